Source: an optimization exercise on an open RTL-to-GDS flow (aim: small area). Production flows keep margins and buffers that such runs may drop.
RTL that was checked went through simulation tests only; none was proved equivalent to the original.
Runs are listed by start time; runs that overlapped did not see each other's results, and the first one shown may already differ from the original design.
Not every run is shown, and edits may drop behaviour that the tests do not exercise.
Only the layout flow was run in run 3; the RTL was not checked for function there.
The clock cells of runs 16 to 27 come from the design's own scripts or RTL, not from TritonCTS.
No driver is modelled on the clock port, so clock power and skew are understated where the tree is cut down; a real chip needs a root buffer or a tree.

--- design.v ---
`timescale 1ns / 1ps
module spi_controller(
    input clk,
    input reset,
    output reg sensor_select,
    output reg write_start,
    output reg [7:0] write_data,
    output reg [2:0] write_count_bytes,
    input write_ready
    );
    parameter GYRO = 0;
    parameter ACCL = 1;
    parameter state_init = 0;
    parameter state_idle = 1;
    parameter state_gyro_x = 2;
    parameter state_idle_1 = 3;
    parameter state_gyro_y = 4;
    parameter state_idle_2 = 5;
    parameter state_accl_x = 6;
    parameter state_idle_3 = 7;
    parameter state_accl_y = 8;
    parameter state_idle_4 = 9;
    parameter state_accl_z = 10;
    parameter state_idle_5 = 11;
    reg [3:0] current_state;
    reg [3:0] next_state;
    always @ (posedge clk) begin
        if (reset)
            current_state <= state_init;
        else
            current_state <= next_state;
        end
    always @ (*) begin
        next_state = current_state;
        case (current_state)
            state_init: begin
                next_state = state_idle;
                end
            state_idle: begin
                if (write_ready)
                    next_state = state_gyro_x;
                end
            state_gyro_x: begin
                next_state = state_idle_1;
                end
            state_idle_1: begin
                if (write_ready)
                    next_state = state_gyro_y;
                end
            state_gyro_y: begin
                next_state = state_idle_2;
                end
            state_idle_2: begin
                if (write_ready)
                    next_state = state_accl_x;
                end
            state_accl_x: begin
                next_state = state_idle_3;
                end
            state_idle_3: begin
                if (write_ready)
                    next_state = state_accl_y;
                end
            state_accl_y: begin
                next_state = state_idle_4;
                end
            state_idle_4: begin
                if (write_ready)
                    next_state = state_accl_z;
                end
            state_accl_z: begin
                next_state = state_idle_5;
                end
            state_idle_5: begin
                if (write_ready)
                    next_state = state_gyro_x;
                end
            endcase
        end
    always @ (*) begin
        case (current_state)
            state_init: begin
                sensor_select = 1'b0;
                write_start = 1'b0;
                write_data = 8'd0;
                write_count_bytes = 3'b0;
                end
            state_idle: begin
                sensor_select = 1'b0;
                write_start = 1'b0;
                write_data = 8'd0;
                write_count_bytes = 3'b0;
                end
            state_gyro_x: begin
                sensor_select = GYRO;
                write_start = 1'b1;
                write_data = 8'h02;
                write_count_bytes = 3'd3;
                end
            state_idle_1: begin
                sensor_select = GYRO;
                write_start = 1'b0;
                write_data = 8'h02;
                write_count_bytes = 3'd3;
                end
            state_gyro_y: begin
                sensor_select = GYRO;
                write_start = 1'b1;
                write_data = 8'h04;
                write_count_bytes = 3'd3;
                end
            state_idle_2: begin
                sensor_select = GYRO;
                write_start = 1'b0;
                write_data = 8'h04;
                write_count_bytes = 3'd3;
                end
            state_accl_x: begin
                sensor_select = ACCL;
                write_start = 1'b1;
                write_data = 8'h12;
                write_count_bytes = 3'd4;
                end
            state_idle_3: begin
                sensor_select = ACCL;
                write_start = 1'b0;
                write_data = 8'h12;
                write_count_bytes = 3'd4;
                end
            state_accl_y: begin
                sensor_select = ACCL;
                write_start = 1'b1;
                write_data = 8'h14;
                write_count_bytes = 3'd4;
                end
            state_idle_4: begin
                sensor_select = ACCL;
                write_start = 1'b0;
                write_data = 8'h14;
                write_count_bytes = 3'd4;
                end
            state_accl_z: begin
                sensor_select = ACCL;
                write_start = 1'b1;
                write_data = 8'h16;
                write_count_bytes = 3'd4;
                end
            state_idle_5: begin
                sensor_select = ACCL;
                write_start = 1'b0;
                write_data = 8'h16;
                write_count_bytes = 3'd4;
                end
            default: begin
                sensor_select = 1'b0;
                write_start = 1'b0;
                write_data = 8'd0;
                write_count_bytes = 3'b0;
                end
            endcase
        end
endmodule
`timescale 1ns / 1ps
module spi_interface(
    input div_clk,
    input reset,
    input sensor_select,
    input write_start,
    input [7:0] write_data,
    input [2:0] write_count_bytes,
    output reg write_ready,
    output wire read_ready,
    output wire [7:0] read_data,
    output wire SCLK,
    output wire MOSI,
    input  wire MISO_G,
    output wire SS_G,
    input  wire MISO_A,
    output wire SS_A
    );
    parameter GYRO = 0;
    parameter ACCL = 1;
    parameter state_init = 0;
    parameter state_idle = 1;
    parameter state_write_init = 2;
    parameter state_write_set_ss = 3;
    parameter state_write_hi = 4;
    parameter state_write_lo = 5;
    parameter state_write_done = 6;
    reg [3:0] current_state;
    reg [3:0] next_state;
    reg [7:0] shift_reg_tx;
    reg tx_reset;
    reg tx_parallel_load_enable;
    reg tx_shift_right_enable;
    reg [7:0] shift_reg_rx;
    reg rx_reset;
    reg rx_shift_left_enable;
    reg slave_select_gyro;
    reg slave_select_accl;
    reg shared_clk;
    reg [3:0] count;
    reg [2:0] count_bytes;
    reg count_reset;
    reg count_load;
    reg count_enable;
    reg count_done;
    reg count_bytes_done;
    always @ (posedge div_clk) begin
        if (reset)
            current_state <= state_init;
        else
            current_state <= next_state;
        end
    always @ (*) begin
        next_state = current_state;
        case (current_state)
            state_init: begin
                next_state = state_idle;
                end
            state_idle: begin
                if (write_start)
                    next_state = state_write_init;
                end
            state_write_init: begin
                next_state = state_write_set_ss;
                end
            state_write_set_ss: begin
                next_state = state_write_hi;
                end
            state_write_hi: begin
                if (count_bytes_done)
                    next_state = state_write_done;
                else
                    next_state = state_write_lo;
                end
            state_write_lo: begin
                next_state = state_write_hi;
                end
            state_write_done: begin
                next_state = state_idle;
                end
            default: begin
                next_state = state_init;
                end
            endcase
        end
    always @ (posedge div_clk) begin
        if (tx_reset)
            shift_reg_tx <= 8'd0;
        else if (tx_parallel_load_enable)
            shift_reg_tx <= write_data;
        else if (tx_shift_right_enable)
            shift_reg_tx <= {shift_reg_tx[6:0], 1'b0};
        if (rx_reset)
            shift_reg_rx <= 8'd0;
        else if (rx_shift_left_enable && (sensor_select == GYRO))
            shift_reg_rx <= {shift_reg_rx[6:0], MISO_G};
        else if (rx_shift_left_enable && (sensor_select == ACCL))
            shift_reg_rx <= {shift_reg_rx[6:0], MISO_A};
        if (count_reset) begin
            count <= 4'd0;
            count_bytes <= 3'd0;
            count_done <= 1'b0;
            count_bytes_done <= 1'b0;
            end
        else if (count_load) begin
            count <= 4'd15;
            count_bytes <= write_count_bytes;
            end
        else if (count_enable) begin
            count <= count - 1;
            count_done <= 1'b0;
            if (count == 4'd1 && (write_count_bytes != count_bytes))
                count_done <= 1'b1;
            if (count == 4'd0) begin
                count_bytes <= count_bytes - 1;
                end
            if (count_bytes == 3'd1 && count == 4'd2)
                count_bytes_done <= 1'b1;
            end
        end
    always @ (*) begin
            write_ready = 1'b0;
            tx_reset = 1'b0;
            tx_parallel_load_enable = 1'b0;
            tx_shift_right_enable = 1'b0;
            rx_reset = 1'b0;
            rx_shift_left_enable = 1'b0;
            slave_select_gyro = 1'b1;
            slave_select_accl = 1'b1;
            shared_clk = 1'b0;
            count_reset = 1'b0;
            count_load = 1'b0;
            count_enable = 1'b0;
            case (current_state)
                state_init: begin
                    tx_reset = 1'b1;
                    rx_reset = 1'b1;
                    count_reset = 1'b1;
                    end
                state_idle: begin
                    write_ready = 1'b1;
                    count_reset = 1'b1;
                    end
                state_write_init: begin
                    count_load = 1'b1;
                    tx_parallel_load_enable = 1'b1;
                    end
                state_write_set_ss: begin
                    rx_shift_left_enable = 1'b1;
                    if (sensor_select == GYRO)
                        slave_select_gyro = 1'b0;
                    else
                        slave_select_accl = 1'b0;
                    end
                state_write_hi: begin
                    shared_clk = 1'b1;
                    tx_shift_right_enable = 1'b1;
                    count_enable = 1'b1;
                    if (sensor_select == GYRO)
                        slave_select_gyro = 1'b0;
                    else
                        slave_select_accl = 1'b0;
                    end
                state_write_lo: begin
                    shared_clk = 1'b0;
                    rx_shift_left_enable = 1'b1;
                    count_enable = 1'b1;
                    if (sensor_select == GYRO)
                        slave_select_gyro = 1'b0;
                    else
                        slave_select_accl = 1'b0;
                    end
                state_write_done: begin
                    shared_clk = 1'b0;
                    count_enable = 1'b1;
                    if (sensor_select == GYRO)
                        slave_select_gyro = 1'b0;
                    else
                        slave_select_accl = 1'b0;
                    end
                endcase
            end
        assign MOSI = shift_reg_tx[7];
        assign SS_G = slave_select_gyro;
        assign SS_A = slave_select_accl;
        assign SCLK = shared_clk;
        assign read_ready = count_done;
        assign read_data = shift_reg_rx;
endmodule
`timescale 1ns / 1ps
module spi_master(
    input clk,
    input reset,
    output wire read_ready,
    output wire [7:0] read_data,
    output wire SCLK,
    output wire MOSI,
    input  wire MISO_G,
    output wire SS_G,
    input  wire MISO_A,
    output wire SS_A
    );
    wire sensor_select;
    wire write_start;
    wire [7:0] write_data;
    wire [2:0] write_count_bytes;
    wire write_ready;
    spi_controller controller(.clk(clk),
                              .reset(reset),
                              .sensor_select(sensor_select),
                              .write_start(write_start),
                              .write_data(write_data),
                              .write_count_bytes(write_count_bytes),
                              .write_ready(write_ready));
    spi_interface spi_if(.div_clk(clk),
                            .reset(reset),
                            .sensor_select(sensor_select),
                            .write_start(write_start),
                            .write_data(write_data),
                            .write_count_bytes(write_count_bytes),
                            .write_ready(write_ready),
                            .read_ready(read_ready),
                            .read_data(read_data),
                            .SCLK(SCLK),
                            .MOSI(MOSI),
                            .MISO_G(MISO_G),
                            .SS_G(SS_G),
                            .MISO_A(MISO_A),
                            .SS_A(SS_A));
endmodule
`timescale 1ns / 1ps
module spi_axis_bridge(
    input clk,
    input reset,
    input read_ready,
    input [7:0] read_data,
    input TREADY,
    output reg TVALID,
    output [103:0] TDATA
    );
    reg [103:0] register_buffer;
    reg [3:0] internal_counter;
    always @ (posedge clk) begin
        if (reset)
            register_buffer <= 104'd0;
        else if (read_ready)
            register_buffer <= {register_buffer[95:0], read_data};
        end
    always @ (posedge clk) begin
        if (reset)
            internal_counter <= 4'd0;
        else if (internal_counter == 4'd13)
            internal_counter <= 4'd0;
        else if (read_ready)
            internal_counter <= internal_counter + 1'b1;
        end
    always @ (posedge clk) begin
        if (reset)
            TVALID <= 1'b0;
        else if (internal_counter == 4'd13)
            TVALID <= 1'b1;
        else if (TVALID && TREADY)
            TVALID <= 1'b0;
        end
    assign TDATA = register_buffer;
endmodule
`timescale 1 ns / 1 ns
module preprocessor
          (clk,
           reset,
           RAW_GYRO_X,
           RAW_GYRO_Y,
           RAW_ACCL_X,
           RAW_ACCL_Y,
           RAW_ACCL_Z,
           GYRO_X,
           GYRO_Y,
           ACCL_X,
           ACCL_Y,
           ACCL_Z,
           TVALID,
           TREADY);
  input   clk;
  input   reset;
  input   signed [15:0] RAW_GYRO_X;   
  input   signed [15:0] RAW_GYRO_Y;   
  input   signed [15:0] RAW_ACCL_X;   
  input   signed [15:0] RAW_ACCL_Y;   
  input   signed [15:0] RAW_ACCL_Z;   
  output  signed [15:0] GYRO_X;   
  output  signed [15:0] GYRO_Y;   
  output  signed [15:0] ACCL_X;   
  output  signed [15:0] ACCL_Y;   
  output  signed [15:0] ACCL_Z;   
  input TVALID;
  output TREADY;
  assign TREADY = 1'b1;
  wire signed [30:0] Data_Type_Conversion6_out1;   
  wire signed [61:0] Gain8_mul_temp;   
  wire signed [16:0] Gain8_out1;   
  wire signed [33:0] Gain12_mul_temp;   
  wire signed [15:0] Gain12_out1;   
  reg signed [15:0] Unit_Delay_out1;   
  wire signed [30:0] Data_Type_Conversion1_out1;   
  wire signed [61:0] Gain2_mul_temp;   
  wire signed [16:0] Gain2_out1;   
  wire signed [33:0] Gain1_mul_temp;   
  wire signed [15:0] Gain1_out1;   
  reg signed [15:0] Unit_Delay1_out1;   
  wire signed [30:0] Data_Type_Conversion_out1;   
  wire signed [61:0] Gain3_mul_temp;   
  wire signed [16:0] Gain3_out1;   
  wire signed [33:0] Gain4_mul_temp;   
  wire signed [15:0] Gain4_out1;   
  reg signed [15:0] Unit_Delay2_out1;   
  wire signed [30:0] Data_Type_Conversion2_out1;   
  wire signed [61:0] Gain5_mul_temp;   
  wire signed [16:0] Gain5_out1;   
  wire signed [33:0] Gain6_mul_temp;   
  wire signed [15:0] Gain6_out1;   
  reg signed [15:0] Unit_Delay3_out1;   
  wire signed [30:0] Data_Type_Conversion3_out1;   
  wire signed [61:0] Gain7_mul_temp;   
  wire signed [16:0] Gain7_out1;   
  wire signed [33:0] Gain9_mul_temp;   
  wire signed [15:0] Gain9_out1;   
  reg signed [15:0] Unit_Delay4_out1;   
  assign Data_Type_Conversion6_out1 = {RAW_GYRO_X, 15'b000000000000000};
  assign Gain8_mul_temp = 31'sb0100000000000000100000000000001 * Data_Type_Conversion6_out1;
  assign Gain8_out1 = Gain8_mul_temp[60:44] + $signed({1'b0, Gain8_mul_temp[43] & (( ~ Gain8_mul_temp[61]) | (|Gain8_mul_temp[42:0]))});
  assign Gain12_mul_temp = 17'sb01111101000000000 * Gain8_out1;
  assign Gain12_out1 = Gain12_mul_temp[31:16] + $signed({1'b0, Gain12_mul_temp[15] & (( ~ Gain12_mul_temp[33]) | (|Gain12_mul_temp[14:0]))});
  always @(posedge clk)
    begin : Unit_Delay_process
      if (reset == 1'b1) begin
        Unit_Delay_out1 <= 16'sb0000000000000000;
      end
      else if (TREADY && TVALID) begin
        Unit_Delay_out1 <= Gain12_out1;
      end
    end
  assign GYRO_X = Unit_Delay_out1;
  assign Data_Type_Conversion1_out1 = {RAW_GYRO_Y, 15'b000000000000000};
  assign Gain2_mul_temp = 31'sb0100000000000000100000000000001 * Data_Type_Conversion1_out1;
  assign Gain2_out1 = Gain2_mul_temp[60:44] + $signed({1'b0, Gain2_mul_temp[43] & (( ~ Gain2_mul_temp[61]) | (|Gain2_mul_temp[42:0]))});
  assign Gain1_mul_temp = 17'sb01111101000000000 * Gain2_out1;
  assign Gain1_out1 = Gain1_mul_temp[31:16] + $signed({1'b0, Gain1_mul_temp[15] & (( ~ Gain1_mul_temp[33]) | (|Gain1_mul_temp[14:0]))});
  always @(posedge clk)
    begin : Unit_Delay1_process
      if (reset == 1'b1) begin
        Unit_Delay1_out1 <= 16'sb0000000000000000;
      end
      else if (TREADY && TVALID) begin
        Unit_Delay1_out1 <= Gain1_out1;
      end
    end
  assign GYRO_Y = Unit_Delay1_out1;
  assign Data_Type_Conversion_out1 = {RAW_ACCL_X, 15'b000000000000000};
  assign Gain3_mul_temp = 31'sb0100000000000000100000000000001 * Data_Type_Conversion_out1;
  assign Gain3_out1 = Gain3_mul_temp[60:44] + $signed({1'b0, Gain3_mul_temp[43] & (( ~ Gain3_mul_temp[61]) | (|Gain3_mul_temp[42:0]))});
  assign Gain4_mul_temp = 17'sb01011101110000000 * Gain3_out1;
  assign Gain4_out1 = Gain4_mul_temp[31:16] + $signed({1'b0, Gain4_mul_temp[15] & (( ~ Gain4_mul_temp[33]) | (|Gain4_mul_temp[14:0]))});
  always @(posedge clk)
    begin : Unit_Delay2_process
      if (reset == 1'b1) begin
        Unit_Delay2_out1 <= 16'sb0000000000000000;
      end
      else if (TREADY && TVALID) begin
        Unit_Delay2_out1 <= Gain4_out1;
      end
    end
  assign ACCL_X = Unit_Delay2_out1;
  assign Data_Type_Conversion2_out1 = {RAW_ACCL_Y, 15'b000000000000000};
  assign Gain5_mul_temp = 31'sb0100000000000000100000000000001 * Data_Type_Conversion2_out1;
  assign Gain5_out1 = Gain5_mul_temp[60:44] + $signed({1'b0, Gain5_mul_temp[43] & (( ~ Gain5_mul_temp[61]) | (|Gain5_mul_temp[42:0]))});
  assign Gain6_mul_temp = 17'sb01011101110000000 * Gain5_out1;
  assign Gain6_out1 = Gain6_mul_temp[31:16] + $signed({1'b0, Gain6_mul_temp[15] & (( ~ Gain6_mul_temp[33]) | (|Gain6_mul_temp[14:0]))});
  always @(posedge clk)
    begin : Unit_Delay3_process
      if (reset == 1'b1) begin
        Unit_Delay3_out1 <= 16'sb0000000000000000;
      end
      else if (TREADY && TVALID) begin
        Unit_Delay3_out1 <= Gain6_out1;
      end
    end
  assign ACCL_Y = Unit_Delay3_out1;
  assign Data_Type_Conversion3_out1 = {RAW_ACCL_Z, 15'b000000000000000};
  assign Gain7_mul_temp = 31'sb0100000000000000100000000000001 * Data_Type_Conversion3_out1;
  assign Gain7_out1 = Gain7_mul_temp[60:44] + $signed({1'b0, Gain7_mul_temp[43] & (( ~ Gain7_mul_temp[61]) | (|Gain7_mul_temp[42:0]))});
  assign Gain9_mul_temp = 17'sb01011101110000000 * Gain7_out1;
  assign Gain9_out1 = Gain9_mul_temp[31:16] + $signed({1'b0, Gain9_mul_temp[15] & (( ~ Gain9_mul_temp[33]) | (|Gain9_mul_temp[14:0]))});
  always @(posedge clk)
    begin : Unit_Delay4_process
      if (reset == 1'b1) begin
        Unit_Delay4_out1 <= 16'sb0000000000000000;
      end
      else if (TREADY && TVALID) begin
        Unit_Delay4_out1 <= Gain9_out1;
      end
    end
  assign ACCL_Z = Unit_Delay4_out1;
endmodule
`timescale 1ns / 1ps
module attitude_estimation(
    input clk,
    input reset,
    output SCLK,
    output MOSI,
    input  MISO_G,
    output SS_G,
    input  MISO_A,
    output SS_A,
    output [15:0] gyro_x,
    output [15:0] gyro_y,
    output [15:0] accl_x,
    output [15:0] accl_y,
    output [15:0] accl_z
    );
    wire read_ready;
    wire [7:0] read_data;
    wire TREADY;
    wire TVALID;
    wire [103:0] TDATA;
    spi_master master (.clk(clk),
                       .reset(reset),
                       .read_ready(read_ready),
                       .read_data(read_data),
                       .SCLK(SCLK),
                       .MOSI(MOSI),
                       .MISO_G(MISO_G),
                       .SS_G(SS_G),
                       .MISO_A(MISO_A),
                       .SS_A(SS_A));
    spi_axis_bridge bridge (.clk(clk),
                            .reset(reset),
                            .read_ready(read_ready),
                            .read_data(read_data),
                            .TREADY(TREADY),
                            .TVALID(TVALID),
                            .TDATA(TDATA));
    preprocessor preprocessor (.clk(clk),
                               .reset(reset),
                               .RAW_GYRO_X({TDATA[95:88], TDATA[103:96]}),
                               .RAW_GYRO_Y({TDATA[79:72], TDATA[87:80]}),
                               .RAW_ACCL_X({TDATA[55:48], TDATA[63:56]}),
                               .RAW_ACCL_Y({TDATA[31:24], TDATA[39:32]}),
                               .RAW_ACCL_Z({TDATA[7:0], TDATA[15:8]}),
                               .GYRO_X(gyro_x),
                               .GYRO_Y(gyro_y),
                               .ACCL_X(accl_x),
                               .ACCL_Y(accl_y),
                               .ACCL_Z(accl_z),
                               .TREADY(TREADY),
                               .TVALID(TVALID));
endmodule
--- constraint.sdc ---
create_clock -name core_clock -period 16.0 [get_ports {clk}]
set_input_delay 3.2000 -clock core_clock [delete_from_list [all_inputs] [get_ports {clk}]]
set_output_delay 3.2000 -clock core_clock [all_outputs]
set_load 0.01 [all_outputs]
--- config.mk ---
export PLATFORM = sky130hd
export DESIGN_NAME = attitude_estimation
export DESIGN_NICKNAME = attitude_estimation
export VERILOG_FILES = /design/flow/design.v
export SDC_FILE = /design/flow/constraint.sdc
export NUM_CORES = 4
export LEC_CHECK = 0
export CAP_MARGIN = 20
export CORE_MARGIN = 2
export CORE_UTILIZATION = 40
export SLEW_MARGIN = 20
--- run.sh ---
#!/bin/bash
# synth_recipe.tcl (not shown) runs the flow's synth.tcl, then flattens the netlist and writes it again
# the make line also repeats each setting of config.mk as NAME=value (left out here)
make -C /OpenROAD-flow-scripts/flow DESIGN_CONFIG=/design/flow/config.mk WORK_HOME=/design/flow/orfs CLKGATE_MAP_FILE= SYNTH_SCRIPT=/design/flow/synth_recipe.tcl finish
==> run_results.csv, run 1 <==
group,metric,value,unit
die,fp.dieH,326,um
drt,ant_nets,0,
logic_synthesis,synth_nets,5910,
finish,seqCellArea,0.00451,mm^2
setup_path,critPathArrivalTime,14.41,ns
finish,fin_nets,5903,
global_route,grt_overflow_total,0,
logic_synthesis,ys_ff_latch,225,
timing,setup_viol,0,
setup_path,r2r_cells,53,
setup_path,crit_slowest_cell,"dfxtp_1",
drt,drt_first_pass_iters,5,
finish,multi_input_area,0.0335,mm^2
outcome,status,"timing/DRC/antenna clean",
timing,fin_tns_setup,0,ns
timing,hold_viol,0,
drt,top_layer,"met5",
die,die_w,326,um
timing,fmax,0.0715,GHz
min_path,holdPathEnd,"master.spi_if.shift_reg_tx[1]",
timing,rsz0062_at_grt,"false",
min_path,min_delay_path_depth,1,
drt,vias,32900,
global_route,track_usage,0.186,
finish,drive_above_1_share,0.0287,
timing,period_share,0.874,
die,ios,88,
finish,fillers,10300,
clock_tree,htree_levels,1,
drt,dr_wl_met3,3.60,mm
clock_tree,root_buffer,"clkbuf_16",
finish,utilization,0.433,
placement,place_ws,2.01,ns
setup_path,worstReg2RegEnd,"preprocessor.Unit_Delay3_out1[14]",
clock_tree,cts_buffers,29,
timing,worst_pin_slew,1.07,ns
clock_tree,clkLatencyLatePin,0.64,ns
global_route,grt_pass1_vias,32900,
clock_tree,clk_pin_slew_worst_paths,0.06,ns
die,coreArea,0.103,mm^2
logic_synthesis,synth_top_area_cell,"ha_1",
timing,fin_crit,13.99,ns
setup_path,rrSetupSlack,2.01,ns
placement,place.gp.congestion,0.936,
timing,slew_headroom,0.289,
logic_synthesis,synth_commonest_cells,"inv_1, ha_1, fa_1, nor2_1, dfxtp_1",
logic_synthesis,synth.area.top_cells,"ha_1, fa_1, dfxtp_1",
clock_tree,cts_tree,"yes",
setup_path,path_max_fanout,18,
global_route,antenna_found_initial,1,
clock_tree,cts_buffer_depth,3,
logic_synthesis,synthCells,4785,
die,rows,118,
drt,met2_length,44.5,mm
die,initial_utilization,0.402,
clock_tree,cts_num_sinks,225,
clock_tree,hold_buffers,0,
logic_synthesis,synth_edf_count,0,
logic_synthesis,yosysSeqAreaShare,0.109,
min_path,hold_class,"reg -> reg",
drt,avgRoutedWirePerCell,15.9,um
logic_synthesis,synth_ff_type,"dfxtp_1",
logic_synthesis,yosysTopAreaCellShare,0.224,
finish,syn_to_final_growth,7.78,%
placement,io_buffers,87,
logic_synthesis,synthDistinctLibCells,106,
drt,first_iter_violations,1879,
die,dieArea,0.106,mm^2
setup_path,worstSetupPathType,"reg -> reg",
drt,wl_met1,47.8,mm
logic_synthesis,yosysMostFrequentCell,"inv_1",
logic_synthesis,avgSynthCellArea,8.65,um^2
global_route,grt_pass1_wl,167,mm
setup_path,required,16.42,ns
placement,dp_hpwl,81.1,mm
logic_synthesis,async_flop_share,0,
run,cap_viol_max_count,0,
logic_synthesis,yosys_warnings,4,
setup_path,reg2reg_from,"bridge.register_buffer[31]",
setup_path,max_stage_delay,0.75,ns
timing,slew_violations,0,
setup_path,end_kind,"flip-flop",
drt,drt-total-wl,98.6,mm
min_path,hp-start,"master.spi_if.write_data[1]",
clock_tree,cts_setup_buffers,0,
global_route,grt_max_degree,143,
drt,routed_via_density,5.32,
finish,antenna_cells,0,
clock_tree,ctsResizeCount,0,
timing,clock_skew,0.0482,ns
setup_path,cp-start-kind,"flip-flop",
drt,drc_errors,0,
logic_synthesis,syn_area,0.0414,mm^2
setup_path,cpMostUsedCell,"ha_1",
timing,fin_ws,2.01,ns
==> flip-flops by register name, summed over array words and instances (netlist names), 4 cells and up <==
signal                           cells
master.spi_if.shift_reg_tx           7
master.spi_if.shift_reg_rx           8
bridge.register_buffer             104
preprocessor.Unit_Delay4_out1       16
preprocessor.Unit_Delay2_out1       16
preprocessor.Unit_Delay_out1        16
preprocessor.Unit_Delay1_out1       16
bridge.internal_counter              4
master.spi_if.count                  4
master.controller.current_state      4
preprocessor.Unit_Delay3_out1       16
==> through the flow <==
stage	std cells	area, um^2	hold WS (ns)
after floorplan	4785	41400	0.424
after CTS	6181	44600	0.465
final	6181	44600	0.469
after detailed placement	6127	43500	0.451
after global routing	6181	44600	0.495
after global placement	6127	43500	0.453
==> placed cells by master (no fill, tap or decap), types with 11 or more instances in the layout <==
cell type,n
a2111oi_0,13
a211o_1,17
a211oi_1,79
a21o_1,91
a21oi_1,202
a221oi_1,11
a311oi_1,20
a31o_2,11
a31oi_1,46
and2_1,43
and3_1,46
and4_1,30
clkbuf_16,30
clkdlybuf4s50_1,86
dfxtp_1,223
fa_1,381
ha_1,740
inv_1,761
mux2i_1,133
nand2_1,187
nand2b_1,36
nand3_1,94
nand4_1,71
nor2_1,356
nor2b_1,29
nor3_1,97
nor3b_1,14
nor4_1,43
o2111ai_1,15
o211ai_1,30
o21a_1,37
o21ai_0,133
o21bai_1,19
o22ai_1,13
o31ai_1,14
or2_2,20
or3_1,36
or4_1,13
xnor2_1,201
xor2_1,151
==> critical path: cells and delay by family (launching register included) <==
kind	cells	cell delay (ns)
flip-flops	1	0.75
adder cells (fa/ha/maj)	16	5.76
XOR/XNOR	4	1.06
buffers and inverters	7	0.40
AND/OR/NAND/NOR	10	2.27
AO/OA/AOI/OAI	16	3.56
==> cell type report <==
class                   count  share of cell area
well taps                1380              0.0387
clock inverters            19             0.00620
multi-input cells        3661               0.750
flip-flops and latches    225               0.101
inverters                 763              0.0642
repair buffers             98              0.0217
clock buffers              35              0.0179
==> layer usage <==
metal | GRT usage | vias to the layer above
li1 | - | 16600
met1 | 0.262 | 15700
met2 | 0.305 | 523
met3 | 0.0175 | 124
met4 | 0.0510 | 2
met5 | 0 | -
==> worst max-delay path by stage <==
stage,startpoint,endpoint,slack [ns]
2_1_floorplan,bridge.register_buffer[31],preprocessor.Unit_Delay3_out1[14],3.17
3_3_place_gp,bridge.register_buffer[31],preprocessor.Unit_Delay3_out1[14],2.31
3_5_place_dp,bridge.register_buffer[31],preprocessor.Unit_Delay3_out1[14],2.01
4_1_cts,bridge.register_buffer[31],preprocessor.Unit_Delay3_out1[14],1.96
5_1_grt,bridge.register_buffer[31],preprocessor.Unit_Delay3_out1[14],0.94
6_report,bridge.register_buffer[31],preprocessor.Unit_Delay3_out1[14],2.01
==> logic make-up (layout without fill, tap and decap cells) <==
logic type | count (synthesis) | in the layout | share of synthesized area
adder cells (fa/ha/maj) | 1121 | 1121 | 0.408
AO/OA/AOI/OAI | 874 | 874 | 0.145
buffers and inverters | 899 | 915 | 0.0828
AND/OR/NAND/NOR | 1171 | 1171 | 0.145
XOR/XNOR | 358 | 358 | 0.0774
flip-flops | 225 | 225 | 0.109
multiplexers | 137 | 137 | 0.0332
Power of run 1 is not shown: the default activity estimate is doubtful for this run.
==> run 2: changes to the inputs <==
==> design.v (replaced) <==
module rca #(parameter W = 8) (input [W-1:0] a, input [W-1:0] b, input ci, output [W-1:0] s);
  wire [W:0] c;
  assign c[0] = ci;
  genvar i;
  generate for (i = 0; i < W; i = i + 1) begin : g
    assign s[i] = a[i] ^ b[i] ^ c[i];
    assign c[i+1] = (a[i] & b[i]) | (c[i] & (a[i] ^ b[i]));
  end endgenerate
endmodule
module preprocessor(input [15:0] x, input acc, output [15:0] r);
  wire s = x[15];
  wire pos = ~x[15] & x[14];
  wire neg = x[15] & (~x[14] | ~|x[13:0]);
  wire [16:0] y;
  rca #(17) ay (.a({x[15], x}), .b({{16{neg}}, pos|neg}), .ci(1'b0), .s(y));
  wire [19:0] y20 = {{3{y[16]}}, y};
  wire [18:0] A;
  rca #(18) aa (.a(y20[18:1]), .b(y20[17:0]), .ci(1'b1), .s(A[18:1]));
  assign A[0] = y[0];
  wire [18:0] Pm = acc ? A : {y20[16:0], 2'b10};
  wire [19:0] Q;
  rca #(20) aq (.a({y20[16:0], 3'b0}), .b(acc ? y20 : {y20[17:0], s, s}), .ci(1'b0), .s(Q));
  wire [25:0] m;
  rca #(26) am (.a({Pm, 7'b0}), .b(~{{6{Q[19]}}, Q}), .ci(~s), .s(m));
  assign r = m[24:9];
endmodule
`timescale 1ns / 1ps
module attitude_estimation(
    input clk,
    input reset,
    output SCLK,
    output MOSI,
    input  MISO_G,
    output SS_G,
    input  MISO_A,
    output SS_A,
    output [15:0] gyro_x,
    output [15:0] gyro_y,
    output [15:0] accl_x,
    output [15:0] accl_y,
    output [15:0] accl_z
    );
    reg [8:0] t;
    always @(posedge clk)
        if (reset)        t <= 9'd0;
        else if (t == 310) t <= 9'd3;
        else              t <= t + 9'd1;
    wire ssg = (t >= 4 && t <= 104 && !(t >= 53 && t <= 55));
    wire ssa = (t >= 108 && t <= 308 && !(t >= 173 && t <= 175) && !(t >= 241 && t <= 243));
    assign SS_G = ~ssg;
    assign SS_A = ~ssa;
    assign SCLK = t[0] & (ssg | ssa);
    reg mosi;
    always @* case (t[8:1])
        8, 33, 57, 60, 91, 93, 125, 127, 128: mosi = 1'b1;
        default: mosi = 1'b0;
    endcase
    assign MOSI = mosi;
    wire sample = ~t[0] & ((t >= 20 && t <= 50) || (t >= 72 && t <= 102) || (t >= 140 && t <= 170) ||
                           (t >= 208 && t <= 238) || (t >= 276 && t <= 306));
    wire wb = (t == 51) || (t == 103) || (t == 171) || (t == 239);
    wire acc = t[8] | (t > 105);
    reg [79:0] S;
    wire [15:0] r;
    preprocessor pp (.x({S[7:0], S[15:8]}), .acc(acc), .r(r));
    always @(posedge clk)
        if (sample)  S <= {S[78:0], (t < 105) ? MISO_G : MISO_A};
        else if (wb) S[15:0] <= r;
    reg [79:0] O;
    always @(posedge clk)
        if (reset)         O <= 80'd0;
        else if (t == 310) O <= {S[79:16], r};
    assign {gyro_x, gyro_y, accl_x, accl_y, accl_z} = O;
endmodule
==> run_results.csv, run 2 <==
group,metric,value,unit
outcome,status,"timing/DRC/antenna clean",
min_path,hold_class,"reg -> reg",
finish,fin_area,0.00988,mm^2
logic_synthesis,synth_top_area_cell,"edfxtp_1",
clock_tree,cts_buffers,17,
global_route,grt_pass1_wl,29.0,mm
clock_tree,ctsResizeCount,0,
timing,fmax,0.0817,GHz
finish,fin_nets,908,
drt,first_iter_violations,415,
setup_path,cp-start-kind,"flip-flop",
logic_synthesis,synth_ff_type,"dfxtp_1",
clock_tree,cts_num_sinks,169,
finish,seqCellArea,0.00418,mm^2
die,coreArea,0.0202,mm^2
die,initial_utilization,0.409,
logic_synthesis,syn_area,0.00827,mm^2
setup_path,crit_slowest_cell,"fa_1",
timing,hold_viol,0,
timing,holdWs,0.440,ns
global_route,track_usage,0.167,
logic_synthesis,synthCells,772,
drt,vias,5627,
clock_tree,htree_levels,4,
timing,worst_pin_slew,0.987,ns
finish,final_common_cell,"nand2_1",
timing,fin_ws,3.77,ns
clock_tree,clk_pin_slew_worst_paths,0.08,ns
placement,place_ws,3.68,ns
logic_synthesis,synth.area.top_cells,"edfxtp_1, dfxtp_1, fa_1",
drt,avgRoutedWirePerCell,15.8,um
logic_synthesis,yosys_warnings,1,
finish,antenna_cells,0,
timing,period_share,0.765,
placement,dp_hpwl,11.5,mm
setup_path,cpMostUsedCell,"fa_1",
timing,slew_violations,0,
logic_synthesis,ys_ff_latch,169,
clock_tree,cts_setup_buffers,0,
setup_path,critPathArrivalTime,12.39,ns
logic_synthesis,yosysTopAreaCellShare,0.290,
global_route,grt_max_degree,98,
drt,drc_errors,0,
drt,routed_via_density,5.03,
clock_tree,root_buffer,"clkbuf_16",
logic_synthesis,synth_edf_count,80,
drt,dr_wl_met3,742,um
setup_path,crit_family,"adder cells",
timing,rsz0062_at_grt,"false",
logic_synthesis,synth_nets,845,
placement,io_buffers,87,
setup_path,max_stage_delay,0.56,ns
setup_path,rrSetupSlack,3.77,ns
die,fp.dieH,148,um
timing,setup_viol,0,
logic_synthesis,synth_commonest_cells,"nand2_1, dfxtp_1, a21oi_1, edfxtp_1, fa_1",
placement,place.gp.congestion,0.850,
timing,fin_tns_setup,0,ns
clock_tree,clkLatencyLatePin,0.43,ns
clock_tree,cts_buffer_depth,2,
finish,top_regs,"O: 80 flops, S: 80 flops, t: 9 flops",
clock_tree,cts_tree,"yes",
finish,syn_to_final_growth,19.5,%
finish,drive_above_1_share,0.0731,
logic_synthesis,avgSynthCellArea,10.7,um^2
setup_path,required,16.16,ns
timing,slew_headroom,0.342,
finish,fillers,1867,
logic_synthesis,yosysSeqAreaShare,0.506,
die,dieArea,0.0218,mm^2
global_route,grt_pass1_vias,5422,
setup_path,worst-path-buf-inv,6,
setup_path,end_kind,"flip-flop",
global_route,grt_overflow_total,0,
run,cap_viol_max_count,0,
drt,drt_first_pass_iters,5,
placement,placed_cell_area,0.00928,mm^2
logic_synthesis,synthDistinctLibCells,63,
drt,wl_met1,8.26,mm
timing,clock_skew,0.00985,ns
die,rows,52,
drt,drt-total-wl,17.7,mm
die,die_w,148,um
finish,mostFrequentLayoutCells,"nand2_1, dfxtp_1, a21oi_1",
drt,met2_length,8.59,mm
die,ios,88,
logic_synthesis,yosysMostFrequentCell,"nand2_1",
setup_path,path_max_fanout,6,
logic_synthesis,async_flop_share,0,
timing,fin_crit,12.24,ns
drt,top_layer,"met4",
drt,ant_nets,0,
setup_path,worstSetupPathType,"reg -> reg",
finish,multi_input_area,0.00365,mm^2
global_route,antenna_found_initial,0,
clock_tree,hold_buffers,0,
[run 2: cell types whose count changed in the layout (fill, tap and decap cells not counted), sizes merged, moves of 89 or more]
cell	change
ha	-730
a21oi	-115
dfxtp	-136
nor2	-318
inv	-702
xnor2	-193
nand3	-89
fa	-322
mux2i	-120
o21ai	-129
xor2	-150
[run 2: layer usage]
layer  GRT usage  vias up
met5           0        -
met4      0.0346        0
met3      0.0404        6
met2       0.272      127
met1       0.229     2758
li1            -     2736
[run 2: area by class of cell]
type | instances | area share
timing repair buffer | 92 | 0.0938
multi-input combinational | 500 | 0.370
inverter | 55 | 0.0209
clock buffer | 17 | 0.0430
sequential | 169 | 0.423
tap | 270 | 0.0342
clock inverter | 15 | 0.0151
[run 2: kinds of logic (layout without fill, tap and decap cells)]
| family | count (synthesis) | in the layout | synth area share |
|---|---|---|---|
| mux | 25 | 25 | 0.0321 |
| simple gates | 249 | 249 | 0.130 |
| fa+ha+maj | 69 | 69 | 0.158 |
| flops | 169 | 169 | 0.506 |
| xor+xnor | 10 | 10 | 0.0106 |
| buf+inv | 103 | 179 | 0.0537 |
| compound gates | 147 | 147 | 0.110 |
[run 2: through the flow]
stage / std cells / util
after floorplan: 772 / -
after global placement: 1085 / 0.459
after detailed placement: 1085 / 0.459
after CTS: 1117 / 0.487
after global routing: 1118 / 0.488
final: 1118 / 0.488
[run 2: path summary, 6_finish.rpt]
path / start / endpoint / cells after the start
worst max-delay path: S[1] / S[15] / 40
worst min-delay path: S[55] / S[56] / 0
worst max register to register: S[1] / S[15] / 40
worst min register to register: S[55] / S[56] / 0
[run 2: worst reg2reg max path: cells and delay by family (launching register included)]
family,cells,cell delay [ns]
fa+ha+maj,26,9.91
mux,1,0.09
simple gates,3,0.22
flops,1,0.43
buf+inv,6,0.41
xor+xnor,2,0.37
compound gates,2,0.55
Power of run 2 is not shown: the default activity estimate is doubtful for this run.
==> run 3: changes to the inputs <==
--- a/design.v
+++ b/design.v
@@ -60,10 +60,29 @@
                            (t >= 208 && t <= 238) || (t >= 276 && t <= 306));
-    wire wb = (t == 51) || (t == 103) || (t == 171) || (t == 239);
-    wire acc = t[8] | (t > 105);
-    reg [79:0] S;
+    wire wb = (t == 54) || (t == 106) || (t == 174) || (t == 242);
+    wire acc = t[8] | (t > 107);
+    reg [16:0] rw;
+    always @(posedge clk)
+        rw <= {rw[15:0], sample ? ((t < 105) ? MISO_G : MISO_A) : rw[16]};
+    wire [15:0] x = {rw[0], rw[15], rw[13], rw[11], rw[9], rw[7], rw[5], rw[3],
+                     rw[16], rw[14], rw[12], rw[10], rw[8], rw[6], rw[4], rw[2]};
     wire [15:0] r;
-    preprocessor pp (.x({S[7:0], S[15:8]}), .acc(acc), .r(r));
-    always @(posedge clk)
-        if (sample)  S <= {S[78:0], (t < 105) ? MISO_G : MISO_A};
-        else if (wb) S[15:0] <= r;
+    preprocessor pp (.x(x), .acc(acc), .r(r));
+    reg [63:0] rp;
+    wire [63:0] rot = {rp[62:0], rp[63]};
+    integer i;
+    reg [63:0] rpn;
+    always @* begin
+        rpn = rot;
+        if (wb)
+            for (i = 0; i < 16; i = i + 1)
+                rpn[16*(i/4) + i%4] = r[i];
+    end
+    always @(posedge clk) rp <= rpn;
+    function [15:0] pick(input [63:0] v, input integer T);
+        integer b;
+        begin
+            for (b = 0; b < 16; b = b + 1)
+                pick[b] = v[(16*(b/4) + b%4 + 309 - T) % 64];
+        end
+    endfunction
     reg [79:0] O;
@@ -71,3 +90,3 @@
         if (reset)         O <= 80'd0;
-        else if (t == 310) O <= {S[79:16], r};
+        else if (t == 310) O <= {pick(rp, 54), pick(rp, 106), pick(rp, 174), pick(rp, 242), r};
     assign {gyro_x, gyro_y, accl_x, accl_y, accl_z} = O;
--- a/config.mk
+++ b/config.mk
@@ -9,3 +9,5 @@
 export CORE_MARGIN = 2
-export CORE_UTILIZATION = 40
+export CORE_UTILIZATION = 70
+export CTS_BUF_LIST = sky130_fd_sc_hd__clkbuf_8
+export PLACE_DENSITY = 0.8
 export SLEW_MARGIN = 20
==> run_results.csv, run 3 <==
group,metric,value,unit
timing,setup_viol,0,
clock_tree,hold_buffers,0,
logic_synthesis,yosysSeqAreaShare,0.458,
finish,top_regs,"O: 80 flops, rp: 64 flops, rw: 17 flops",
timing,slew_violations,0,
setup_path,critPathArrivalTime,13.01,ns
setup_path,end_kind,"flip-flop",
timing,period_share,0.795,
setup_path,r2r_cells,42,
outcome,status,"timing/DRC/antenna clean",
logic_synthesis,synth.area.top_cells,"dfxtp_1, fa_1, nand2_1",
clock_tree,cts_buffer_depth,2,
setup_path,rrSetupSlack,3.28,ns
logic_synthesis,synthDistinctLibCells,53,
logic_synthesis,ys_ff_latch,170,
placement,io_buffers,87,
timing,fin_crit,12.72,ns
finish,stdcell_count,993,
timing,worst_pin_slew,0.811,ns
drt,first_iter_violations,366,
die,ios,88,
placement,place.gp.congestion,0.886,
timing,rsz0062_at_grt,"false",
die,fp.dieH,107,um
placement,placedCellCount,961,
die,coreArea,0.0103,mm^2
clock_tree,cts_buffers,17,
die,rows,37,
min_path,holdPathEnd,"rp[42]",
min_path,hold_class,"reg -> reg",
die,dieArea,0.0115,mm^2
timing,hold_viol,0,
clock_tree,htree_levels,4,
clock_tree,ctsResizeCount,0,
setup_path,path_max_fanout,10,
finish,drive_above_1_share,0.0677,
logic_synthesis,synth_nets,855,
drt,vias,5660,
clock_tree,root_buffer,"clkbuf_8",
global_route,grt_pass1_wl,27.6,mm
logic_synthesis,yosysMostFrequentCell,"nand2_1",
finish,largest_reg_flops,80,
global_route,antenna_found_initial,0,
min_path,hp-start,"rp[41]",
setup_path,reg2reg_from,"rw[12]",
clock_tree,cts_setup_buffers,0,
die,die_w,107,um
setup_path,cp-start-kind,"flip-flop",
global_route,grt_pass1_vias,5656,
drt,ant_nets,0,
min_path,min_delay_path_depth,0,
drt,drt-total-wl,16.8,mm
drt,avgRoutedWirePerCell,16.9,um
finish,fillers,581,
logic_synthesis,synth_ff_type,"dfxtp_1",
clock_tree,cts_tree,"yes",
clock_tree,cts_num_sinks,170,
setup_path,worstSetupPathType,"reg -> reg",
timing,clock_skew,0.0157,ns
global_route,grt_overflow_total,0,
drt,routed_via_density,5.70,
logic_synthesis,yosys_warnings,1,
clock_tree,clk_pin_slew_worst_paths,0.10,ns
logic_synthesis,avgSynthCellArea,9.51,um^2
setup_path,worstReg2RegEnd,"O[15]",
placement,dp_hpwl,11.4,mm
die,initial_utilization,0.720,
finish,mostFrequentLayoutCells,"nand2_1, dfxtp_1, a21oi_1",
finish,regMostFlops,"O",
finish,final_common_cell,"nand2_1",
clock_tree,clkLatencyLatePin,0.45,ns
finish,syn_to_final_growth,16.9,%
global_route,grt_max_degree,80,
logic_synthesis,synth_commonest_cells,"nand2_1, dfxtp_1, a21oi_1, fa_1, inv_1",
global_route,track_usage,0.308,
timing,fin_tns_setup,0,ns
logic_synthesis,syn_area,0.00743,mm^2
drt,drc_errors,0,
logic_synthesis,synthCells,782,
timing,slew_headroom,0.458,
logic_synthesis,yosysTopAreaCellShare,0.458,
run,cap_viol_max_count,0,
setup_path,cpMostUsedCell,"fa_1",
drt,drt_first_pass_iters,5,
finish,fin_nets,917,
setup_path,required,16.29,ns
finish,antenna_cells,0,
logic_synthesis,synth_top_area_cell,"dfxtp_1",
logic_synthesis,async_flop_share,0,
setup_path,crit_slowest_cell,"nand2b_1",
setup_path,max_stage_delay,0.65,ns
logic_synthesis,synth_edf_count,0,
timing,fmax,0.0786,GHz
run 3: cell types whose count changed after synthesis, sizes merged, moves of 3 or more:
cell and delta:
a211oi -10, a21oi +15, a31oi +3, dfxtp +81
edfxtp -80, mux2i -9, nand2 +10, nand3 +5
nor2 -11, o21ai +3, or2 +3
run 3: metrics by stage:
step                utilization  hold slack (ns)  cell area, um^2  worst slack, ns
CTS                       0.842            0.347             8690             3.24
global placement          0.803            0.317             8290             3.83
floorplan                     -            0.310             7430             4.18
finish                    0.842            0.344             8690             3.28
global route              0.842            0.354             8690             2.64
detailed placement        0.803            0.323             8290             3.34
run 3: worst max path at each step:
| stage | end | from | cells past startpoint |
|---|---|---|---|
| finish | O[15] | rw[12] | 42 |
| global route | O[15] | rw[12] | 42 |
| CTS | O[15] | rw[12] | 42 |
| detailed placement | O[15] | rw[12] | 42 |
| global placement | O[15] | rw[6] | 42 |
| floorplan | O[15] | rw[6] | 42 |
run 3: cell families after synthesis:
kind of cell / synth area share
adders and majority gates: 0.176
and+or+nand+nor: 0.143
DFF: 0.458
muxes: 0.0296
xor gates and xnor gates: 0.0118
buffers and inverters: 0.0571
AOI/OAI and AO/OA: 0.125
run 3: worst max-delay path, delay by kind of cell (launching register included):
kind	cells	cell delay, ns
flip-flops	1	0.40
adder cells (fa/ha/maj)	25	9.27
buffers and inverters	9	1.00
AO/OA/AOI/OAI	4	0.77
XOR/XNOR	2	0.42
AND/OR/NAND/NOR	2	0.74
run 3: layout make-up:
type	count	area, um^2	share of cell area
multi-input cells	508	3610	0.416
repair buffers	91	896	0.103
clock inverters	15	163	0.0187
inverters	56	210	0.0242
clock buffers	17	234	0.0269
flip-flops and latches	170	3400	0.392
well taps	136	170	0.0196
run 3: routing by layer:
layer / vias up / share of wire / wire (um) / track usage
li1: 2672 / - / - / -
met1: 2756 / 0.42 / 7040 / 0.396
met2: 197 / 0.50 / 8480 / 0.522
met3: 35 / 0.054 / 912 / 0.0590
met4: 0 / 0.024 / 401 / 0.109
met5: - / 0 / 0 / 0
Power of run 3 is not shown: the default activity estimate is doubtful for this run.
==> run 4: changes to the inputs <==
==> design.v (replaced) <==
module rca #(parameter W = 8) (input [W-1:0] a, input [W-1:0] b, input ci, output [W-1:0] s);
  wire [W:0] c;
  assign c[0] = ci;
  genvar i;
  generate for (i = 0; i < W; i = i + 1) begin : g
    assign s[i] = a[i] ^ b[i] ^ c[i];
    assign c[i+1] = (a[i] & b[i]) | (c[i] & (a[i] ^ b[i]));
  end endgenerate
endmodule
module preprocessor(input [15:0] x, input acc, output [15:0] r);
  wire s = x[15];
  wire pos = ~x[15] & x[14];
  wire neg = x[15] & (~x[14] | ~|x[13:0]);
  wire [16:0] y;
  rca #(17) ay (.a({x[15], x}), .b({{16{neg}}, pos|neg}), .ci(1'b0), .s(y));
  wire [19:0] y20 = {{3{y[16]}}, y};
  wire [18:0] A;
  rca #(18) aa (.a(y20[18:1]), .b(y20[17:0]), .ci(1'b1), .s(A[18:1]));
  assign A[0] = y[0];
  wire [18:0] Pm = acc ? A : {y20[16:0], 2'b10};
  wire [19:0] Q;
  rca #(20) aq (.a({y20[16:0], 3'b0}), .b(acc ? y20 : {y20[17:0], s, s}), .ci(1'b0), .s(Q));
  wire [25:0] m;
  rca #(26) am (.a({Pm, 7'b0}), .b(~{{6{Q[19]}}, Q}), .ci(~s), .s(m));
  assign r = m[24:9];
endmodule
`timescale 1ns / 1ps
module attitude_estimation(
    input clk,
    input reset,
    output SCLK,
    output MOSI,
    input  MISO_G,
    output SS_G,
    input  MISO_A,
    output SS_A,
    output [15:0] gyro_x,
    output [15:0] gyro_y,
    output [15:0] accl_x,
    output [15:0] accl_y,
    output [15:0] accl_z
    );
    reg [3:0] c; reg [2:0] j; reg [2:0] k;
    wire gyro = ~k[2] & ~k[1];
    wire accl = (k == 2) | (k == 3) | (k == 4);
    wire ovh = j[2];
    wire c15 = &c;
    always @(posedge clk)
        if (reset) begin c <= 4'd12; j <= 3'd4; k <= 3'd7; end
        else begin
            c <= (c15 & (j == 3)) ? 4'd12 : c + 4'd1;
            if (c15) begin
                case (j)
                  0: j <= gyro ? 3'd2 : 3'd1;
                  1: j <= 3'd2;
                  2: j <= 3'd3;
                  3: j <= 3'd4;
                  default: j <= 3'd0;
                endcase
                if (ovh) k <= (k == 4 || k == 7) ? 3'd0 : k + 3'd1;
            end
        end
    wire act = ~ovh | (c == 12);
    assign SS_G = ~(gyro & act);
    assign SS_A = ~(accl & act);
    assign SCLK = c[0] & ~ovh;
    wire [2:0] bi = c[3:1];
    assign MOSI = (j == 0) & ((bi == 6 & (k == 0 | k == 2 | k == 4)) | (bi == 5 & (k == 1 | k == 3 | k == 4)) | (bi == 3 & ~gyro));
    wire sample = ~ovh & j[1] & ~c[0];
    wire wb = (c == 14) & ovh;
    wire upd = wb & (k == 4);
    wire acc = ~gyro;
    reg [16:0] rw;
    always @(posedge clk)
        rw <= {rw[15:0], sample ? (gyro ? MISO_G : MISO_A) : rw[16]};
    wire [15:0] x = {rw[0], rw[15], rw[13], rw[11], rw[9], rw[7], rw[5], rw[3],
                     rw[16], rw[14], rw[12], rw[10], rw[8], rw[6], rw[4], rw[2]};
    wire [15:0] r;
    preprocessor pp (.x(x), .acc(acc), .r(r));
    reg [63:0] rp;
    wire [63:0] rpn;
    genvar g;
    generate for (g = 0; g < 64; g = g + 1) begin : ring
        if ((g % 16) < 4)
            assign rpn[g] = wb ? r[4*(g/16) + g%16] : rp[(g + 63) % 64];
        else
            assign rpn[g] = rp[(g + 63) % 64];
    end endgenerate
    always @(posedge clk) rp <= rpn;
    wire [15:0] p0, p1, p2, p3;
    generate for (g = 0; g < 16; g = g + 1) begin : pk
        assign p0[g] = rp[(16*(g/4) + g%4 + 255) % 64];
        assign p1[g] = rp[(16*(g/4) + g%4 + 203) % 64];
        assign p2[g] = rp[(16*(g/4) + g%4 + 135) % 64];
        assign p3[g] = rp[(16*(g/4) + g%4 + 67) % 64];
    end endgenerate
    reg [79:0] O;
    always @(posedge clk)
        if (reset)         O <= 80'd0;
        else if (upd) O <= {p0, p1, p2, p3, r};
    assign {gyro_x, gyro_y, accl_x, accl_y, accl_z} = O;
endmodule
--- a/config.mk
+++ b/config.mk
@@ -7,2 +7,3 @@
 export LEC_CHECK = 0
+export ABC_AREA = 1
 export CAP_MARGIN = 20
==> run_results.csv, run 4 <==
group,metric,value,unit
setup_path,end_kind,"flip-flop",
logic_synthesis,ys_ff_latch,171,
clock_tree,cts_tree,"yes",
global_route,grt_overflow_total,0,
die,initial_utilization,0.721,
clock_tree,cts_setup_buffers,0,
clock_tree,cts_buffer_depth,2,
setup_path,path_max_fanout,11,
logic_synthesis,synth.area.top_cells,"dfxtp_1, fa_1, nor2_1",
logic_synthesis,yosys_warnings,1,
clock_tree,htree_levels,4,
drt,drc_errors,0,
setup_path,required,16.31,ns
timing,slew_headroom,0.398,
setup_path,worst-path-buf-inv,8,
setup_path,crit_family,"adder cells",
finish,final_common_cell,"nor2_1",
timing,worst_pin_slew,0.903,ns
logic_synthesis,yosysSeqAreaShare,0.483,
timing,hold_viol,0,
global_route,grt_pass1_wl,25.6,mm
clock_tree,hold_buffers,0,
die,fp.dieH,105,um
setup_path,rrSetupSlack,3.54,ns
logic_synthesis,synth_edf_count,0,
logic_synthesis,yosysTopAreaCellShare,0.483,
clock_tree,cts_buffers,17,
placement,place.gp.congestion,0.927,
setup_path,cp-start-kind,"flip-flop",
drt,ant_nets,0,
clock_tree,clk_pin_slew_worst_paths,0.09,ns
run,cap_viol_max_count,0,
logic_synthesis,async_flop_share,0,
global_route,track_usage,0.293,
timing,rsz0062_at_grt,"false",
placement,dp_hpwl,10.2,mm
finish,top_regs,"O: 80 flops, rp: 64 flops, rw: 17 flops",
finish,fin_nets,922,
timing,clock_skew,0.00985,ns
die,ios,88,
drt,avgRoutedWirePerCell,15.5,um
outcome,status,"timing/DRC/antenna clean",
logic_synthesis,synthCells,767,
setup_path,cpMostUsedCell,"fa_1",
global_route,grt_pass1_vias,5395,
clock_tree,ctsResizeCount,0,
finish,drive_above_1_share,0.0525,
finish,regMostFlops,"O",
clock_tree,cts_num_sinks,171,
logic_synthesis,avgSynthCellArea,9.23,um^2
timing,slew_violations,0,
logic_synthesis,synth_ff_type,"dfxtp_1",
die,rows,36,
timing,fin_tns_setup,0,ns
setup_path,crit_slowest_cell,"nand2_1",
logic_synthesis,yosysMostFrequentCell,"nor2_1",
min_path,hold_class,"reg -> reg",
timing,fmax,0.0802,GHz
finish,mostFrequentLayoutCells,"nor2_1, dfxtp_1, clkdlybuf4s50_1",
logic_synthesis,synth_top_area_cell,"dfxtp_1",
global_route,grt_max_degree,86,
setup_path,worstSetupPathType,"reg -> reg",
drt,routed_via_density,5.36,
setup_path,max_stage_delay,0.53,ns
die,die_w,105,um
drt,drt_first_pass_iters,5,
drt,drt-total-wl,15.3,mm
logic_synthesis,synth_nets,845,
logic_synthesis,synth_commonest_cells,"nor2_1, dfxtp_1, nand2_1, o21ai_1, inv_1",
logic_synthesis,syn_area,0.00708,mm^2
setup_path,critPathArrivalTime,12.77,ns
timing,setup_viol,0,
finish,antenna_cells,0,
die,coreArea,0.00982,mm^2
clock_tree,root_buffer,"clkbuf_8",
logic_synthesis,synthDistinctLibCells,28,
placement,io_buffers,87,
global_route,antenna_found_initial,0,
drt,first_iter_violations,358,
finish,syn_to_final_growth,17.7,%
timing,period_share,0.779,
timing,fin_crit,12.46,ns
finish,largest_reg_flops,80,
die,dieArea,0.0109,mm^2
clock_tree,clkLatencyLatePin,0.45,ns
drt,vias,5303,
[run 4: cell types whose count changed in the layout (fill, tap and decap cells not counted), moves of 7 or more]
| cell | previous run | this run |
|---|---|---|
| nand3_1 | 9 | 2 |
| mux2_2 | 8 | 0 |
| nor2_1 | 27 | 193 |
| xnor2_1 | 9 | 2 |
| o21ai_1 | 0 | 65 |
| o21ai_0 | 17 | 27 |
| nand2_1 | 172 | 78 |
| inv_1 | 57 | 64 |
| a21o_1 | 7 | 0 |
| nor3_1 | 13 | 2 |
| a21oi_1 | 102 | 35 |
[run 4: stage by stage]
step	utilization	worst slack [ns]	area [um^2]	std cells	hold WS, ns
floorplan	-	4.37	7080	767	0.310
global placement	0.808	4.05	7940	958	0.315
detailed placement	0.808	3.51	7940	958	0.320
CTS	0.849	3.48	8340	990	0.346
global route	0.849	2.85	8340	990	0.351
finish	0.849	3.54	8340	990	0.341
[run 4: cell type report]
class / instances / area (um^2)
inverter: 67 / 251
tap: 133 / 166
fill: 571 / 1480
sequential: 171 / 3420
multi-input combinational: 496 / 3200
clock inverter: 15 / 165
timing repair buffer: 91 / 901
clock buffer: 17 / 234
[run 4: final timing paths]
kind	start	to	depth (start not counted)
max	rw[12]	O[15]	44
min reg2reg	rw[1]	rw[2]	0
max reg2reg	rw[12]	O[15]	44
min	rw[1]	rw[2]	0
[run 4: logic make-up after synthesis]
group / Yosys count / share of synthesized area
AND/OR/NAND/NOR: 283 / 0.155
flip-flops: 171 / 0.483
AO/OA/AOI/OAI: 135 / 0.0981
buffers and inverters: 100 / 0.0652
adder cells (fa/ha/maj): 74 / 0.193
XOR/XNOR: 4 / 0.00495
[run 4: layer usage]
metal  vias up  part of all wire  global-route usage
met4         0             0.014              0.0933
met3        25             0.057              0.0593
li1       2558                 -                   -
met2       190              0.49               0.505
met5         -                 0                   0
met1      2530              0.44               0.375
Power of run 4 is not shown: the default activity estimate is doubtful for this run.
==> run 5: changes to the inputs <==
--- a/config.mk
+++ b/config.mk
@@ -10,5 +10,5 @@
 export CORE_MARGIN = 2
-export CORE_UTILIZATION = 70
+export CORE_UTILIZATION = 85
 export CTS_BUF_LIST = sky130_fd_sc_hd__clkbuf_8
-export PLACE_DENSITY = 0.8
+export PLACE_DENSITY = 0.92
 export SLEW_MARGIN = 20
==> run_results.csv, run 5 <==
group,metric,value,unit
outcome,status,"stopped before the end",
outcome,lastStage,"3_3_place_gp",
outcome,stop_error,"[ERROR GPL-0301] Utilization 100.748 % exceeds 100%.",
logic_synthesis,synth_top_area_cell,"dfxtp_1",
die,die_w,95.3,um
die,rows,33,
logic_synthesis,synth.area.top_cells,"dfxtp_1, fa_1, nor2_1",
logic_synthesis,yosys_warnings,1,
placement,io_buffers,87,
logic_synthesis,synth_commonest_cells,"nor2_1, dfxtp_1, nand2_1, o21ai_1, inv_1",
logic_synthesis,avgSynthCellArea,9.23,um^2
die,initial_utilization,0.871,
logic_synthesis,synthCells,767,
logic_synthesis,yosysMostFrequentCell,"nor2_1",
die,fp.dieH,95.3,um
logic_synthesis,ys_ff_latch,171,
logic_synthesis,async_flop_share,0,
logic_synthesis,syn_area,0.00708,mm^2
logic_synthesis,yosysTopAreaCellShare,0.483,
logic_synthesis,yosysSeqAreaShare,0.483,
logic_synthesis,synth_edf_count,0,
die,ios,88,
logic_synthesis,synthDistinctLibCells,28,
logic_synthesis,synth_ff_type,"dfxtp_1",
logic_synthesis,synth_nets,845,
## run 5: cell counts after synthesis
Identical to the previous run, type by type.
## run 5: cell families after synthesis
logic type / after synthesis / share of synthesized area
AO/OA/AOI/OAI: 135 / 0.0981
XOR/XNOR: 4 / 0.00495
adder cells (fa/ha/maj): 74 / 0.193
buffers and inverters: 100 / 0.0652
flip-flops: 171 / 0.483
AND/OR/NAND/NOR: 283 / 0.155
==> run 6: changes to the inputs <==
--- a/design.v
+++ b/design.v
@@ -1,25 +1,43 @@
-module rca #(parameter W = 8) (input [W-1:0] a, input [W-1:0] b, input ci, output [W-1:0] s);
-  wire [W:0] c;
-  assign c[0] = ci;
-  genvar i;
-  generate for (i = 0; i < W; i = i + 1) begin : g
-    assign s[i] = a[i] ^ b[i] ^ c[i];
-    assign c[i+1] = (a[i] & b[i]) | (c[i] & (a[i] ^ b[i]));
-  end endgenerate
-endmodule
 module preprocessor(input [15:0] x, input acc, output [15:0] r);
-  wire s = x[15];
-  wire pos = ~x[15] & x[14];
-  wire neg = x[15] & (~x[14] | ~|x[13:0]);
-  wire [16:0] y;
-  rca #(17) ay (.a({x[15], x}), .b({{16{neg}}, pos|neg}), .ci(1'b0), .s(y));
-  wire [19:0] y20 = {{3{y[16]}}, y};
-  wire [18:0] A;
-  rca #(18) aa (.a(y20[18:1]), .b(y20[17:0]), .ci(1'b1), .s(A[18:1]));
-  assign A[0] = y[0];
-  wire [18:0] Pm = acc ? A : {y20[16:0], 2'b10};
-  wire [19:0] Q;
-  rca #(20) aq (.a({y20[16:0], 3'b0}), .b(acc ? y20 : {y20[17:0], s, s}), .ci(1'b0), .s(Q));
-  wire [25:0] m;
-  rca #(26) am (.a({Pm, 7'b0}), .b(~{{6{Q[19]}}, Q}), .ci(~s), .s(m));
+  reg [16:0] y, ea, eb;
+  reg [18:0] A, aa, ab, Pm;
+  reg [19:0] Q, qa, qb;
+  reg [25:0] m, ma, mb;
+  reg s, pos, neg, c;
+  integer i;
+  always @* begin
+    s = x[15];
+    pos = ~x[15] & x[14];
+    neg = x[15] & (~x[14] | ~|x[13:0]);
+    ea = {x[15], x};
+    eb = {{16{neg}}, pos | neg};
+    c = 1'b0;
+    for (i = 0; i < 17; i = i + 1) begin
+      y[i] = ea[i] ^ eb[i] ^ c;
+      c = (ea[i] & eb[i]) | (c & (ea[i] ^ eb[i]));
+    end
+    aa = {{2{y[16]}}, y};
+    ab = {y[16], y, 1'b0};
+    A[0] = y[0];
+    c = 1'b1;
+    for (i = 1; i < 19; i = i + 1) begin
+      A[i] = aa[i] ^ ab[i] ^ c;
+      c = (aa[i] & ab[i]) | (c & (aa[i] ^ ab[i]));
+    end
+    Pm = acc ? A : {y[16], y, 1'b1, 1'b0};
+    qa = {y[16], y[16], y, 3'b000};
+    qb = acc ? {{3{y[16]}}, y} : {y[16], y, s, s};
+    c = 1'b0;
+    for (i = 0; i < 20; i = i + 1) begin
+      Q[i] = qa[i] ^ qb[i] ^ c;
+      c = (qa[i] & qb[i]) | (c & (qa[i] ^ qb[i]));
+    end
+    ma = {Pm, 7'b0};
+    mb = ~{{6{Q[19]}}, Q};
+    c = ~s;
+    for (i = 0; i < 26; i = i + 1) begin
+      m[i] = ma[i] ^ mb[i] ^ c;
+      c = (ma[i] & mb[i]) | (c & (ma[i] ^ mb[i]));
+    end
+  end
   assign r = m[24:9];
@@ -96,6 +114,7 @@
     end endgenerate
+    wire ld = upd & ~reset;
+    wire hd = ~upd & ~reset;
     reg [79:0] O;
     always @(posedge clk)
-        if (reset)         O <= 80'd0;
-        else if (upd) O <= {p0, p1, p2, p3, r};
+        O <= ({p0, p1, p2, p3, r} & {80{ld}}) | (O & {80{hd}});
     assign {gyro_x, gyro_y, accl_x, accl_y, accl_z} = O;
--- a/config.mk
+++ b/config.mk
@@ -7,8 +7,9 @@
 export LEC_CHECK = 0
-export ABC_AREA = 1
 export CAP_MARGIN = 20
 export CORE_MARGIN = 2
-export CORE_UTILIZATION = 85
+export CORE_UTILIZATION = 70
 export CTS_BUF_LIST = sky130_fd_sc_hd__clkbuf_8
-export PLACE_DENSITY = 0.92
+export CTS_CLUSTER_DIAMETER = 150
+export CTS_CLUSTER_SIZE = 40
+export PLACE_DENSITY = 0.8
 export SLEW_MARGIN = 20
==> run_results.csv, run 6 <==
group,metric,value,unit
timing,slew_violations,0,
clock_tree,cts_num_sinks,171,
setup_path,cpMostUsedCell,"fa_1",
timing,setup_viol,0,
setup_path,required,16.34,ns
finish,drive_above_1_share,0.0874,
clock_tree,cts_buffers,17,
logic_synthesis,synth.area.top_cells,"dfxtp_1, fa_1, a22o_1",
setup_path,crit_slowest_cell,"fa_1",
timing,slew_headroom,0.449,
logic_synthesis,async_flop_share,0,
global_route,grt_busiest_layer,"met2",
global_route,grt_max_degree,81,
timing,fmax,0.0787,GHz
logic_synthesis,synth_ff_type,"dfxtp_1",
die,fp.dieH,102,um
timing,clock_skew,0.0140,ns
logic_synthesis,yosys_warnings,2,
logic_synthesis,synth_edf_count,0,
die,dieArea,0.0104,mm^2
die,initial_utilization,0.727,
finish,largest_reg_flops,80,
global_route,antenna_found_initial,0,
setup_path,end_kind,"flip-flop",
placement,place.gp.congestion,0.873,
setup_path,cp-start-kind,"flip-flop",
finish,fin_nets,694,
clock_tree,root_buffer,"clkbuf_8",
drt,first_iter_violations,237,
global_route,grtUsageMet1,0.389,
min_path,hold_class,"reg -> reg",
drt,vias,4355,
drt,avgRoutedWirePerCell,18.9,um
global_route,grt.met3_usage,0.0759,
finish,syn_to_final_growth,19.3,%
finish,top_regs,"O: 80 flops, rp: 64 flops, rw: 17 flops",
timing,hold_viol,0,
finish,mostFrequentLayoutCells,"dfxtp_1, clkdlybuf4s50_1, a22o_1",
logic_synthesis,syn_area,0.00675,mm^2
logic_synthesis,yosysSeqAreaShare,0.507,
drt,drt_first_pass_iters,5,
clock_tree,cts_setup_buffers,0,
setup_path,path_max_fanout,5,
die,die_w,102,um
clock_tree,ctsResizeCount,0,
timing,rsz0062_at_grt,"false",
logic_synthesis,synth_nets,613,
logic_synthesis,yosysTopAreaCellShare,0.507,
setup_path,critPathArrivalTime,13.05,ns
drt,ant_nets,0,
clock_tree,hold_buffers,0,
drt,drt-total-wl,14.3,mm
logic_synthesis,synth_commonest_cells,"dfxtp_1, a22o_1, fa_1, inv_1, nor2_1",
die,ios,88,
setup_path,worstSetupPathType,"reg -> reg",
setup_path,max_stage_delay,0.54,ns
logic_synthesis,yosysMostFrequentCell,"dfxtp_1",
placement,io_buffers,87,
logic_synthesis,synth_top_area_cell,"dfxtp_1",
finish,antenna_cells,0,
global_route,grt_overflow_total,0,
finish,regMostFlops,"O",
timing,fin_crit,12.71,ns
timing,fin_tns_setup,0,ns
global_route,grt_pass1_vias,4446,
clock_tree,clkLatencyLatePin,0.44,ns
finish,final_common_cell,"dfxtp_1",
global_route,grt_pass1_wl,23.4,mm
clock_tree,cts_buffer_depth,2,
die,coreArea,0.00928,mm^2
clock_tree,clk_pin_slew_worst_paths,0.10,ns
clock_tree,cts_tree,"yes",
placement,dp_hpwl,9.54,mm
timing,worst_pin_slew,0.827,ns
drt,routed_via_density,5.75,
outcome,status,"timing/DRC/antenna clean",
global_route,use_met2,0.504,
clock_tree,htree_levels,4,
logic_synthesis,avgSynthCellArea,12.6,um^2
timing,period_share,0.794,
global_route,track_usage,0.298,
drt,drc_errors,0,
logic_synthesis,ys_ff_latch,171,
run,cap_viol_max_count,0,
logic_synthesis,synthCells,535,
logic_synthesis,synthDistinctLibCells,42,
die,rows,35,
## run 6: changes by cell type after synthesis, sizes merged, moves of 10 or more
| cell | before | now |
|---|---|---|
| nor2 | 196 | 25 |
| clkbuf | 20 | 6 |
| mux2i | 0 | 10 |
| a22o | 0 | 77 |
| mux2 | 0 | 13 |
| inv | 67 | 38 |
| o21ai | 92 | 15 |
| a21oi | 35 | 16 |
| nand2 | 79 | 22 |
## run 6: path summary, 6_finish.rpt
check	to	slack (ns)	cells after the start	start
max	rp[51]	3.29	37	rw[10]
min	rw[2]	0.34	0	rw[1]
max reg2reg	rp[51]	3.29	37	rw[10]
min reg2reg	rw[2]	0.34	0	rw[1]
## run 6: worst max-delay path: cells and delay by family, from the launching register on
| family | cells | cell delay [ns] |
|---|---|---|
| fa+ha+maj | 26 | 10.40 |
| buf+inv | 3 | 0.23 |
| mux | 1 | 0.27 |
| simple gates | 3 | 0.36 |
| compound gates | 2 | 0.63 |
| flops | 1 | 0.42 |
| xor+xnor | 2 | 0.31 |
## run 6: cell type report
class                           count  area [um^2]
Sequential cell                   171         3420
Multi-Input combinational cell    298         3000
Fill cell                         453         1230
Timing Repair Buffer               90          893
Clock buffer                       18          248
Clock inverter                     14          180
Tap cell                          129          161
Inverter                           38          143
## run 6: logic make-up after synthesis
group                    synth area share
AO/OA/AOI/OAI                       0.146
XOR/XNOR                          0.00519
adder cells (fa/ha/maj)             0.203
buffers and inverters              0.0499
flip-flops                          0.507
multiplexers                       0.0365
AND/OR/NAND/NOR                    0.0523
## run 6: per-layer routing
metal  up-vias  wire length, um  share of wire
met4         0               97         0.0068
met2       138             7400           0.52
met1      2190             6040           0.42
li1       2016                -              -
met3        11              788          0.055
met5         -                0              0
## run 6: metrics by stage
stage / setup slack [ns] / utilization / std cells / instance area [um^2] / hold slack, ns
6_report: 3.29 / 0.867 / 758 / 8050 / 0.336
5_1_grt: 2.68 / 0.867 / 758 / 8050 / 0.344
4_1_cts: 3.31 / 0.867 / 758 / 8050 / 0.340
3_5_place_dp: 3.43 / 0.820 / 726 / 7620 / 0.318
3_3_place_gp: 3.86 / 0.820 / 726 / 7620 / 0.314
2_1_floorplan: 4.04 / - / 535 / 6750 / 0.310
Power of run 6 is not shown: the default activity estimate is doubtful for this run.
==> run 7: changes to the inputs <==
--- a/config.mk
+++ b/config.mk
@@ -11,4 +11,2 @@
 export CTS_BUF_LIST = sky130_fd_sc_hd__clkbuf_8
-export CTS_CLUSTER_DIAMETER = 150
-export CTS_CLUSTER_SIZE = 40
 export PLACE_DENSITY = 0.8
==> run_results.csv, run 7 <==
group,metric,value,unit
logic_synthesis,yosys_warnings,2,
run,cap_viol_max_count,0,
setup_path,max_stage_delay,0.54,ns
placement,io_buffers,87,
timing,slew_violations,0,
global_route,grt_pass1_vias,4446,
clock_tree,cts_setup_buffers,0,
logic_synthesis,avgSynthCellArea,12.6,um^2
die,coreArea,0.00928,mm^2
timing,fin_crit,12.71,ns
setup_path,cpMostUsedCell,"fa_1",
finish,top_regs,"O: 80 flops, rp: 64 flops, rw: 17 flops",
global_route,grt_max_degree,81,
setup_path,cp-start-kind,"flip-flop",
logic_synthesis,ys_ff_latch,171,
drt,drc_errors,0,
drt,drt_first_pass_iters,5,
logic_synthesis,synth_edf_count,0,
drt,vias,4355,
finish,drive_above_1_share,0.0874,
logic_synthesis,yosysTopAreaCellShare,0.507,
die,rows,35,
global_route,track_usage,0.298,
finish,largest_reg_flops,80,
setup_path,path_max_fanout,5,
die,initial_utilization,0.727,
setup_path,worstReg2RegEnd,"rp[51]",
setup_path,reg2reg_from,"rw[10]",
placement,dp_hpwl,9.54,mm
drt,routed_via_density,5.75,
placement,place.gp.congestion,0.873,
logic_synthesis,yosysMostFrequentCell,"dfxtp_1",
setup_path,crit_slowest_cell,"fa_1",
min_path,min_delay_path_depth,0,
drt,drt-total-wl,14.3,mm
finish,regMostFlops,"O",
finish,syn_to_final_growth,19.3,%
setup_path,worstSetupPathType,"reg -> reg",
clock_tree,htree_levels,4,
finish,fin_nets,694,
logic_synthesis,synth_nets,613,
die,die_w,102,um
timing,fin_tns_setup,0,ns
logic_synthesis,synth.area.top_cells,"dfxtp_1, fa_1, a22o_1",
setup_path,critPathArrivalTime,13.05,ns
logic_synthesis,synth_top_area_cell,"dfxtp_1",
logic_synthesis,syn_area,0.00675,mm^2
drt,ant_nets,0,
clock_tree,cts_buffers,17,
die,ios,88,
clock_tree,clkLatencyLatePin,0.44,ns
finish,mostFrequentLayoutCells,"dfxtp_1, clkdlybuf4s50_1, a22o_1",
logic_synthesis,synthDistinctLibCells,42,
setup_path,end_kind,"flip-flop",
clock_tree,clk_pin_slew_worst_paths,0.10,ns
logic_synthesis,yosysSeqAreaShare,0.507,
die,fp.dieH,102,um
timing,slew_headroom,0.449,
timing,period_share,0.794,
clock_tree,root_buffer,"clkbuf_8",
min_path,hold_class,"reg -> reg",
die,dieArea,0.0104,mm^2
timing,fmax,0.0787,GHz
global_route,grt_pass1_wl,23.4,mm
clock_tree,cts_num_sinks,171,
timing,setup_viol,0,
drt,first_iter_violations,237,
timing,hold_viol,0,
min_path,hp-start,"rw[1]",
clock_tree,hold_buffers,0,
global_route,grt_overflow_total,0,
clock_tree,ctsResizeCount,0,
setup_path,rrSetupSlack,3.29,ns
logic_synthesis,synth_ff_type,"dfxtp_1",
outcome,status,"timing/DRC/antenna clean",
clock_tree,cts_tree,"yes",
finish,final_common_cell,"dfxtp_1",
setup_path,r2r_cells,37,
clock_tree,cts_buffer_depth,2,
logic_synthesis,synth_commonest_cells,"dfxtp_1, a22o_1, fa_1, inv_1, nor2_1",
finish,antenna_cells,0,
timing,rsz0062_at_grt,"false",
setup_path,required,16.34,ns
min_path,holdPathEnd,"rw[2]",
logic_synthesis,async_flop_share,0,
drt,avgRoutedWirePerCell,18.9,um
timing,clock_skew,0.0140,ns
timing,worst_pin_slew,0.827,ns
global_route,antenna_found_initial,0,
logic_synthesis,synthCells,535,
## run 7: cell counts in the layout (fill, tap and decap cells not counted)
No cell type changed its count.
## run 7: area by class of cell
cell class | instances | area (um^2)
fillers | 453 | 1230
flip-flops and latches | 171 | 3420
well taps | 129 | 161
repair buffers | 90 | 893
clock inverters | 14 | 180
clock buffers | 18 | 248
multi-input cells | 298 | 3000
inverters | 38 | 143
## run 7: how the worst max path moves through the flow
stage                 from      to  slack, ns  cells past startpoint
floorplan           rw[10]  rp[51]       4.04                     35
global placement    rw[16]  rp[51]       3.86                     37
detailed placement  rw[10]  rp[51]       3.43                     37
CTS                 rw[10]  rp[51]       3.31                     37
global route        rw[10]  rp[51]       2.68                     37
finish              rw[10]  rp[51]       3.29                     37
## run 7: cells by family (layout without fill, tap and decap cells)
group / after synthesis / count (layout) / share of synthesized area
flip-flops: 171 / 171 / 0.507
AO/OA/AOI/OAI: 126 / 126 / 0.146
adder cells (fa/ha/maj): 74 / 74 / 0.203
AND/OR/NAND/NOR: 71 / 71 / 0.0523
buffers and inverters: 66 / 160 / 0.0499
multiplexers: 23 / 23 / 0.0365
XOR/XNOR: 4 / 4 / 0.00519
## run 7: stage by stage
stage / setup slack, ns / hold slack [ns] / instances / utilization / cell area (um^2)
6_report: 3.29 / 0.336 / 758 / 0.867 / 8050
2_1_floorplan: 4.04 / 0.310 / 535 / - / 6750
5_1_grt: 2.68 / 0.344 / 758 / 0.867 / 8050
3_3_place_gp: 3.86 / 0.314 / 726 / 0.820 / 7620
3_5_place_dp: 3.43 / 0.318 / 726 / 0.820 / 7620
4_1_cts: 3.31 / 0.340 / 758 / 0.867 / 8050
## run 7: metal layers
metal / wire, um / global-route usage
met5: 0 / 0
met4: 97 / 0.0779
met3: 788 / 0.0759
met2: 7400 / 0.504
met1: 6040 / 0.389
## run 7: worst max-delay path, delay by kind of cell (launching register included)
kind | cells | cell delay [ns]
XOR/XNOR | 2 | 0.31
AO/OA/AOI/OAI | 2 | 0.63
flip-flops | 1 | 0.42
AND/OR/NAND/NOR | 3 | 0.36
multiplexers | 1 | 0.27
buffers and inverters | 3 | 0.23
adder cells (fa/ha/maj) | 26 | 10.40
Power of run 7 is not shown: the default activity estimate is doubtful for this run.
==> run 8: changes to the inputs <==
--- a/design.v
+++ b/design.v
@@ -60,5 +60,4 @@
     );
-    reg [3:0] c; reg [2:0] j; reg [2:0] k;
-    wire gyro = ~k[2] & ~k[1];
-    wire accl = (k == 2) | (k == 3) | (k == 4);
+    reg [3:0] c; reg [2:0] j; reg a, b1, b2;
+    wire gyro = ~a & (b1 | b2);
     wire ovh = j[2];
@@ -66,3 +65,3 @@
     always @(posedge clk)
-        if (reset) begin c <= 4'd12; j <= 3'd4; k <= 3'd7; end
+        if (reset) begin c <= 4'd12; j <= 3'd4; {a, b1, b2} <= 3'b000; end
         else begin
@@ -77,3 +76,9 @@
                 endcase
-                if (ovh) k <= (k == 4 || k == 7) ? 3'd0 : k + 3'd1;
+                if (ovh) case ({a, b1, b2})
+                  3'b010: {a, b1, b2} <= 3'b001;
+                  3'b001: {a, b1, b2} <= 3'b110;
+                  3'b110: {a, b1, b2} <= 3'b101;
+                  3'b101: {a, b1, b2} <= 3'b111;
+                  default: {a, b1, b2} <= 3'b010;
+                endcase
             end
@@ -82,13 +87,13 @@
     assign SS_G = ~(gyro & act);
-    assign SS_A = ~(accl & act);
+    assign SS_A = ~(a & act);
     assign SCLK = c[0] & ~ovh;
     wire [2:0] bi = c[3:1];
-    assign MOSI = (j == 0) & ((bi == 6 & (k == 0 | k == 2 | k == 4)) | (bi == 5 & (k == 1 | k == 3 | k == 4)) | (bi == 3 & ~gyro));
+    assign MOSI = (j == 0) & ((bi == 6 & b1) | (bi == 5 & b2) | (bi == 3 & a));
     wire sample = ~ovh & j[1] & ~c[0];
     wire wb = (c == 14) & ovh;
-    wire upd = wb & (k == 4);
-    wire acc = ~gyro;
+    wire upd = wb & a & b1 & b2;
+    wire acc = a;
     reg [16:0] rw;
     always @(posedge clk)
-        rw <= {rw[15:0], sample ? (gyro ? MISO_G : MISO_A) : rw[16]};
+        rw <= {rw[15:0], sample ? (a ? MISO_A : MISO_G) : rw[16]};
     wire [15:0] x = {rw[0], rw[15], rw[13], rw[11], rw[9], rw[7], rw[5], rw[3],
==> flow/run.sh (new file) <==
#!/bin/bash
# Standard layout, except: port buffers use the smallest buffer cell, and
# clock tree synthesis inserts no dummy loads.
set -euo pipefail
export BUFFER_PORTS_ARGS="-buffer_cell sky130_fd_sc_hd__buf_1"
export CTS_ARGS="-sink_clustering_enable -repair_clock_nets -dont_use_dummy_load -buf_list sky130_fd_sc_hd__clkbuf_8"
bash standard.sh finish > standard_finish.log 2>&1
==> standard.sh (new file) <==
#!/bin/bash
# synth_recipe.tcl (not shown) runs the flow's synth.tcl, then flattens the netlist and writes it again
# the make line also repeats each setting of config.mk as NAME=value (left out here)
make -C /OpenROAD-flow-scripts/flow DESIGN_CONFIG=/design/flow/config.mk WORK_HOME=/design/flow/orfs CLKGATE_MAP_FILE= SYNTH_SCRIPT=/design/flow/synth_recipe.tcl "${@:-finish}"
removed: run.sh
==> run_results.csv, run 8 <==
group,metric,value,unit
timing,setup_viol,0,
setup_path,required,16.30,ns
logic_synthesis,synth.area.top_cells,"dfxtp_1, fa_1, a22o_1",
drt,ant_nets,0,
placement,dp_hpwl,9.13,mm
setup_path,reg2reg_from,"rw[0]",
global_route,antenna_found_initial,0,
timing,clock_skew,0.0343,ns
logic_synthesis,yosys_warnings,2,
clock_tree,cts_buffer_depth,2,
timing,fin_tns_setup,0,ns
drt,drt_first_pass_iters,4,
finish,mostFrequentLayoutCells,"dfxtp_1, buf_1, a22o_1",
global_route,grt_overflow_total,0,
drt,first_iter_violations,181,
die,dieArea,0.0104,mm^2
drt,vias,4314,
die,die_w,102,um
outcome,status,"timing/DRC/antenna clean",
setup_path,rrSetupSlack,3.59,ns
setup_path,crit_start,"rw[0]",
finish,seqCellArea,0.00342,mm^2
global_route,grt_pass1_wl,20.5,mm
logic_synthesis,yosysMostFrequentCell,"dfxtp_1",
logic_synthesis,synth_nets,617,
setup_path,cp-start-kind,"flip-flop",
finish,fin_nets,698,
clock_tree,htree_levels,4,
min_path,hold_class,"reg -> reg",
clock_tree,cts_tree,"yes",
setup_path,r2r_cells,35,
timing,fmax,0.0806,GHz
logic_synthesis,synthDistinctLibCells,46,
timing,slew_violations,0,
drt,dr_wl_met3,522,um
finish,drive_above_1_share,0.0497,
drt,avgRoutedWirePerCell,17.1,um
logic_synthesis,ys_ff_latch,171,
clock_tree,clk_pin_slew_worst_paths,0.09,ns
timing,period_share,0.776,
drt,wl_met1,5.59,mm
drt,drt-total-wl,12.9,mm
logic_synthesis,async_flop_share,0,
finish,regMostFlops,"O",
timing,slew_headroom,0.414,
setup_path,max_stage_delay,0.56,ns
setup_path,end_kind,"flip-flop",
finish,syn_to_final_growth,8.35,%
clock_tree,hold_buffers,0,
finish,largest_reg_flops,80,
setup_path,critPathArrivalTime,12.71,ns
logic_synthesis,yosysSeqAreaShare,0.510,
clock_tree,cts_num_sinks,171,
placement,io_buffers,87,
setup_path,worstSetupPathType,"reg -> reg",
timing,worst_pin_slew,0.876,ns
setup_path,path_max_fanout,8,
timing,hold_viol,0,
finish,final_common_cell,"dfxtp_1",
global_route,track_usage,0.259,
clock_tree,root_buffer,"clkbuf_8",
clock_tree,ctsResizeCount,0,
die,fp.dieH,102,um
timing,rsz0062_at_grt,"false",
drt,drc_errors,0,
die,coreArea,0.00928,mm^2
logic_synthesis,yosysTopAreaCellShare,0.510,
setup_path,cpMostUsedCell,"fa_1",
die,initial_utilization,0.723,
clock_tree,cts_buffers,17,
logic_synthesis,synth_edf_count,0,
logic_synthesis,avgSynthCellArea,12.3,um^2
logic_synthesis,synthCells,545,
drt,top_layer,"met4",
placement,place.gp.congestion,0.868,
logic_synthesis,synth_top_area_cell,"dfxtp_1",
finish,multi_input_area,0.00296,mm^2
setup_path,worstReg2RegEnd,"rp[51]",
global_route,grt_max_degree,81,
clock_tree,cts_setup_buffers,0,
run,cap_viol_max_count,0,
die,ios,88,
setup_path,crit_slowest_cell,"fa_1",
logic_synthesis,synth_commonest_cells,"dfxtp_1, a22o_1, fa_1, nand2_1, inv_1",
timing,fin_crit,12.41,ns
die,rows,35,
logic_synthesis,synth_ff_type,"dfxtp_1",
clock_tree,clkLatencyLatePin,0.44,ns
drt,routed_via_density,5.73,
finish,antenna_cells,0,
setup_path,critical_path.endpoint,"rp[51]",
drt,met2_length,6.52,mm
global_route,grt_pass1_vias,4157,
logic_synthesis,syn_area,0.00671,mm^2
finish,top_regs,"O: 80 flops, rp: 64 flops, rw: 17 flops",
finish,fillers,610,
==> run 8: cell count changes after synthesis, moves of 4 or more <==
cell	delta
ha_1	-6
a21oi_1	-4
a211o_1	-4
o21ai_0	+8
mux2_2	-11
nand2_1	+30
buf_4	-5
mux2i_1	+7
nor2_1	-15
==> run 8: kinds of logic (layout without fill, tap and decap cells) <==
kind of cell,count (synthesis),count (layout),synth area share
xor+xnor,4,4,0.00522
fa+ha+maj,68,68,0.193
simple gates,93,93,0.0671
mux,19,19,0.0287
flops,171,171,0.510
compound gates,124,124,0.145
buf+inv,66,145,0.0507
==> run 8: layout make-up <==
cell class | count | share of cell area
well taps | 129 | 0.0222
inverters | 37 | 0.0191
flip-flops and latches | 171 | 0.471
repair buffers | 91 | 0.0490
clock buffers | 17 | 0.0322
multi-input cells | 308 | 0.407
==> run 8: per-stage QoR <==
step            util  cell area (um^2)  cells  setup WS [ns]  hold slack, ns
2_1_floorplan      -              6710    545           3.37           0.310
3_3_place_gp   0.758              7040    736           3.84           0.328
3_5_place_dp   0.758              7040    736           3.55           0.313
4_1_cts        0.783              7270    753           3.51           0.324
5_1_grt        0.783              7270    753           3.07           0.338
6_report       0.783              7270    753           3.59           0.320
==> run 8: worst min-delay path by stage <==
stage / depth (start not counted) / to / from
2_1_floorplan: 0 / rw[2] / rw[1]
3_3_place_gp: 0 / rw[2] / rw[1]
3_5_place_dp: 0 / rw[2] / rw[1]
4_1_cts: 0 / rp[54] / rp[53]
5_1_grt: 0 / rp[56] / rp[55]
6_report: 0 / rp[54] / rp[53]
==> run 8: metal layers <==
layer | vias up | GRT usage
li1 | 2030 | -
met1 | 2161 | 0.328
met2 | 101 | 0.434
met3 | 22 | 0.0616
met4 | 0 | 0.102
met5 | - | 0
==> run 8: worst max-delay path, delay by kind of cell, from the launching register on <==
family	cells	cell delay, ns
AO/OA/AOI/OAI	1	0.11
flip-flops	1	0.47
AND/OR/NAND/NOR	1	0.25
multiplexers	2	0.62
buffers and inverters	3	0.22
adder cells (fa/ha/maj)	26	10.27
XOR/XNOR	2	0.33
Power of run 8 is not shown: the default activity estimate is doubtful for this run.
==> run 9: changes to the inputs <==
==> flow/run.sh (replaced) <==
#!/bin/bash
# Standard layout, except: port buffers use the smallest buffer cell, and
# clock tree synthesis inserts no dummy loads.
set -euo pipefail
export BUFFER_PORTS_ARGS="-buffer_cell sky130_fd_sc_hd__buf_1"
export CTS_ARGS="-sink_clustering_enable -repair_clock_nets -dont_use_dummy_load -buf_list sky130_fd_sc_hd__clkbuf_8 -sink_clustering_size 30 -sink_clustering_max_diameter 80"
bash standard.sh finish > standard_finish.log 2>&1
==> run_results.csv, run 9 <==
group,metric,value,unit
setup_path,end_kind,"flip-flop",
logic_synthesis,synth_edf_count,0,
placement,dp_hpwl,9.13,mm
finish,fin_area,0.00727,mm^2
clock_tree,hold_buffers,0,
logic_synthesis,synthSimpleGateAreaFrac,0.0671,
run,cap_viol_max_count,0,
clock_tree,cts_buffers,17,
clock_tree,root_buffer,"clkbuf_8",
logic_synthesis,synth_compound_area_frac,0.145,
global_route,antenna_found_initial,0,
min_path,hold_class,"reg -> reg",
global_route,grt_pass1_wl,20.5,mm
clock_tree,cts_num_sinks,171,
logic_synthesis,synth_ff_type,"dfxtp_1",
logic_synthesis,synth_top_family_by_area,"adder cells",
setup_path,rrSetupSlack,3.59,ns
logic_synthesis,yosys_warnings,2,
timing,period_share,0.776,
logic_synthesis,synth_top_area_cell,"dfxtp_1",
timing,slew_headroom,0.414,
drt,drc_errors,0,
finish,mostFrequentLayoutCells,"dfxtp_1, buf_1, a22o_1",
placement,place.gp.congestion,0.868,
die,ios,88,
timing,slew_violations,0,
timing,fin_crit,12.41,ns
logic_synthesis,synth_nets,617,
finish,regMostFlops,"O",
finish,top_regs,"O: 80 flops, rp: 64 flops, rw: 17 flops",
drt,drt_first_pass_iters,4,
timing,worst_pin_slew,0.876,ns
global_route,track_usage,0.259,
timing,clock_skew,0.0343,ns
die,die_w,102,um
setup_path,critPathArrivalTime,12.71,ns
logic_synthesis,async_flop_share,0,
die,dieArea,0.0104,mm^2
drt,vias,4314,
logic_synthesis,ys_ff_latch,171,
clock_tree,cts_tree,"yes",
placement,placedCellCount,736,
clock_tree,clk_pin_slew_worst_paths,0.09,ns
timing,holdWs,0.320,ns
setup_path,reg2reg_from,"rw[0]",
logic_synthesis,syn_area,0.00671,mm^2
setup_path,critical_path.endpoint,"rp[51]",
timing,fmax,0.0806,GHz
outcome,status,"timing/DRC/antenna clean",
logic_synthesis,yosysTopAreaCellShare,0.510,
timing,rsz0062_at_grt,"false",
finish,stdcell_count,753,
setup_path,required,16.30,ns
logic_synthesis,synthAdderAreaFrac,0.193,
logic_synthesis,synthDistinctLibCells,46,
setup_path,path_max_fanout,8,
drt,routed_via_density,5.73,
drt,first_iter_violations,181,
setup_path,max_stage_delay,0.56,ns
clock_tree,clkLatencyLatePin,0.44,ns
placement,placed_cell_area,0.00704,mm^2
setup_path,worstSetupPathType,"reg -> reg",
logic_synthesis,synthCells,545,
clock_tree,htree_levels,4,
global_route,grt_overflow_total,0,
drt,avgRoutedWirePerCell,17.1,um
timing,fin_tns_setup,0,ns
global_route,grt_pass1_vias,4157,
timing,setup_viol,0,
logic_synthesis,yosysMostFrequentCell,"dfxtp_1",
die,fp.dieH,102,um
clock_tree,ctsResizeCount,0,
logic_synthesis,synthXorXnorAreaFrac,0.00522,
global_route,grt_max_degree,81,
setup_path,crit_start,"rw[0]",
finish,drive_above_1_share,0.0497,
logic_synthesis,yosysSeqAreaShare,0.510,
finish,fin_nets,698,
die,coreArea,0.00928,mm^2
setup_path,cp-start-kind,"flip-flop",
timing,hold_viol,0,
logic_synthesis,synthMuxAreaShare,0.0287,
setup_path,r2r_cells,35,
logic_synthesis,avgSynthCellArea,12.3,um^2
clock_tree,cts_buffer_depth,2,
setup_path,crit_slowest_cell,"fa_1",
die,rows,35,
finish,fillers,610,
finish,syn_to_final_growth,8.35,%
finish,final_common_cell,"dfxtp_1",
setup_path,worstReg2RegEnd,"rp[51]",
placement,io_buffers,87,
die,initial_utilization,0.723,
drt,ant_nets,0,
clock_tree,cts_setup_buffers,0,
drt,drt-total-wl,12.9,mm
setup_path,cpMostUsedCell,"fa_1",
finish,antenna_cells,0,
finish,largest_reg_flops,80,
logic_synthesis,synth.area.top_cells,"dfxtp_1, fa_1, a22o_1",
logic_synthesis,synth_commonest_cells,"dfxtp_1, a22o_1, fa_1, nand2_1, inv_1",
run 9: how the worst min path moves through the flow:
| stage | slack, ns | end | from | depth (start not counted) |
|---|---|---|---|---|
| finish | 0.32 | rp[54] | rp[53] | 0 |
| global route | 0.34 | rp[56] | rp[55] | 0 |
| CTS | 0.32 | rp[54] | rp[53] | 0 |
| detailed placement | 0.31 | rw[2] | rw[1] | 0 |
| global placement | 0.33 | rw[2] | rw[1] | 0 |
| floorplan | 0.31 | rw[2] | rw[1] | 0 |
run 9: cells by family (layout without fill, tap and decap cells):
family	Yosys count	in the layout
flip-flops	171	171
AO/OA/AOI/OAI	124	124
AND/OR/NAND/NOR	93	93
adder cells (fa/ha/maj)	68	68
buffers and inverters	66	145
multiplexers	19	19
XOR/XNOR	4	4
run 9: worst max-delay path: cells and delay by family (launching register included):
kind	cells	cell delay, ns
fa+ha+maj	26	10.27
mux	2	0.62
flops	1	0.47
xor+xnor	2	0.33
simple gates	1	0.25
buf+inv	3	0.22
compound gates	1	0.11
run 9: cell type report:
type | count | area (um^2) | share of cell area
tap | 129 | 161 | 0.0222
timing repair buffer | 91 | 357 | 0.0490
inverter | 37 | 139 | 0.0191
clock buffer | 17 | 234 | 0.0322
multi-input combinational | 308 | 2960 | 0.407
sequential | 171 | 3420 | 0.471
run 9: layer usage:
| metal | global-route usage | share of wire | vias to the layer above |
|---|---|---|---|
| met1 | 0.328 | 0.43 | 2161 |
| met5 | 0 | 0 | - |
| met4 | 0.102 | 0.019 | 0 |
| met2 | 0.434 | 0.51 | 101 |
| met3 | 0.0616 | 0.041 | 22 |
| li1 | - | - | 2030 |
run 9: stage by stage:
stage / utilization / setup slack, ns
CTS: 0.783 / 3.51
detailed placement: 0.758 / 3.55
global placement: 0.758 / 3.84
floorplan: - / 3.37
finish: 0.783 / 3.59
global route: 0.783 / 3.07
Power of run 9 is not shown: the default activity estimate is doubtful for this run.
==> run 10: changes to the inputs <==
==> flow/run.sh (replaced) <==
#!/bin/bash
# Standard layout, except: port buffers use the smallest buffer cell, and
# clock tree synthesis inserts no dummy loads.
set -euo pipefail
export BUFFER_PORTS_ARGS="-buffer_cell sky130_fd_sc_hd__buf_1"
export CTS_ARGS="-sink_clustering_enable -repair_clock_nets -dont_use_dummy_load -buf_list \"sky130_fd_sc_hd__clkbuf_4 sky130_fd_sc_hd__clkbuf_8\""
bash standard.sh finish > standard_finish.log 2>&1
==> run_results.csv, run 10 <==
group,metric,value,unit
timing,clock_skew,0.0343,ns
placement,place.gp.congestion,0.868,
logic_synthesis,synth_edf_count,0,
setup_path,reg2reg_from,"rw[0]",
clock_tree,clkLatencyLatePin,0.44,ns
clock_tree,cts_buffer_depth,2,
finish,fillers,610,
logic_synthesis,synth_commonest_cells,"dfxtp_1, a22o_1, fa_1, nand2_1, inv_1",
finish,seqCellArea,0.00342,mm^2
clock_tree,hold_buffers,0,
timing,setup_viol,0,
logic_synthesis,yosysTopAreaCellShare,0.510,
setup_path,crit_family,"adder cells",
timing,rsz0062_at_grt,"false",
logic_synthesis,synth_ff_type,"dfxtp_1",
drt,avgRoutedWirePerCell,17.1,um
timing,worst_pin_slew,0.876,ns
outcome,status,"timing/DRC/antenna clean",
clock_tree,clk_pin_slew_worst_paths,0.09,ns
setup_path,cpMostUsedCell,"fa_1",
logic_synthesis,syn_area,0.00671,mm^2
setup_path,cp-start-kind,"flip-flop",
setup_path,r2r_cells,35,
timing,slew_headroom,0.414,
die,ios,88,
logic_synthesis,ys_ff_latch,171,
timing,fin_crit,12.41,ns
drt,drt-total-wl,12.9,mm
placement,io_buffers,87,
global_route,antenna_found_initial,0,
clock_tree,cts_setup_buffers,0,
setup_path,critPathArrivalTime,12.71,ns
setup_path,crit_slowest_cell,"fa_1",
setup_path,critical_path.endpoint,"rp[51]",
clock_tree,cts_num_sinks,171,
drt,vias,4314,
global_route,grt_pass1_wl,20.5,mm
clock_tree,htree_levels,4,
setup_path,required,16.30,ns
finish,drive_above_1_share,0.0497,
finish,final_common_cell,"dfxtp_1",
setup_path,worst-path-buf-inv,3,
setup_path,crit_start,"rw[0]",
logic_synthesis,avgSynthCellArea,12.3,um^2
logic_synthesis,synth.area.top_cells,"dfxtp_1, fa_1, a22o_1",
logic_synthesis,synthSimpleGateAreaFrac,0.0671,
finish,fin_nets,698,
setup_path,worstSetupPathType,"reg -> reg",
clock_tree,ctsResizeCount,0,
run,cap_viol_max_count,0,
setup_path,rrSetupSlack,3.59,ns
timing,hold_viol,0,
logic_synthesis,yosys_warnings,2,
placement,dp_hpwl,9.13,mm
global_route,grt_pass1_vias,4157,
drt,first_iter_violations,181,
logic_synthesis,synthDistinctLibCells,46,
logic_synthesis,synthXorXnorAreaFrac,0.00522,
global_route,track_usage,0.259,
setup_path,cp.depth,35,
clock_tree,root_buffer,"clkbuf_8",
logic_synthesis,synthCells,545,
logic_synthesis,synth_top_family_by_area,"adder cells",
drt,routed_via_density,5.73,
die,coreArea,0.00928,mm^2
die,rows,35,
logic_synthesis,synth_compound_area_frac,0.145,
finish,top_regs,"O: 80 flops, rp: 64 flops, rw: 17 flops",
finish,largest_reg_flops,80,
drt,ant_nets,0,
placement,placed_cell_area,0.00704,mm^2
setup_path,max_stage_delay,0.56,ns
logic_synthesis,yosysSeqAreaShare,0.510,
logic_synthesis,synth_top_area_cell,"dfxtp_1",
logic_synthesis,yosysMostFrequentCell,"dfxtp_1",
global_route,grt_overflow_total,0,
min_path,hold_class,"reg -> reg",
die,die_w,102,um
timing,fin_tns_setup,0,ns
die,initial_utilization,0.723,
die,fp.dieH,102,um
logic_synthesis,synthMuxAreaShare,0.0287,
timing,fmax,0.0806,GHz
die,dieArea,0.0104,mm^2
setup_path,path_max_fanout,8,
drt,drt_first_pass_iters,4,
timing,slew_violations,0,
finish,fin_area,0.00727,mm^2
logic_synthesis,async_flop_share,0,
logic_synthesis,synth_nets,617,
clock_tree,cts_buffers,17,
logic_synthesis,synthAdderAreaFrac,0.193,
global_route,grt_max_degree,81,
finish,syn_to_final_growth,8.35,%
finish,mostFrequentLayoutCells,"dfxtp_1, buf_1, a22o_1",
timing,period_share,0.776,
finish,antenna_cells,0,
drt,drc_errors,0,
setup_path,worstReg2RegEnd,"rp[51]",
finish,utilization,0.783,
finish,multi_input_area,0.00296,mm^2
setup_path,end_kind,"flip-flop",
clock_tree,cts_tree,"yes",
finish,regMostFlops,"O",
==> run 10: how the worst min path moves through the flow <==
| stage | start | to | slack [ns] | cells past startpoint |
|---|---|---|---|---|
| 2_1_floorplan | rw[1] | rw[2] | 0.31 | 0 |
| 3_5_place_dp | rw[1] | rw[2] | 0.31 | 0 |
| 4_1_cts | rp[53] | rp[54] | 0.32 | 0 |
| 3_3_place_gp | rw[1] | rw[2] | 0.33 | 0 |
| 6_report | rp[53] | rp[54] | 0.32 | 0 |
| 5_1_grt | rp[55] | rp[56] | 0.34 | 0 |
==> run 10: layer usage <==
| metal | track usage | share of wire | vias to the layer above | routed length [um] |
|---|---|---|---|---|
| met1 | 0.328 | 0.43 | 2161 | 5590 |
| met2 | 0.434 | 0.51 | 101 | 6520 |
| li1 | - | - | 2030 | - |
| met3 | 0.0616 | 0.041 | 22 | 522 |
| met4 | 0.102 | 0.019 | 0 | 242 |
| met5 | 0 | 0 | - | 0 |
==> run 10: cells by family (layout without fill, tap and decap cells) <==
kind of cell,Yosys count,after routing
mux,19,19
compound gates,124,124
fa+ha+maj,68,68
flops,171,171
xor+xnor,4,4
simple gates,93,93
buf+inv,66,145
==> run 10: stage by stage <==
stage	cells	hold WS, ns	worst slack (ns)
global route	753	0.338	3.07
global placement	736	0.328	3.84
finish	753	0.320	3.59
detailed placement	736	0.313	3.55
CTS	753	0.324	3.51
floorplan	545	0.310	3.37
==> run 10: final cells by class <==
cell class,count,area share
Sequential cell,171,0.471
Multi-Input combinational cell,308,0.407
Timing Repair Buffer,91,0.0490
Clock buffer,17,0.0322
Tap cell,129,0.0222
Inverter,37,0.0191
==> run 10: worst register-to-register path, delay by kind of cell, from the launching register on <==
family / cells / cell delay, ns
fa+ha+maj: 26 / 10.28
mux: 2 / 0.62
flops: 1 / 0.47
xor+xnor: 2 / 0.33
simple gates: 1 / 0.25
buf+inv: 3 / 0.22
compound gates: 1 / 0.11
Power of run 10 is not shown: the default activity estimate is doubtful for this run.
==> run 11: changes to the inputs <==
==> flow/run.sh (replaced) <==
#!/bin/bash
# Standard layout, except: port buffers use the smallest buffer cell, and
# clock tree synthesis inserts no dummy loads.
set -euo pipefail
export BUFFER_PORTS_ARGS="-buffer_cell sky130_fd_sc_hd__buf_1"
export CTS_ARGS="-sink_clustering_enable -repair_clock_nets -dont_use_dummy_load -buf_list sky130_fd_sc_hd__clkbuf_16 -sink_buffer_max_cap_derate 1.0"
bash standard.sh finish > standard_finish.log 2>&1
==> run_results.csv, run 11 <==
group,metric,value,unit
outcome,status,"timing/DRC/antenna clean",
global_route,grt_overflow_total,0,
die,coreArea,0.00928,mm^2
setup_path,path_max_fanout,8,
timing,fin_tns_setup,0,ns
placement,io_buffers,87,
clock_tree,cts_setup_buffers,0,
finish,drive_above_1_share,0.0497,
drt,routed_via_density,5.79,
clock_tree,ctsResizeCount,0,
timing,fin_crit,12.42,ns
logic_synthesis,synth_commonest_cells,"dfxtp_1, a22o_1, fa_1, nand2_1, inv_1",
logic_synthesis,synth_nets,617,
timing,rsz0062_at_grt,"false",
timing,period_share,0.776,
drt,drc_errors,0,
finish,fin_nets,698,
global_route,grt_max_degree,81,
logic_synthesis,yosysTopAreaCellShare,0.510,
logic_synthesis,synth_edf_count,0,
finish,fillers,553,
logic_synthesis,synth_ff_type,"dfxtp_1",
timing,worst_pin_slew,0.918,ns
drt,avgRoutedWirePerCell,18.0,um
logic_synthesis,yosys_warnings,2,
die,rows,35,
die,fp.dieH,102,um
min_path,hold_class,"reg -> reg",
finish,syn_to_final_growth,11.2,%
setup_path,cp-start-kind,"flip-flop",
finish,seqCellArea,0.00342,mm^2
finish,final_common_cell,"dfxtp_1",
min_path,hp-start,"rw[1]",
global_route,grt_pass1_wl,21.7,mm
die,initial_utilization,0.723,
logic_synthesis,yosysSeqAreaShare,0.510,
placement,dp_hpwl,9.13,mm
clock_tree,cts_num_sinks,171,
clock_tree,root_buffer,"clkbuf_16",
global_route,grt_pass1_vias,4327,
finish,multi_input_area,0.00296,mm^2
clock_tree,cts_buffers,17,
clock_tree,htree_levels,4,
logic_synthesis,avgSynthCellArea,12.3,um^2
logic_synthesis,synthCells,545,
setup_path,critPathArrivalTime,12.70,ns
placement,place_ws,3.55,ns
timing,slew_headroom,0.386,
logic_synthesis,synth.area.top_cells,"dfxtp_1, fa_1, a22o_1",
clock_tree,clkLatencyLatePin,0.41,ns
finish,largest_reg_flops,80,
drt,vias,4358,
logic_synthesis,ys_ff_latch,171,
setup_path,end_kind,"flip-flop",
setup_path,worstSetupPathType,"reg -> reg",
drt,drt_first_pass_iters,4,
global_route,antenna_found_initial,0,
clock_tree,clk_pin_slew_worst_paths,0.05,ns
finish,top_regs,"O: 80 flops, rp: 64 flops, rw: 17 flops",
die,ios,88,
timing,slew_violations,0,
clock_tree,cts_buffer_depth,2,
setup_path,max_stage_delay,0.58,ns
run,cap_viol_max_count,0,
finish,antenna_cells,0,
drt,drt-total-wl,13.6,mm
clock_tree,hold_buffers,0,
timing,fin_ws,3.58,ns
setup_path,crit_start,"rw[0]",
setup_path,required,16.28,ns
die,die_w,102,um
finish,mostFrequentLayoutCells,"dfxtp_1, buf_1, a22o_1",
drt,first_iter_violations,171,
placement,place.gp.congestion,0.868,
logic_synthesis,yosysMostFrequentCell,"dfxtp_1",
timing,setup_viol,0,
finish,regMostFlops,"O",
global_route,track_usage,0.274,
drt,ant_nets,0,
timing,clock_skew,0.0220,ns
logic_synthesis,syn_area,0.00671,mm^2
timing,hold_viol,0,
logic_synthesis,synthDistinctLibCells,46,
timing,fmax,0.0805,GHz
clock_tree,cts_tree,"yes",
logic_synthesis,synth_top_area_cell,"dfxtp_1",
logic_synthesis,async_flop_share,0,
setup_path,reg2reg_from,"rw[0]",
die,dieArea,0.0104,mm^2
setup_path,crit_slowest_cell,"fa_1",
setup_path,cpMostUsedCell,"fa_1",
-- run 11: cell count changes in the layout (fill, tap and decap cells not counted) --
cell       delta
clkbuf_16    +17
clkbuf_8     -17
-- run 11: final cells by class --
cell class,instances,area share
clock buffers,17,0.0570
multi-input cells,308,0.396
repair buffers,91,0.0478
well taps,129,0.0216
flip-flops and latches,171,0.459
inverters,37,0.0186
-- run 11: critical path, delay by kind of cell (launching register included) --
kind                     cells  cell delay, ns
adder cells (fa/ha/maj)     26           10.30
multiplexers                 2            0.62
flip-flops                   1            0.46
XOR/XNOR                     2            0.33
AND/OR/NAND/NOR              1            0.25
buffers and inverters        3            0.22
AO/OA/AOI/OAI                1            0.11
-- run 11: path summary, 6_finish.rpt --
check	end	cells after the start	slack, ns
worst max-delay path	rp[51]	35	3.58
worst min-delay path	rw[2]	0	0.32
worst max register to register	rp[51]	35	3.58
worst min register to register	rw[2]	0	0.32
-- run 11: metrics by stage --
| step | area (um^2) | std cells | util | hold slack [ns] |
|---|---|---|---|---|
| after floorplan | 6710 | 545 | - | 0.310 |
| after global placement | 7040 | 736 | 0.758 | 0.328 |
| after detailed placement | 7040 | 736 | 0.758 | 0.313 |
| after CTS | 7460 | 753 | 0.804 | 0.326 |
| after global routing | 7460 | 753 | 0.804 | 0.342 |
| final | 7460 | 753 | 0.804 | 0.325 |
-- run 11: cell families after synthesis --
group,after synthesis,share of synthesized area
muxes,19,0.0287
buffers and inverters,66,0.0507
adders and majority gates,68,0.193
xor gates and xnor gates,4,0.00522
AOI/OAI and AO/OA,124,0.145
and+or+nand+nor,93,0.0671
DFF,171,0.510
-- run 11: layer usage --
layer / wire length (um) / global-route usage / vias to the layer above
met1: 5630 / 0.339 / 2189
met4: 333 / 0.0985 / 0
met3: 583 / 0.0643 / 30
met2: 7020 / 0.473 / 110
li1: - / - / 2029
met5: 0 / 0 / -
Power of run 11 is not shown: the default activity estimate is doubtful for this run.
==> run 12: changes to the inputs <==
==> flow/run.sh (replaced) <==
#!/bin/bash
# Standard layout, except: port buffers use the smallest buffer cell, and
# clock tree synthesis inserts no dummy loads.
set -euo pipefail
export BUFFER_PORTS_ARGS="-buffer_cell sky130_fd_sc_hd__buf_1"
export CTS_ARGS="-sink_clustering_enable -repair_clock_nets -dont_use_dummy_load -buf_list sky130_fd_sc_hd__clkbuf_8 -sink_buffer_max_cap_derate 1.0"
bash standard.sh finish > standard_finish.log 2>&1
==> run_results.csv, run 12 <==
group,metric,value,unit
timing,slew_violations,0,
global_route,track_usage,0.259,
logic_synthesis,yosysSeqAreaShare,0.510,
logic_synthesis,ys_ff_latch,171,
finish,multi_input_area,0.00296,mm^2
timing,fin_crit,12.41,ns
setup_path,critPathArrivalTime,12.71,ns
setup_path,cp-start-kind,"flip-flop",
clock_tree,ctsResizeCount,0,
placement,place.gp.congestion,0.868,
setup_path,required,16.30,ns
logic_synthesis,yosysMostFrequentCell,"dfxtp_1",
drt,drc_errors,0,
timing,period_share,0.776,
timing,hold_viol,0,
outcome,status,"timing/DRC/antenna clean",
die,dieArea,0.0104,mm^2
timing,clock_skew,0.0343,ns
logic_synthesis,synth_nets,617,
logic_synthesis,synthCells,545,
clock_tree,clk_pin_slew_worst_paths,0.09,ns
setup_path,end_kind,"flip-flop",
logic_synthesis,synth_ff_type,"dfxtp_1",
clock_tree,cts_setup_buffers,0,
die,ios,88,
logic_synthesis,synthDistinctLibCells,46,
finish,drive_above_1_share,0.0497,
clock_tree,cts_buffer_depth,2,
die,fp.dieH,102,um
run,cap_viol_max_count,0,
logic_synthesis,avgSynthCellArea,12.3,um^2
clock_tree,cts_tree,"yes",
clock_tree,hold_buffers,0,
clock_tree,htree_levels,4,
drt,vias,4314,
die,die_w,102,um
drt,first_iter_violations,181,
drt,drt_first_pass_iters,4,
finish,seqCellArea,0.00342,mm^2
finish,syn_to_final_growth,8.35,%
setup_path,worstSetupPathType,"reg -> reg",
setup_path,crit_start,"rw[0]",
global_route,antenna_found_initial,0,
global_route,grt_overflow_total,0,
global_route,grt_max_degree,81,
timing,setup_viol,0,
finish,top_regs,"O: 80 flops, rp: 64 flops, rw: 17 flops",
logic_synthesis,yosysTopAreaCellShare,0.510,
setup_path,cpMostUsedCell,"fa_1",
global_route,grt_pass1_wl,20.5,mm
logic_synthesis,async_flop_share,0,
setup_path,max_stage_delay,0.56,ns
timing,rsz0062_at_grt,"false",
timing,slew_headroom,0.414,
drt,avgRoutedWirePerCell,17.1,um
finish,fin_nets,698,
timing,worst_pin_slew,0.876,ns
min_path,hp-start,"rp[53]",
clock_tree,clkLatencyLatePin,0.44,ns
finish,antenna_cells,0,
setup_path,reg2reg_from,"rw[0]",
logic_synthesis,synth_edf_count,0,
finish,regMostFlops,"O",
logic_synthesis,synth_commonest_cells,"dfxtp_1, a22o_1, fa_1, nand2_1, inv_1",
drt,ant_nets,0,
clock_tree,cts_num_sinks,171,
timing,fmax,0.0806,GHz
global_route,grt_pass1_vias,4157,
placement,dp_hpwl,9.13,mm
placement,io_buffers,87,
finish,largest_reg_flops,80,
logic_synthesis,syn_area,0.00671,mm^2
logic_synthesis,synth_top_area_cell,"dfxtp_1",
min_path,hold_class,"reg -> reg",
logic_synthesis,synth.area.top_cells,"dfxtp_1, fa_1, a22o_1",
die,coreArea,0.00928,mm^2
drt,drt-total-wl,12.9,mm
clock_tree,cts_buffers,17,
logic_synthesis,yosys_warnings,2,
finish,mostFrequentLayoutCells,"dfxtp_1, buf_1, a22o_1",
drt,routed_via_density,5.73,
setup_path,path_max_fanout,8,
timing,fin_tns_setup,0,ns
clock_tree,root_buffer,"clkbuf_8",
die,initial_utilization,0.723,
finish,final_common_cell,"dfxtp_1",
die,rows,35,
setup_path,crit_slowest_cell,"fa_1",
finish,fillers,610,
-- run 12: cell type report --
| class | instances | area share |
|---|---|---|
| Tap cell | 129 | 0.0222 |
| Multi-Input combinational cell | 308 | 0.407 |
| Inverter | 37 | 0.0191 |
| Timing Repair Buffer | 91 | 0.0490 |
| Sequential cell | 171 | 0.471 |
| Clock buffer | 17 | 0.0322 |
-- run 12: cells by family (layout without fill, tap and decap cells) --
logic type | count (synthesis) | in the layout | share of synthesized area
simple gates | 93 | 93 | 0.0671
xor+xnor | 4 | 4 | 0.00522
flops | 171 | 171 | 0.510
mux | 19 | 19 | 0.0287
buf+inv | 66 | 145 | 0.0507
compound gates | 124 | 124 | 0.145
fa+ha+maj | 68 | 68 | 0.193
-- run 12: worst paths after layout --
check | slack [ns] | endpoint | cells past startpoint
setup reg to reg | 3.59 | rp[51] | 35
setup / recovery | 3.59 | rp[51] | 35
hold / removal | 0.32 | rp[54] | 0
hold reg to reg | 0.32 | rp[54] | 0
-- run 12: worst max-delay path: cells and delay by family, from the launching register on --
kind / cells / cell delay, ns
adder cells (fa/ha/maj): 26 / 10.27
multiplexers: 2 / 0.62
flip-flops: 1 / 0.47
XOR/XNOR: 2 / 0.33
AND/OR/NAND/NOR: 1 / 0.25
buffers and inverters: 3 / 0.22
AO/OA/AOI/OAI: 1 / 0.11
-- run 12: routing by layer --
| layer | global-route usage | routed length (um) | vias to the layer above |
|---|---|---|---|
| met2 | 0.434 | 6520 | 101 |
| met5 | 0 | 0 | - |
| li1 | - | - | 2030 |
| met3 | 0.0616 | 522 | 22 |
| met1 | 0.328 | 5590 | 2161 |
| met4 | 0.102 | 242 | 0 |
-- run 12: per-stage QoR --
stage                     area, um^2  utilization  hold WS, ns  setup slack (ns)  instances
after global routing            7270        0.783        0.338              3.07        753
after CTS                       7270        0.783        0.324              3.51        753
after detailed placement        7040        0.758        0.313              3.55        736
after global placement          7040        0.758        0.328              3.84        736
final                           7270        0.783        0.320              3.59        753
after floorplan                 6710            -        0.310              3.37        545
Power of run 12 is not shown: the default activity estimate is doubtful for this run.
==> run 13: changes to the inputs <==
==> flow/run.sh (replaced) <==
#!/bin/bash
# Standard layout, except: port buffers use the smallest buffer cell, and
# clock tree synthesis inserts no dummy loads.
set -euo pipefail
export BUFFER_PORTS_ARGS="-buffer_cell sky130_fd_sc_hd__buf_1"
export CTS_ARGS="-repair_clock_nets -dont_use_dummy_load -buf_list sky130_fd_sc_hd__clkbuf_8"
bash standard.sh finish > standard_finish.log 2>&1
==> run_results.csv, run 13 <==
group,metric,value,unit
die,fp.dieH,102,um
setup_path,worstSetupPathType,"reg -> reg",
timing,period_share,0.776,
setup_path,max_stage_delay,0.56,ns
finish,seqCellArea,0.00342,mm^2
setup_path,end_kind,"flip-flop",
finish,antenna_cells,0,
logic_synthesis,synth_commonest_cells,"dfxtp_1, a22o_1, fa_1, nand2_1, inv_1",
finish,multi_input_area,0.00296,mm^2
logic_synthesis,yosys_warnings,2,
timing,fin_crit,12.41,ns
timing,fmax,0.0806,GHz
finish,regMostFlops,"O",
logic_synthesis,yosysMostFrequentCell,"dfxtp_1",
setup_path,cpMostUsedCell,"fa_1",
drt,routed_via_density,5.73,
setup_path,critPathArrivalTime,12.71,ns
logic_synthesis,avgSynthCellArea,12.3,um^2
die,die_w,102,um
timing,setup_viol,0,
die,rows,35,
logic_synthesis,synthDistinctLibCells,46,
die,ios,88,
global_route,antenna_found_initial,0,
finish,top_regs,"O: 80 flops, rp: 64 flops, rw: 17 flops",
timing,worst_pin_slew,0.876,ns
run,cap_viol_max_count,0,
setup_path,crit_slowest_cell,"fa_1",
finish,fillers,610,
clock_tree,clk_pin_slew_worst_paths,0.09,ns
clock_tree,cts_num_sinks,171,
timing,clock_skew,0.0343,ns
die,coreArea,0.00928,mm^2
outcome,status,"timing/DRC/antenna clean",
clock_tree,ctsResizeCount,0,
finish,utilization,0.783,
clock_tree,hold_buffers,0,
clock_tree,cts_tree,"yes",
clock_tree,clkLatencyLatePin,0.44,ns
drt,drt_first_pass_iters,4,
drt,ant_nets,0,
placement,dp_hpwl,9.13,mm
setup_path,required,16.30,ns
drt,vias,4314,
logic_synthesis,yosysTopAreaCellShare,0.510,
global_route,grt_pass1_wl,20.5,mm
logic_synthesis,synth_edf_count,0,
placement,io_buffers,87,
setup_path,crit_family,"adder cells",
drt,first_iter_violations,181,
logic_synthesis,yosysSeqAreaShare,0.510,
logic_synthesis,synth_top_area_cell,"dfxtp_1",
drt,drc_errors,0,
logic_synthesis,async_flop_share,0,
logic_synthesis,syn_area,0.00671,mm^2
placement,place.gp.congestion,0.868,
setup_path,cp-start-kind,"flip-flop",
timing,rsz0062_at_grt,"false",
global_route,grt_overflow_total,0,
finish,largest_reg_flops,80,
die,dieArea,0.0104,mm^2
clock_tree,cts_buffer_depth,2,
finish,fin_nets,698,
finish,mostFrequentLayoutCells,"dfxtp_1, buf_1, a22o_1",
clock_tree,cts_setup_buffers,0,
timing,slew_violations,0,
drt,avgRoutedWirePerCell,17.1,um
finish,final_common_cell,"dfxtp_1",
finish,drive_above_1_share,0.0497,
global_route,grt_max_degree,81,
timing,fin_tns_setup,0,ns
clock_tree,root_buffer,"clkbuf_8",
global_route,track_usage,0.259,
clock_tree,cts_buffers,17,
setup_path,worst-path-buf-inv,3,
die,initial_utilization,0.723,
timing,hold_viol,0,
timing,slew_headroom,0.414,
clock_tree,htree_levels,4,
logic_synthesis,synthCells,545,
logic_synthesis,synth.area.top_cells,"dfxtp_1, fa_1, a22o_1",
setup_path,path_max_fanout,8,
logic_synthesis,synth_ff_type,"dfxtp_1",
global_route,grt_pass1_vias,4157,
min_path,hold_class,"reg -> reg",
drt,drt-total-wl,12.9,mm
logic_synthesis,ys_ff_latch,171,
logic_synthesis,synth_nets,617,
finish,syn_to_final_growth,8.35,%
run 13: cell counts after synthesis:
No cell type changed its count.
run 13: logic make-up after synthesis:
group / after synthesis / share of synthesized area
AO/OA/AOI/OAI: 124 / 0.145
XOR/XNOR: 4 / 0.00522
adder cells (fa/ha/maj): 68 / 0.193
buffers and inverters: 66 / 0.0507
flip-flops: 171 / 0.510
multiplexers: 19 / 0.0287
AND/OR/NAND/NOR: 93 / 0.0671
run 13: metrics by stage:
stage | hold slack (ns) | std cells | setup slack (ns) | instance area (um^2)
after floorplan | 0.310 | 545 | 3.37 | 6710
after global placement | 0.328 | 736 | 3.84 | 7040
after detailed placement | 0.313 | 736 | 3.55 | 7040
after CTS | 0.324 | 753 | 3.51 | 7270
after global routing | 0.338 | 753 | 3.07 | 7270
final | 0.320 | 753 | 3.59 | 7270
run 13: path summary, 6_finish.rpt:
kind,depth (start not counted),from,slack [ns],end
max reg2reg,35,rw[0],3.59,rp[51]
min,0,rp[53],0.32,rp[54]
max,35,rw[0],3.59,rp[51]
min reg2reg,0,rp[53],0.32,rp[54]
run 13: layout make-up:
class                           instances  share of cell area
Sequential cell                       171               0.471
Multi-Input combinational cell        308               0.407
Timing Repair Buffer                   91              0.0490
Clock buffer                           17              0.0322
Tap cell                              129              0.0222
Inverter                               37              0.0191
run 13: worst register-to-register path: cells and delay by family, from the launching register on:
family	cells	cell delay [ns]
AOI/OAI and AO/OA	1	0.11
xor gates and xnor gates	2	0.33
adders and majority gates	26	10.28
buffers and inverters	3	0.22
DFF	1	0.47
muxes	2	0.62
and+or+nand+nor	1	0.25
run 13: per-layer routing:
metal	global-route usage	part of all wire
met5	0	0
met4	0.102	0.019
met3	0.0616	0.041
met2	0.434	0.51
met1	0.328	0.43
Power of run 13 is not shown: the default activity estimate is doubtful for this run.
==> run 14: changes to the inputs <==
--- a/flow/run.sh
+++ b/flow/run.sh
@@ -5,3 +5,3 @@
 export BUFFER_PORTS_ARGS="-buffer_cell sky130_fd_sc_hd__buf_1"
-export CTS_ARGS="-repair_clock_nets -dont_use_dummy_load -buf_list sky130_fd_sc_hd__clkbuf_8"
+export CTS_ARGS="-sink_clustering_enable -repair_clock_nets -dont_use_dummy_load -buf_list sky130_fd_sc_hd__clkbuf_8 -sink_clustering_size 30 -sink_clustering_max_diameter 80 -sink_clustering_levels 1"
 bash standard.sh finish > standard_finish.log 2>&1
==> run_results.csv, run 14 <==
group,metric,value,unit
run,cap_viol_max_count,0,
logic_synthesis,synth_edf_count,0,
setup_path,worstReg2RegEnd,"rp[51]",
finish,final_common_cell,"dfxtp_1",
logic_synthesis,synthDistinctLibCells,46,
die,ios,88,
logic_synthesis,synth_ff_type,"dfxtp_1",
finish,utilization,0.783,
finish,syn_to_final_growth,8.35,%
timing,holdWs,0.320,ns
timing,fin_tns_setup,0,ns
clock_tree,cts_num_sinks,171,
timing,fin_ws,3.59,ns
die,coreArea,0.00928,mm^2
clock_tree,clk_pin_slew_worst_paths,0.09,ns
timing,hold_viol,0,
logic_synthesis,synth_top_area_cell,"dfxtp_1",
finish,regMostFlops,"O",
die,fp.dieH,102,um
global_route,grt_pass1_wl,20.5,mm
finish,fillers,610,
setup_path,critPathArrivalTime,12.71,ns
global_route,grt_pass1_vias,4157,
drt,routed_via_density,5.73,
timing,rsz0062_at_grt,"false",
die,die_w,102,um
logic_synthesis,syn_area,0.00671,mm^2
logic_synthesis,yosysTopAreaCellShare,0.510,
setup_path,crit_start,"rw[0]",
setup_path,worstSetupPathType,"reg -> reg",
finish,mostFrequentLayoutCells,"dfxtp_1, buf_1, a22o_1",
min_path,min_delay_path_depth,0,
timing,slew_violations,0,
setup_path,crit_slowest_cell,"fa_1",
die,dieArea,0.0104,mm^2
logic_synthesis,synthCells,545,
finish,antenna_cells,0,
setup_path,rrSetupSlack,3.59,ns
clock_tree,ctsResizeCount,0,
timing,fin_crit,12.41,ns
clock_tree,clkLatencyLatePin,0.44,ns
setup_path,end_kind,"flip-flop",
timing,worst_pin_slew,0.876,ns
drt,drt_first_pass_iters,4,
setup_path,reg2reg_from,"rw[0]",
drt,vias,4314,
finish,drive_above_1_share,0.0497,
drt,drc_errors,0,
die,rows,35,
logic_synthesis,synth_commonest_cells,"dfxtp_1, a22o_1, fa_1, nand2_1, inv_1",
drt,first_iter_violations,181,
finish,fin_nets,698,
die,initial_utilization,0.723,
timing,slew_headroom,0.414,
global_route,track_usage,0.259,
outcome,status,"timing/DRC/antenna clean",
timing,clock_skew,0.0343,ns
setup_path,cpMostUsedCell,"fa_1",
logic_synthesis,yosysMostFrequentCell,"dfxtp_1",
drt,ant_nets,0,
drt,drt-total-wl,12.9,mm
finish,largest_reg_flops,80,
clock_tree,htree_levels,4,
setup_path,required,16.30,ns
clock_tree,cts_setup_buffers,0,
global_route,grt_max_degree,81,
logic_synthesis,yosys_warnings,2,
timing,period_share,0.776,
clock_tree,cts_buffer_depth,2,
setup_path,r2r_cells,35,
logic_synthesis,avgSynthCellArea,12.3,um^2
placement,place.gp.congestion,0.868,
logic_synthesis,ys_ff_latch,171,
clock_tree,cts_buffers,17,
timing,setup_viol,0,
logic_synthesis,synth.area.top_cells,"dfxtp_1, fa_1, a22o_1",
placement,io_buffers,87,
global_route,grt_overflow_total,0,
clock_tree,hold_buffers,0,
placement,place_ws,3.55,ns
setup_path,path_max_fanout,8,
logic_synthesis,synth_nets,617,
timing,fmax,0.0806,GHz
finish,top_regs,"O: 80 flops, rp: 64 flops, rw: 17 flops",
min_path,hold_class,"reg -> reg",
clock_tree,root_buffer,"clkbuf_8",
setup_path,critical_path.endpoint,"rp[51]",
clock_tree,cts_tree,"yes",
logic_synthesis,yosysSeqAreaShare,0.510,
placement,dp_hpwl,9.13,mm
setup_path,cp-start-kind,"flip-flop",
setup_path,max_stage_delay,0.56,ns
logic_synthesis,async_flop_share,0,
drt,avgRoutedWirePerCell,17.1,um
global_route,antenna_found_initial,0,
-- run 14: cell type report --
cell class | instances | area, um^2 | area share
clock buffers | 17 | 234 | 0.0322
inverters | 37 | 139 | 0.0191
multi-input cells | 308 | 2960 | 0.407
flip-flops and latches | 171 | 3420 | 0.471
well taps | 129 | 161 | 0.0222
repair buffers | 91 | 357 | 0.0490
-- run 14: per-layer routing --
layer	GRT usage	vias up	wire length, um
li1	-	2030	-
met4	0.102	0	242
met5	0	-	0
met2	0.434	101	6520
met1	0.328	2161	5590
met3	0.0616	22	522
-- run 14: worst min-delay path by stage --
stage            from  slack (ns)     end
6_report       rp[53]        0.32  rp[54]
5_1_grt        rp[55]        0.34  rp[56]
4_1_cts        rp[53]        0.32  rp[54]
3_5_place_dp    rw[1]        0.31   rw[2]
3_3_place_gp    rw[1]        0.33   rw[2]
2_1_floorplan   rw[1]        0.31   rw[2]
-- run 14: critical path: cells and delay by family (launching register included) --
kind / cells / cell delay [ns]
compound gates: 1 / 0.11
fa+ha+maj: 26 / 10.27
flops: 1 / 0.47
xor+xnor: 2 / 0.33
buf+inv: 3 / 0.22
mux: 2 / 0.62
simple gates: 1 / 0.25
-- run 14: cell families (layout without fill, tap and decap cells) --
logic type / count (synthesis) / in the layout / synth area share
AOI/OAI and AO/OA: 124 / 124 / 0.145
xor gates and xnor gates: 4 / 4 / 0.00522
adders and majority gates: 68 / 68 / 0.193
buffers and inverters: 66 / 145 / 0.0507
DFF: 171 / 171 / 0.510
muxes: 19 / 19 / 0.0287
and+or+nand+nor: 93 / 93 / 0.0671
-- run 14: stage by stage --
step | instances | area, um^2
finish | 753 | 7270
global route | 753 | 7270
CTS | 753 | 7270
detailed placement | 736 | 7040
global placement | 736 | 7040
floorplan | 545 | 6710
Power of run 14 is not shown: the default activity estimate is doubtful for this run.
==> run 15: changes to the inputs <==
==> flow/run.sh (replaced) <==
#!/bin/bash
set -euo pipefail
export BUFFER_PORTS_ARGS="-buffer_cell sky130_fd_sc_hd__buf_1"
export CTS_ARGS="-sink_clustering_enable -repair_clock_nets -dont_use_dummy_load -buf_list sky130_fd_sc_hd__clkbuf_8 -sink_clustering_size 30 -sink_clustering_max_diameter 80"
export PRE_CTS_TCL="$PWD/flow/pre_cts.tcl"
bash standard.sh finish > standard_finish.log 2>&1
==> flow/pre_cts.tcl (new file) <==
set_max_fanout 40 [current_design]
==> run_results.csv, run 15 <==
group,metric,value,unit
logic_synthesis,synth_nets,617,
drt,first_iter_violations,175,
clock_tree,hold_buffers,0,
setup_path,crit_slowest_cell,"fa_1",
clock_tree,ctsResizeCount,0,
clock_tree,clk_pin_slew_worst_paths,0.09,ns
global_route,grt_overflow_total,0,
setup_path,critPathArrivalTime,12.76,ns
global_route,grt_pass1_wl,20.5,mm
die,dieArea,0.0104,mm^2
logic_synthesis,synth_top_area_cell,"dfxtp_1",
timing,clock_skew,0.0344,ns
drt,drc_errors,0,
placement,io_buffers,87,
finish,drive_above_1_share,0.0569,
timing,worst_pin_slew,0.870,ns
placement,dp_hpwl,9.13,mm
timing,fin_tns_setup,0,ns
clock_tree,cts_setup_buffers,0,
logic_synthesis,yosys_warnings,2,
logic_synthesis,synth.area.top_cells,"dfxtp_1, fa_1, a22o_1",
timing,fmax,0.0803,GHz
logic_synthesis,synth_commonest_cells,"dfxtp_1, a22o_1, fa_1, nand2_1, inv_1",
global_route,grt_max_degree,81,
placement,place.gp.congestion,0.868,
run,cap_viol_max_count,0,
finish,syn_to_final_growth,10.0,%
drt,drt_first_pass_iters,8,
finish,top_regs,"O: 80 flops, rp: 64 flops, rw: 17 flops",
logic_synthesis,yosysTopAreaCellShare,0.510,
logic_synthesis,ys_ff_latch,171,
die,initial_utilization,0.723,
die,coreArea,0.00928,mm^2
logic_synthesis,yosysMostFrequentCell,"dfxtp_1",
logic_synthesis,async_flop_share,0,
global_route,grt_pass1_vias,4157,
clock_tree,cts_buffers,17,
setup_path,rrSetupSlack,3.54,ns
timing,slew_headroom,0.418,
outcome,status,"timing/DRC/antenna clean",
timing,period_share,0.779,
drt,avgRoutedWirePerCell,17.8,um
drt,ant_nets,0,
setup_path,required,16.31,ns
finish,fin_nets,707,
setup_path,crit_family,"adder cells",
finish,mostFrequentLayoutCells,"dfxtp_1, buf_1, a22o_1",
finish,largest_reg_flops,80,
timing,fin_crit,12.46,ns
logic_synthesis,synthCells,545,
drt,drt-total-wl,13.6,mm
setup_path,worstSetupPathType,"reg -> reg",
logic_synthesis,synthDistinctLibCells,46,
setup_path,worst-path-buf-inv,3,
die,die_w,102,um
min_path,hold_class,"reg -> reg",
drt,routed_via_density,5.81,
logic_synthesis,syn_area,0.00671,mm^2
timing,slew_violations,0,
logic_synthesis,yosysSeqAreaShare,0.510,
timing,rsz0062_at_grt,"false",
finish,final_common_cell,"dfxtp_1",
logic_synthesis,synth_ff_type,"dfxtp_1",
drt,vias,4424,
logic_synthesis,avgSynthCellArea,12.3,um^2
global_route,track_usage,0.259,
setup_path,max_stage_delay,0.57,ns
die,ios,88,
setup_path,cp-start-kind,"flip-flop",
die,rows,35,
logic_synthesis,synth_edf_count,0,
clock_tree,clkLatencyLatePin,0.45,ns
timing,setup_viol,0,
clock_tree,cts_num_sinks,171,
setup_path,cpMostUsedCell,"fa_1",
timing,hold_viol,0,
global_route,antenna_found_initial,0,
setup_path,path_max_fanout,8,
finish,antenna_cells,0,
clock_tree,cts_tree,"yes",
setup_path,end_kind,"flip-flop",
finish,regMostFlops,"O",
die,fp.dieH,102,um
[run 15: cell families after synthesis]
family | Yosys count | synth area share
xor gates and xnor gates | 4 | 0.00522
buffers and inverters | 66 | 0.0507
adders and majority gates | 68 | 0.193
DFF | 171 | 0.510
and+or+nand+nor | 93 | 0.0671
muxes | 19 | 0.0287
AOI/OAI and AO/OA | 124 | 0.145
[run 15: final timing paths]
path / end / cells past startpoint / start
setup / recovery: rp[51] / 35 / rw[0]
hold / removal: rp[54] / 0 / rp[53]
hold reg to reg: rp[54] / 0 / rp[53]
setup reg to reg: rp[51] / 35 / rw[0]
[run 15: metrics by stage]
step | hold WS (ns) | worst slack, ns | instance area [um^2] | utilization | cells
floorplan | 0.310 | 3.37 | 6710 | - | 545
global placement | 0.328 | 3.84 | 7040 | 0.758 | 736
detailed placement | 0.313 | 3.55 | 7040 | 0.758 | 736
CTS | 0.324 | 3.51 | 7270 | 0.783 | 753
global route | 0.338 | 3.06 | 7380 | 0.795 | 762
finish | 0.325 | 3.54 | 7380 | 0.795 | 762
[run 15: layout make-up]
type | instances | area [um^2]
inverter | 37 | 139
fill | 586 | 1900
multi-input combinational | 308 | 2960
tap | 129 | 161
sequential | 171 | 3420
timing repair buffer | 100 | 468
clock buffer | 17 | 234
[run 15: routing by layer]
metal	up-vias	global-route usage	wire length, um
met5	-	0	0
met4	0	0.102	300
met3	28	0.0616	704
met2	132	0.434	6920
met1	2220	0.328	5650
li1	2044	-	-
Power of run 15 is not shown: the default activity estimate is doubtful for this run.
==> run 16: changes to the inputs <==
==> flow/run.sh (replaced) <==
#!/bin/bash
# Standard layout, except: port buffers use the smallest buffer cell, and
# the clock tree is a single level of leaf buffers (flow/cts_hook.tcl).
set -euo pipefail
export BUFFER_PORTS_ARGS="-buffer_cell sky130_fd_sc_hd__buf_1"
export PRE_CTS_TCL="$PWD/flow/cts_hook.tcl"
export LEAF_COUNT=10
export ROOT_CELL=sky130_fd_sc_hd__clkbuf_8
export LEAF_CELL=sky130_fd_sc_hd__clkbuf_8
bash standard.sh finish > standard_finish.log 2>&1
==> flow/cts_hook.tcl (new file) <==
# Clock tree: instead of TritonCTS's H-tree, the clock port drives a few
# leaf clock buffers directly, each feeding one cluster of nearby
# flip-flops (recursive median bisection of the placed flip-flop positions).
set ::leaf_count [expr {[info exists ::env(LEAF_COUNT)] ? $::env(LEAF_COUNT) : 4}]
set ::leaf_cell [expr {[info exists ::env(LEAF_CELL)] ? $::env(LEAF_CELL) : "sky130_fd_sc_hd__clkbuf_8"}]
set ::root_cell [expr {[info exists ::env(ROOT_CELL)] ? $::env(ROOT_CELL) : ""}]

rename clock_tree_synthesis orfs_clock_tree_synthesis
proc clock_tree_synthesis {args} {
  set block [ord::get_db_block]
  set net [$block findNet clk]
  set its {}
  set xs {}
  set ys {}
  foreach it [$net getITerms] {
    set inst [$it getInst]
    set bb [$inst getBBox]
    lappend its $it
    lappend xs [expr {([$bb xMin] + [$bb xMax]) / 2.0}]
    lappend ys [expr {([$bb yMin] + [$bb yMax]) / 2.0}]
  }
  set n [llength $its]
  set k $::leaf_count
  # balanced clusters: split a group that is to hold kk clusters at the
  # matching quantile of the longer side of its bounding box, recursively
  set todo [list [list [lsearch -all [lrepeat $n 1] 1] $k]]
  set groups {}
  while {[llength $todo] > 0} {
    lassign [lindex $todo 0] grp kk
    set todo [lrange $todo 1 end]
    if {$kk == 1} { lappend groups $grp; continue }
    set gx [lmap i $grp {lindex $xs $i}]
    set gy [lmap i $grp {lindex $ys $i}]
    set w [expr {[tcl::mathfunc::max {*}$gx] - [tcl::mathfunc::min {*}$gx]}]
    set h [expr {[tcl::mathfunc::max {*}$gy] - [tcl::mathfunc::min {*}$gy]}]
    if {$w >= $h} { set key $gx } else { set key $gy }
    set srt [lsort -real -indices $key]
    set k1 [expr {$kk / 2}]
    set cut [expr {([llength $grp] * $k1 + $kk / 2) / $kk}]
    lappend todo [list [lmap j [lrange $srt 0 [expr {$cut - 1}]] {lindex $grp $j}] $k1]
    lappend todo [list [lmap j [lrange $srt $cut end] {lindex $grp $j}] [expr {$kk - $k1}]]
  }
  set asg [lrepeat $n 0]
  set cx {}
  set cy {}
  for {set c 0} {$c < $k} {incr c} {
    set sx 0.0; set sy 0.0
    foreach i [lindex $groups $c] {
      lset asg $i $c
      set sx [expr {$sx + [lindex $xs $i]}]
      set sy [expr {$sy + [lindex $ys $i]}]
    }
    set m [llength [lindex $groups $c]]
    lappend cx [expr {$sx / $m}]
    lappend cy [expr {$sy / $m}]
  }
  set master [[ord::get_db] findMaster $::leaf_cell]
  set src $net
  if {$::root_cell ne ""} {
    # one root buffer, at the mean of the cluster centres, between the
    # clock port and the leaf buffers
    set rb [odb::dbInst_create $block [[ord::get_db] findMaster $::root_cell] "clkroot"]
    set src [odb::dbNet_create $block "clknet_root"]
    $src setSigType CLOCK
    [$rb findITerm A] connect $net
    [$rb findITerm X] connect $src
    set sx 0.0; set sy 0.0
    for {set c 0} {$c < $k} {incr c} {
      set sx [expr {$sx + [lindex $cx $c]}]
      set sy [expr {$sy + [lindex $cy $c]}]
    }
    $rb setLocation [expr {int($sx / $k)}] [expr {int($sy / $k)}]
    $rb setPlacementStatus PLACED
  }
  for {set c 0} {$c < $k} {incr c} {
    set b [odb::dbInst_create $block $master "clkleaf_$c"]
    set ln [odb::dbNet_create $block "clknet_leaf_$c"]
    $ln setSigType CLOCK
    [$b findITerm A] connect $src
    [$b findITerm X] connect $ln
    set m 0
    for {set i 0} {$i < $n} {incr i} {
      if {[lindex $asg $i] == $c} {
        set it [lindex $its $i]
        $it disconnect
        $it connect $ln
        incr m
      }
    }
    $b setLocation [expr {int([lindex $cx $c])}] [expr {int([lindex $cy $c])}]
    $b setPlacementStatus PLACED
    puts "clock leaf $c: $m sinks at [lindex $cx $c] [lindex $cy $c]"
  }
  set_propagated_clock [all_clocks]
}
removed: flow/pre_cts.tcl
==> run_results.csv, run 16 <==
group,metric,value,unit
die,coreArea,0.00928,mm^2
clock_tree,cts_setup_buffers,0,
logic_synthesis,async_flop_share,0,
logic_synthesis,syn_area,0.00671,mm^2
timing,worst_pin_slew,0.872,ns
timing,slew_headroom,0.417,
timing,fmax,0.0807,GHz
drt,vias,4191,
die,rows,35,
finish,final_common_cell,"dfxtp_1",
placement,place.gp.congestion,0.868,
placement,dp_hpwl,9.13,mm
finish,fillers,624,
setup_path,max_stage_delay,0.56,ns
drt,ant_nets,0,
global_route,track_usage,0.239,
logic_synthesis,synthDistinctLibCells,46,
logic_synthesis,synth.area.top_cells,"dfxtp_1, fa_1, a22o_1",
global_route,grt_pass1_wl,20.0,mm
setup_path,crit_family,"adder cells",
drt,routed_via_density,5.61,
drt,first_iter_violations,162,
setup_path,required,16.31,ns
finish,fin_nets,692,
logic_synthesis,yosysTopAreaCellShare,0.510,
setup_path,cpMostUsedCell,"fa_1",
logic_synthesis,avgSynthCellArea,12.3,um^2
timing,setup_viol,0,
logic_synthesis,synthCells,545,
timing,clock_skew,0.0145,ns
finish,largest_reg_flops,80,
finish,syn_to_final_growth,7.12,%
die,initial_utilization,0.723,
clock_tree,ctsResizeCount,0,
drt,drt-total-wl,12.6,mm
finish,regMostFlops,"O",
logic_synthesis,synth_ff_type,"dfxtp_1",
setup_path,path_max_fanout,8,
setup_path,critPathArrivalTime,12.71,ns
timing,rsz0062_at_grt,"false",
drt,drt_first_pass_iters,4,
logic_synthesis,ys_ff_latch,171,
logic_synthesis,synth_commonest_cells,"dfxtp_1, a22o_1, fa_1, nand2_1, inv_1",
min_path,hold_class,"reg -> reg",
setup_path,worstSetupPathType,"reg -> reg",
clock_tree,clk_pin_slew_worst_paths,0.11,ns
global_route,grt_overflow_total,0,
setup_path,crit_slowest_cell,"fa_1",
global_route,grt_pass1_vias,3993,
finish,antenna_cells,0,
timing,fin_tns_setup,0,ns
logic_synthesis,synth_top_area_cell,"dfxtp_1",
finish,drive_above_1_share,0.0405,
timing,period_share,0.775,
drt,avgRoutedWirePerCell,16.9,um
outcome,status,"timing/DRC/antenna clean",
setup_path,worst-path-buf-inv,3,
logic_synthesis,synth_edf_count,0,
die,dieArea,0.0104,mm^2
run,cap_viol_max_count,0,
global_route,antenna_found_initial,0,
logic_synthesis,synth_nets,617,
finish,mostFrequentLayoutCells,"dfxtp_1, buf_1, a22o_1",
logic_synthesis,yosysSeqAreaShare,0.510,
drt,drc_errors,0,
setup_path,rrSetupSlack,3.61,ns
die,fp.dieH,102,um
global_route,grt_max_degree,81,
die,ios,88,
logic_synthesis,yosys_warnings,2,
clock_tree,hold_buffers,0,
clock_tree,clkLatencyLatePin,0.41,ns
timing,slew_violations,0,
placement,io_buffers,87,
setup_path,cp-start-kind,"flip-flop",
timing,fin_crit,12.39,ns
logic_synthesis,yosysMostFrequentCell,"dfxtp_1",
die,die_w,102,um
finish,top_regs,"O: 80 flops, rp: 64 flops, rw: 17 flops",
timing,hold_viol,0,
setup_path,end_kind,"flip-flop",
[run 16: cell type report]
cell class | instances | area, um^2 | area share
Sequential cell | 171 | 3420 | 0.476
Timing Repair Buffer | 91 | 357 | 0.0496
Multi-Input combinational cell | 308 | 2960 | 0.411
Inverter | 37 | 139 | 0.0193
Buffer | 11 | 151 | 0.0211
Tap cell | 129 | 161 | 0.0225
[run 16: cell families (layout without fill, tap and decap cells)]
| group | Yosys count | after routing | synth area share |
|---|---|---|---|
| AO/OA/AOI/OAI | 124 | 124 | 0.145 |
| XOR/XNOR | 4 | 4 | 0.00522 |
| adder cells (fa/ha/maj) | 68 | 68 | 0.193 |
| buffers and inverters | 66 | 139 | 0.0507 |
| flip-flops | 171 | 171 | 0.510 |
| multiplexers | 19 | 19 | 0.0287 |
| AND/OR/NAND/NOR | 93 | 93 | 0.0671 |
[run 16: worst paths after layout]
path	from	endpoint	depth (start not counted)
max reg2reg	rw[0]	rp[51]	35
min	rw[1]	rw[2]	0
min reg2reg	rw[1]	rw[2]	0
max	rw[0]	rp[51]	35
[run 16: layer usage]
layer  wire length [um]  track usage
met1               5520        0.327
met2               6460        0.427
met3                472       0.0239
met4                174       0.0338
met5                  0            0
[run 16: worst reg2reg max path, delay by kind of cell, from the launching register on]
kind / cells / cell delay (ns)
adders and majority gates: 26 / 10.27
muxes: 2 / 0.61
DFF: 1 / 0.48
xor gates and xnor gates: 2 / 0.32
and+or+nand+nor: 1 / 0.25
buffers and inverters: 3 / 0.22
AOI/OAI and AO/OA: 1 / 0.11
[run 16: per-stage QoR]
stage                      util  cell area [um^2]  hold WS, ns  std cells  setup WS (ns)
after floorplan               -              6710        0.310        545           3.37
after global placement    0.758              7040        0.328        736           3.84
after CTS                 0.774              7190        0.340        747           3.51
final                     0.774              7190        0.338        747           3.61
after global routing      0.774              7190        0.355        747           3.09
after detailed placement  0.758              7040        0.313        736           3.55
Power of run 16 is not shown: the default activity estimate is doubtful for this run.
==> run 17: changes to the inputs <==
--- a/flow/run.sh
+++ b/flow/run.sh
@@ -6,3 +6,3 @@
 export PRE_CTS_TCL="$PWD/flow/cts_hook.tcl"
-export LEAF_COUNT=10
+export LEAF_COUNT=9
 export ROOT_CELL=sky130_fd_sc_hd__clkbuf_8
==> run_results.csv, run 17 <==
group,metric,value,unit
logic_synthesis,synth_commonest_cells,"dfxtp_1, a22o_1, fa_1, nand2_1, inv_1",
timing,hold_viol,0,
finish,final_common_cell,"dfxtp_1",
drt,vias,4178,
logic_synthesis,synth.area.top_cells,"dfxtp_1, fa_1, a22o_1",
drt,ant_nets,0,
min_path,min_delay_path_depth,0,
setup_path,cpMostUsedCell,"fa_1",
timing,period_share,0.776,
clock_tree,hold_buffers,0,
setup_path,cp-start-kind,"flip-flop",
global_route,grt_max_degree,81,
clock_tree,clkLatencyLatePin,0.40,ns
drt,drt-total-wl,12.5,mm
placement,place.gp.congestion,0.868,
logic_synthesis,synthCells,545,
global_route,grt_overflow_total,0,
timing,slew_headroom,0.411,
setup_path,required,16.31,ns
logic_synthesis,synth_nets,617,
logic_synthesis,synthDistinctLibCells,46,
setup_path,path_max_fanout,8,
outcome,status,"timing/DRC/antenna clean",
min_path,hold_class,"reg -> reg",
finish,fin_nets,691,
finish,largest_reg_flops,80,
run,cap_viol_max_count,0,
finish,regMostFlops,"O",
logic_synthesis,async_flop_share,0,
global_route,antenna_found_initial,0,
logic_synthesis,synth_edf_count,0,
die,initial_utilization,0.723,
global_route,grt_pass1_vias,3978,
setup_path,cp.depth,35,
finish,mostFrequentLayoutCells,"dfxtp_1, buf_1, a22o_1",
die,dieArea,0.0104,mm^2
die,fp.dieH,102,um
setup_path,critPathArrivalTime,12.72,ns
setup_path,worst-path-buf-inv,3,
logic_synthesis,syn_area,0.00671,mm^2
logic_synthesis,yosys_warnings,2,
logic_synthesis,synth_top_area_cell,"dfxtp_1",
logic_synthesis,yosysMostFrequentCell,"dfxtp_1",
timing,fmax,0.0806,GHz
setup_path,end_kind,"flip-flop",
logic_synthesis,yosysSeqAreaShare,0.510,
finish,syn_to_final_growth,6.92,%
finish,utilization,0.773,
clock_tree,clk_pin_slew_worst_paths,0.11,ns
timing,worst_pin_slew,0.880,ns
drt,avgRoutedWirePerCell,16.7,um
logic_synthesis,yosysTopAreaCellShare,0.510,
logic_synthesis,avgSynthCellArea,12.3,um^2
timing,slew_violations,0,
setup_path,r2r_cells,35,
finish,antenna_cells,0,
finish,top_regs,"O: 80 flops, rp: 64 flops, rw: 17 flops",
placement,dp_hpwl,9.13,mm
die,rows,35,
setup_path,crit_slowest_cell,"fa_1",
die,die_w,102,um
clock_tree,cts_setup_buffers,0,
timing,fin_tns_setup,0,ns
timing,setup_viol,0,
setup_path,max_stage_delay,0.56,ns
global_route,grt_pass1_wl,19.7,mm
timing,rsz0062_at_grt,"false",
finish,drive_above_1_share,0.0389,
drt,drt_first_pass_iters,4,
global_route,track_usage,0.235,
drt,first_iter_violations,176,
die,ios,88,
setup_path,rrSetupSlack,3.59,ns
logic_synthesis,ys_ff_latch,171,
drt,drc_errors,0,
placement,io_buffers,87,
logic_synthesis,synth_ff_type,"dfxtp_1",
timing,clock_skew,0.0117,ns
timing,fin_crit,12.41,ns
clock_tree,ctsResizeCount,0,
setup_path,worstSetupPathType,"reg -> reg",
setup_path,crit_family,"adder cells",
drt,routed_via_density,5.60,
die,coreArea,0.00928,mm^2
[run 17: cell counts after synthesis]
No cell type changed its count.
[run 17: cell type report]
type / count / area, um^2
inverter: 37 / 139
buffer: 10 / 138
multi-input combinational: 308 / 2960
sequential: 171 / 3420
tap: 129 / 161
fill: 628 / 2110
timing repair buffer: 91 / 357
[run 17: worst reg2reg max path, delay by kind of cell (launching register included)]
family                     cells  cell delay (ns)
DFF                            1             0.48
and+or+nand+nor                1             0.25
muxes                          2             0.62
buffers and inverters          3             0.22
xor gates and xnor gates       2             0.33
adders and majority gates     26            10.28
AOI/OAI and AO/OA              1             0.11
[run 17: logic make-up (layout without fill, tap and decap cells)]
logic type	count (synthesis)	in the layout	share of synthesized area
flip-flops	171	171	0.510
buffers and inverters	66	138	0.0507
multiplexers	19	19	0.0287
AO/OA/AOI/OAI	124	124	0.145
AND/OR/NAND/NOR	93	93	0.0671
adder cells (fa/ha/maj)	68	68	0.193
XOR/XNOR	4	4	0.00522
[run 17: worst paths after layout]
kind | startpoint | end
max | rw[0] | rp[51]
min | rw[1] | rw[2]
max reg2reg | rw[0] | rp[51]
min reg2reg | rw[1] | rw[2]
[run 17: layer usage]
metal / wire (um) / global-route usage / vias up
li1: - / - / 2009
met5: 0 / 0 / -
met2: 6210 / 0.414 / 79
met3: 473 / 0.0253 / 16
met4: 245 / 0.0492 / 0
met1: 5560 / 0.318 / 2074
[run 17: through the flow]
stage,cell area [um^2],std cells,setup WS [ns],hold slack [ns]
3_3_place_gp,7040,736,3.84,0.328
5_1_grt,7170,746,3.09,0.356
2_1_floorplan,6710,545,3.37,0.310
6_report,7170,746,3.59,0.338
4_1_cts,7170,746,3.51,0.340
3_5_place_dp,7040,736,3.55,0.313
Power of run 17 is not shown: the default activity estimate is doubtful for this run.
==> run 18: changes to the inputs <==
--- a/flow/run.sh
+++ b/flow/run.sh
@@ -9,2 +9,3 @@
 export LEAF_CELL=sky130_fd_sc_hd__clkbuf_8
+export POST_CTS_TCL="$PWD/flow/post_cts.tcl"
 bash standard.sh finish > standard_finish.log 2>&1
==> flow/post_cts.tcl (new file) <==
# Area recovery: with several ns of slack, size cells down where timing allows.
repair_timing -recover_power 100
detailed_placement
check_placement -verbose
==> run_results.csv, run 18 <==
group,metric,value,unit
outcome,status,"timing/DRC/antenna clean",
finish,top_regs,"O: 80 flops, rp: 64 flops, rw: 17 flops",
logic_synthesis,yosys_warnings,2,
finish,regMostFlops,"O",
finish,fillers,625,
logic_synthesis,yosysSeqAreaShare,0.510,
logic_synthesis,ys_ff_latch,171,
timing,fin_crit,12.46,ns
drt,drc_errors,0,
finish,antenna_cells,0,
drt,routed_via_density,5.60,
global_route,grt_busiest_layer,"met2",
logic_synthesis,synth_edf_count,0,
timing,fin_tns_setup,0,ns
timing,period_share,0.779,
logic_synthesis,synth_commonest_cells,"dfxtp_1, a22o_1, fa_1, nand2_1, inv_1",
drt,vias,4185,
timing,fin_ws,3.54,ns
logic_synthesis,avgSynthCellArea,12.3,um^2
setup_path,end_kind,"flip-flop",
min_path,hold_class,"reg -> reg",
placement,io_buffers,87,
placement,placed_cell_area,0.00704,mm^2
die,ios,88,
timing,rsz0062_at_grt,"false",
die,coreArea,0.00928,mm^2
die,die_w,102,um
timing,clock_skew,0.0149,ns
logic_synthesis,synthDistinctLibCells,46,
placement,place_ws,3.55,ns
global_route,grt_overflow_total,0,
global_route,antenna_found_initial,0,
finish,syn_to_final_growth,7.29,%
drt,first_iter_violations,135,
setup_path,cp-start-kind,"flip-flop",
global_route,use_met2,0.414,
logic_synthesis,synthXorXnorAreaFrac,0.00522,
timing,fmax,0.0803,GHz
global_route,track_usage,0.235,
setup_path,crit_slowest_cell,"fa_1",
die,rows,35,
drt,drt-total-wl,12.6,mm
logic_synthesis,synth_ff_type,"dfxtp_1",
global_route,grt_max_degree,81,
finish,drive_above_1_share,0.0405,
logic_synthesis,syn_area,0.00671,mm^2
timing,worst_pin_slew,0.876,ns
timing,hold_viol,0,
logic_synthesis,synthMuxAreaShare,0.0287,
timing,setup_viol,0,
logic_synthesis,synthSimpleGateAreaFrac,0.0671,
logic_synthesis,async_flop_share,0,
setup_path,critPathArrivalTime,12.77,ns
logic_synthesis,synth_compound_area_frac,0.145,
timing,slew_headroom,0.414,
drt,avgRoutedWirePerCell,16.8,um
finish,fin_area,0.00720,mm^2
clock_tree,clk_pin_slew_worst_paths,0.12,ns
global_route,grt_pass1_vias,3978,
setup_path,worstSetupPathType,"reg -> reg",
logic_synthesis,yosysMostFrequentCell,"dfxtp_1",
run,cap_viol_max_count,0,
finish,fin_nets,692,
placement,place.gp.congestion,0.868,
finish,largest_reg_flops,80,
clock_tree,clkLatencyLatePin,0.41,ns
finish,mostFrequentLayoutCells,"dfxtp_1, buf_1, a22o_1",
timing,slew_violations,0,
logic_synthesis,synth_top_area_cell,"dfxtp_1",
drt,ant_nets,0,
setup_path,max_stage_delay,0.56,ns
setup_path,required,16.31,ns
setup_path,cpMostUsedCell,"fa_1",
drt,drt_first_pass_iters,4,
global_route,grt.met3_usage,0.0253,
die,initial_utilization,0.723,
logic_synthesis,synth_top_family_by_area,"adder cells",
die,dieArea,0.0104,mm^2
logic_synthesis,synthCells,545,
logic_synthesis,synthAdderAreaFrac,0.193,
logic_synthesis,synth_nets,617,
logic_synthesis,yosysTopAreaCellShare,0.510,
placement,dp_hpwl,9.13,mm
die,fp.dieH,102,um
logic_synthesis,synth.area.top_cells,"dfxtp_1, fa_1, a22o_1",
global_route,grt_pass1_wl,19.7,mm
global_route,grtUsageMet1,0.318,
finish,final_common_cell,"dfxtp_1",
setup_path,path_max_fanout,8,
-- run 18: cell count changes in the layout (fill, tap and decap cells not counted) --
| cell | previous run | this run |
|---|---|---|
| and2_0 | 0 | 2 |
| and2_1 | 4 | 2 |
| buf_4 | 4 | 2 |
| buf_1 | 87 | 86 |
| buf_16 | 0 | 1 |
| clkbuf_1 | 0 | 1 |
| clkbuf_2 | 0 | 1 |
| clkbuf_4 | 0 | 1 |
-- run 18: layer usage --
layer,wire length (um),part of all wire
met1,5530,0.44
met2,6270,0.50
met3,485,0.039
met4,287,0.023
met5,0,0
-- run 18: area by class of cell --
cell class,count,area (um^2),share of cell area
timing repair buffer,92,382,0.0530
sequential,171,3420,0.475
tap,129,161,0.0224
buffer,10,138,0.0191
inverter,37,139,0.0193
multi-input combinational,308,2960,0.411
-- run 18: path summary, 6_finish.rpt --
check	start	endpoint	slack, ns	cells past startpoint
hold / removal	rw[1]	rw[2]	0.34	0
setup / recovery	rw[0]	rp[51]	3.54	35
setup reg to reg	rw[0]	rp[51]	3.54	35
hold reg to reg	rw[1]	rw[2]	0.34	0
-- run 18: kinds of logic (layout without fill, tap and decap cells) --
group,Yosys count,after routing
compound gates,124,124
xor+xnor,4,4
fa+ha+maj,68,68
buf+inv,66,139
flops,171,171
mux,19,19
simple gates,93,93
-- run 18: through the flow --
stage	util	instances	hold WS, ns
2_1_floorplan	-	545	0.310
3_3_place_gp	0.758	736	0.328
3_5_place_dp	0.758	736	0.313
5_1_grt	0.775	747	0.356
6_report	0.775	747	0.338
-- run 18: worst max-delay path: cells and delay by family (launching register included) --
kind | cells | cell delay, ns
mux | 2 | 0.61
compound gates | 1 | 0.13
buf+inv | 3 | 0.22
fa+ha+maj | 26 | 10.28
xor+xnor | 2 | 0.32
flops | 1 | 0.48
simple gates | 1 | 0.28
Power of run 18 is not shown: the default activity estimate is doubtful for this run.
==> run 19: changes to the inputs <==
--- a/design.v
+++ b/design.v
@@ -1,5 +1,5 @@
-module preprocessor(input [15:0] x, input acc, output [15:0] r);
-  reg [16:0] y, ea, eb;
+module preprocessor(input [15:0] xn, input acc, output [15:0] r);
+  reg [16:0] yn, y, ea, eb;
   reg [18:0] A, aa, ab, Pm;
-  reg [19:0] Q, qa, qb;
+  reg [19:0] Qn, qa, qb;
   reg [25:0] m, ma, mb;
@@ -8,12 +8,13 @@
   always @* begin
-    s = x[15];
-    pos = ~x[15] & x[14];
-    neg = x[15] & (~x[14] | ~|x[13:0]);
-    ea = {x[15], x};
-    eb = {{16{neg}}, pos | neg};
-    c = 1'b0;
+    s = ~xn[15];
+    pos = xn[15] & ~xn[14];
+    neg = ~xn[15] & (xn[14] | &xn[13:0]);
+    ea = {xn[15], xn};
+    eb = ~{{16{neg}}, pos | neg};
+    c = 1'b1;
     for (i = 0; i < 17; i = i + 1) begin
-      y[i] = ea[i] ^ eb[i] ^ c;
+      yn[i] = ea[i] ^ eb[i] ^ c;
       c = (ea[i] & eb[i]) | (c & (ea[i] ^ eb[i]));
     end
+    y = ~yn;
     aa = {{2{y[16]}}, y};
@@ -27,7 +28,7 @@
     Pm = acc ? A : {y[16], y, 1'b1, 1'b0};
-    qa = {y[16], y[16], y, 3'b000};
-    qb = acc ? {{3{y[16]}}, y} : {y[16], y, s, s};
-    c = 1'b0;
+    qa = {yn[16], yn[16], yn, 3'b111};
+    qb = acc ? {{3{yn[16]}}, yn} : {yn[16], yn, ~s, ~s};
+    c = 1'b1;
     for (i = 0; i < 20; i = i + 1) begin
-      Q[i] = qa[i] ^ qb[i] ^ c;
+      Qn[i] = qa[i] ^ qb[i] ^ c;
       c = (qa[i] & qb[i]) | (c & (qa[i] ^ qb[i]));
@@ -35,3 +36,3 @@
     ma = {Pm, 7'b0};
-    mb = ~{{6{Q[19]}}, Q};
+    mb = {{6{Qn[19]}}, Qn};
     c = ~s;
@@ -97,7 +98,7 @@
     always @(posedge clk)
-        rw <= {rw[15:0], sample ? (a ? MISO_A : MISO_G) : rw[16]};
-    wire [15:0] x = {rw[0], rw[15], rw[13], rw[11], rw[9], rw[7], rw[5], rw[3],
+        rw <= {rw[15:0], sample ? ~(a ? MISO_A : MISO_G) : rw[16]};
+    wire [15:0] xn = {rw[0], rw[15], rw[13], rw[11], rw[9], rw[7], rw[5], rw[3],
                      rw[16], rw[14], rw[12], rw[10], rw[8], rw[6], rw[4], rw[2]};
     wire [15:0] r;
-    preprocessor pp (.x(x), .acc(acc), .r(r));
+    preprocessor pp (.xn(xn), .acc(acc), .r(r));
     reg [63:0] rp;
==> flow/run.sh (replaced) <==
#!/bin/bash
# Standard layout, except: port buffers use the smallest buffer cell, and
# the clock tree is one root buffer feeding LEAF_COUNT leaf buffers, each
# driving one cluster of nearby flip-flops (flow/cts_hook.tcl).
set -euo pipefail
export BUFFER_PORTS_ARGS="-buffer_cell sky130_fd_sc_hd__buf_1"
export PRE_CTS_TCL="$PWD/flow/cts_hook.tcl"
export LEAF_COUNT=9
export ROOT_CELL=sky130_fd_sc_hd__clkbuf_8
export LEAF_CELL=sky130_fd_sc_hd__clkbuf_8
bash standard.sh finish > standard_finish.log 2>&1
removed: flow/post_cts.tcl
==> run_results.csv, run 19 <==
group,metric,value,unit
outcome,status,"timing/DRC/antenna clean",
finish,top_regs,"O: 80 flops, rp: 64 flops, rw: 17 flops",
placement,place.gp.congestion,0.851,
finish,syn_to_final_growth,6.70,%
logic_synthesis,ys_ff_latch,171,
global_route,grt_max_degree,81,
timing,fin_tns_setup,0,ns
logic_synthesis,synth_edf_count,0,
run,cap_viol_max_count,0,
timing,hold_viol,0,
logic_synthesis,yosys_warnings,2,
logic_synthesis,synth_top_area_cell,"dfxtp_1",
clock_tree,hold_buffers,0,
global_route,grt_pass1_vias,4036,
finish,fin_nets,670,
timing,worst_pin_slew,0.846,ns
die,initial_utilization,0.721,
timing,rsz0062_at_grt,"false",
finish,utilization,0.769,
die,rows,35,
timing,slew_violations,0,
logic_synthesis,avgSynthCellArea,12.7,um^2
die,fp.dieH,102,um
finish,drive_above_1_share,0.0587,
global_route,grt_overflow_total,0,
clock_tree,clkLatencyLatePin,0.41,ns
logic_synthesis,synthDistinctLibCells,38,
logic_synthesis,synth_ff_type,"dfxtp_1",
timing,period_share,0.823,
logic_synthesis,async_flop_share,0,
drt,first_iter_violations,145,
timing,setup_viol,0,
drt,vias,4041,
logic_synthesis,yosysSeqAreaShare,0.514,
logic_synthesis,yosysMostFrequentCell,"dfxtp_1",
timing,holdWs,0.342,ns
finish,antenna_cells,0,
logic_synthesis,synthCells,525,
setup_path,crit_family,"adder cells",
placement,io_buffers,87,
setup_path,worst-path-buf-inv,1,
setup_path,worstSetupPathType,"reg -> reg",
setup_path,critPathArrivalTime,13.47,ns
finish,regMostFlops,"O",
drt,avgRoutedWirePerCell,16.2,um
drt,routed_via_density,5.57,
setup_path,end_kind,"flip-flop",
placement,placed_cell_area,0.00697,mm^2
timing,fmax,0.0759,GHz
global_route,track_usage,0.233,
finish,largest_reg_flops,80,
drt,drc_errors,0,
die,die_w,102,um
finish,fin_area,0.00711,mm^2
placement,dp_hpwl,8.60,mm
setup_path,required,16.30,ns
die,dieArea,0.0103,mm^2
die,ios,88,
finish,fillers,607,
logic_synthesis,synth_nets,597,
setup_path,max_stage_delay,0.65,ns
die,coreArea,0.00924,mm^2
clock_tree,cts_setup_buffers,0,
global_route,grt_pass1_wl,19.6,mm
timing,clock_skew,0.0201,ns
global_route,antenna_found_initial,0,
min_path,hold_class,"reg -> reg",
finish,final_common_cell,"dfxtp_1",
drt,drt_first_pass_iters,4,
drt,ant_nets,0,
logic_synthesis,synth.area.top_cells,"dfxtp_1, fa_1, a22o_1",
setup_path,cpMostUsedCell,"fa_1",
timing,fin_crit,13.17,ns
logic_synthesis,synth_commonest_cells,"dfxtp_1, a22o_1, fa_1, inv_1, a21oi_1",
clock_tree,clk_pin_slew_worst_paths,0.12,ns
finish,mostFrequentLayoutCells,"dfxtp_1, buf_1, a22o_1",
drt,drt-total-wl,11.7,mm
logic_synthesis,yosysTopAreaCellShare,0.514,
logic_synthesis,syn_area,0.00666,mm^2
clock_tree,ctsResizeCount,0,
setup_path,cp-start-kind,"flip-flop",
setup_path,crit_slowest_cell,"fa_1",
timing,slew_headroom,0.436,
setup_path,path_max_fanout,13,
[run 19: cell types whose count changed after synthesis, sizes merged, moves of 5 or more]
cell	delta
mux2	+16
a21oi	+16
mux2i	-10
nor2	+10
o21ai	-11
clkbuf	-5
buf	+5
nand2	-37
[run 19: layout make-up]
class,count,area [um^2],area share
plain buffers,10,138,0.0194
well taps,129,161,0.0227
repair buffers,90,349,0.0491
inverters,40,150,0.0211
flip-flops and latches,171,3420,0.482
multi-input cells,285,2890,0.406
[run 19: cell families (layout without fill, tap and decap cells)]
logic type / Yosys count / in the layout / share of synthesized area
compound gates: 126 / 126 / 0.144
xor+xnor: 4 / 4 / 0.00526
fa+ha+maj: 68 / 68 / 0.193
buf+inv: 69 / 140 / 0.0539
flops: 171 / 171 / 0.514
mux: 25 / 25 / 0.0409
simple gates: 62 / 62 / 0.0490
[run 19: stage by stage]
| step | setup WS, ns | instances |
|---|---|---|
| final | 2.83 | 725 |
| after global routing | 2.25 | 725 |
| after CTS | 2.75 | 725 |
| after detailed placement | 2.79 | 715 |
| after global placement | 3.19 | 715 |
| after floorplan | 3.39 | 525 |
[run 19: worst paths after layout]
check              from     end  slack (ns)  depth (start not counted)
setup / recovery  rw[5]  rp[51]        2.83                         33
hold / removal    rw[1]   rw[2]        0.34                          0
setup reg to reg  rw[5]  rp[51]        2.83                         33
hold reg to reg   rw[1]   rw[2]        0.34                          0
[run 19: metal layers]
layer  GRT usage  vias up  wire [um]
met5           0        -          0
met4      0.0426        0        241
met3      0.0214       16        422
met2       0.385       90       5460
met1       0.342     1984       5610
li1            -     1951          -
Power of run 19 is not shown: the default activity estimate is doubtful for this run.
==> run 20: changes to the inputs <==
--- a/design.v
+++ b/design.v
@@ -5,3 +5,4 @@
   reg [25:0] m, ma, mb;
-  reg s, pos, neg, c;
+  reg s, pos, neg;
+  reg [26:0] cv;
   integer i;
@@ -13,7 +14,7 @@
     eb = ~{{16{neg}}, pos | neg};
-    c = 1'b1;
-    for (i = 0; i < 17; i = i + 1) begin
-      yn[i] = ea[i] ^ eb[i] ^ c;
-      c = (ea[i] & eb[i]) | (c & (ea[i] ^ eb[i]));
-    end
+    cv = 18'd0;
+    cv[0] = 1'b1;
+    for (i = 0; i < 17; i = i + 1)
+      cv[17:1] = (ea[16:0] & eb[16:0]) | (cv[16:0] & (ea[16:0] ^ eb[16:0]));
+    yn[16:0] = ea[16:0] ^ eb[16:0] ^ cv[16:0];
     y = ~yn;
@@ -22,7 +23,7 @@
     A[0] = y[0];
-    c = 1'b1;
-    for (i = 1; i < 19; i = i + 1) begin
-      A[i] = aa[i] ^ ab[i] ^ c;
-      c = (aa[i] & ab[i]) | (c & (aa[i] ^ ab[i]));
-    end
+    cv = 20'd0;
+    cv[1] = 1'b1;
+    for (i = 1; i < 19; i = i + 1)
+      cv[19:2] = (aa[18:1] & ab[18:1]) | (cv[18:1] & (aa[18:1] ^ ab[18:1]));
+    A[18:1] = aa[18:1] ^ ab[18:1] ^ cv[18:1];
     Pm = acc ? A : {y[16], y, 1'b1, 1'b0};
@@ -30,14 +31,14 @@
     qb = acc ? {{3{yn[16]}}, yn} : {yn[16], yn, ~s, ~s};
-    c = 1'b1;
-    for (i = 0; i < 20; i = i + 1) begin
-      Qn[i] = qa[i] ^ qb[i] ^ c;
-      c = (qa[i] & qb[i]) | (c & (qa[i] ^ qb[i]));
-    end
+    cv = 21'd0;
+    cv[0] = 1'b1;
+    for (i = 0; i < 20; i = i + 1)
+      cv[20:1] = (qa[19:0] & qb[19:0]) | (cv[19:0] & (qa[19:0] ^ qb[19:0]));
+    Qn[19:0] = qa[19:0] ^ qb[19:0] ^ cv[19:0];
     ma = {Pm, 7'b0};
     mb = {{6{Qn[19]}}, Qn};
-    c = ~s;
-    for (i = 0; i < 26; i = i + 1) begin
-      m[i] = ma[i] ^ mb[i] ^ c;
-      c = (ma[i] & mb[i]) | (c & (ma[i] ^ mb[i]));
-    end
+    cv = 27'd0;
+    cv[0] = ~s;
+    for (i = 0; i < 26; i = i + 1)
+      cv[26:1] = (ma[25:0] & mb[25:0]) | (cv[25:0] & (ma[25:0] ^ mb[25:0]));
+    m[25:0] = ma[25:0] ^ mb[25:0] ^ cv[25:0];
   end
==> run_results.csv, run 20 <==
group,metric,value,unit
outcome,status,"timing/DRC/antenna clean",
finish,antenna_cells,0,
drt,vias,4082,
clock_tree,clkLatencyLatePin,0.41,ns
timing,period_share,0.791,
logic_synthesis,synthCells,532,
timing,clock_skew,0.0104,ns
finish,mostFrequentLayoutCells,"dfxtp_1, buf_1, a22o_1",
logic_synthesis,synth_ff_type,"dfxtp_1",
drt,routed_via_density,5.57,
setup_path,r2r_cells,36,
setup_path,crit_family,"adder cells",
global_route,track_usage,0.242,
setup_path,cpMostUsedCell,"fa_1",
finish,drive_above_1_share,0.0596,
setup_path,reg2reg_from,"rw[3]",
timing,slew_headroom,0.455,
clock_tree,cts_setup_buffers,0,
logic_synthesis,synth_commonest_cells,"dfxtp_1, a22o_1, fa_1, inv_1, nand2_1",
logic_synthesis,synthDistinctLibCells,39,
drt,drt-total-wl,12.4,mm
logic_synthesis,synth_top_area_cell,"dfxtp_1",
logic_synthesis,yosysSeqAreaShare,0.513,
placement,placedCellCount,723,
setup_path,worst-path-buf-inv,2,
global_route,grt_pass1_wl,20.1,mm
timing,setup_viol,0,
global_route,grt_pass1_vias,3949,
drt,drt_first_pass_iters,4,
setup_path,worstReg2RegEnd,"rp[51]",
logic_synthesis,yosys_warnings,2,
drt,first_iter_violations,109,
setup_path,max_stage_delay,0.61,ns
clock_tree,hold_buffers,0,
setup_path,cp.depth,36,
min_path,hp-start,"rw[1]",
global_route,antenna_found_initial,0,
min_path,holdPathEnd,"rw[2]",
timing,fin_crit,12.66,ns
setup_path,path_max_fanout,8,
run,cap_viol_max_count,0,
finish,syn_to_final_growth,7.03,%
die,rows,35,
setup_path,crit_slowest_cell,"fa_1",
die,dieArea,0.0103,mm^2
timing,worst_pin_slew,0.817,ns
logic_synthesis,synth.area.top_cells,"dfxtp_1, fa_1, a22o_1",
die,fp.dieH,102,um
global_route,grt_overflow_total,0,
setup_path,rrSetupSlack,3.34,ns
setup_path,required,16.30,ns
logic_synthesis,synth_nets,604,
min_path,min_delay_path_depth,0,
drt,drc_errors,0,
placement,place.gp.congestion,0.851,
finish,largest_reg_flops,80,
clock_tree,ctsResizeCount,0,
placement,dp_hpwl,9.24,mm
logic_synthesis,syn_area,0.00667,mm^2
die,initial_utilization,0.722,
logic_synthesis,ys_ff_latch,171,
placement,io_buffers,87,
timing,holdWs,0.338,ns
logic_synthesis,synth_edf_count,0,
setup_path,critPathArrivalTime,12.96,ns
timing,fin_tns_setup,0,ns
logic_synthesis,avgSynthCellArea,12.5,um^2
finish,top_regs,"O: 80 flops, rp: 64 flops, rw: 17 flops",
die,die_w,102,um
die,ios,88,
min_path,hold_class,"reg -> reg",
timing,fmax,0.0790,GHz
drt,ant_nets,0,
global_route,grt_max_degree,81,
finish,stdcell_count,733,
logic_synthesis,async_flop_share,0,
logic_synthesis,yosysMostFrequentCell,"dfxtp_1",
setup_path,cp-start-kind,"flip-flop",
timing,slew_violations,0,
finish,regMostFlops,"O",
clock_tree,clk_pin_slew_worst_paths,0.11,ns
setup_path,end_kind,"flip-flop",
timing,rsz0062_at_grt,"false",
setup_path,worstSetupPathType,"reg -> reg",
die,coreArea,0.00924,mm^2
timing,hold_viol,0,
drt,avgRoutedWirePerCell,16.9,um
finish,final_common_cell,"dfxtp_1",
finish,fin_nets,678,
logic_synthesis,yosysTopAreaCellShare,0.513,
## run 20: cell families (layout without fill, tap and decap cells)
logic type,after synthesis,in the layout,synth area share
XOR/XNOR,4,4,0.00525
multiplexers,27,27,0.0441
buffers and inverters,71,143,0.0521
AND/OR/NAND/NOR,74,74,0.0553
flip-flops,171,171,0.513
adder cells (fa/ha/maj),68,68,0.193
AO/OA/AOI/OAI,117,117,0.138
## run 20: worst max-delay path by stage
stage | from | endpoint | slack [ns]
after detailed placement | rw[3] | rp[51] | 3.34
after CTS | rw[3] | rp[51] | 3.32
after global placement | rw[3] | rp[51] | 3.66
after global routing | rw[3] | rp[51] | 2.83
final | rw[3] | rp[51] | 3.34
after floorplan | rw[13] | rp[51] | 4.01
## run 20: final cells by class
cell class	count	area, um^2
Fill cell	601	2100
Multi-Input combinational cell	290	2910
Timing Repair Buffer	90	349
Buffer	10	138
Inverter	43	161
Tap cell	129	161
Sequential cell	171	3420
## run 20: metrics by stage
| stage | util | instance area [um^2] | worst slack (ns) |
|---|---|---|---|
| after detailed placement | 0.758 | 7010 | 3.34 |
| after global placement | 0.758 | 7010 | 3.66 |
| after global routing | 0.773 | 7140 | 2.83 |
| final | 0.773 | 7140 | 3.34 |
| after CTS | 0.773 | 7140 | 3.32 |
| after floorplan | - | 6670 | 4.01 |
## run 20: layer usage
layer / GRT usage / vias up / routed length (um)
li1: - / 1964 / -
met1: 0.350 / 2017 / 5620
met2: 0.406 / 81 / 6060
met3: 0.0221 / 20 / 427
met4: 0.0489 / 0 / 308
met5: 0 / - / 0
Power of run 20 is not shown: the default activity estimate is doubtful for this run.
==> run 21: changes to the inputs <==
--- a/design.v
+++ b/design.v
@@ -5,4 +5,3 @@
   reg [25:0] m, ma, mb;
-  reg s, pos, neg;
-  reg [26:0] cv;
+  reg s, pos, neg, c;
   integer i;
@@ -14,7 +13,7 @@
     eb = ~{{16{neg}}, pos | neg};
-    cv = 18'd0;
-    cv[0] = 1'b1;
-    for (i = 0; i < 17; i = i + 1)
-      cv[17:1] = (ea[16:0] & eb[16:0]) | (cv[16:0] & (ea[16:0] ^ eb[16:0]));
-    yn[16:0] = ea[16:0] ^ eb[16:0] ^ cv[16:0];
+    c = 1'b1;
+    for (i = 0; i < 17; i = i + 1) begin
+      yn[i] = ea[i] ^ eb[i] ^ c;
+      c = (ea[i] & eb[i]) | (c & (ea[i] ^ eb[i]));
+    end
     y = ~yn;
@@ -23,7 +22,7 @@
     A[0] = y[0];
-    cv = 20'd0;
-    cv[1] = 1'b1;
-    for (i = 1; i < 19; i = i + 1)
-      cv[19:2] = (aa[18:1] & ab[18:1]) | (cv[18:1] & (aa[18:1] ^ ab[18:1]));
-    A[18:1] = aa[18:1] ^ ab[18:1] ^ cv[18:1];
+    c = 1'b1;
+    for (i = 1; i < 19; i = i + 1) begin
+      A[i] = aa[i] ^ ab[i] ^ c;
+      c = (aa[i] & ab[i]) | (c & (aa[i] ^ ab[i]));
+    end
     Pm = acc ? A : {y[16], y, 1'b1, 1'b0};
@@ -31,14 +30,14 @@
     qb = acc ? {{3{yn[16]}}, yn} : {yn[16], yn, ~s, ~s};
-    cv = 21'd0;
-    cv[0] = 1'b1;
-    for (i = 0; i < 20; i = i + 1)
-      cv[20:1] = (qa[19:0] & qb[19:0]) | (cv[19:0] & (qa[19:0] ^ qb[19:0]));
-    Qn[19:0] = qa[19:0] ^ qb[19:0] ^ cv[19:0];
+    c = 1'b1;
+    for (i = 0; i < 20; i = i + 1) begin
+      Qn[i] = qa[i] ^ qb[i] ^ c;
+      c = (qa[i] & qb[i]) | (c & (qa[i] ^ qb[i]));
+    end
     ma = {Pm, 7'b0};
     mb = {{6{Qn[19]}}, Qn};
-    cv = 27'd0;
-    cv[0] = ~s;
-    for (i = 0; i < 26; i = i + 1)
-      cv[26:1] = (ma[25:0] & mb[25:0]) | (cv[25:0] & (ma[25:0] ^ mb[25:0]));
-    m[25:0] = ma[25:0] ^ mb[25:0] ^ cv[25:0];
+    c = ~s;
+    for (i = 0; i < 26; i = i + 1) begin
+      m[i] = ma[i] ^ mb[i] ^ c;
+      c = (ma[i] & mb[i]) | (c & (ma[i] ^ mb[i]));
+    end
   end
--- a/flow/run.sh
+++ b/flow/run.sh
@@ -7,3 +7,3 @@
 export PRE_CTS_TCL="$PWD/flow/cts_hook.tcl"
-export LEAF_COUNT=9
+export LEAF_COUNT=10
 export ROOT_CELL=sky130_fd_sc_hd__clkbuf_8
==> run_results.csv, run 21 <==
group,metric,value,unit
drt,vias,4026,
die,fp.dieH,102,um
logic_synthesis,synth_top_family_by_area,"adder cells",
setup_path,path_max_fanout,13,
logic_synthesis,async_flop_share,0,
clock_tree,hold_buffers,0,
setup_path,rrSetupSlack,2.82,ns
clock_tree,clkLatencyLatePin,0.41,ns
timing,fin_tns_setup,0,ns
logic_synthesis,yosysMostFrequentCell,"dfxtp_1",
die,die_w,102,um
timing,fin_crit,13.18,ns
logic_synthesis,synthAdderAreaFrac,0.193,
setup_path,worstSetupPathType,"reg -> reg",
placement,place.gp.congestion,0.851,
drt,avgRoutedWirePerCell,16.3,um
setup_path,worstReg2RegEnd,"rp[51]",
min_path,hold_class,"reg -> reg",
drt,first_iter_violations,162,
setup_path,crit_slowest_cell,"fa_1",
setup_path,crit_start,"rw[4]",
die,dieArea,0.0103,mm^2
logic_synthesis,synth_compound_area_frac,0.144,
die,ios,88,
outcome,status,"timing/DRC/antenna clean",
logic_synthesis,synthDistinctLibCells,38,
logic_synthesis,synth_ff_type,"dfxtp_1",
setup_path,crit_family,"adder cells",
timing,hold_viol,0,
finish,top_regs,"O: 80 flops, rp: 64 flops, rw: 17 flops",
timing,rsz0062_at_grt,"false",
logic_synthesis,synthMuxAreaShare,0.0409,
logic_synthesis,synthCells,525,
timing,slew_headroom,0.445,
global_route,grt_pass1_vias,4008,
clock_tree,clk_pin_slew_worst_paths,0.12,ns
logic_synthesis,ys_ff_latch,171,
drt,routed_via_density,5.55,
finish,mostFrequentLayoutCells,"dfxtp_1, buf_1, a22o_1",
finish,regMostFlops,"O",
finish,fin_nets,671,
global_route,grt_pass1_wl,19.6,mm
clock_tree,cts_setup_buffers,0,
global_route,grt_overflow_total,0,
run,cap_viol_max_count,0,
drt,drt-total-wl,11.8,mm
finish,antenna_cells,0,
setup_path,required,16.29,ns
logic_synthesis,synth.area.top_cells,"dfxtp_1, fa_1, a22o_1",
setup_path,critical_path.endpoint,"rp[51]",
global_route,grt_max_degree,81,
setup_path,reg2reg_from,"rw[4]",
global_route,track_usage,0.233,
placement,placed_cell_area,0.00697,mm^2
logic_synthesis,synth_nets,597,
logic_synthesis,synth_commonest_cells,"dfxtp_1, a22o_1, fa_1, inv_1, a21oi_1",
logic_synthesis,syn_area,0.00666,mm^2
die,coreArea,0.00924,mm^2
drt,drt_first_pass_iters,4,
placement,placedCellCount,715,
timing,slew_violations,0,
finish,final_common_cell,"dfxtp_1",
timing,fmax,0.0759,GHz
die,initial_utilization,0.721,
setup_path,cp.depth,33,
setup_path,critPathArrivalTime,13.47,ns
finish,stdcell_count,726,
timing,clock_skew,0.0225,ns
drt,drc_errors,0,
finish,largest_reg_flops,80,
setup_path,worst-path-buf-inv,1,
logic_synthesis,avgSynthCellArea,12.7,um^2
timing,period_share,0.824,
placement,dp_hpwl,8.60,mm
finish,syn_to_final_growth,6.91,%
logic_synthesis,synth_top_area_cell,"dfxtp_1",
drt,ant_nets,0,
setup_path,end_kind,"flip-flop",
clock_tree,ctsResizeCount,0,
timing,setup_viol,0,
setup_path,r2r_cells,33,
setup_path,cpMostUsedCell,"fa_1",
setup_path,cp-start-kind,"flip-flop",
global_route,antenna_found_initial,0,
logic_synthesis,yosysSeqAreaShare,0.514,
logic_synthesis,yosysTopAreaCellShare,0.514,
logic_synthesis,synth_edf_count,0,
placement,io_buffers,87,
timing,worst_pin_slew,0.833,ns
logic_synthesis,yosys_warnings,2,
finish,drive_above_1_share,0.0603,
setup_path,max_stage_delay,0.64,ns
die,rows,35,
logic_synthesis,synthXorXnorAreaFrac,0.00526,
logic_synthesis,synthSimpleGateAreaFrac,0.0490,
finish,fin_area,0.00712,mm^2
[run 21: cell count changes after synthesis, sizes merged, moves of 2 or more]
cell | previous run | this run
nand2 | 33 | 15
nor2 | 15 | 19
a21oi | 17 | 28
inv | 42 | 40
nand3 | 5 | 7
buf | 22 | 24
[run 21: routing by layer]
layer	up-vias	GRT usage	wire, um
met1	1975	0.344	5570
li1	1952	-	-
met2	83	0.388	5580
met4	0	0.0364	212
met5	-	0	0
met3	16	0.0214	461
[run 21: cell type report]
cell class | count | area (um^2)
inverter | 40 | 150
sequential | 171 | 3420
timing repair buffer | 90 | 349
multi-input combinational | 285 | 2890
tap | 129 | 161
buffer | 11 | 151
fill | 612 | 2120
[run 21: worst min-delay path by stage]
stage,end,from,cells past startpoint,slack [ns]
6_report,rw[2],rw[1],0,0.34
5_1_grt,rw[2],rw[1],0,0.36
4_1_cts,rw[2],rw[1],0,0.34
3_5_place_dp,rw[2],rw[1],0,0.31
3_3_place_gp,rw[2],rw[1],0,0.31
2_1_floorplan,rw[2],rw[1],0,0.31
[run 21: kinds of logic after synthesis]
logic type,Yosys count
AOI/OAI and AO/OA,126
xor gates and xnor gates,4
adders and majority gates,68
buffers and inverters,69
DFF,171
muxes,25
and+or+nand+nor,62
[run 21: metrics by stage]
step	util	hold slack (ns)	setup slack, ns
floorplan	-	0.310	3.39
global placement	0.755	0.314	3.19
detailed placement	0.755	0.312	2.79
CTS	0.771	0.336	2.74
global route	0.771	0.356	2.24
finish	0.771	0.337	2.82
[run 21: worst reg2reg max path, delay by kind of cell, from the launching register on]
family / cells / cell delay, ns
flops: 1 / 0.40
simple gates: 2 / 0.64
buf+inv: 1 / 0.05
xor+xnor: 2 / 0.31
fa+ha+maj: 25 / 10.81
mux: 1 / 0.28
compound gates: 2 / 0.57
Power of run 21 is not shown: the default activity estimate is doubtful for this run.
==> run 22: changes to the inputs <==
--- a/design.v
+++ b/design.v
@@ -5,3 +5,4 @@
   reg [25:0] m, ma, mb;
-  reg s, pos, neg, c;
+  reg s, pos, neg;
+  reg [26:0] cv;
   integer i;
@@ -13,7 +14,7 @@
     eb = ~{{16{neg}}, pos | neg};
-    c = 1'b1;
-    for (i = 0; i < 17; i = i + 1) begin
-      yn[i] = ea[i] ^ eb[i] ^ c;
-      c = (ea[i] & eb[i]) | (c & (ea[i] ^ eb[i]));
-    end
+    cv = 18'd0;
+    cv[0] = 1'b1;
+    for (i = 0; i < 17; i = i + 1)
+      cv[17:1] = (ea[16:0] & eb[16:0]) | (cv[16:0] & (ea[16:0] ^ eb[16:0]));
+    yn[16:0] = ea[16:0] ^ eb[16:0] ^ cv[16:0];
     y = ~yn;
@@ -22,7 +23,7 @@
     A[0] = y[0];
-    c = 1'b1;
-    for (i = 1; i < 19; i = i + 1) begin
-      A[i] = aa[i] ^ ab[i] ^ c;
-      c = (aa[i] & ab[i]) | (c & (aa[i] ^ ab[i]));
-    end
+    cv = 20'd0;
+    cv[1] = 1'b1;
+    for (i = 1; i < 19; i = i + 1)
+      cv[19:2] = (aa[18:1] & ab[18:1]) | (cv[18:1] & (aa[18:1] ^ ab[18:1]));
+    A[18:1] = aa[18:1] ^ ab[18:1] ^ cv[18:1];
     Pm = acc ? A : {y[16], y, 1'b1, 1'b0};
@@ -30,14 +31,14 @@
     qb = acc ? {{3{yn[16]}}, yn} : {yn[16], yn, ~s, ~s};
-    c = 1'b1;
-    for (i = 0; i < 20; i = i + 1) begin
-      Qn[i] = qa[i] ^ qb[i] ^ c;
-      c = (qa[i] & qb[i]) | (c & (qa[i] ^ qb[i]));
-    end
+    cv = 21'd0;
+    cv[0] = 1'b1;
+    for (i = 0; i < 20; i = i + 1)
+      cv[20:1] = (qa[19:0] & qb[19:0]) | (cv[19:0] & (qa[19:0] ^ qb[19:0]));
+    Qn[19:0] = qa[19:0] ^ qb[19:0] ^ cv[19:0];
     ma = {Pm, 7'b0};
     mb = {{6{Qn[19]}}, Qn};
-    c = ~s;
-    for (i = 0; i < 26; i = i + 1) begin
-      m[i] = ma[i] ^ mb[i] ^ c;
-      c = (ma[i] & mb[i]) | (c & (ma[i] ^ mb[i]));
-    end
+    cv = 27'd0;
+    cv[0] = ~s;
+    for (i = 0; i < 26; i = i + 1)
+      cv[26:1] = (ma[25:0] & mb[25:0]) | (cv[25:0] & (ma[25:0] ^ mb[25:0]));
+    m[25:0] = ma[25:0] ^ mb[25:0] ^ cv[25:0];
   end
==> run_results.csv, run 22 <==
group,metric,value,unit
global_route,grt_pass1_wl,20.4,mm
clock_tree,clkLatencyLatePin,0.40,ns
global_route,grt_pass1_vias,4039,
die,dieArea,0.0103,mm^2
die,rows,35,
setup_path,required,16.30,ns
timing,clock_skew,0.0122,ns
timing,slew_violations,0,
drt,avgRoutedWirePerCell,17.2,um
timing,period_share,0.792,
logic_synthesis,synth_nets,604,
logic_synthesis,synthDistinctLibCells,39,
logic_synthesis,avgSynthCellArea,12.5,um^2
timing,rsz0062_at_grt,"false",
finish,final_common_cell,"dfxtp_1",
setup_path,max_stage_delay,0.61,ns
logic_synthesis,syn_area,0.00667,mm^2
logic_synthesis,yosys_warnings,2,
drt,drc_errors,0,
timing,slew_headroom,0.454,
timing,fmax,0.0790,GHz
logic_synthesis,yosysTopAreaCellShare,0.513,
timing,hold_viol,0,
global_route,grt_overflow_total,0,
finish,fin_nets,679,
die,fp.dieH,102,um
logic_synthesis,yosysMostFrequentCell,"dfxtp_1",
setup_path,critPathArrivalTime,12.96,ns
die,die_w,102,um
setup_path,end_kind,"flip-flop",
logic_synthesis,synth_edf_count,0,
logic_synthesis,async_flop_share,0,
logic_synthesis,synth_commonest_cells,"dfxtp_1, a22o_1, fa_1, inv_1, nand2_1",
finish,top_regs,"O: 80 flops, rp: 64 flops, rw: 17 flops",
global_route,track_usage,0.246,
die,coreArea,0.00924,mm^2
drt,routed_via_density,5.57,
placement,place.gp.congestion,0.851,
die,ios,88,
setup_path,cpMostUsedCell,"fa_1",
logic_synthesis,synthCells,532,
global_route,grt_max_degree,81,
finish,mostFrequentLayoutCells,"dfxtp_1, buf_1, a22o_1",
logic_synthesis,synth_top_area_cell,"dfxtp_1",
finish,regMostFlops,"O",
placement,io_buffers,87,
finish,stdcell_count,734,
placement,placedCellCount,723,
drt,first_iter_violations,122,
min_path,hold_class,"reg -> reg",
finish,largest_reg_flops,80,
logic_synthesis,synth_ff_type,"dfxtp_1",
logic_synthesis,ys_ff_latch,171,
clock_tree,hold_buffers,0,
timing,setup_viol,0,
timing,fin_crit,12.66,ns
clock_tree,cts_setup_buffers,0,
drt,ant_nets,0,
die,initial_utilization,0.722,
finish,antenna_cells,0,
logic_synthesis,yosysSeqAreaShare,0.513,
setup_path,path_max_fanout,8,
drt,drt-total-wl,12.6,mm
global_route,antenna_found_initial,0,
outcome,status,"timing/DRC/antenna clean",
clock_tree,clk_pin_slew_worst_paths,0.11,ns
finish,syn_to_final_growth,7.24,%
drt,vias,4091,
timing,worst_pin_slew,0.818,ns
timing,holdWs,0.338,ns
drt,drt_first_pass_iters,4,
run,cap_viol_max_count,0,
setup_path,crit_slowest_cell,"fa_1",
logic_synthesis,synth.area.top_cells,"dfxtp_1, fa_1, a22o_1",
placement,dp_hpwl,9.24,mm
setup_path,cp-start-kind,"flip-flop",
timing,fin_tns_setup,0,ns
finish,drive_above_1_share,0.0612,
setup_path,worstSetupPathType,"reg -> reg",
clock_tree,ctsResizeCount,0,
run 22: cell count changes in the layout (fill, tap and decap cells not counted), moves of 2 or more:
cell,before,now
a21oi_1,28,17
inv_1,40,42
nand2_1,15,33
nand3_1,7,5
nor2_1,18,14
run 22: final timing paths:
| path | slack (ns) | from | endpoint | cells after the start |
|---|---|---|---|---|
| setup / recovery | 3.34 | rw[3] | rp[51] | 36 |
| setup reg to reg | 3.34 | rw[3] | rp[51] | 36 |
| hold reg to reg | 0.34 | rw[1] | rw[2] | 0 |
| hold / removal | 0.34 | rw[1] | rw[2] | 0 |
run 22: metal layers:
metal	vias to the layer above	GRT usage	part of all wire
li1	1959	-	-
met1	2009	0.348	0.45
met2	105	0.420	0.49
met3	18	0.0276	0.045
met4	0	0.0416	0.018
met5	-	0	0
run 22: metrics by stage:
| stage | cell area, um^2 | worst slack (ns) | util |
|---|---|---|---|
| 3_3_place_gp | 7010 | 3.66 | 0.758 |
| 5_1_grt | 7160 | 2.83 | 0.775 |
| 6_report | 7160 | 3.34 | 0.775 |
| 2_1_floorplan | 6670 | 4.01 | - |
| 4_1_cts | 7160 | 3.32 | 0.775 |
| 3_5_place_dp | 7010 | 3.34 | 0.758 |
run 22: area by class of cell:
cell class / count / area [um^2]
multi-input combinational: 290 / 2910
buffer: 11 / 151
inverter: 43 / 161
sequential: 171 / 3420
timing repair buffer: 90 / 349
fill: 587 / 2080
tap: 129 / 161
run 22: logic make-up (layout without fill, tap and decap cells):
kind of cell	Yosys count	count (layout)	synth area share
xor gates and xnor gates	4	4	0.00525
buffers and inverters	71	144	0.0521
DFF	171	171	0.513
muxes	27	27	0.0441
and+or+nand+nor	74	74	0.0553
adders and majority gates	68	68	0.193
AOI/OAI and AO/OA	117	117	0.138
run 22: worst max-delay path: cells and delay by family (launching register included):
family                     cells  cell delay (ns)
adders and majority gates     25            10.32
and+or+nand+nor                4             0.58
AOI/OAI and AO/OA              2             0.37
DFF                            1             0.36
buffers and inverters          2             0.32
xor gates and xnor gates       2             0.31
muxes                          1             0.27
Power of run 22 is not shown: the default activity estimate is doubtful for this run.
==> run 23: changes to the inputs <==
--- a/design.v
+++ b/design.v
@@ -5,4 +5,3 @@
   reg [25:0] m, ma, mb;
-  reg s, pos, neg;
-  reg [26:0] cv;
+  reg s, pos, neg, c;
   integer i;
@@ -14,7 +13,7 @@
     eb = ~{{16{neg}}, pos | neg};
-    cv = 18'd0;
-    cv[0] = 1'b1;
-    for (i = 0; i < 17; i = i + 1)
-      cv[17:1] = (ea[16:0] & eb[16:0]) | (cv[16:0] & (ea[16:0] ^ eb[16:0]));
-    yn[16:0] = ea[16:0] ^ eb[16:0] ^ cv[16:0];
+    c = 1'b1;
+    for (i = 0; i < 17; i = i + 1) begin
+      yn[i] = ea[i] ^ eb[i] ^ c;
+      c = (ea[i] & eb[i]) | (c & (ea[i] ^ eb[i]));
+    end
     y = ~yn;
@@ -23,7 +22,7 @@
     A[0] = y[0];
-    cv = 20'd0;
-    cv[1] = 1'b1;
-    for (i = 1; i < 19; i = i + 1)
-      cv[19:2] = (aa[18:1] & ab[18:1]) | (cv[18:1] & (aa[18:1] ^ ab[18:1]));
-    A[18:1] = aa[18:1] ^ ab[18:1] ^ cv[18:1];
+    c = 1'b1;
+    for (i = 1; i < 19; i = i + 1) begin
+      A[i] = aa[i] ^ ab[i] ^ c;
+      c = (aa[i] & ab[i]) | (c & (aa[i] ^ ab[i]));
+    end
     Pm = acc ? A : {y[16], y, 1'b1, 1'b0};
@@ -31,14 +30,14 @@
     qb = acc ? {{3{yn[16]}}, yn} : {yn[16], yn, ~s, ~s};
-    cv = 21'd0;
-    cv[0] = 1'b1;
-    for (i = 0; i < 20; i = i + 1)
-      cv[20:1] = (qa[19:0] & qb[19:0]) | (cv[19:0] & (qa[19:0] ^ qb[19:0]));
-    Qn[19:0] = qa[19:0] ^ qb[19:0] ^ cv[19:0];
+    c = 1'b1;
+    for (i = 0; i < 20; i = i + 1) begin
+      Qn[i] = qa[i] ^ qb[i] ^ c;
+      c = (qa[i] & qb[i]) | (c & (qa[i] ^ qb[i]));
+    end
     ma = {Pm, 7'b0};
     mb = {{6{Qn[19]}}, Qn};
-    cv = 27'd0;
-    cv[0] = ~s;
-    for (i = 0; i < 26; i = i + 1)
-      cv[26:1] = (ma[25:0] & mb[25:0]) | (cv[25:0] & (ma[25:0] ^ mb[25:0]));
-    m[25:0] = ma[25:0] ^ mb[25:0] ^ cv[25:0];
+    c = ~s;
+    for (i = 0; i < 26; i = i + 1) begin
+      m[i] = ma[i] ^ mb[i] ^ c;
+      c = (ma[i] & mb[i]) | (c & (ma[i] ^ mb[i]));
+    end
   end
--- a/flow/run.sh
+++ b/flow/run.sh
@@ -7,4 +7,4 @@
 export PRE_CTS_TCL="$PWD/flow/cts_hook.tcl"
-export LEAF_COUNT=10
-export ROOT_CELL=sky130_fd_sc_hd__clkbuf_8
+export LEAF_COUNT=9
+export ROOT_CELL=sky130_fd_sc_hd__clkbuf_4
 export LEAF_CELL=sky130_fd_sc_hd__clkbuf_8
==> run_results.csv, run 23 <==
group,metric,value,unit
clock_tree,clkLatencyLatePin,0.50,ns
timing,worst_pin_slew,0.841,ns
timing,clock_skew,0.0199,ns
global_route,track_usage,0.232,
logic_synthesis,syn_area,0.00666,mm^2
outcome,status,"timing/DRC/antenna clean",
finish,fin_nets,670,
die,ios,88,
timing,slew_violations,0,
drt,first_iter_violations,150,
logic_synthesis,yosysMostFrequentCell,"dfxtp_1",
logic_synthesis,synth_nets,597,
die,rows,35,
placement,dp_hpwl,8.60,mm
global_route,grt_max_degree,81,
setup_path,critPathArrivalTime,13.57,ns
setup_path,crit_slowest_cell,"fa_1",
setup_path,path_max_fanout,13,
min_path,hold_class,"reg -> reg",
placement,place.gp.congestion,0.851,
logic_synthesis,synthDistinctLibCells,38,
die,initial_utilization,0.721,
drt,drc_errors,0,
timing,fin_tns_setup,0,ns
finish,final_common_cell,"dfxtp_1",
finish,antenna_cells,0,
timing,setup_viol,0,
clock_tree,ctsResizeCount,0,
clock_tree,clk_pin_slew_worst_paths,0.12,ns
die,fp.dieH,102,um
logic_synthesis,async_flop_share,0,
setup_path,worstSetupPathType,"reg -> reg",
logic_synthesis,yosysTopAreaCellShare,0.514,
finish,fillers,610,
global_route,grt_pass1_vias,4032,
logic_synthesis,ys_ff_latch,171,
setup_path,end_kind,"flip-flop",
drt,vias,4018,
setup_path,max_stage_delay,0.65,ns
finish,top_regs,"O: 80 flops, rp: 64 flops, rw: 17 flops",
logic_synthesis,yosys_warnings,2,
drt,drt_first_pass_iters,4,
finish,drive_above_1_share,0.0587,
timing,fmax,0.0759,GHz
clock_tree,cts_setup_buffers,0,
logic_synthesis,synth.area.top_cells,"dfxtp_1, fa_1, a22o_1",
die,dieArea,0.0103,mm^2
setup_path,rrSetupSlack,2.82,ns
global_route,grt_pass1_wl,19.5,mm
finish,regMostFlops,"O",
finish,mostFrequentLayoutCells,"dfxtp_1, buf_1, a22o_1",
logic_synthesis,synth_edf_count,0,
drt,ant_nets,0,
timing,slew_headroom,0.439,
die,coreArea,0.00924,mm^2
drt,routed_via_density,5.54,
logic_synthesis,yosysSeqAreaShare,0.514,
logic_synthesis,synth_top_area_cell,"dfxtp_1",
finish,largest_reg_flops,80,
logic_synthesis,synth_commonest_cells,"dfxtp_1, a22o_1, fa_1, inv_1, a21oi_1",
timing,period_share,0.824,
global_route,antenna_found_initial,0,
logic_synthesis,avgSynthCellArea,12.7,um^2
drt,avgRoutedWirePerCell,16.2,um
finish,syn_to_final_growth,6.61,%
logic_synthesis,synth_ff_type,"dfxtp_1",
global_route,grt_overflow_total,0,
drt,drt-total-wl,11.7,mm
setup_path,required,16.39,ns
placement,io_buffers,87,
setup_path,cpMostUsedCell,"fa_1",
timing,hold_viol,0,
timing,fin_crit,13.18,ns
clock_tree,hold_buffers,0,
setup_path,cp-start-kind,"flip-flop",
timing,rsz0062_at_grt,"false",
die,die_w,102,um
logic_synthesis,synthCells,525,
run,cap_viol_max_count,0,
run 23: layout make-up:
cell class	instances	area, um^2	area share
plain buffers	10	131	0.0185
multi-input cells	285	2890	0.407
well taps	129	161	0.0227
inverters	40	150	0.0211
flip-flops and latches	171	3420	0.482
repair buffers	90	349	0.0491
run 23: through the flow:
stage	hold slack (ns)	instance area, um^2	worst slack (ns)	util	cells
global route	0.358	7100	2.25	0.769	725
global placement	0.314	6970	3.19	0.755	715
detailed placement	0.312	6970	2.79	0.755	715
floorplan	0.310	6660	3.39	-	525
CTS	0.341	7100	2.75	0.769	725
finish	0.342	7100	2.82	0.769	725
run 23: kinds of logic (layout without fill, tap and decap cells):
family	after synthesis	count (layout)	synth area share
AO/OA/AOI/OAI	126	126	0.144
AND/OR/NAND/NOR	62	62	0.0490
multiplexers	25	25	0.0409
adder cells (fa/ha/maj)	68	68	0.193
flip-flops	171	171	0.514
XOR/XNOR	4	4	0.00526
buffers and inverters	69	140	0.0539
run 23: layer usage:
layer / track usage / wire (um) / vias to the layer above / part of all wire
met5: 0 / 0 / - / 0
met4: 0.0416 / 238 / 0 / 0.020
met1: 0.342 / 5650 / 1976 / 0.48
met3: 0.0214 / 394 / 16 / 0.034
li1: - / - / 1951 / -
met2: 0.385 / 5450 / 75 / 0.46
run 23: final timing paths:
check | endpoint | cells past startpoint | from
worst max-delay path | rp[51] | 33 | rw[5]
worst min-delay path | rw[2] | 0 | rw[1]
worst max register to register | rp[51] | 33 | rw[5]
worst min register to register | rw[2] | 0 | rw[1]
run 23: critical path: cells and delay by family (launching register included):
kind	cells	cell delay, ns
adders and majority gates	25	10.82
and+or+nand+nor	2	0.64
AOI/OAI and AO/OA	2	0.57
DFF	1	0.40
xor gates and xnor gates	2	0.31
muxes	1	0.28
buffers and inverters	1	0.06
Power of run 23 is not shown: the default activity estimate is doubtful for this run.
==> run 24: changes to the inputs <==
--- a/flow/run.sh
+++ b/flow/run.sh
@@ -7,5 +7,5 @@
 export PRE_CTS_TCL="$PWD/flow/cts_hook.tcl"
-export LEAF_COUNT=9
-export ROOT_CELL=sky130_fd_sc_hd__clkbuf_4
-export LEAF_CELL=sky130_fd_sc_hd__clkbuf_8
+export LEAF_COUNT=18
+export ROOT_CELL=sky130_fd_sc_hd__clkbuf_8
+export LEAF_CELL=sky130_fd_sc_hd__clkbuf_4
 bash standard.sh finish > standard_finish.log 2>&1
==> run_results.csv, run 24 <==
group,metric,value,unit
global_route,grt_overflow_total,0,
global_route,grt_pass1_vias,4077,
setup_path,crit_slowest_cell,"fa_1",
logic_synthesis,ys_ff_latch,171,
die,ios,88,
logic_synthesis,synth_edf_count,0,
finish,multi_input_area,0.00289,mm^2
die,initial_utilization,0.721,
global_route,grt_pass1_wl,19.6,mm
drt,routed_via_density,5.57,
setup_path,critPathArrivalTime,13.48,ns
finish,regMostFlops,"O",
finish,final_common_cell,"dfxtp_1",
global_route,antenna_found_initial,0,
setup_path,cpMostUsedCell,"fa_1",
setup_path,rrSetupSlack,2.84,ns
logic_synthesis,async_flop_share,0,
finish,syn_to_final_growth,6.87,%
finish,seqCellArea,0.00342,mm^2
timing,setup_viol,0,
drt,drt-total-wl,11.7,mm
die,fp.dieH,102,um
finish,largest_reg_flops,80,
drt,first_iter_violations,155,
finish,antenna_cells,0,
die,die_w,102,um
clock_tree,cts_setup_buffers,0,
timing,worst_pin_slew,0.852,ns
setup_path,end_kind,"flip-flop",
clock_tree,ctsResizeCount,0,
setup_path,max_stage_delay,0.64,ns
setup_path,required,16.32,ns
setup_path,worst-path-buf-inv,1,
finish,drive_above_1_share,0.0727,
setup_path,crit_family,"adder cells",
placement,io_buffers,87,
logic_synthesis,avgSynthCellArea,12.7,um^2
logic_synthesis,synthDistinctLibCells,38,
setup_path,worstSetupPathType,"reg -> reg",
clock_tree,hold_buffers,0,
clock_tree,clk_pin_slew_worst_paths,0.10,ns
timing,period_share,0.822,
die,rows,35,
timing,hold_viol,0,
run,cap_viol_max_count,0,
timing,fin_crit,13.16,ns
timing,fin_tns_setup,0,ns
logic_synthesis,synth.area.top_cells,"dfxtp_1, fa_1, a22o_1",
outcome,status,"timing/DRC/antenna clean",
timing,slew_headroom,0.432,
logic_synthesis,yosys_warnings,2,
timing,clock_skew,0.0238,ns
clock_tree,clkLatencyLatePin,0.43,ns
logic_synthesis,yosysTopAreaCellShare,0.514,
logic_synthesis,synthCells,525,
logic_synthesis,synth_nets,597,
logic_synthesis,synth_commonest_cells,"dfxtp_1, a22o_1, fa_1, inv_1, a21oi_1",
placement,dp_hpwl,8.60,mm
setup_path,path_max_fanout,13,
drt,drc_errors,0,
drt,vias,4091,
setup_path,cp-start-kind,"flip-flop",
logic_synthesis,syn_area,0.00666,mm^2
min_path,hold_class,"reg -> reg",
logic_synthesis,yosysMostFrequentCell,"dfxtp_1",
drt,avgRoutedWirePerCell,16.0,um
timing,slew_violations,0,
finish,mostFrequentLayoutCells,"dfxtp_1, buf_1, a22o_1",
placement,place.gp.congestion,0.851,
logic_synthesis,yosysSeqAreaShare,0.514,
drt,drt_first_pass_iters,5,
global_route,track_usage,0.233,
finish,utilization,0.771,
timing,rsz0062_at_grt,"false",
drt,ant_nets,0,
timing,fmax,0.0760,GHz
logic_synthesis,synth_top_area_cell,"dfxtp_1",
global_route,grt_max_degree,81,
finish,fillers,594,
finish,fin_nets,679,
die,coreArea,0.00924,mm^2
finish,top_regs,"O: 80 flops, rp: 64 flops, rw: 17 flops",
logic_synthesis,synth_ff_type,"dfxtp_1",
die,dieArea,0.0103,mm^2
==> run 24: cell counts after synthesis <==
No cell type changed its count.
==> run 24: path summary, 6_finish.rpt <==
path	from	to	cells past startpoint
max	rw[5]	rp[51]	33
min	rw[1]	rw[2]	0
min reg2reg	rw[1]	rw[2]	0
max reg2reg	rw[5]	rp[51]	33
==> run 24: stage by stage <==
| step | hold slack, ns | worst slack [ns] | cell area [um^2] | cells |
|---|---|---|---|---|
| 6_report | 0.339 | 2.84 | 7120 | 734 |
| 5_1_grt | 0.355 | 2.26 | 7120 | 734 |
| 4_1_cts | 0.337 | 2.75 | 7120 | 734 |
| 3_5_place_dp | 0.312 | 2.79 | 6970 | 715 |
| 3_3_place_gp | 0.314 | 3.19 | 6970 | 715 |
| 2_1_floorplan | 0.310 | 3.39 | 6660 | 525 |
==> run 24: cell type report <==
cell class,instances,share of cell area
timing repair buffer,90,0.0490
inverter,40,0.0211
buffer,19,0.0209
multi-input combinational,285,0.406
sequential,171,0.481
tap,129,0.0227
==> run 24: per-layer routing <==
layer / GRT usage / wire length (um) / vias to the layer above
met1: 0.341 / 5460 / 2024
met5: 0 / 0 / -
li1: - / - / 1976
met2: 0.385 / 5630 / 79
met3: 0.0248 / 487 / 12
met4: 0.0447 / 150 / 0
==> run 24: kinds of logic after synthesis <==
kind of cell | Yosys count | synth area share
AND/OR/NAND/NOR | 62 | 0.0490
flip-flops | 171 | 0.514
AO/OA/AOI/OAI | 126 | 0.144
XOR/XNOR | 4 | 0.00526
buffers and inverters | 69 | 0.0539
multiplexers | 25 | 0.0409
adder cells (fa/ha/maj) | 68 | 0.193
==> run 24: worst register-to-register path, delay by kind of cell (launching register included) <==
family,cells,cell delay [ns]
AOI/OAI and AO/OA,2,0.57
xor gates and xnor gates,2,0.31
adders and majority gates,25,10.84
buffers and inverters,1,0.05
DFF,1,0.40
muxes,1,0.27
and+or+nand+nor,2,0.64
Power of run 24 is not shown: the default activity estimate is doubtful for this run.
==> run 25: changes to the inputs <==
--- a/flow/run.sh
+++ b/flow/run.sh
@@ -7,3 +7,3 @@
 export PRE_CTS_TCL="$PWD/flow/cts_hook.tcl"
-export LEAF_COUNT=18
+export LEAF_COUNT=16
 export ROOT_CELL=sky130_fd_sc_hd__clkbuf_8
==> run_results.csv, run 25 <==
group,metric,value,unit
outcome,status,"timing/DRC/antenna clean",
logic_synthesis,synth_ff_type,"dfxtp_1",
placement,io_buffers,87,
logic_synthesis,yosysMostFrequentCell,"dfxtp_1",
logic_synthesis,synthDistinctLibCells,38,
setup_path,end_kind,"flip-flop",
timing,setup_viol,0,
global_route,grt_max_degree,81,
finish,largest_reg_flops,80,
finish,fillers,599,
setup_path,crit_slowest_cell,"fa_1",
logic_synthesis,syn_area,0.00666,mm^2
setup_path,worstSetupPathType,"reg -> reg",
global_route,grt_overflow_total,0,
die,ios,88,
timing,clock_skew,0.0236,ns
logic_synthesis,synth_top_area_cell,"dfxtp_1",
timing,slew_violations,0,
min_path,hold_class,"reg -> reg",
setup_path,critPathArrivalTime,13.50,ns
global_route,grt_pass1_vias,4079,
clock_tree,hold_buffers,0,
logic_synthesis,synth_nets,597,
setup_path,cpMostUsedCell,"fa_1",
drt,drt-total-wl,11.7,mm
logic_synthesis,yosys_warnings,2,
timing,rsz0062_at_grt,"false",
die,initial_utilization,0.721,
clock_tree,clk_pin_slew_worst_paths,0.12,ns
drt,drt_first_pass_iters,4,
logic_synthesis,synth_edf_count,0,
die,coreArea,0.00924,mm^2
die,die_w,102,um
timing,slew_headroom,0.447,
logic_synthesis,avgSynthCellArea,12.7,um^2
setup_path,cp.depth,33,
die,fp.dieH,102,um
finish,mostFrequentLayoutCells,"dfxtp_1, buf_1, a22o_1",
timing,worst_pin_slew,0.829,ns
min_path,min_delay_path_depth,0,
die,dieArea,0.0103,mm^2
finish,final_common_cell,"dfxtp_1",
run,cap_viol_max_count,0,
placement,dp_hpwl,8.60,mm
finish,antenna_cells,0,
setup_path,cp-start-kind,"flip-flop",
setup_path,required,16.34,ns
logic_synthesis,synth.area.top_cells,"dfxtp_1, fa_1, a22o_1",
drt,vias,4090,
timing,fmax,0.0760,GHz
logic_synthesis,yosysSeqAreaShare,0.514,
logic_synthesis,yosysTopAreaCellShare,0.514,
drt,ant_nets,0,
timing,period_share,0.822,
global_route,track_usage,0.232,
finish,fin_nets,677,
setup_path,max_stage_delay,0.64,ns
clock_tree,ctsResizeCount,0,
setup_path,r2r_cells,33,
logic_synthesis,ys_ff_latch,171,
timing,fin_crit,13.16,ns
setup_path,worst-path-buf-inv,1,
setup_path,crit_family,"adder cells",
finish,syn_to_final_growth,6.65,%
finish,regMostFlops,"O",
die,rows,35,
drt,first_iter_violations,139,
global_route,grt_pass1_wl,19.5,mm
finish,drive_above_1_share,0.0697,
logic_synthesis,synthCells,525,
timing,holdWs,0.330,ns
clock_tree,cts_setup_buffers,0,
global_route,antenna_found_initial,0,
drt,routed_via_density,5.59,
setup_path,path_max_fanout,13,
logic_synthesis,async_flop_share,0,
drt,drc_errors,0,
timing,fin_tns_setup,0,ns
placement,place.gp.congestion,0.851,
logic_synthesis,synth_commonest_cells,"dfxtp_1, a22o_1, fa_1, inv_1, a21oi_1",
clock_tree,clkLatencyLatePin,0.44,ns
timing,hold_viol,0,
finish,top_regs,"O: 80 flops, rp: 64 flops, rw: 17 flops",
drt,avgRoutedWirePerCell,16.0,um
[run 25: cell counts after synthesis]
No cell type changed its count.
[run 25: metrics by stage]
stage | utilization | cell area (um^2) | setup WS (ns) | std cells
2_1_floorplan | - | 6660 | 3.39 | 525
3_3_place_gp | 0.755 | 6970 | 3.19 | 715
3_5_place_dp | 0.755 | 6970 | 2.79 | 715
4_1_cts | 0.769 | 7110 | 2.74 | 732
5_1_grt | 0.769 | 7110 | 2.25 | 732
6_report | 0.769 | 7110 | 2.84 | 732
[run 25: area by class of cell]
cell class,instances,area [um^2],share of cell area
multi-input cells,285,2890,0.406
flip-flops and latches,171,3420,0.482
plain buffers,17,134,0.0188
well taps,129,161,0.0227
inverters,40,150,0.0211
repair buffers,90,349,0.0491
[run 25: metal layers]
layer	routed length, um	global-route usage	share of wire
met1	5480	0.338	0.47
met2	5500	0.382	0.47
met3	494	0.0214	0.042
met4	263	0.0551	0.022
met5	0	0	0
[run 25: cells by family after synthesis]
| kind of cell | share of synthesized area |
|---|---|
| flip-flops | 0.514 |
| AO/OA/AOI/OAI | 0.144 |
| buffers and inverters | 0.0539 |
| adder cells (fa/ha/maj) | 0.193 |
| AND/OR/NAND/NOR | 0.0490 |
| multiplexers | 0.0409 |
| XOR/XNOR | 0.00526 |
[run 25: worst paths after layout]
check / endpoint / start / slack (ns)
max: rp[51] / rw[4] / 2.84
min: rw[2] / rw[1] / 0.33
max reg2reg: rp[51] / rw[4] / 2.84
min reg2reg: rw[2] / rw[1] / 0.33
Power of run 25 is not shown: the default activity estimate is doubtful for this run.
==> run 26: changes to the inputs <==
--- a/flow/run.sh
+++ b/flow/run.sh
@@ -7,5 +7,5 @@
 export PRE_CTS_TCL="$PWD/flow/cts_hook.tcl"
-export LEAF_COUNT=16
-export ROOT_CELL=sky130_fd_sc_hd__clkbuf_8
-export LEAF_CELL=sky130_fd_sc_hd__clkbuf_4
+export LEAF_COUNT=10
+export ROOT_CELL=sky130_fd_sc_hd__clkbuf_4
+export LEAF_CELL=sky130_fd_sc_hd__clkbuf_8
 bash standard.sh finish > standard_finish.log 2>&1
==> run_results.csv, run 26 <==
group,metric,value,unit
finish,drive_above_1_share,0.0603,
logic_synthesis,yosys_warnings,2,
timing,clock_skew,0.0228,ns
global_route,grt_overflow_total,0,
placement,dp_hpwl,8.60,mm
die,ios,88,
placement,io_buffers,87,
global_route,grt_max_degree,81,
timing,fin_tns_setup,0,ns
die,fp.dieH,102,um
finish,final_common_cell,"dfxtp_1",
logic_synthesis,syn_area,0.00666,mm^2
finish,fin_nets,671,
drt,vias,4031,
drt,avgRoutedWirePerCell,16.3,um
placement,placed_cell_area,0.00697,mm^2
clock_tree,clkLatencyLatePin,0.51,ns
drt,routed_via_density,5.55,
setup_path,path_max_fanout,13,
global_route,grt_pass1_vias,4016,
finish,top_regs,"O: 80 flops, rp: 64 flops, rw: 17 flops",
logic_synthesis,async_flop_share,0,
timing,period_share,0.823,
logic_synthesis,yosysTopAreaCellShare,0.514,
logic_synthesis,synthDistinctLibCells,38,
logic_synthesis,yosysMostFrequentCell,"dfxtp_1",
setup_path,critPathArrivalTime,13.56,ns
clock_tree,clk_pin_slew_worst_paths,0.12,ns
logic_synthesis,synth_ff_type,"dfxtp_1",
clock_tree,ctsResizeCount,0,
setup_path,end_kind,"flip-flop",
clock_tree,cts_setup_buffers,0,
timing,rsz0062_at_grt,"false",
finish,mostFrequentLayoutCells,"dfxtp_1, buf_1, a22o_1",
timing,hold_viol,0,
timing,setup_viol,0,
logic_synthesis,synth_edf_count,0,
global_route,grt_pass1_wl,19.6,mm
finish,utilization,0.770,
min_path,hold_class,"reg -> reg",
finish,fillers,613,
finish,regMostFlops,"O",
finish,fin_area,0.00712,mm^2
drt,drt_first_pass_iters,4,
setup_path,worstSetupPathType,"reg -> reg",
global_route,track_usage,0.233,
finish,largest_reg_flops,80,
logic_synthesis,avgSynthCellArea,12.7,um^2
die,coreArea,0.00924,mm^2
timing,worst_pin_slew,0.826,ns
logic_synthesis,synth.area.top_cells,"dfxtp_1, fa_1, a22o_1",
setup_path,required,16.39,ns
drt,ant_nets,0,
logic_synthesis,ys_ff_latch,171,
timing,slew_violations,0,
logic_synthesis,synthCells,525,
logic_synthesis,synth_top_area_cell,"dfxtp_1",
drt,first_iter_violations,162,
logic_synthesis,synth_commonest_cells,"dfxtp_1, a22o_1, fa_1, inv_1, a21oi_1",
logic_synthesis,synth_nets,597,
placement,place.gp.congestion,0.851,
die,die_w,102,um
finish,antenna_cells,0,
setup_path,crit_slowest_cell,"fa_1",
setup_path,max_stage_delay,0.65,ns
timing,fmax,0.0759,GHz
drt,drt-total-wl,11.8,mm
outcome,status,"timing/DRC/antenna clean",
drt,drc_errors,0,
die,rows,35,
run,cap_viol_max_count,0,
global_route,antenna_found_initial,0,
logic_synthesis,yosysSeqAreaShare,0.514,
die,initial_utilization,0.721,
finish,syn_to_final_growth,6.82,%
setup_path,cp-start-kind,"flip-flop",
clock_tree,hold_buffers,0,
die,dieArea,0.0103,mm^2
timing,slew_headroom,0.449,
timing,fin_crit,13.17,ns
setup_path,cpMostUsedCell,"fa_1",
run 26: cell count changes in the layout (fill, tap and decap cells not counted):
cell	delta
clkbuf_4	-15
clkbuf_8	+9
run 26: logic make-up after synthesis:
logic type               synth area share
buffers and inverters              0.0539
multiplexers                       0.0409
XOR/XNOR                          0.00526
AO/OA/AOI/OAI                       0.144
AND/OR/NAND/NOR                    0.0490
flip-flops                          0.514
adder cells (fa/ha/maj)             0.193
run 26: critical path, delay by kind of cell, from the launching register on:
family,cells,cell delay [ns]
and+or+nand+nor,2,0.64
buffers and inverters,1,0.05
xor gates and xnor gates,2,0.31
muxes,1,0.28
AOI/OAI and AO/OA,2,0.57
DFF,1,0.40
adders and majority gates,25,10.80
run 26: routing by layer:
| metal | global-route usage | part of all wire | vias up |
|---|---|---|---|
| met5 | 0 | 0 | - |
| met4 | 0.0312 | 0.015 | 0 |
| met3 | 0.0248 | 0.044 | 14 |
| met2 | 0.388 | 0.47 | 82 |
| met1 | 0.344 | 0.47 | 1981 |
| li1 | - | - | 1954 |
run 26: cell type report:
| class | instances | area, um^2 | area share |
|---|---|---|---|
| plain buffers | 11 | 145 | 0.0204 |
| inverters | 40 | 150 | 0.0211 |
| multi-input cells | 285 | 2890 | 0.406 |
| flip-flops and latches | 171 | 3420 | 0.481 |
| well taps | 129 | 161 | 0.0227 |
| repair buffers | 90 | 349 | 0.0491 |
run 26: path summary, 6_finish.rpt:
check             endpoint  slack (ns)  start  cells after the start
setup / recovery    rp[51]        2.83  rw[4]                     33
hold / removal       rw[2]        0.34  rw[1]                      0
setup reg to reg    rp[51]        2.83  rw[4]                     33
hold reg to reg      rw[2]        0.34  rw[1]                      0
run 26: stage by stage:
stage          hold WS, ns  cells  setup WS (ns)
6_report             0.337    726           2.83
5_1_grt              0.356    726           2.23
4_1_cts              0.337    726           2.74
3_5_place_dp         0.312    715           2.79
3_3_place_gp         0.314    715           3.19
2_1_floorplan        0.310    525           3.39
Power of run 26 is not shown: the default activity estimate is doubtful for this run.
==> run 27: changes to the inputs <==
--- a/flow/run.sh
+++ b/flow/run.sh
@@ -7,5 +7,5 @@
 export PRE_CTS_TCL="$PWD/flow/cts_hook.tcl"
-export LEAF_COUNT=10
+export LEAF_COUNT=5
 export ROOT_CELL=sky130_fd_sc_hd__clkbuf_4
-export LEAF_CELL=sky130_fd_sc_hd__clkbuf_8
+export LEAF_CELL=sky130_fd_sc_hd__clkbuf_16
 bash standard.sh finish > standard_finish.log 2>&1
==> run_results.csv, run 27 <==
group,metric,value,unit
drt,ant_nets,0,
setup_path,crit_slowest_cell,"fa_1",
drt,avgRoutedWirePerCell,16.4,um
timing,period_share,0.824,
setup_path,path_max_fanout,13,
drt,routed_via_density,5.65,
timing,slew_violations,0,
timing,hold_viol,0,
timing,fmax,0.0758,GHz
timing,fin_crit,13.19,ns
global_route,grt_overflow_total,0,
die,initial_utilization,0.721,
logic_synthesis,synth_ff_type,"dfxtp_1",
finish,regMostFlops,"O",
finish,syn_to_final_growth,6.63,%
setup_path,critPathArrivalTime,13.57,ns
drt,drt_first_pass_iters,4,
timing,clock_skew,0.0129,ns
timing,setup_viol,0,
timing,slew_headroom,0.439,
finish,drive_above_1_share,0.0524,
drt,vias,4073,
setup_path,rrSetupSlack,2.81,ns
setup_path,cp.depth,33,
setup_path,worstSetupPathType,"reg -> reg",
logic_synthesis,yosysTopAreaCellShare,0.514,
finish,mostFrequentLayoutCells,"dfxtp_1, buf_1, a22o_1",
placement,dp_hpwl,8.60,mm
setup_path,crit_start,"rw[4]",
die,rows,35,
finish,largest_reg_flops,80,
logic_synthesis,async_flop_share,0,
finish,final_common_cell,"dfxtp_1",
global_route,grt_max_degree,81,
placement,place.gp.congestion,0.851,
setup_path,crit_family,"adder cells",
run,cap_viol_max_count,0,
die,fp.dieH,102,um
global_route,antenna_found_initial,0,
finish,antenna_cells,0,
logic_synthesis,synth.area.top_cells,"dfxtp_1, fa_1, a22o_1",
setup_path,r2r_cells,33,
setup_path,critical_path.endpoint,"rp[51]",
setup_path,end_kind,"flip-flop",
clock_tree,ctsResizeCount,0,
setup_path,required,16.38,ns
drt,drc_errors,0,
logic_synthesis,synth_top_area_cell,"dfxtp_1",
timing,rsz0062_at_grt,"false",
logic_synthesis,synth_nets,597,
logic_synthesis,synth_commonest_cells,"dfxtp_1, a22o_1, fa_1, inv_1, a21oi_1",
placement,io_buffers,87,
logic_synthesis,yosys_warnings,2,
logic_synthesis,ys_ff_latch,171,
global_route,grt_pass1_vias,4054,
logic_synthesis,synthCells,525,
setup_path,cp-start-kind,"flip-flop",
clock_tree,cts_setup_buffers,0,
setup_path,reg2reg_from,"rw[4]",
logic_synthesis,avgSynthCellArea,12.7,um^2
outcome,status,"timing/DRC/antenna clean",
min_path,hold_class,"reg -> reg",
clock_tree,clk_pin_slew_worst_paths,0.12,ns
setup_path,cpMostUsedCell,"fa_1",
logic_synthesis,synth_edf_count,0,
timing,fin_tns_setup,0,ns
logic_synthesis,synthDistinctLibCells,38,
finish,fin_area,0.00710,mm^2
drt,drt-total-wl,11.8,mm
setup_path,worstReg2RegEnd,"rp[51]",
global_route,grt_pass1_wl,19.7,mm
die,coreArea,0.00924,mm^2
die,ios,88,
logic_synthesis,syn_area,0.00666,mm^2
global_route,track_usage,0.234,
logic_synthesis,yosysSeqAreaShare,0.514,
clock_tree,hold_buffers,0,
finish,fin_nets,666,
logic_synthesis,yosysMostFrequentCell,"dfxtp_1",
drt,first_iter_violations,155,
setup_path,max_stage_delay,0.65,ns
placement,placed_cell_area,0.00697,mm^2
timing,worst_pin_slew,0.841,ns
finish,top_regs,"O: 80 flops, rp: 64 flops, rw: 17 flops",
die,die_w,102,um
clock_tree,clkLatencyLatePin,0.48,ns
die,dieArea,0.0103,mm^2
setup_path,worst-path-buf-inv,1,
==> run 27: how the worst min path moves through the flow <==
| stage | startpoint | endpoint | slack, ns | cells after the start |
|---|---|---|---|---|
| floorplan | rw[1] | rw[2] | 0.31 | 0 |
| global placement | rw[1] | rw[2] | 0.31 | 0 |
| detailed placement | rw[1] | rw[2] | 0.31 | 0 |
| CTS | rw[1] | rw[2] | 0.34 | 0 |
| global route | rw[1] | rw[2] | 0.36 | 0 |
| finish | rw[1] | rw[2] | 0.34 | 0 |
==> run 27: cells by family (layout without fill, tap and decap cells) <==
kind of cell,after synthesis,in the layout,synth area share
xor+xnor,4,4,0.00526
fa+ha+maj,68,68,0.193
mux,25,25,0.0409
flops,171,171,0.514
buf+inv,69,136,0.0539
simple gates,62,62,0.0490
compound gates,126,126,0.144
==> run 27: metal layers <==
layer	part of all wire	vias to the layer above	GRT usage
met5	0	-	0
met1	0.47	2027	0.343
met4	0.013	0	0.0281
met3	0.040	16	0.0262
li1	-	1946	-
met2	0.47	84	0.393
==> run 27: final cells by class <==
type	count	area [um^2]
multi-input combinational	285	2890
fill	599	2140
tap	129	161
inverter	40	150
buffer	6	133
timing repair buffer	90	349
sequential	171	3420
==> run 27: metrics by stage <==
step	std cells	hold slack (ns)	util	setup WS (ns)
floorplan	525	0.310	-	3.39
global placement	715	0.314	0.755	3.19
CTS	721	0.341	0.769	2.72
finish	721	0.343	0.769	2.81
detailed placement	715	0.312	0.755	2.79
global route	721	0.358	0.769	2.24
Power of run 27 is not shown: the default activity estimate is doubtful for this run.

[separate check: timing with driven ports]
The results above use ideal ports. As a check the final layouts listed here were re-extracted and re-timed, cells and wires unchanged. Step 1 sets driving cells, clkbuf_16 on the clock port and buf_2 on the other inputs (assumed; they add their load-dependent delay and slew). Step 2 also shifts input and output timing later by t, the mid clock arrival at the registers, as if the neighbouring blocks saw the same clock. a / b / c = no drivers / after step 1 / after step 2; a / b = the first two.
| run | shift t [ns] | setup slack, ns | hold slack, ns | slew at the worst register clock pin (ns) | cell pins on the clock port's net |
|---|---|---|---|---|---|
| run 1 | 0.672 | 2.011 / 2.011 / 2.011 | 0.469 / 0.469 / 0.469 | 0.07 / 0.07 | 1 |
| run 2 | 0.471 | 3.765 / 3.765 / 3.765 | 0.440 / 0.440 / 0.440 | 0.08 / 0.08 | 1 |
| run 3 | 0.476 | 3.280 / 3.280 / 3.280 | 0.344 / 0.344 / 0.344 | 0.11 / 0.11 | 1 |
| run 4 | 0.476 | 3.537 / 3.537 / 3.537 | 0.341 / 0.341 / 0.341 | 0.09 / 0.09 | 1 |
| run 6 | 0.470 | 3.290 / 3.290 / 3.290 | 0.336 / 0.336 / 0.336 | 0.10 / 0.10 | 1 |
| run 7 | 0.470 | 3.290 / 3.290 / 3.290 | 0.336 / 0.336 / 0.336 | 0.10 / 0.10 | 1 |
| run 8 | 0.462 | 3.590 / 3.590 / 3.590 | 0.320 / 0.320 / 0.320 | 0.10 / 0.10 | 1 |
| run 9 | 0.462 | 3.590 / 3.590 / 3.590 | 0.320 / 0.320 / 0.320 | 0.10 / 0.10 | 1 |
| run 10 | 0.462 | 3.590 / 3.590 / 3.590 | 0.320 / 0.320 / 0.320 | 0.10 / 0.10 | 1 |
| run 11 | 0.442 | 3.578 / 3.578 / 3.578 | 0.325 / 0.325 / 0.325 | 0.07 / 0.07 | 1 |
| run 12 | 0.462 | 3.590 / 3.590 / 3.590 | 0.320 / 0.320 / 0.320 | 0.10 / 0.10 | 1 |
| run 13 | 0.462 | 3.590 / 3.590 / 3.590 | 0.320 / 0.320 / 0.320 | 0.10 / 0.10 | 1 |
| run 14 | 0.462 | 3.590 / 3.590 / 3.590 | 0.320 / 0.320 / 0.320 | 0.10 / 0.10 | 1 |
| run 15 | 0.464 | 3.543 / 3.543 / 3.543 | 0.325 / 0.325 / 0.325 | 0.10 / 0.10 | 1 |
| run 16 | 0.438 | 3.607 / 3.607 / 3.607 | 0.338 / 0.338 / 0.338 | 0.11 / 0.11 | 1 |
| run 17 | 0.432 | 3.587 / 3.587 / 3.587 | 0.338 / 0.338 / 0.338 | 0.11 / 0.11 | 1 |
| run 18 | 0.432 | 3.542 / 3.542 / 3.542 | 0.338 / 0.338 / 0.338 | 0.12 / 0.12 | 1 |
| run 19 | 0.430 | 2.826 / 2.826 / 2.826 | 0.342 / 0.342 / 0.342 | 0.12 / 0.12 | 1 |
| run 20 | 0.430 | 3.342 / 3.342 / 3.342 | 0.338 / 0.338 / 0.338 | 0.11 / 0.11 | 1 |
| run 21 | 0.433 | 2.823 / 2.823 / 2.823 | 0.337 / 0.337 / 0.337 | 0.12 / 0.12 | 1 |
| run 22 | 0.428 | 3.335 / 3.335 / 3.335 | 0.338 / 0.338 / 0.338 | 0.11 / 0.11 | 1 |
| run 23 | 0.518 | 2.822 / 2.822 / 2.822 | 0.342 / 0.342 / 0.342 | 0.12 / 0.12 | 1 |
| run 24 | 0.452 | 2.841 / 2.841 / 2.841 | 0.339 / 0.339 / 0.339 | 0.11 / 0.11 | 1 |
| run 25 | 0.464 | 2.840 / 2.840 / 2.840 | 0.330 / 0.330 / 0.330 | 0.12 / 0.12 | 1 |
| run 26 | 0.532 | 2.829 / 2.829 / 2.829 | 0.337 / 0.337 / 0.337 | 0.12 / 0.12 | 1 |
| run 27 | 0.498 | 2.811 / 2.811 / 2.811 | 0.343 / 0.343 / 0.343 | 0.12 / 0.12 | 1 |
After both steps every run listed still meets setup and hold.
